From an optimization exercise on the open Yosys and OpenROAD flow, aimed at small area and a short achievable clock period; shortcuts taken in it are not production practice.
RTL that was checked went through simulation tests only; none was proved equivalent to the original.
Runs are listed by start time; runs that overlapped did not see each other's results, and the first one shown may already differ from the original design.
The series may have gaps, and a smaller design here may also do less where the tests do not look.
No functional check of the RTL was part of runs 11, 14 and 16.

**design/flow/config.mk**
```make
export PLATFORM = sky130hd
export DESIGN_NAME = am_modem
export DESIGN_NICKNAME = am_modem
export VERILOG_FILES = /design/flow/design.v
export SDC_FILE = /design/flow/constraint.sdc
export NUM_CORES = 4
export LEC_CHECK = 0
export CAP_MARGIN = 20
export CORE_MARGIN = 2
export CORE_UTILIZATION = 40
export SLEW_MARGIN = 20
```
**design/flow/constraint.sdc**
```tcl
create_clock -name core_clock -period 60.0 [get_ports {clk_pin}]
set_input_delay 12.0000 -clock core_clock [delete_from_list [all_inputs] [get_ports {clk_pin}]]
set_output_delay 12.0000 -clock core_clock [all_outputs]
set_load 0.01 [all_outputs]
```
**design/flow/design.v**
```verilog
package pack_me;
typedef logic signed [15:0] sig;
typedef logic signed [16:0] psig;
typedef logic signed [31:0] msig;
typedef logic signed [7:0] int_8;
typedef logic signed [15:0] int_16;
typedef logic signed [31:0] int_32;
typedef logic signed [63:0] int_64;
function sig p2(input sig a, input sig b);
    psig intermediate_result;
    intermediate_result = a + b;
    p2 = intermediate_result[16:1];
  endfunction
endpackage
`timescale 1ns / 1ps
`default_nettype none
module AM #(parameter integer FAC_Q8 = 256)(
    input pack_me::sig carrier_in,
    input pack_me::sig signal_in,
    output pack_me::msig signal_out
);
    pack_me::msig mul;
    wire [40:0] inter;
    wire [32:0] full_range;
    pack_me::msig buf_carrier_in;
    assign buf_carrier_in = carrier_in <<< 16;
    assign mul = (carrier_in * signal_in) <<< 1;
    assign inter = (mul * FAC_Q8) >>> 8;
    assign full_range = ($signed(inter[31:0]) + buf_carrier_in) >>> 1;
    assign signal_out = full_range[31:0];
endmodule
`timescale 1ns / 1ps
`default_nettype none
module LP #(parameter integer A_NUM = 1, parameter integer A_DEN = 10)(
    input wire clk,
    input wire rst,
    input pack_me::int_64 sig_in,
    output pack_me::int_64 sig_out
    );
always @(posedge clk) begin
    sig_out <= rst ? 64'sd0 : ((sig_out * (A_DEN - A_NUM)) + (sig_in * A_NUM)) / A_DEN;
end
endmodule
`timescale 1ns / 1ps
`default_nettype none
module HP(
    input wire clk,
    input wire rst,
    input pack_me::int_64 sig_in,
    output pack_me::int_64 sig_out
    );
pack_me::int_64 pre_sig_out, pre_sig_in;
assign pre_sig_out = rst ? 64'sd0 : sig_out;
always @(posedge clk) begin
    sig_out <= (sig_in*1024 - pre_sig_in*1024 + pre_sig_out*1023) >>> 10;
    pre_sig_in <= rst ? 64'sd0 : sig_in;
end
endmodule
`timescale 1ns / 1ps
`default_nettype none
module am_modem(
    input wire clk_pin,
    input wire reset_pin,
    input wire [15:0] carrier,
    input wire [15:0] tone_a,
    input wire [15:0] tone_b,
    output wire [31:0] am_mod,
    output wire [15:0] demod
);
pack_me::sig sin_0, sin_3, sin_5;
always @(posedge clk_pin) begin
    sin_0 <= carrier;
    sin_3 <= tone_a;
    sin_5 <= tone_b;
end
pack_me::psig modulating_inside;
assign modulating_inside = (sin_5 + sin_3 )>> 1;
pack_me::int_32 AM_mod_in;
assign am_mod = AM_mod_in;
AM #(.FAC_Q8(204)) AM_top(
    .carrier_in(sin_0),
    .signal_in(modulating_inside[15:0]),
    .signal_out(AM_mod_in)
);
pack_me::int_16 AM_demod;
pack_me::int_32 AM_mod_abs;
pack_me::int_64 AM_ENV, AM_LP, AM_HP;
assign AM_mod_abs = (AM_mod_in < 0) ? - AM_mod_in : AM_mod_in;
LP LP1(clk_pin, reset_pin, AM_ENV, AM_LP);
HP HP1(clk_pin, reset_pin, AM_LP, AM_HP);
always @(posedge clk_pin) begin
    AM_ENV <= (reset_pin) ? 64'sd0 : ((AM_ENV < AM_mod_abs) ? 64'(AM_mod_abs) : (AM_ENV * 49) / 50);
    AM_demod <= 16'((AM_HP*10) >>> 18);
end
assign demod = AM_demod;
endmodule
```
**design/flow/run.sh**
```bash
#!/bin/bash
# synth_recipe.tcl (not shown) runs the flow's synth.tcl, then flattens the netlist and writes it again
# the make line also repeats each setting of config.mk as NAME=value (left out here)
make -C /OpenROAD-flow-scripts/flow DESIGN_CONFIG=/design/flow/config.mk WORK_HOME=/design/flow/orfs CLKGATE_MAP_FILE= SYNTH_SCRIPT=/design/flow/synth_recipe.tcl finish
```
==> results of run 1 <==
## cell type report
| cell class | count | area, sq um |
|---|---|---|
| fillers | 20600 | 117000 |
| inverters | 1569 | 5890 |
| multi-input cells | 7963 | 68800 |
| flip-flops and latches | 300 | 6010 |
| clock inverters | 30 | 373 |
| clock buffers | 53 | 1250 |
| diodes | 4 | 10.0 |
| well taps | 2688 | 3360 |
| repair buffers | 172 | 1540 |
## sequential cells by signal (all words and copies together), names as in the netlist
register and cells:
AM_demod 16, HP1.sig_out 54, LP1.sig_out 64, sin_3 16, AM_ENV 64, HP1.pre_sig_in 54, sin_5 16, sin_0 16
## cells by family (layout without fill, tap and decap cells)
group | after synthesis | count (layout) | share of synthesized area (%)
buf+inv | 1881 | 1824 | 9.13
compound gates | 2517 | 2517 | 22.4
simple gates | 2933 | 2933 | 18.1
mux | 114 | 114 | 1.53
fa+ha+maj | 1761 | 1761 | 34.6
xor+xnor | 637 | 637 | 7.00
flops | 300 | 300 | 7.31
other cells | 1 | 5 | 0.00457
## cells in the final DEF, fill, tap and decap left out, types with 54 or more instances in the layout
cell type / n
sky130_fd_sc_hd__a211oi_1: 101
sky130_fd_sc_hd__a21o_1: 87
sky130_fd_sc_hd__a21oi_1: 547
sky130_fd_sc_hd__a31oi_1: 116
sky130_fd_sc_hd__and2_1: 217
sky130_fd_sc_hd__and3_1: 72
sky130_fd_sc_hd__buf_4: 75
sky130_fd_sc_hd__clkdlybuf4s50_1: 96
sky130_fd_sc_hd__dfxtp_1: 300
sky130_fd_sc_hd__fa_1: 851
sky130_fd_sc_hd__ha_1: 894
sky130_fd_sc_hd__inv_1: 1565
sky130_fd_sc_hd__mux2i_1: 66
sky130_fd_sc_hd__nand2_1: 630
sky130_fd_sc_hd__nand2b_1: 68
sky130_fd_sc_hd__nand3_1: 168
sky130_fd_sc_hd__nand4_1: 104
sky130_fd_sc_hd__nor2_1: 773
sky130_fd_sc_hd__nor2b_1: 159
sky130_fd_sc_hd__nor3_1: 311
sky130_fd_sc_hd__nor4_1: 69
sky130_fd_sc_hd__o211ai_1: 95
sky130_fd_sc_hd__o21a_1: 146
sky130_fd_sc_hd__o21ai_0: 309
sky130_fd_sc_hd__o21ai_1: 101
sky130_fd_sc_hd__o21bai_1: 62
sky130_fd_sc_hd__o22ai_1: 54
sky130_fd_sc_hd__o31ai_1: 75
sky130_fd_sc_hd__or3_1: 58
sky130_fd_sc_hd__xnor2_1: 408
sky130_fd_sc_hd__xor2_1: 194
## worst min path at each step
stage | from | endpoint | slack, ns
after floorplan | LP1.sig_out[50] | HP1.pre_sig_in[50] | 0.47
after global placement | LP1.sig_out[45] | HP1.pre_sig_in[45] | 0.59
after detailed placement | LP1.sig_out[45] | HP1.pre_sig_in[45] | 0.59
after CTS | LP1.sig_out[36] | HP1.pre_sig_in[36] | 0.60
after global routing | LP1.sig_out[36] | HP1.pre_sig_in[36] | 0.62
final | LP1.sig_out[30] | HP1.pre_sig_in[30] | 0.60
## stage by stage
stage / setup WS, ns / hold slack (ns) / instances / util [%] / area (sq um)
after floorplan: 18.83 / 0.473 / 10100 / - / 82100
after global placement: 10.03 / 0.586 / 12700 / 41.9 / 85500
after detailed placement: 8.69 / 0.590 / 12700 / 41.9 / 85600
after CTS: 8.44 / 0.597 / 12800 / 42.7 / 87200
after global routing: 3.69 / 0.621 / 12800 / 42.7 / 87300
final: 8.09 / 0.598 / 12800 / 42.7 / 87300
## per-layer routing
layer / up-vias / routed length (um)
met4: 0 / 5570
met3: 310 / 12400
met2: 2024 / 113000
li1: 35100 / -
met5: - / 0
met1: 35700 / 107000
## worst register-to-register path: cells and delay by family (launching register included)
family | cells | cell delay (ns)
flops | 1 | 0.52
simple gates | 38 | 11.16
compound gates | 85 | 28.37
xor+xnor | 10 | 4.88
mux | 8 | 3.47
fa+ha+maj | 8 | 2.63
buf+inv | 6 | 0.77
==> flow_metrics.tcl, run 1 <==
set metrics [dict create \
    grtUsageMet1_pct 30.2 \
    post_synthesis_mean_instance_area_sq_um 8.10 \
    cp_max_fo 19 \
    drt-total-wl_mm 238 \
    setup_violations 0 \
    seq_area_frac_synth_pct 7.31 \
    netlist_cell_types 188 \
    grt_pass1_vias 72200 \
    cts.clk_slew.worst_paths_ns 0.07 \
    num_io_pins 98 \
    count_of_buffers_added_by_post_cts_timing_repair_for_setup 0 \
    startpoint_type "flip-flop" \
    worstRegToRegCells 155 \
    regToRegSetupSlack_ns 8.09 \
    synthesis.area_sq_mm 0.0821 \
    start_util_pct 40.2 \
    die_area_sq_mm 0.209 \
    cp_top_family "compound AO/OA/AOI/OAI gates" \
    synth_largest_area_cell "sky130_fd_sc_hd__fa_1" \
    average_wire_per_cell_in_the_routed_design_um 18.6 \
    timing.critical_path.from "AM_ENV[5]" \
    grt_use_met2_pct 38.1 \
    highest_achievable_clock_rate_ghz 0.0193 \
    timing.critical_path.slowest_stage_cell "sky130_fd_sc_hd__a32oi_2" \
    cts_tree "yes" \
    synthMostInstantiatedCell "sky130_fd_sc_hd__inv_1" \
    synthToLayoutAreaGrowth_pct 6.25 \
    rsz_0062_raised_after_global_routing "no" \
    most_utilized_layer_in_the_global_route_result "met2" \
    htree_num_levels 2 \
    gp_congestion 0.940 \
    clock_tree.buffer_depth 3 \
    rows 166 \
    synth_common_cells "sky130_fd_sc_hd__inv_1 (1565), sky130_fd_sc_hd__ha_1 (894), sky130_fd_sc_hd__fa_1 (851)" \
    nets 11800 \
    asyncSetResetFlopFracSynth_pct 0 \
    postSynthCellCount 10100 \
    max_slew_margin_pct 26.4 \
    worstSetupPathDepth 155 \
    die-width_um 457 \
    worst_skew_pair.late_latency_ns 0.67 \
    maximum_number_of_pins_on_one_net_before_global_route_repair 82 \
    finalSetupTns_ns 0 \
    core_area_sq_mm 0.204 \
    routed-via-count 73200 \
    r2r-end "AM_ENV[52]" \
    route.detailed.drc 0 \
    setup.worst_path.end_class "flip-flop" \
    worst_r2r_startpoint "AM_ENV[5]" \
    synth.top_cells.by_area "sky130_fd_sc_hd__fa_1 (21%), sky130_fd_sc_hd__ha_1 (14%), sky130_fd_sc_hd__dfxtp_1 (7.3%), sky130_fd_sc_hd__inv_1 (7.2%), sky130_fd_sc_hd__xnor2_1 (4.5%)" \
    synth.ff_latch_count 300 \
    outcome "timing/DRC/antenna clean" \
    antenna_violating_nets_post_route 0 \
    worstSetupPathType "flip-flop to flip-flop" \
    hold_path_class "flip-flop to flip-flop" \
    grt_pass1_wl_mm 386 \
    cts-buffers-inserted 46 \
    cp_data_required_time_ns 60.54 \
    drt_first_iter_violations 5352 \
    synth.top_cell.area_share_pct 20.7 \
    global_route.overflow_total 0 \
    ctsRootBufferMaster "sky130_fd_sc_hd__clkbuf_16" \
    timing.critical_path.to "AM_ENV[52]" \
    post-route-min-period_ns 51.91 \
    min_period_over_period_pct 86.5 \
    layout-drive-gt1-share_pct 5.98 \
    post_cts_resize_count 0 \
    cts_hold_buffers 0 \
    antenna_found_initial 3 \
    timing.critical_path.arrival_ns 52.46 \
    yosys_warnings 3 \
    path_common_cell "sky130_fd_sc_hd__a21oi_1" \
    synth_flop_cell "sky130_fd_sc_hd__dfxtp_1" \
    worst_slew_pin_slew_ns 1.10 \
    timing_hold_violations_final 0 \
    critical_path.n_buffers_inverters 6 \
    die_h_um 457 \
    detailed_place_hpwl_mm 197 \
    timing_max_transition_violations_final 0 \
    global_route.usage.total_pct 22.3 \
    clock-skew-final_ns 0.0396 \
    io_buffer_count 97 \
    maxCapViolCount 0 \
    critPathMaxStageDelay_ns 0.87 \
    clock_sinks 300 \
    vias_per_cell 5.73 \
    met3_usage_pct 2.22 \
    dr.pass1.iters 8 \
    hold_path_depth 1 \
    synth-edff-count 0 \
]
Power of run 1 is not shown: default switching activity piles up to over one toggle a cycle in this logic, so the estimate is an artifact.
## Run 2: large edit since run 1, in outline
design/flow/design.v: 96 -> 2958 lines; modules unchanged: 0
  am_modem: edited, 36 -> 2953 lines, shown in part
  removed: AM, LP, HP
  code outside the modules changed too, not shown
==> module am_modem, changes in run 2, first 56 of 2968 lines <==
@@ -9,28 +9,2945 @@
 );
-pack_me::sig sin_0, sin_3, sin_5;
+wire n1 = tone_a[0] & tone_b[0];
+wire n2 = tone_a[0] ^ tone_b[0];
+wire n3 = tone_a[1] & tone_b[1];
+wire n4 = tone_a[1] ^ tone_b[1];
+wire n5 = tone_a[2] & tone_b[2];
+wire n6 = tone_a[2] ^ tone_b[2];
+wire n7 = tone_a[3] & tone_b[3];
+wire n8 = tone_a[3] ^ tone_b[3];
+wire n9 = tone_a[4] & tone_b[4];
+wire n10 = tone_a[4] ^ tone_b[4];
+wire n11 = tone_a[5] & tone_b[5];
+wire n12 = tone_a[5] ^ tone_b[5];
+wire n13 = tone_a[6] & tone_b[6];
+wire n14 = tone_a[6] ^ tone_b[6];
+wire n15 = tone_a[7] & tone_b[7];
+wire n16 = tone_a[7] ^ tone_b[7];
+wire n17 = tone_a[8] & tone_b[8];
+wire n18 = tone_a[8] ^ tone_b[8];
+wire n19 = tone_a[9] & tone_b[9];
+wire n20 = tone_a[9] ^ tone_b[9];
+wire n21 = tone_a[10] & tone_b[10];
+wire n22 = tone_a[10] ^ tone_b[10];
+wire n23 = tone_a[11] & tone_b[11];
+wire n24 = tone_a[11] ^ tone_b[11];
+wire n25 = tone_a[12] & tone_b[12];
+wire n26 = tone_a[12] ^ tone_b[12];
+wire n27 = tone_a[13] & tone_b[13];
+wire n28 = tone_a[13] ^ tone_b[13];
+wire n29 = tone_a[14] & tone_b[14];
+wire n30 = tone_a[14] ^ tone_b[14];
+wire n31 = tone_a[15] & tone_b[15];
+wire n32 = tone_a[15] ^ tone_b[15];
+wire n33 = tone_a[15] & tone_b[15];
+wire n34 = tone_a[15] ^ tone_b[15];
+wire n35 = n5 | (n6 & n3);
+wire n36 = n6 & n4;
+wire n37 = n9 | (n10 & n7);
+wire n38 = n10 & n8;
+wire n39 = n13 | (n14 & n11);
+wire n40 = n14 & n12;
+wire n41 = n17 | (n18 & n15);
+wire n42 = n18 & n16;
+wire n43 = n21 | (n22 & n19);
+wire n44 = n22 & n20;
+wire n45 = n25 | (n26 & n23);
+wire n46 = n26 & n24;
+wire n47 = n29 | (n30 & n27);
+wire n48 = n30 & n28;
+wire n49 = n33 | (n34 & n31);
+wire n50 = n34 & n32;
+wire n51 = n3 | (n4 & n1);
+wire n52 = n35 | (n36 & n1);
+wire n53 = n11 | (n12 & n37);
--- a/design/flow/config.mk
+++ b/design/flow/config.mk
@@ -7,2 +7,3 @@
 export LEC_CHECK = 0
+export ABC_AREA = 1
 export CAP_MARGIN = 20
==> run 2 against run 1 <==
Effect of this change:
- largest cell class unchanged
- still clean on timing, DRC and antenna
- highest routed layer unchanged
- die area shrank 65%
- critical path depth fell by 124
- hold slack gained 0.026 ns
- synthesized area is 65% lower
- cell area is 65% lower
- core utilization increased by 1.1 points
- final cell count shrank 61%
- via count fell by 66%
- clock-buffer cell count is 36 lower
- worst setup slack improved by 32 ns
- global-route usage fell by 3.7 points
- synthesized cell count down 61%
==> flow_metrics.tcl, run 2 <==
set metrics [dict create \
    drt_first_iter_violations 1358 \
    timing.critical_path.slowest_stage_cell "sky130_fd_sc_hd__clkinv_1" \
    synth.top_cell.area_share_pct 17.4 \
    io_buffer_count 97 \
    seq_area_frac_synth_pct 13.0 \
    asyncSetResetFlopFracSynth_pct 0 \
    fillerInstances 7171 \
    mostFrequentLayoutCell "sky130_fd_sc_hd__nand2_1" \
    antenna_violating_nets_post_route 0 \
    ctsRootBufferMaster "sky130_fd_sc_hd__clkbuf_16" \
    global_route.usage.total_pct 18.6 \
    met1_length_mm 32.3 \
    rsz_0062_raised_after_global_routing "no" \
    htree_num_levels 4 \
    synth_flop_cell "sky130_fd_sc_hd__dfxtp_1" \
    layout_common_cells "sky130_fd_sc_hd__nand2_1 (780), sky130_fd_sc_hd__inv_1 (674), sky130_fd_sc_hd__nand3_1 (323)" \
    largest_register_ff_count 32 \
    post-route-min-period_ns 20.30 \
    synth.top_cells.by_area "sky130_fd_sc_hd__fa_1 (17%), sky130_fd_sc_hd__dfxtp_1 (13%), sky130_fd_sc_hd__nand2_1 (10%), sky130_fd_sc_hd__ha_1 (10%), sky130_fd_sc_hd__inv_1 (8.9%)" \
    grt_pass1_vias 23400 \
    setup_violations 0 \
    top_layer_used "met4" \
    outcome "timing/DRC/antenna clean" \
    num_io_pins 98 \
    hold_path_class "flip-flop to flip-flop" \
    synth_common_cells "sky130_fd_sc_hd__nand2_1 (782), sky130_fd_sc_hd__inv_1 (674), sky130_fd_sc_hd__nand3_1 (323)" \
    netlist_cell_types 59 \
    post_synthesis_mean_instance_area_sq_um 7.17 \
    grt_pass1_wl_mm 113 \
    path_common_cell "sky130_fd_sc_hd__nand2_1" \
    synth.ff_latch_count 185 \
    global_route.overflow_total 0 \
    critical_path.n_buffers_inverters 8 \
    die_area_sq_mm 0.0734 \
    cts-buffers-inserted 17 \
    layout-drive-gt1-share_pct 8.55 \
    cp_top_family "adder cells" \
    finalHoldWorstSlack_ns 0.624 \
    cts_hold_buffers 0 \
    routed-via-count 24700 \
    worst_slew_pin_slew_ns 1.07 \
    startpoint_type "flip-flop" \
    postSynthCellCount 3974 \
    timing_max_transition_violations_final 0 \
    maximum_number_of_pins_on_one_net_before_global_route_repair 78 \
    dr_wl_met3_mm 2.92 \
    yosys_warnings 1 \
    detailed_place_hpwl_mm 55.0 \
    synthesis.area_sq_mm 0.0285 \
    cts_tree "yes" \
    timing_hold_violations_final 0 \
    dr.pass1.iters 6 \
    setup.worst_path.end_class "primary output" \
    synthMostInstantiatedCell "sky130_fd_sc_hd__nand2_1" \
    nets 4501 \
    average_wire_per_cell_in_the_routed_design_um 13.6 \
    highest_achievable_clock_rate_ghz 0.0493 \
    rows 97 \
    cp_max_fo 14 \
    gp_congestion 0.843 \
    clock_tree.buffer_depth 2 \
    antenna_cells_inserted 0 \
    cts.clk_slew.worst_paths_ns 0.09 \
    core_area_sq_mm 0.0703 \
    finalSetupTns_ns 0 \
    critPathMaxStageDelay_ns 0.72 \
    die-width_um 271 \
    min_period_over_period_pct 33.8 \
    drt-total-wl_mm 67.0 \
    synthToLayoutAreaGrowth_pct 7.96 \
    vias_per_cell 5.02 \
    regMostFlops "hp" \
    clock-skew-final_ns 0.0132 \
    worst_skew_pair.late_latency_ns 0.51 \
    met2RoutedLength_mm 30.8 \
    count_of_buffers_added_by_post_cts_timing_repair_for_setup 0 \
    biggestRegsByFlops "hp x32, env x31, lp x31" \
    antenna_found_initial 0 \
    synth_largest_area_cell "sky130_fd_sc_hd__fa_1" \
    worstSetupPathType "flip-flop to primary output" \
    clock_sinks 185 \
    die_h_um 271 \
    cp_data_required_time_ns 48.00 \
    synth-edff-count 0 \
    route.detailed.drc 0 \
    max_slew_margin_pct 28.6 \
    maxCapViolCount 0 \
    timing.critical_path.arrival_ns 8.30 \
    start_util_pct 40.6 \
    post_cts_resize_count 0 \
]
-- run 2: cell families (layout without fill, tap and decap cells) --
family	count (synthesis)	count (layout)	share of synthesized area (%)
and+or+nand+nor	1652	1652	27.4
buffers and inverters	853	866	11.7
AOI/OAI and AO/OA	489	489	10.7
adders and majority gates	478	478	27.5
xor gates and xnor gates	317	317	9.79
DFF	185	185	13.0
-- run 2: worst register-to-register path: cells and delay by family, from the launching register on --
| family | cells | cell delay [ns] |
|---|---|---|
| simple gates | 102 | 9.41 |
| fa+ha+maj | 3 | 0.85 |
| flops | 1 | 0.49 |
| buf+inv | 7 | 0.57 |
| xor+xnor | 1 | 0.24 |
| compound gates | 14 | 3.06 |
-- run 2: final timing paths --
kind | endpoint | slack, ns | startpoint | depth (start not counted)
min | lp[0] | 0.62 | lp[0] | 3
min reg2reg | lp[0] | 0.62 | lp[0] | 3
max reg2reg | lp[30] | 45.29 | env[2] | 127
max | am_mod[31] | 39.70 | bneg[1] | 31
-- run 2: metal layers --
metal,track usage [%],vias to the layer above
met4,4.13,0
met1,25.3,11400
met3,2.80,55
met5,0,-
met2,31.0,438
li1,-,12800
-- run 2: final cells by class --
type | instances | area, sq um | area share (%)
clock inverters | 15 | 210 | 0.683
repair buffers | 108 | 1050 | 3.41
multi-input cells | 2936 | 21500 | 69.8
inverters | 726 | 2730 | 8.85
clock buffers | 17 | 425 | 1.38
well taps | 940 | 1180 | 3.82
flip-flops and latches | 185 | 3700 | 12.0
-- run 2: through the flow --
step           std cells  util, %  instance area [sq um]  worst slack [ns]
4_1_cts             4927     43.8                  30800             39.61
2_1_floorplan       3974        -                  28500             40.23
5_1_grt             4927     43.8                  30800             39.07
6_report            4927     43.8                  30800             39.70
3_3_place_gp        4895     42.9                  30100             40.24
3_5_place_dp        4895     42.9                  30100             40.15
Power of run 2 is left out for the same reason.
## Run 3: large edit since run 2, in outline
design/flow/design.v: 2958 -> 2979 lines; modules unchanged: 0
  am_modem: edited, 2953 -> 2974 lines, shown in part
==> module am_modem as of run 3, first 39 of 2974 lines <==
module am_modem(
    input wire clk_pin,
    input wire reset_pin,
    input wire [15:0] carrier,
    input wire [15:0] tone_a,
    input wire [15:0] tone_b,
    output wire [31:0] am_mod,
    output wire [15:0] demod
);
wire n1 = ~tone_a[15];
wire n2 = ~tone_a[15];
wire n3 = ~tone_a[15];
wire n4 = ~tone_a[15];
wire n5 = ~tone_b[15];
wire n6 = ~tone_b[15];
wire n7 = ~tone_b[15];
wire n8 = ~tone_b[15];
wire n9 = tone_a[0] & tone_b[0];
wire s10 = tone_a[5] ^ tone_a[4];
wire c11 = tone_a[5] & tone_a[4];
wire s12 = tone_a[6] ^ tone_a[5] ^ tone_a[2];
wire c13 = (tone_a[6] & tone_a[5]) | (tone_a[6] & tone_a[2]) | (tone_a[5] & tone_a[2]);
wire s14 = tone_a[1] ^ tone_b[6] ^ tone_b[5];
wire c15 = (tone_a[1] & tone_b[6]) | (tone_a[1] & tone_b[5]) | (tone_b[6] & tone_b[5]);
wire s16 = tone_a[7] ^ tone_a[6] ^ tone_a[3];
wire c17 = (tone_a[7] & tone_a[6]) | (tone_a[7] & tone_a[3]) | (tone_a[6] & tone_a[3]);
wire s18 = tone_a[2] ^ tone_b[7] ^ tone_b[6];
wire c19 = (tone_a[2] & tone_b[7]) | (tone_a[2] & tone_b[6]) | (tone_b[7] & tone_b[6]);
wire s20 = tone_a[8] ^ tone_a[7] ^ tone_a[4];
wire c21 = (tone_a[8] & tone_a[7]) | (tone_a[8] & tone_a[4]) | (tone_a[7] & tone_a[4]);
wire s22 = tone_a[3] ^ tone_b[8] ^ tone_b[7];
wire c23 = (tone_a[3] & tone_b[8]) | (tone_a[3] & tone_b[7]) | (tone_b[8] & tone_b[7]);
wire s24 = tone_a[9] ^ tone_a[8] ^ tone_a[5];
wire c25 = (tone_a[9] & tone_a[8]) | (tone_a[9] & tone_a[5]) | (tone_a[8] & tone_a[5]);
wire s26 = tone_a[4] ^ tone_b[9] ^ tone_b[8];
wire c27 = (tone_a[4] & tone_b[9]) | (tone_a[4] & tone_b[8]) | (tone_b[9] & tone_b[8]);
wire s28 = tone_a[10] ^ tone_a[9] ^ tone_a[6];
wire c29 = (tone_a[10] & tone_a[9]) | (tone_a[10] & tone_a[6]) | (tone_a[9] & tone_a[6]);
wire s30 = tone_a[5] ^ tone_b[10] ^ tone_b[9];
--- a/design/flow/config.mk
+++ b/design/flow/config.mk
@@ -10,3 +10,4 @@
 export CORE_MARGIN = 2
-export CORE_UTILIZATION = 40
+export CORE_UTILIZATION = 60
+export CTS_BUF_LIST = sky130_fd_sc_hd__clkbuf_4 sky130_fd_sc_hd__clkbuf_8
 export SLEW_MARGIN = 20
==> run 3 against run 2 <==
Effect of this change:
- hold slack worse by 0.034 ns
- via count is 3.6% higher
- wire length shrank 0.41%
- synthesized area grew 7.3%
- maximum frequency rose by 6.7%
- sequential cell count up 24
- still clean on timing, DRC and antenna
- critical endpoint unchanged
- clock skew increased by 0.034 ns
- register-to-register slack improved by 0.04 ns
- critical path depth is 2 higher
==> flow_metrics.tcl, run 3 <==
set metrics [dict create \
    outcome "timing/DRC/antenna clean" \
    detailed_place_hpwl_mm 56.0 \
    layout-drive-gt1-share_pct 10.6 \
    postSynthCellCount 4148 \
    cp_top_family "compound AO/OA/AOI/OAI gates" \
    finalHoldWorstSlack_ns 0.589 \
    seq_area_frac_synth_pct 13.7 \
    num_io_pins 98 \
    io_buffer_count 97 \
    grt_pass1_wl_mm 114 \
    layout_common_cells "sky130_fd_sc_hd__inv_1 (780), sky130_fd_sc_hd__nand2_1 (754), sky130_fd_sc_hd__nand3_1 (304)" \
    worst_skew_pair.late_latency_ns 0.63 \
    timing.critical_path.arrival_ns 7.03 \
    max_slew_margin_pct 43.3 \
    worstSetupPathType "flip-flop to primary output" \
    synth_common_cells "sky130_fd_sc_hd__inv_1 (781), sky130_fd_sc_hd__nand2_1 (756), sky130_fd_sc_hd__nand3_1 (304)" \
    cp_max_fo 16 \
    rows 82 \
    post-route-min-period_ns 19.03 \
    met2RoutedLength_mm 32.2 \
    sequential_cell_area_sq_mm 0.00418 \
    synthesis.area_sq_mm 0.0306 \
    largest_register_ff_count 32 \
    clock_tree.buffer_depth 3 \
    antenna_found_initial 0 \
    hold_path_class "flip-flop to flip-flop" \
    die_area_sq_mm 0.0528 \
    cts-buffers-inserted 41 \
    fillerInstances 4638 \
    clock_sinks 209 \
    synth.top_cells.by_area "sky130_fd_sc_hd__fa_1 (20%), sky130_fd_sc_hd__dfxtp_1 (14%), sky130_fd_sc_hd__ha_1 (9.7%), sky130_fd_sc_hd__inv_1 (9.6%), sky130_fd_sc_hd__nand2_1 (9.3%)" \
    global_route.usage.total_pct 25.8 \
    post_place_instance_area_sq_mm 0.0318 \
    setup_violations 0 \
    met1_length_mm 30.7 \
    antenna_violating_nets_post_route 0 \
    asyncSetResetFlopFracSynth_pct 0 \
    cts_hold_buffers 0 \
    gp_congestion 0.929 \
    synthMostInstantiatedCell "sky130_fd_sc_hd__inv_1" \
    path_common_cell "sky130_fd_sc_hd__nand2_1" \
    antenna_cells_inserted 0 \
    synth-edff-count 0 \
    setup.worst_path.end_class "primary output" \
    worst_slew_pin_slew_ns 0.845 \
    synth_largest_area_cell "sky130_fd_sc_hd__fa_1" \
    rsz_0062_raised_after_global_routing "no" \
    synth_flop_cell "sky130_fd_sc_hd__dfxtp_1" \
    finalSetupTns_ns 0 \
    biggestRegsByFlops "hp x32, env x31, lp x31" \
    mostFrequentLayoutCell "sky130_fd_sc_hd__inv_1" \
    drt-total-wl_mm 66.7 \
    startpoint_type "flip-flop" \
    core_area_sq_mm 0.0503 \
    synthToLayoutAreaGrowth_pct 7.62 \
    critPathMaxStageDelay_ns 0.56 \
    synth.ff_latch_count 209 \
    multi_input_comb_area_sq_mm 0.0226 \
    yosys_warnings 1 \
    htree_num_levels 2 \
    post_cts_resize_count 0 \
    timing_max_transition_violations_final 0 \
    die_h_um 230 \
    post_synthesis_mean_instance_area_sq_um 7.37 \
    route.detailed.drc 0 \
    min_period_over_period_pct 31.7 \
    cp_data_required_time_ns 48.00 \
    synth.top_cell.area_share_pct 19.8 \
    timing_hold_violations_final 0 \
    critical_path.n_buffers_inverters 5 \
    cts.clk_slew.worst_paths_ns 0.06 \
    maxCapViolCount 0 \
    clock-skew-final_ns 0.0469 \
    finalCoreUtilization_pct 65.5 \
    die-width_um 230 \
    cts_tree "yes" \
    global_route.overflow_total 0 \
    dr_wl_met3_mm 2.55 \
    vias_per_cell 5.26 \
    dr.pass1.iters 6 \
    highest_achievable_clock_rate_ghz 0.0525 \
    timing.critical_path.slowest_stage_cell "sky130_fd_sc_hd__clkdlybuf4s50_1" \
    regMostFlops "hp" \
    routed-via-count 25600 \
    maximum_number_of_pins_on_one_net_before_global_route_repair 68 \
    netlist_cell_types 67 \
    grt_pass1_vias 24400 \
    count_of_buffers_added_by_post_cts_timing_repair_for_setup 0 \
    ctsRootBufferMaster "sky130_fd_sc_hd__clkbuf_8" \
    drt_first_iter_violations 1445 \
    postLayoutCellArea_sq_mm 0.0329 \
    start_util_pct 60.8 \
    top_layer_used "met4" \
    average_wire_per_cell_in_the_routed_design_um 13.7 \
    nets 4756 \
]
run 3: changes by cell type after synthesis, sizes merged, moves of 10 or more:
cell,delta
o21ai,-15
xnor2,-16
a21oi,-17
dfxtp,+24
fa,+55
nor2,+18
inv,+118
nand2,+10
run 3: final timing paths:
kind | start | end | slack [ns] | cells past startpoint
max | k_r[7] | am_mod[31] | 40.97 | 33
min | lp[0] | lp[0] | 0.59 | 3
max reg2reg | env[8] | lp[30] | 45.33 | 131
min reg2reg | lp[0] | lp[0] | 0.59 | 3
run 3: layer usage:
| layer | track usage, % | up-vias |
|---|---|---|
| li1 | - | 13200 |
| met1 | 34.2 | 11800 |
| met2 | 45.5 | 497 |
| met3 | 2.62 | 85 |
| met4 | 5.50 | 0 |
| met5 | 0 | - |
run 3: kinds of logic after synthesis:
| logic type | Yosys count | synth area share (%) |
|---|---|---|
| buf+inv | 976 | 12.5 |
| simple gates | 1662 | 26.0 |
| flops | 209 | 13.7 |
| compound gates | 452 | 9.31 |
| mux | 1 | 0.0368 |
| xor+xnor | 307 | 8.88 |
| fa+ha+maj | 541 | 29.6 |
run 3: worst register-to-register path, delay by kind of cell, from the launching register on:
family	cells	cell delay (ns)
AND/OR/NAND/NOR	105	9.69
AO/OA/AOI/OAI	13	2.67
adder cells (fa/ha/maj)	3	0.83
buffers and inverters	9	0.64
flip-flops	1	0.44
XOR/XNOR	1	0.23
run 3: cell type report:
class | instances | area share, %
clock buffers | 57 | 2.25
repair buffers | 103 | 3.07
flip-flops and latches | 209 | 12.7
inverters | 848 | 9.72
well taps | 672 | 2.55
clock inverters | 17 | 1.08
multi-input cells | 2963 | 68.6
run 3: stage by stage:
stage | instances | setup WS [ns]
2_1_floorplan | 4148 | 41.42
3_3_place_gp | 4795 | 41.56
3_5_place_dp | 4795 | 41.52
4_1_cts | 4869 | 40.87
5_1_grt | 4869 | 40.39
6_report | 4869 | 40.97
Power of run 3 is left out for the same reason.
## Run 4: large edit since run 3, in outline
design/flow/design.v: 2979 -> 3181 lines; modules unchanged: 0
  am_modem: edited, 2974 -> 2704 lines, shown in part
  k51_add: new, 164 lines
  prod_add: new, 308 lines, not shown
==> module am_modem as of run 4, first 39 of 2704 lines <==
module am_modem(
    input wire clk_pin,
    input wire reset_pin,
    input wire [15:0] carrier,
    input wire [15:0] tone_a,
    input wire [15:0] tone_b,
    output wire [31:0] am_mod,
    output wire [15:0] demod
);
wire n1 = ~tone_a[15];
wire n2 = ~tone_a[15];
wire n3 = ~tone_a[15];
wire n4 = ~tone_a[15];
wire n5 = ~tone_b[15];
wire n6 = ~tone_b[15];
wire n7 = ~tone_b[15];
wire n8 = ~tone_b[15];
wire n9 = tone_a[0] & tone_b[0];
wire s10 = tone_a[5] ^ tone_a[4];
wire c11 = tone_a[5] & tone_a[4];
wire s12 = tone_a[6] ^ tone_a[5] ^ tone_a[2];
wire c13 = (tone_a[6] & tone_a[5]) | (tone_a[6] & tone_a[2]) | (tone_a[5] & tone_a[2]);
wire s14 = tone_a[1] ^ tone_b[6] ^ tone_b[5];
wire c15 = (tone_a[1] & tone_b[6]) | (tone_a[1] & tone_b[5]) | (tone_b[6] & tone_b[5]);
wire s16 = tone_a[7] ^ tone_a[6] ^ tone_a[3];
wire c17 = (tone_a[7] & tone_a[6]) | (tone_a[7] & tone_a[3]) | (tone_a[6] & tone_a[3]);
wire s18 = tone_a[2] ^ tone_b[7] ^ tone_b[6];
wire c19 = (tone_a[2] & tone_b[7]) | (tone_a[2] & tone_b[6]) | (tone_b[7] & tone_b[6]);
wire s20 = tone_a[8] ^ tone_a[7] ^ tone_a[4];
wire c21 = (tone_a[8] & tone_a[7]) | (tone_a[8] & tone_a[4]) | (tone_a[7] & tone_a[4]);
wire s22 = tone_a[3] ^ tone_b[8] ^ tone_b[7];
wire c23 = (tone_a[3] & tone_b[8]) | (tone_a[3] & tone_b[7]) | (tone_b[8] & tone_b[7]);
wire s24 = tone_a[9] ^ tone_a[8] ^ tone_a[5];
wire c25 = (tone_a[9] & tone_a[8]) | (tone_a[9] & tone_a[5]) | (tone_a[8] & tone_a[5]);
wire s26 = tone_a[4] ^ tone_b[9] ^ tone_b[8];
wire c27 = (tone_a[4] & tone_b[9]) | (tone_a[4] & tone_b[8]) | (tone_b[9] & tone_b[8]);
wire s28 = tone_a[10] ^ tone_a[9] ^ tone_a[6];
wire c29 = (tone_a[10] & tone_a[9]) | (tone_a[10] & tone_a[6]) | (tone_a[9] & tone_a[6]);
wire s30 = tone_a[5] ^ tone_b[10] ^ tone_b[9];
==> module k51_add as of run 4 <==
module k51_add(input wire [21:0] a, input wire [21:0] b, output wire [21:0] s);
wire n1 = a[0] & b[0];
wire n2 = a[0] ^ b[0];
wire n3 = a[1] & b[1];
wire n4 = a[1] ^ b[1];
wire n5 = a[2] & b[2];
wire n6 = a[2] ^ b[2];
wire n7 = a[3] & b[3];
wire n8 = a[3] ^ b[3];
wire n9 = a[4] & b[4];
wire n10 = a[4] ^ b[4];
wire n11 = a[5] & b[5];
wire n12 = a[5] ^ b[5];
wire n13 = a[6] & b[6];
wire n14 = a[6] ^ b[6];
wire n15 = a[7] & b[7];
wire n16 = a[7] ^ b[7];
wire n17 = a[8] & b[8];
wire n18 = a[8] ^ b[8];
wire n19 = a[9] & b[9];
wire n20 = a[9] ^ b[9];
wire n21 = a[10] & b[10];
wire n22 = a[10] ^ b[10];
wire n23 = a[11] & b[11];
wire n24 = a[11] ^ b[11];
wire n25 = a[12] & b[12];
wire n26 = a[12] ^ b[12];
wire n27 = a[13] & b[13];
wire n28 = a[13] ^ b[13];
wire n29 = a[14] & b[14];
wire n30 = a[14] ^ b[14];
wire n31 = a[15] & b[15];
wire n32 = a[15] ^ b[15];
wire n33 = a[16] & b[16];
wire n34 = a[16] ^ b[16];
wire n35 = a[17] & b[17];
wire n36 = a[17] ^ b[17];
wire n37 = a[18] & b[18];
wire n38 = a[18] ^ b[18];
wire n39 = a[19] & b[19];
wire n40 = a[19] ^ b[19];
wire n41 = a[20] & b[20];
wire n42 = a[20] ^ b[20];
wire n43 = a[21] & b[21];
wire n44 = a[21] ^ b[21];
wire n45 = n5 | (n6 & n3);
wire n46 = n6 & n4;
wire n47 = n9 | (n10 & n7);
wire n48 = n10 & n8;
wire n49 = n13 | (n14 & n11);
wire n50 = n14 & n12;
wire n51 = n17 | (n18 & n15);
wire n52 = n18 & n16;
wire n53 = n21 | (n22 & n19);
wire n54 = n22 & n20;
wire n55 = n25 | (n26 & n23);
wire n56 = n26 & n24;
wire n57 = n29 | (n30 & n27);
wire n58 = n30 & n28;
wire n59 = n33 | (n34 & n31);
wire n60 = n34 & n32;
wire n61 = n37 | (n38 & n35);
wire n62 = n38 & n36;
wire n63 = n41 | (n42 & n39);
wire n64 = n42 & n40;
wire n65 = n3 | (n4 & n1);
wire n66 = n45 | (n46 & n1);
wire n67 = n11 | (n12 & n47);
wire n68 = n12 & n48;
wire n69 = n49 | (n50 & n47);
wire n70 = n50 & n48;
wire n71 = n19 | (n20 & n51);
wire n72 = n20 & n52;
wire n73 = n53 | (n54 & n51);
wire n74 = n54 & n52;
wire n75 = n27 | (n28 & n55);
wire n76 = n28 & n56;
wire n77 = n57 | (n58 & n55);
wire n78 = n58 & n56;
wire n79 = n35 | (n36 & n59);
wire n80 = n36 & n60;
wire n81 = n61 | (n62 & n59);
wire n82 = n62 & n60;
wire n83 = n43 | (n44 & n63);
wire n84 = n44 & n64;
wire n85 = n7 | (n8 & n66);
wire n86 = n47 | (n48 & n66);
wire n87 = n67 | (n68 & n66);
wire n88 = n69 | (n70 & n66);
wire n89 = n23 | (n24 & n73);
wire n90 = n24 & n74;
wire n91 = n55 | (n56 & n73);
wire n92 = n56 & n74;
wire n93 = n75 | (n76 & n73);
wire n94 = n76 & n74;
wire n95 = n77 | (n78 & n73);
wire n96 = n78 & n74;
wire n97 = n39 | (n40 & n81);
wire n98 = n40 & n82;
wire n99 = n63 | (n64 & n81);
wire n100 = n64 & n82;
wire n101 = n83 | (n84 & n81);
wire n102 = n84 & n82;
wire n103 = n15 | (n16 & n88);
wire n104 = n51 | (n52 & n88);
wire n105 = n71 | (n72 & n88);
wire n106 = n73 | (n74 & n88);
wire n107 = n89 | (n90 & n88);
wire n108 = n91 | (n92 & n88);
wire n109 = n93 | (n94 & n88);
wire n110 = n95 | (n96 & n88);
wire n111 = n31 | (n32 & n110);
wire n112 = n59 | (n60 & n110);
wire n113 = n79 | (n80 & n110);
wire n114 = n81 | (n82 & n110);
wire n115 = n97 | (n98 & n110);
wire n116 = n99 | (n100 & n110);
wire n117 = n101 | (n102 & n110);
wire n118 = n4 ^ n1;
wire n119 = n6 ^ n65;
wire n120 = n8 ^ n66;
wire n121 = n10 ^ n85;
wire n122 = n12 ^ n86;
wire n123 = n14 ^ n87;
wire n124 = n16 ^ n88;
wire n125 = n18 ^ n103;
wire n126 = n20 ^ n104;
wire n127 = n22 ^ n105;
wire n128 = n24 ^ n106;
wire n129 = n26 ^ n107;
wire n130 = n28 ^ n108;
wire n131 = n30 ^ n109;
wire n132 = n32 ^ n110;
wire n133 = n34 ^ n111;
wire n134 = n36 ^ n112;
wire n135 = n38 ^ n113;
wire n136 = n40 ^ n114;
wire n137 = n42 ^ n115;
wire n138 = n44 ^ n116;
wire [21:0] y;
assign y[0] = n2;
assign y[1] = n118;
assign y[2] = n119;
assign y[3] = n120;
assign y[4] = n121;
assign y[5] = n122;
assign y[6] = n123;
assign y[7] = n124;
assign y[8] = n125;
assign y[9] = n126;
assign y[10] = n127;
assign y[11] = n128;
assign y[12] = n129;
assign y[13] = n130;
assign y[14] = n131;
assign y[15] = n132;
assign y[16] = n133;
assign y[17] = n134;
assign y[18] = n135;
assign y[19] = n136;
assign y[20] = n137;
assign y[21] = n138;
assign s = y[21:0];
endmodule
--- a/design/flow/config.mk
+++ b/design/flow/config.mk
@@ -11,3 +11,3 @@
 export CORE_UTILIZATION = 60
-export CTS_BUF_LIST = sky130_fd_sc_hd__clkbuf_4 sky130_fd_sc_hd__clkbuf_8
 export SLEW_MARGIN = 20
+export SYNTH_HIERARCHICAL = 1
==> run 4 against run 3 <==
Effect of this change:
- still clean on timing, DRC and antenna
- clock skew fell by 0.027 ns
- clock-buffer cell count decreased by 25
- non-clock buffer count shrank 1
- synthesized cell count rose by 0.80%
- sequential cell count did not move
- critical path type unchanged
==> flow_metrics.tcl, run 4 <==
set metrics [dict create \
    worst_skew_pair.late_latency_ns 0.56 \
    die_h_um 231 \
    die-width_um 231 \
    asyncSetResetFlopFracSynth_pct 0 \
    layout_common_cells "sky130_fd_sc_hd__nand2_1 (772), sky130_fd_sc_hd__inv_1 (744), sky130_fd_sc_hd__fa_1 (303)" \
    count_of_buffers_added_by_post_cts_timing_repair_for_setup 0 \
    average_wire_per_cell_in_the_routed_design_um 14.0 \
    post-place-ws_ns 42.25 \
    synth.ff_latch_count 209 \
    routed-via-count 25800 \
    cts_tree "yes" \
    num_io_pins 98 \
    setup.worst_path.end_class "primary output" \
    worstRegToRegCells 120 \
    largest_register_ff_count 32 \
    global_route.usage.total_pct 26.1 \
    grtUsageMet1_pct 34.6 \
    crit_chain "inv_1 > o22ai_1 > xor2_1 > fa_1 > fa_1 > inv_1 > fa_1 > inv_1 > fa_1 > ha_1 > nand2_1 > nor3_2 > nand2_2 > nand2_4 > inv_1 > fa_1 > xnor2_1 > clkdlybuf4s50_1" \
    post_synthesis_mean_instance_area_sq_um 7.40 \
    rows 83 \
    drt_first_iter_violations 1404 \
    post-route-min-period_ns 18.33 \
    route.detailed.drc 0 \
    synth-simple-area-share_pct 26.0 \
    ctsRootBufferMaster "sky130_fd_sc_hd__clkbuf_16" \
    most_utilized_layer_in_the_global_route_result "met2" \
    post_cts_resize_count 0 \
    finalSetupTns_ns 0 \
    synth_largest_area_cell "sky130_fd_sc_hd__fa_1" \
    htree_num_levels 1 \
    worst_slew_pin_slew_ns 0.737 \
    synthToLayoutAreaGrowth_pct 6.51 \
    postSynthCellCount 4181 \
    synth-edff-count 0 \
    timing_hold_violations_final 0 \
    antenna_violating_nets_post_route 0 \
    timing.critical_path.slowest_stage_cell "sky130_fd_sc_hd__clkdlybuf4s50_1" \
    worstSetupPathType "flip-flop to primary output" \
    synth_flop_cell "sky130_fd_sc_hd__dfxtp_1" \
    cp_data_required_time_ns 48.00 \
    met3_usage_pct 2.65 \
    clock_sinks 209 \
    antenna_found_initial 0 \
    outcome "timing/DRC/antenna clean" \
    synthesis.area_sq_mm 0.0310 \
    maxCapViolCount 0 \
    startpoint_type "flip-flop" \
    fin_cells 4871 \
    cts.clk_slew.worst_paths_ns 0.06 \
    highest_achievable_clock_rate_ghz 0.0546 \
    synthMostInstantiatedCell "sky130_fd_sc_hd__nand2_1" \
    synth.top_cell.area_share_pct 19.6 \
    fillerInstances 4719 \
    netlist_cell_types 76 \
    synth_xor_area_share_pct 8.20 \
    muxShareOfSynthArea_pct 0.0364 \
    maximum_number_of_pins_on_one_net_before_global_route_repair 53 \
    regToRegSetupSlack_ns 45.55 \
    clock-skew-final_ns 0.0195 \
    start_util_pct 60.5 \
    detailed_place_hpwl_mm 58.0 \
    rsz_0062_raised_after_global_routing "no" \
    core_area_sq_mm 0.0512 \
    setup_violations 0 \
    multi_input_comb_area_sq_mm 0.0230 \
    timing.critical_path.arrival_ns 6.33 \
    synth-adder-area-share_pct 29.2 \
    min_period_over_period_pct 30.5 \
    cp_max_fo 16 \
    vias_per_cell 5.30 \
    global_route.overflow_total 0 \
    timing_max_transition_violations_final 0 \
    cts_hold_buffers 0 \
    hold_path_depth 2 \
    nets 4762 \
    placed_cells_incl_taps 4822 \
    regMostFlops "hp" \
    sequential_cell_area_sq_mm 0.00418 \
    combinational_family_with_the_most_area_after_synthesis "adder cells" \
    clock_tree.buffer_depth 3 \
    yosys_warnings 7 \
    setup_slack_ns 41.67 \
    dr.pass1.iters 5 \
    synth.top_cells.by_area "sky130_fd_sc_hd__fa_1 (20%), sky130_fd_sc_hd__dfxtp_1 (14%), sky130_fd_sc_hd__ha_1 (9.6%), sky130_fd_sc_hd__nand2_1 (9.4%), sky130_fd_sc_hd__inv_1 (9.0%)" \
    io_buffer_count 97 \
    synth_compound_gate_area_share_pct 10.7 \
    grt_pass1_vias 24500 \
    layout-drive-gt1-share_pct 10.4 \
    mostFrequentLayoutCell "sky130_fd_sc_hd__nand2_1" \
    gp_congestion 0.909 \
    seq_area_frac_synth_pct 13.5 \
    die_area_sq_mm 0.0534 \
    grt_pass1_wl_mm 116 \
    max_slew_margin_pct 49.6 \
    finalCoreUtilization_pct 64.4 \
    drt-total-wl_mm 68.2 \
    synth_common_cells "sky130_fd_sc_hd__nand2_1 (773), sky130_fd_sc_hd__inv_1 (744), sky130_fd_sc_hd__fa_1 (303)" \
    grt_use_met2_pct 46.0 \
    critPathMaxStageDelay_ns 0.64 \
    antenna_cells_inserted 0 \
    cts-buffers-inserted 27 \
    biggestRegsByFlops "hp x32, env x31, lp x31" \
    path_common_cell "sky130_fd_sc_hd__fa_1" \
    hold_path_class "flip-flop to flip-flop" \
]
[run 4: layout make-up]
type                       count  area share (%)
timing repair buffer         102            3.04
sequential                   209            12.7
multi-input combinational   3022            69.7
tap                          680            2.58
inverter                     809            9.24
clock buffer                  32            2.23
clock inverter                17           0.543
[run 4: metrics by stage]
stage	hold slack, ns	area, sq um
after floorplan	0.544	31000
after global placement	0.570	32100
after detailed placement	0.576	32100
after CTS	0.594	33000
after global routing	0.607	33000
final	0.589	33000
[run 4: worst paths after layout]
check | start | end
setup / recovery | k_r[11] | am_mod[10]
hold / removal | lp[30] | lp[30]
setup reg to reg | env[2] | lp[30]
hold reg to reg | lp[30] | lp[30]
[run 4: metal layers]
layer,vias to the layer above,part of all wire [%]
li1,13300,-
met3,88,4.1
met2,470,48
met4,0,2.3
met1,11900,46
met5,-,0
[run 4: worst max-delay path: cells and delay by family (launching register included)]
family                     cells  cell delay, ns
xor gates and xnor gates       2            0.68
buffers and inverters          5            1.27
and+or+nand+nor                4            0.58
adders and majority gates      6            2.75
DFF                            1            0.29
AOI/OAI and AO/OA              1            0.20
[run 4: cell families after synthesis]
group / after synthesis
and+or+nand+nor: 1673
xor gates and xnor gates: 289
buffers and inverters: 951
AOI/OAI and AO/OA: 515
adders and majority gates: 541
other: 2
muxes: 1
DFF: 209
[run 4: modules after synthesis, one instance, submodules excluded]
module    cells inside  area, sq um
prod_add           354         2120
am_modem          3634        27600
k51_add            193         1260
Power of run 4 is left out for the same reason.
==> run 5, diff against run 4 <==
==> design/flow/flow/run.sh (new file) <==
#!/bin/bash
# Layout flow: the standard flow (standard.sh) with two changes:
#  - Yosys's generic synth skips its internal ABC pass (SYNTH_ARGS=-noabc), so the full-adder
#    extraction sees the adders as written; registers and their names are unchanged.
#  - ports are buffered with buf_2 cells instead of the default clkdlybuf4s50_1.
# The make output goes to standard.log; ORFS keeps each tool's log under orfs/logs/.
set -uo pipefail
bash standard.sh SYNTH_ARGS=-noabc "BUFFER_PORTS_ARGS=-buffer_cell sky130_fd_sc_hd__buf_2" finish > standard.log 2>&1
status=$?
tail -n 20 standard.log
exit $status
==> design/flow/standard.sh (new file) <==
#!/bin/bash
# synth_recipe.tcl (not shown) runs the flow's synth.tcl, then flattens the netlist and writes it again
# the make line also repeats each setting of config.mk as NAME=value (left out here)
make -C /OpenROAD-flow-scripts/flow DESIGN_CONFIG=/design/flow/config.mk WORK_HOME=/design/flow/orfs CLKGATE_MAP_FILE= SYNTH_SCRIPT=/design/flow/synth_recipe.tcl "${@:-finish}"
removed: design/flow/run.sh
==> run 5 against run 4 <==
Effect of this change:
- still clean on timing, DRC and antenna
- clock-buffer cell count down 3
- non-clock buffer count down 1
- worst setup slack better by 0.55 ns
- synthesized area down 0.85%
- critical path type unchanged
==> flow_metrics.tcl, run 5 <==
set metrics [dict create \
    post_synthesis_mean_instance_area_sq_um 7.53 \
    die_h_um 230 \
    largest_register_ff_count 32 \
    multi_input_comb_area_sq_mm 0.0234 \
    asyncSetResetFlopFracSynth_pct 0 \
    rows 82 \
    global_route.usage.total_pct 27.9 \
    vias_per_cell 5.41 \
    cts-buffers-inserted 26 \
    worst_slew_pin_slew_ns 0.847 \
    num_io_pins 98 \
    detailed_place_hpwl_mm 60.7 \
    synthMostInstantiatedCell "sky130_fd_sc_hd__nand2_1" \
    drt-total-wl_mm 72.9 \
    outcome "timing/DRC/antenna clean" \
    synth_flop_cell "sky130_fd_sc_hd__dfxtp_1" \
    regToRegSetupSlack_ns 45.43 \
    antenna_violating_nets_post_route 0 \
    worstSetupPathType "flip-flop to primary output" \
    post_place_instance_area_sq_mm 0.0313 \
    finalSetupTns_ns 0 \
    synth_largest_area_cell "sky130_fd_sc_hd__fa_1" \
    sequential_cell_area_sq_mm 0.00418 \
    clock_tree.buffer_depth 3 \
    timing.critical_path.arrival_ns 5.78 \
    route.detailed.drc 0 \
    hp-start "lp[0]" \
    htree_num_levels 1 \
    count_of_buffers_added_by_post_cts_timing_repair_for_setup 0 \
    cts_hold_buffers 0 \
    highest_achievable_clock_rate_ghz 0.0563 \
    antenna_cells_inserted 0 \
    synth.top_cells.by_area "sky130_fd_sc_hd__fa_1 (20%), sky130_fd_sc_hd__dfxtp_1 (14%), sky130_fd_sc_hd__ha_1 (9.9%), sky130_fd_sc_hd__nand2_1 (9.3%), sky130_fd_sc_hd__xor2_1 (7.7%)" \
    hold_path_depth 3 \
    synthToLayoutAreaGrowth_pct 4.72 \
    io_buffer_count 97 \
    setup.worst_path.end_class "primary output" \
    cts.clk_slew.worst_paths_ns 0.06 \
    postLayoutCellArea_sq_mm 0.0321 \
    min_period_over_period_pct 29.6 \
    clock-skew-final_ns 0.0118 \
    biggestRegsByFlops "hp x32, env x31, lp x31" \
    antenna_found_initial 0 \
    synthesis.area_sq_mm 0.0307 \
    post-route-min-period_ns 17.78 \
    cp_max_fo 34 \
    cts_tree "yes" \
    nets 4663 \
    ctsRootBufferMaster "sky130_fd_sc_hd__clkbuf_16" \
    netlist_cell_types 63 \
    worstRegToRegCells 137 \
    synth_common_cells "sky130_fd_sc_hd__nand2_1 (761), sky130_fd_sc_hd__inv_1 (544), sky130_fd_sc_hd__nand3_1 (309)" \
    layout_common_cells "sky130_fd_sc_hd__nand2_1 (760), sky130_fd_sc_hd__inv_1 (544), sky130_fd_sc_hd__nand3_1 (309)" \
    layout-drive-gt1-share_pct 13.7 \
    routed-via-count 25700 \
    mostFrequentLayoutCell "sky130_fd_sc_hd__nand2_1" \
    synth.top_cell.area_share_pct 20.1 \
    setup_violations 0 \
    timing_hold_violations_final 0 \
    start_util_pct 60.9 \
    rsz_0062_raised_after_global_routing "no" \
    drt_first_iter_violations 1352 \
    maximum_number_of_pins_on_one_net_before_global_route_repair 50 \
    regMostFlops "hp" \
    average_wire_per_cell_in_the_routed_design_um 15.3 \
    clock_sinks 209 \
    yosys_warnings 7 \
    min_delay_worst_endpoint "lp[0]" \
    startpoint_type "flip-flop" \
    core_area_sq_mm 0.0504 \
    hold_path_class "flip-flop to flip-flop" \
    worst_skew_pair.late_latency_ns 0.57 \
    worst_r2r_startpoint "env[16]" \
    die-width_um 230 \
    synth-edff-count 0 \
    synth.ff_latch_count 209 \
    gp_congestion 0.886 \
    dr.pass1.iters 5 \
    post_cts_resize_count 0 \
    fillerInstances 4637 \
    maxCapViolCount 0 \
    seq_area_frac_synth_pct 13.6 \
    global_route.overflow_total 0 \
    max_slew_margin_pct 43.5 \
    grt_pass1_wl_mm 122 \
    cp_data_required_time_ns 48.00 \
    r2r-end "lp[25]" \
    timing_max_transition_violations_final 0 \
    postSynthCellCount 4077 \
    die_area_sq_mm 0.0530 \
    grt_pass1_vias 25000 \
]
[run 5: cell count changes in the layout (fill, tap and decap cells not counted), moves of 12 or more]
cell                              change
sky130_fd_sc_hd__a21oi_1             +14
sky130_fd_sc_hd__buf_2               +96
sky130_fd_sc_hd__clkdlybuf4s50_1     -96
sky130_fd_sc_hd__inv_1              -200
sky130_fd_sc_hd__inv_2               +17
sky130_fd_sc_hd__nand2_1             -12
sky130_fd_sc_hd__nand2_2             +16
sky130_fd_sc_hd__nand3_1             +21
sky130_fd_sc_hd__nand4_1             +12
sky130_fd_sc_hd__nor2_1              +63
sky130_fd_sc_hd__nor3_1              -21
sky130_fd_sc_hd__o221ai_1            -13
sky130_fd_sc_hd__xnor2_1             -36
sky130_fd_sc_hd__xor2_1              +44
[run 5: routing by layer]
metal / up-vias / global-route usage, % / routed length (um) / part of all wire [%]
met5: - / 0 / 0 / 0
li1: 13200 / - / - / -
met4: 0 / 8.33 / 2360 / 3.2
met1: 11900 / 35.7 / 32400 / 44
met3: 108 / 2.73 / 2870 / 3.9
met2: 521 / 49.9 / 35300 / 48
[run 5: modules after synthesis, one instance, submodules excluded]
module	copies in the design	flops+latches
am_modem	1	209
prod_add	1	0
k51_add	1	0
[run 5: logic make-up after synthesis]
kind of cell / share of synthesized area, %
compound gates: 10.6
xor+xnor: 8.55
fa+ha+maj: 30.0
simple gates: 27.2
flops: 13.6
buf+inv: 10.0
other cells: 0.0245
[run 5: how the worst max path moves through the flow]
stage,start,endpoint,cells after the start
2_1_floorplan,k_r[16],am_mod[26],20
3_3_place_gp,k_r[13],am_mod[31],21
3_5_place_dp,k_r[11],am_mod[31],21
4_1_cts,k_r[11],am_mod[31],21
5_1_grt,k_r[12],am_mod[31],21
6_report,k_r[11],am_mod[31],21
[run 5: per-stage QoR]
stage          cells  hold WS (ns)  utilization (%)  setup WS [ns]
6_report        4754         0.590             63.8          42.22
5_1_grt         4754         0.606             63.8          41.83
4_1_cts         4754         0.594             63.8          42.20
3_5_place_dp    4706         0.578             62.1          42.80
2_1_floorplan   4078         0.552                -          43.36
3_3_place_gp    4706         0.586             62.1          42.88
[run 5: worst max-delay path, stage by stage (launching register included)]
cell,delay [ns]
sky130_fd_sc_hd__dfxtp_1,0.30
sky130_fd_sc_hd__inv_1,0.39
sky130_fd_sc_hd__o22ai_1,0.19
sky130_fd_sc_hd__xor2_1,0.20
sky130_fd_sc_hd__fa_1,0.62
sky130_fd_sc_hd__fa_1,0.44
sky130_fd_sc_hd__fa_1,0.53
sky130_fd_sc_hd__fa_1,0.42
sky130_fd_sc_hd__ha_1,0.33
sky130_fd_sc_hd__nand2_1,0.10
sky130_fd_sc_hd__nand2_1,0.09
sky130_fd_sc_hd__nand2_1,0.08
sky130_fd_sc_hd__nand2_1,0.06
sky130_fd_sc_hd__a21oi_2,0.15
sky130_fd_sc_hd__nand2_4,0.16
sky130_fd_sc_hd__nand2_1,0.14
sky130_fd_sc_hd__nand2_4,0.09
sky130_fd_sc_hd__nand2_2,0.08
sky130_fd_sc_hd__nand3_1,0.08
sky130_fd_sc_hd__nand2_2,0.08
sky130_fd_sc_hd__buf_4,0.43
sky130_fd_sc_hd__buf_2,0.23
[run 5: layout make-up]
class	count	area share [%]
clock inverter	19	0.576
sequential	209	13.0
inverter	615	7.18
multi-input combinational	3109	72.9
tap	672	2.62
clock buffer	29	2.09
timing repair buffer	101	1.60
Power of run 5 is left out for the same reason.
--- run 6: outline of the changes from run 5 ---
design/flow/design.v: 3181 -> 3180 lines; modules unchanged: 2
  am_modem: edited, 2704 -> 2580 lines, shown in part
  ab_add: new, 123 lines
==> module am_modem as of run 6, first 56 of 2580 lines <==
module am_modem(
    input wire clk_pin,
    input wire reset_pin,
    input wire [15:0] carrier,
    input wire [15:0] tone_a,
    input wire [15:0] tone_b,
    output wire [31:0] am_mod,
    output wire [15:0] demod
);
wire [16:0] ab_a;
assign ab_a[0] = tone_a[0];
assign ab_a[1] = tone_a[1];
assign ab_a[2] = tone_a[2];
assign ab_a[3] = tone_a[3];
assign ab_a[4] = tone_a[4];
assign ab_a[5] = tone_a[5];
assign ab_a[6] = tone_a[6];
assign ab_a[7] = tone_a[7];
assign ab_a[8] = tone_a[8];
assign ab_a[9] = tone_a[9];
assign ab_a[10] = tone_a[10];
assign ab_a[11] = tone_a[11];
assign ab_a[12] = tone_a[12];
assign ab_a[13] = tone_a[13];
assign ab_a[14] = tone_a[14];
assign ab_a[15] = tone_a[15];
assign ab_a[16] = tone_a[15];
wire [16:0] ab_b;
assign ab_b[0] = tone_b[0];
assign ab_b[1] = tone_b[1];
assign ab_b[2] = tone_b[2];
assign ab_b[3] = tone_b[3];
assign ab_b[4] = tone_b[4];
assign ab_b[5] = tone_b[5];
assign ab_b[6] = tone_b[6];
assign ab_b[7] = tone_b[7];
assign ab_b[8] = tone_b[8];
assign ab_b[9] = tone_b[9];
assign ab_b[10] = tone_b[10];
assign ab_b[11] = tone_b[11];
assign ab_b[12] = tone_b[12];
assign ab_b[13] = tone_b[13];
assign ab_b[14] = tone_b[14];
assign ab_b[15] = tone_b[15];
assign ab_b[16] = tone_b[15];
wire [16:0] ab_s;
ab_add u_ab(.a(ab_a), .b(ab_b), .s(ab_s));
wire s1 = ab_s[6] ^ ab_s[5];
wire c2 = ab_s[6] & ab_s[5];
wire s3 = ab_s[7] ^ ab_s[6] ^ ab_s[3];
wire c4 = (ab_s[7] & ab_s[6]) | (ab_s[7] & ab_s[3]) | (ab_s[6] & ab_s[3]);
wire s5 = ab_s[8] ^ ab_s[7] ^ ab_s[4];
wire c6 = (ab_s[8] & ab_s[7]) | (ab_s[8] & ab_s[4]) | (ab_s[7] & ab_s[4]);
wire s7 = ab_s[9] ^ ab_s[8] ^ ab_s[5];
wire c8 = (ab_s[9] & ab_s[8]) | (ab_s[9] & ab_s[5]) | (ab_s[8] & ab_s[5]);
wire s9 = ab_s[10] ^ ab_s[9] ^ ab_s[6];
==> module ab_add as of run 6 <==
module ab_add(input wire [16:0] a, input wire [16:0] b, output wire [16:0] s);
wire n1 = a[0] & b[0];
wire n2 = a[0] ^ b[0];
wire n3 = a[1] & b[1];
wire n4 = a[1] ^ b[1];
wire n5 = a[2] & b[2];
wire n6 = a[2] ^ b[2];
wire n7 = a[3] & b[3];
wire n8 = a[3] ^ b[3];
wire n9 = a[4] & b[4];
wire n10 = a[4] ^ b[4];
wire n11 = a[5] & b[5];
wire n12 = a[5] ^ b[5];
wire n13 = a[6] & b[6];
wire n14 = a[6] ^ b[6];
wire n15 = a[7] & b[7];
wire n16 = a[7] ^ b[7];
wire n17 = a[8] & b[8];
wire n18 = a[8] ^ b[8];
wire n19 = a[9] & b[9];
wire n20 = a[9] ^ b[9];
wire n21 = a[10] & b[10];
wire n22 = a[10] ^ b[10];
wire n23 = a[11] & b[11];
wire n24 = a[11] ^ b[11];
wire n25 = a[12] & b[12];
wire n26 = a[12] ^ b[12];
wire n27 = a[13] & b[13];
wire n28 = a[13] ^ b[13];
wire n29 = a[14] & b[14];
wire n30 = a[14] ^ b[14];
wire n31 = a[15] & b[15];
wire n32 = a[15] ^ b[15];
wire n33 = a[16] & b[16];
wire n34 = a[16] ^ b[16];
wire n35 = n5 | (n6 & n3);
wire n36 = n6 & n4;
wire n37 = n9 | (n10 & n7);
wire n38 = n10 & n8;
wire n39 = n13 | (n14 & n11);
wire n40 = n14 & n12;
wire n41 = n17 | (n18 & n15);
wire n42 = n18 & n16;
wire n43 = n21 | (n22 & n19);
wire n44 = n22 & n20;
wire n45 = n25 | (n26 & n23);
wire n46 = n26 & n24;
wire n47 = n29 | (n30 & n27);
wire n48 = n30 & n28;
wire n49 = n33 | (n34 & n31);
wire n50 = n34 & n32;
wire n51 = n3 | (n4 & n1);
wire n52 = n35 | (n36 & n1);
wire n53 = n11 | (n12 & n37);
wire n54 = n12 & n38;
wire n55 = n39 | (n40 & n37);
wire n56 = n40 & n38;
wire n57 = n19 | (n20 & n41);
wire n58 = n20 & n42;
wire n59 = n43 | (n44 & n41);
wire n60 = n44 & n42;
wire n61 = n27 | (n28 & n45);
wire n62 = n28 & n46;
wire n63 = n47 | (n48 & n45);
wire n64 = n48 & n46;
wire n65 = n7 | (n8 & n52);
wire n66 = n37 | (n38 & n52);
wire n67 = n53 | (n54 & n52);
wire n68 = n55 | (n56 & n52);
wire n69 = n23 | (n24 & n59);
wire n70 = n24 & n60;
wire n71 = n45 | (n46 & n59);
wire n72 = n46 & n60;
wire n73 = n61 | (n62 & n59);
wire n74 = n62 & n60;
wire n75 = n63 | (n64 & n59);
wire n76 = n64 & n60;
wire n77 = n15 | (n16 & n68);
wire n78 = n41 | (n42 & n68);
wire n79 = n57 | (n58 & n68);
wire n80 = n59 | (n60 & n68);
wire n81 = n69 | (n70 & n68);
wire n82 = n71 | (n72 & n68);
wire n83 = n73 | (n74 & n68);
wire n84 = n75 | (n76 & n68);
wire n85 = n31 | (n32 & n84);
wire n86 = n49 | (n50 & n84);
wire n87 = n4 ^ n1;
wire n88 = n6 ^ n51;
wire n89 = n8 ^ n52;
wire n90 = n10 ^ n65;
wire n91 = n12 ^ n66;
wire n92 = n14 ^ n67;
wire n93 = n16 ^ n68;
wire n94 = n18 ^ n77;
wire n95 = n20 ^ n78;
wire n96 = n22 ^ n79;
wire n97 = n24 ^ n80;
wire n98 = n26 ^ n81;
wire n99 = n28 ^ n82;
wire n100 = n30 ^ n83;
wire n101 = n32 ^ n84;
wire n102 = n34 ^ n85;
wire [16:0] y;
assign y[0] = n2;
assign y[1] = n87;
assign y[2] = n88;
assign y[3] = n89;
assign y[4] = n90;
assign y[5] = n91;
assign y[6] = n92;
assign y[7] = n93;
assign y[8] = n94;
assign y[9] = n95;
assign y[10] = n96;
assign y[11] = n97;
assign y[12] = n98;
assign y[13] = n99;
assign y[14] = n100;
assign y[15] = n101;
assign y[16] = n102;
assign s = y[16:0];
endmodule
==> run 6 against run 5 <==
Effect of this change:
- first-iteration DRC count rose by 5.2%
- maximum frequency decreased by 1.7%
- clock-buffer cell count rose by 5
- sequential share of layout area increased by 1.2 points
- die area fell by 8.2%
- global-route usage is 2.2 points higher
- cell area fell by 8.1%
- final cell count down 8.3%
- register-to-register slack better by 1.0 ns
- sequential cell count unchanged
==> flow_metrics.tcl, run 6 <==
set metrics [dict create \
    outcome "timing/DRC/antenna clean" \
    maximum_number_of_pins_on_one_net_before_global_route_repair 52 \
    rows 79 \
    nets 4283 \
    detailed_place_hpwl_mm 59.8 \
    clock_sinks 209 \
    die_h_um 221 \
    io_buffer_count 97 \
    timing_max_transition_violations_final 0 \
    drt-total-wl_mm 72.2 \
    setup.worst_path.end_class "primary output" \
    num_io_pins 98 \
    post-route-min-period_ns 18.09 \
    regToRegSetupSlack_ns 46.44 \
    post_synthesis_mean_instance_area_sq_um 7.47 \
    worstSetupPathType "flip-flop to primary output" \
    route.detailed.drc 0 \
    core_area_sq_mm 0.0465 \
    postLayoutCellArea_sq_mm 0.0295 \
    grt_pass1_vias 24000 \
    highest_achievable_clock_rate_ghz 0.0553 \
    worst_slew_pin_slew_ns 0.989 \
    placed_cells_incl_taps 4310 \
    timing.critical_path.slowest_stage_cell "sky130_fd_sc_hd__nand2_2" \
    drt_first_iter_violations 1422 \
    grt_pass1_wl_mm 117 \
    hold_path_depth 4 \
    critical_path.n_buffers_inverters 3 \
    htree_num_levels 1 \
    worstSetupPathDepth 20 \
    postSynthCellCount 3764 \
    cts.clk_slew.worst_paths_ns 0.06 \
    timing_hold_violations_final 0 \
    worst_skew_pair.late_latency_ns 0.60 \
    cts-buffers-inserted 28 \
    layout_common_cells "sky130_fd_sc_hd__nand2_1 (856), sky130_fd_sc_hd__inv_1 (515), sky130_fd_sc_hd__xor2_1 (275)" \
    setup_violations 0 \
    count_of_buffers_added_by_post_cts_timing_repair_for_setup 0 \
    synthesis.area_sq_mm 0.0281 \
    yosys_warnings 7 \
    global_route.overflow_total 0 \
    ctsRootBufferMaster "sky130_fd_sc_hd__clkbuf_16" \
    gp_congestion 1.04 \
    synthToLayoutAreaGrowth_pct 4.97 \
    rsz_0062_raised_after_global_routing "no" \
    startpoint_type "flip-flop" \
    layout-drive-gt1-share_pct 11.6 \
    vias_per_cell 5.52 \
    worstRegToRegCells 36 \
    biggestRegsByFlops "hp x32, env x31, lp x31" \
    average_wire_per_cell_in_the_routed_design_um 16.5 \
    mostFrequentLayoutCell "sky130_fd_sc_hd__nand2_1" \
    post_place_instance_area_sq_mm 0.0285 \
    hold_path_class "flip-flop to flip-flop" \
    clock_tree.buffer_depth 3 \
    cp_top_family "adder cells" \
    antenna_cells_inserted 0 \
    crit_chain "inv_1 > o22ai_1 > xor2_1 > fa_1 > fa_1 > fa_1 > fa_1 > ha_1 > nand2_1 > inv_1 > nand2_1 > nand2_1 > nand2_1 > nand2_2 > a21oi_2 > nand2_4 > nand2_2 > nand3_1 > nand2_2 > buf_2" \
    start_util_pct 60.6 \
    cp_data_required_time_ns 48.00 \
    clock-skew-final_ns 0.0395 \
    min_period_over_period_pct 30.2 \
    post_cts_resize_count 0 \
    routed-via-count 24100 \
    largest_register_ff_count 32 \
    cp_max_fo 34 \
    antenna_found_initial 1 \
    timing.critical_path.arrival_ns 6.09 \
    global_route.usage.total_pct 30.1 \
    regMostFlops "hp" \
    antenna_violating_nets_post_route 0 \
    die_area_sq_mm 0.0486 \
    cts_tree "yes" \
    maxCapViolCount 0 \
    finalSetupTns_ns 0 \
    cts_hold_buffers 0 \
    die-width_um 221 \
    critPathMaxStageDelay_ns 0.69 \
    fin_cells 4361 \
    max_slew_margin_pct 33.6 \
    dr.pass1.iters 6 \
]
==> run 6: cell count changes in the layout (fill, tap and decap cells not counted), moves of 29 or more <==
| cell | previous run | this run |
|---|---|---|
| sky130_fd_sc_hd__inv_2 | 70 | 33 |
| sky130_fd_sc_hd__inv_1 | 544 | 515 |
| sky130_fd_sc_hd__nand2_1 | 760 | 856 |
| sky130_fd_sc_hd__nor2_1 | 260 | 169 |
| sky130_fd_sc_hd__fa_1 | 308 | 253 |
| sky130_fd_sc_hd__nand4_1 | 95 | 49 |
| sky130_fd_sc_hd__nand3_1 | 309 | 228 |
==> run 6: layout make-up <==
class                           instances  area (sq um)
Multi-Input combinational cell       2842         21000
Fill cell                            4116         16900
Sequential cell                       209          4180
Inverter                              553          2080
Clock buffer                           34           773
Tap cell                              607           759
Timing Repair Buffer                  100           512
Clock inverter                         16           228
==> run 6: path summary, 6_finish.rpt <==
path | start | end
max | k_r[11] | am_mod[31]
max reg2reg | hp[10] | hp[31]
min | lp[30] | lp[30]
min reg2reg | lp[30] | lp[30]
==> run 6: worst min-delay path: stages, from the launching register on <==
cell and delay [ns]:
sky130_fd_sc_hd__dfxtp_1 0.30, sky130_fd_sc_hd__inv_1 0.08, sky130_fd_sc_hd__xor2_1 0.07, sky130_fd_sc_hd__inv_1 0.06
sky130_fd_sc_hd__a21oi_1 0.06
==> run 6: through the flow <==
stage               utilization [%]  hold WS [ns]  setup WS (ns)
finish                         63.6         0.608          41.91
global route                   63.6         0.667          41.54
CTS                            63.5         0.602          41.94
detailed placement             61.4         0.587          42.55
global placement               61.4         0.577          42.65
floorplan                         -         0.552          43.36
==> run 6: layer usage <==
layer | vias to the layer above | GRT usage (%) | wire [um]
li1 | 12000 | - | -
met1 | 11300 | 35.3 | 29400
met2 | 593 | 54.3 | 35600
met3 | 177 | 3.01 | 2750
met4 | 2 | 16.0 | 4330
met5 | - | 0 | 13
Power of run 6 is left out for the same reason.
==> run 7, diff against run 6 <==
--- a/design/flow/design.v
+++ b/design/flow/design.v
@@ -90,4 +90,4 @@
 wire c38 = (ab_s[2] & ab_s[1]) | (ab_s[2] & s1) | (ab_s[1] & s1);
-wire s39 = ab_s[2] ^ s3 ^ c2;
-wire c40 = (ab_s[2] & s3) | (ab_s[2] & c2) | (s3 & c2);
+wire s39 = ab_s[2] ^ c2 ^ s3;
+wire c40 = (ab_s[2] & c2) | (ab_s[2] & s3) | (c2 & s3);
 wire s41 = ab_s[3] ^ s5 ^ c4;
@@ -253,2 +253,3 @@
 reg [21:0] k_r;
+reg [21:0] kn_r;    
 reg [7:0] bneg, bone, btwo;
@@ -257,2 +258,3 @@
     k_r <= k_in;
+    kn_r <= ~k_in;
     bneg <= bneg_in; bone <= bone_in; btwo <= btwo_in;
@@ -352,94 +354,94 @@
 wire pp194 = ((~btwon[3] & k_r[21])) ^ ~bnegn[3];
-wire pp195 = ((bone[4] & k_r[0])) ^ bneg[4];
-wire pp196 = ((bone[4] & k_r[1]) | (btwo[4] & k_r[0])) ^ bneg[4];
-wire pp197 = ((bone[4] & k_r[2]) | (btwo[4] & k_r[1])) ^ bneg[4];
-wire pp198 = ((bone[4] & k_r[3]) | (btwo[4] & k_r[2])) ^ bneg[4];
-wire pp199 = ((bone[4] & k_r[4]) | (btwo[4] & k_r[3])) ^ bneg[4];
-wire pp200 = ((bone[4] & k_r[5]) | (btwo[4] & k_r[4])) ^ bneg[4];
-wire pp201 = ((bone[4] & k_r[6]) | (btwo[4] & k_r[5])) ^ bneg[4];
-wire pp202 = ((bone[4] & k_r[7]) | (btwo[4] & k_r[6])) ^ bneg[4];
-wire pp203 = ((bone[4] & k_r[8]) | (btwo[4] & k_r[7])) ^ bneg[4];
-wire pp204 = ((bone[4] & k_r[9]) | (btwo[4] & k_r[8])) ^ bneg[4];
-wire pp205 = ((bone[4] & k_r[10]) | (btwo[4] & k_r[9])) ^ bneg[4];
-wire pp206 = ((bone[4] & k_r[11]) | (btwo[4] & k_r[10])) ^ bneg[4];
-wire pp207 = ((~bonen[4] & k_r[12]) | (~btwon[4] & k_r[11])) ^ ~bnegn[4];
-wire pp208 = ((~bonen[4] & k_r[13]) | (~btwon[4] & k_r[12])) ^ ~bnegn[4];
-wire pp209 = ((~bonen[4] & k_r[14]) | (~btwon[4] & k_r[13])) ^ ~bnegn[4];
-wire pp210 = ((~bonen[4] & k_r[15]) | (~btwon[4] & k_r[14])) ^ ~bnegn[4];
-wire pp211 = ((~bonen[4] & k_r[16]) | (~btwon[4] & k_r[15])) ^ ~bnegn[4];
-wire pp212 = ((~bonen[4] & k_r[17]) | (~btwon[4] & k_r[16])) ^ ~bnegn[4];
-wire pp213 = ((~bonen[4] & k_r[18]) | (~btwon[4] & k_r[17])) ^ ~bnegn[4];
-wire pp214 = ((~bonen[4] & k_r[19]) | (~btwon[4] & k_r[18])) ^ ~bnegn[4];
-wire pp215 = ((~bonen[4] & k_r[20]) | (~btwon[4] & k_r[19])) ^ ~bnegn[4];
-wire pp216 = ((~bonen[4] & k_r[21]) | (~btwon[4] & k_r[20])) ^ ~bnegn[4];
-wire pp217 = ((~btwon[4] & k_r[21])) ^ ~bnegn[4];
-wire pp218 = ((bone[5] & k_r[0])) ^ bneg[5];
-wire pp219 = ((bone[5] & k_r[1]) | (btwo[5] & k_r[0])) ^ bneg[5];
-wire pp220 = ((bone[5] & k_r[2]) | (btwo[5] & k_r[1])) ^ bneg[5];
-wire pp221 = ((bone[5] & k_r[3]) | (btwo[5] & k_r[2])) ^ bneg[5];
-wire pp222 = ((bone[5] & k_r[4]) | (btwo[5] & k_r[3])) ^ bneg[5];
-wire pp223 = ((bone[5] & k_r[5]) | (btwo[5] & k_r[4])) ^ bneg[5];
-wire pp224 = ((bone[5] & k_r[6]) | (btwo[5] & k_r[5])) ^ bneg[5];
-wire pp225 = ((bone[5] & k_r[7]) | (btwo[5] & k_r[6])) ^ bneg[5];
-wire pp226 = ((bone[5] & k_r[8]) | (btwo[5] & k_r[7])) ^ bneg[5];
-wire pp227 = ((bone[5] & k_r[9]) | (btwo[5] & k_r[8])) ^ bneg[5];
-wire pp228 = ((bone[5] & k_r[10]) | (btwo[5] & k_r[9])) ^ bneg[5];
-wire pp229 = ((bone[5] & k_r[11]) | (btwo[5] & k_r[10])) ^ bneg[5];
-wire pp230 = ((~bonen[5] & k_r[12]) | (~btwon[5] & k_r[11])) ^ ~bnegn[5];
-wire pp231 = ((~bonen[5] & k_r[13]) | (~btwon[5] & k_r[12])) ^ ~bnegn[5];
-wire pp232 = ((~bonen[5] & k_r[14]) | (~btwon[5] & k_r[13])) ^ ~bnegn[5];
-wire pp233 = ((~bonen[5] & k_r[15]) | (~btwon[5] & k_r[14])) ^ ~bnegn[5];
-wire pp234 = ((~bonen[5] & k_r[16]) | (~btwon[5] & k_r[15])) ^ ~bnegn[5];
-wire pp235 = ((~bonen[5] & k_r[17]) | (~btwon[5] & k_r[16])) ^ ~bnegn[5];
-wire pp236 = ((~bonen[5] & k_r[18]) | (~btwon[5] & k_r[17])) ^ ~bnegn[5];
-wire pp237 = ((~bonen[5] & k_r[19]) | (~btwon[5] & k_r[18])) ^ ~bnegn[5];
-wire pp238 = ((~bonen[5] & k_r[20]) | (~btwon[5] & k_r[19])) ^ ~bnegn[5];
-wire pp239 = ((~bonen[5] & k_r[21]) | (~btwon[5] & k_r[20])) ^ ~bnegn[5];
-wire pp240 = ((~btwon[5] & k_r[21])) ^ ~bnegn[5];
-wire pp241 = ((bone[6] & k_r[0])) ^ bneg[6];
-wire pp242 = ((bone[6] & k_r[1]) | (btwo[6] & k_r[0])) ^ bneg[6];
-wire pp243 = ((bone[6] & k_r[2]) | (btwo[6] & k_r[1])) ^ bneg[6];
-wire pp244 = ((bone[6] & k_r[3]) | (btwo[6] & k_r[2])) ^ bneg[6];
-wire pp245 = ((bone[6] & k_r[4]) | (btwo[6] & k_r[3])) ^ bneg[6];
-wire pp246 = ((bone[6] & k_r[5]) | (btwo[6] & k_r[4])) ^ bneg[6];
-wire pp247 = ((bone[6] & k_r[6]) | (btwo[6] & k_r[5])) ^ bneg[6];
-wire pp248 = ((bone[6] & k_r[7]) | (btwo[6] & k_r[6])) ^ bneg[6];
-wire pp249 = ((bone[6] & k_r[8]) | (btwo[6] & k_r[7])) ^ bneg[6];
-wire pp250 = ((bone[6] & k_r[9]) | (btwo[6] & k_r[8])) ^ bneg[6];
-wire pp251 = ((bone[6] & k_r[10]) | (btwo[6] & k_r[9])) ^ bneg[6];
-wire pp252 = ((bone[6] & k_r[11]) | (btwo[6] & k_r[10])) ^ bneg[6];
-wire pp253 = ((~bonen[6] & k_r[12]) | (~btwon[6] & k_r[11])) ^ ~bnegn[6];
-wire pp254 = ((~bonen[6] & k_r[13]) | (~btwon[6] & k_r[12])) ^ ~bnegn[6];
-wire pp255 = ((~bonen[6] & k_r[14]) | (~btwon[6] & k_r[13])) ^ ~bnegn[6];
-wire pp256 = ((~bonen[6] & k_r[15]) | (~btwon[6] & k_r[14])) ^ ~bnegn[6];
-wire pp257 = ((~bonen[6] & k_r[16]) | (~btwon[6] & k_r[15])) ^ ~bnegn[6];
-wire pp258 = ((~bonen[6] & k_r[17]) | (~btwon[6] & k_r[16])) ^ ~bnegn[6];
-wire pp259 = ((~bonen[6] & k_r[18]) | (~btwon[6] & k_r[17])) ^ ~bnegn[6];
-wire pp260 = ((~bonen[6] & k_r[19]) | (~btwon[6] & k_r[18])) ^ ~bnegn[6];
-wire pp261 = ((~bonen[6] & k_r[20]) | (~btwon[6] & k_r[19])) ^ ~bnegn[6];
-wire pp262 = ((~bonen[6] & k_r[21]) | (~btwon[6] & k_r[20])) ^ ~bnegn[6];
-wire pp263 = ((~btwon[6] & k_r[21])) ^ ~bnegn[6];
-wire pp264 = ((bone[7] & k_r[0])) ^ bneg[7];
-wire pp265 = ((bone[7] & k_r[1]) | (btwo[7] & k_r[0])) ^ bneg[7];
-wire pp266 = ((bone[7] & k_r[2]) | (btwo[7] & k_r[1])) ^ bneg[7];
-wire pp267 = ((bone[7] & k_r[3]) | (btwo[7] & k_r[2])) ^ bneg[7];
-wire pp268 = ((bone[7] & k_r[4]) | (btwo[7] & k_r[3])) ^ bneg[7];
-wire pp269 = ((bone[7] & k_r[5]) | (btwo[7] & k_r[4])) ^ bneg[7];
-wire pp270 = ((bone[7] & k_r[6]) | (btwo[7] & k_r[5])) ^ bneg[7];
-wire pp271 = ((bone[7] & k_r[7]) | (btwo[7] & k_r[6])) ^ bneg[7];
-wire pp272 = ((bone[7] & k_r[8]) | (btwo[7] & k_r[7])) ^ bneg[7];
-wire pp273 = ((bone[7] & k_r[9]) | (btwo[7] & k_r[8])) ^ bneg[7];
-wire pp274 = ((bone[7] & k_r[10]) | (btwo[7] & k_r[9])) ^ bneg[7];
-wire pp275 = ((bone[7] & k_r[11]) | (btwo[7] & k_r[10])) ^ bneg[7];
-wire pp276 = ((~bonen[7] & k_r[12]) | (~btwon[7] & k_r[11])) ^ ~bnegn[7];
-wire pp277 = ((~bonen[7] & k_r[13]) | (~btwon[7] & k_r[12])) ^ ~bnegn[7];
-wire pp278 = ((~bonen[7] & k_r[14]) | (~btwon[7] & k_r[13])) ^ ~bnegn[7];
-wire pp279 = ((~bonen[7] & k_r[15]) | (~btwon[7] & k_r[14])) ^ ~bnegn[7];
-wire pp280 = ((~bonen[7] & k_r[16]) | (~btwon[7] & k_r[15])) ^ ~bnegn[7];
-wire pp281 = ((~bonen[7] & k_r[17]) | (~btwon[7] & k_r[16])) ^ ~bnegn[7];
-wire pp282 = ((~bonen[7] & k_r[18]) | (~btwon[7] & k_r[17])) ^ ~bnegn[7];
-wire pp283 = ((~bonen[7] & k_r[19]) | (~btwon[7] & k_r[18])) ^ ~bnegn[7];
-wire pp284 = ((~bonen[7] & k_r[20]) | (~btwon[7] & k_r[19])) ^ ~bnegn[7];
-wire pp285 = ((~bonen[7] & k_r[21]) | (~btwon[7] & k_r[20])) ^ ~bnegn[7];
-wire pp286 = ((~btwon[7] & k_r[21])) ^ ~bnegn[7];
+wire pp195 = ((bone[4] & ~kn_r[0])) ^ bneg[4];
+wire pp196 = ((bone[4] & ~kn_r[1]) | (btwo[4] & ~kn_r[0])) ^ bneg[4];
+wire pp197 = ((bone[4] & ~kn_r[2]) | (btwo[4] & ~kn_r[1])) ^ bneg[4];
+wire pp198 = ((bone[4] & ~kn_r[3]) | (btwo[4] & ~kn_r[2])) ^ bneg[4];
+wire pp199 = ((bone[4] & ~kn_r[4]) | (btwo[4] & ~kn_r[3])) ^ bneg[4];
+wire pp200 = ((bone[4] & ~kn_r[5]) | (btwo[4] & ~kn_r[4])) ^ bneg[4];
+wire pp201 = ((bone[4] & ~kn_r[6]) | (btwo[4] & ~kn_r[5])) ^ bneg[4];
+wire pp202 = ((bone[4] & ~kn_r[7]) | (btwo[4] & ~kn_r[6])) ^ bneg[4];
+wire pp203 = ((bone[4] & ~kn_r[8]) | (btwo[4] & ~kn_r[7])) ^ bneg[4];
+wire pp204 = ((bone[4] & ~kn_r[9]) | (btwo[4] & ~kn_r[8])) ^ bneg[4];
+wire pp205 = ((bone[4] & ~kn_r[10]) | (btwo[4] & ~kn_r[9])) ^ bneg[4];
+wire pp206 = ((bone[4] & ~kn_r[11]) | (btwo[4] & ~kn_r[10])) ^ bneg[4];
+wire pp207 = ((~bonen[4] & ~kn_r[12]) | (~btwon[4] & ~kn_r[11])) ^ ~bnegn[4];
+wire pp208 = ((~bonen[4] & ~kn_r[13]) | (~btwon[4] & ~kn_r[12])) ^ ~bnegn[4];
+wire pp209 = ((~bonen[4] & ~kn_r[14]) | (~btwon[4] & ~kn_r[13])) ^ ~bnegn[4];
+wire pp210 = ((~bonen[4] & ~kn_r[15]) | (~btwon[4] & ~kn_r[14])) ^ ~bnegn[4];
+wire pp211 = ((~bonen[4] & ~kn_r[16]) | (~btwon[4] & ~kn_r[15])) ^ ~bnegn[4];
+wire pp212 = ((~bonen[4] & ~kn_r[17]) | (~btwon[4] & ~kn_r[16])) ^ ~bnegn[4];
+wire pp213 = ((~bonen[4] & ~kn_r[18]) | (~btwon[4] & ~kn_r[17])) ^ ~bnegn[4];
+wire pp214 = ((~bonen[4] & ~kn_r[19]) | (~btwon[4] & ~kn_r[18])) ^ ~bnegn[4];
+wire pp215 = ((~bonen[4] & ~kn_r[20]) | (~btwon[4] & ~kn_r[19])) ^ ~bnegn[4];
+wire pp216 = ((~bonen[4] & ~kn_r[21]) | (~btwon[4] & ~kn_r[20])) ^ ~bnegn[4];
+wire pp217 = ((~btwon[4] & ~kn_r[21])) ^ ~bnegn[4];
+wire pp218 = ((bone[5] & ~kn_r[0])) ^ bneg[5];
+wire pp219 = ((bone[5] & ~kn_r[1]) | (btwo[5] & ~kn_r[0])) ^ bneg[5];
+wire pp220 = ((bone[5] & ~kn_r[2]) | (btwo[5] & ~kn_r[1])) ^ bneg[5];
+wire pp221 = ((bone[5] & ~kn_r[3]) | (btwo[5] & ~kn_r[2])) ^ bneg[5];
+wire pp222 = ((bone[5] & ~kn_r[4]) | (btwo[5] & ~kn_r[3])) ^ bneg[5];
+wire pp223 = ((bone[5] & ~kn_r[5]) | (btwo[5] & ~kn_r[4])) ^ bneg[5];
+wire pp224 = ((bone[5] & ~kn_r[6]) | (btwo[5] & ~kn_r[5])) ^ bneg[5];
+wire pp225 = ((bone[5] & ~kn_r[7]) | (btwo[5] & ~kn_r[6])) ^ bneg[5];
+wire pp226 = ((bone[5] & ~kn_r[8]) | (btwo[5] & ~kn_r[7])) ^ bneg[5];
+wire pp227 = ((bone[5] & ~kn_r[9]) | (btwo[5] & ~kn_r[8])) ^ bneg[5];
+wire pp228 = ((bone[5] & ~kn_r[10]) | (btwo[5] & ~kn_r[9])) ^ bneg[5];
+wire pp229 = ((bone[5] & ~kn_r[11]) | (btwo[5] & ~kn_r[10])) ^ bneg[5];
+wire pp230 = ((~bonen[5] & ~kn_r[12]) | (~btwon[5] & ~kn_r[11])) ^ ~bnegn[5];
+wire pp231 = ((~bonen[5] & ~kn_r[13]) | (~btwon[5] & ~kn_r[12])) ^ ~bnegn[5];
+wire pp232 = ((~bonen[5] & ~kn_r[14]) | (~btwon[5] & ~kn_r[13])) ^ ~bnegn[5];
+wire pp233 = ((~bonen[5] & ~kn_r[15]) | (~btwon[5] & ~kn_r[14])) ^ ~bnegn[5];
+wire pp234 = ((~bonen[5] & ~kn_r[16]) | (~btwon[5] & ~kn_r[15])) ^ ~bnegn[5];
+wire pp235 = ((~bonen[5] & ~kn_r[17]) | (~btwon[5] & ~kn_r[16])) ^ ~bnegn[5];
+wire pp236 = ((~bonen[5] & ~kn_r[18]) | (~btwon[5] & ~kn_r[17])) ^ ~bnegn[5];
+wire pp237 = ((~bonen[5] & ~kn_r[19]) | (~btwon[5] & ~kn_r[18])) ^ ~bnegn[5];
+wire pp238 = ((~bonen[5] & ~kn_r[20]) | (~btwon[5] & ~kn_r[19])) ^ ~bnegn[5];
+wire pp239 = ((~bonen[5] & ~kn_r[21]) | (~btwon[5] & ~kn_r[20])) ^ ~bnegn[5];
+wire pp240 = ((~btwon[5] & ~kn_r[21])) ^ ~bnegn[5];
+wire pp241 = ((bone[6] & ~kn_r[0])) ^ bneg[6];
+wire pp242 = ((bone[6] & ~kn_r[1]) | (btwo[6] & ~kn_r[0])) ^ bneg[6];
+wire pp243 = ((bone[6] & ~kn_r[2]) | (btwo[6] & ~kn_r[1])) ^ bneg[6];
+wire pp244 = ((bone[6] & ~kn_r[3]) | (btwo[6] & ~kn_r[2])) ^ bneg[6];
+wire pp245 = ((bone[6] & ~kn_r[4]) | (btwo[6] & ~kn_r[3])) ^ bneg[6];
+wire pp246 = ((bone[6] & ~kn_r[5]) | (btwo[6] & ~kn_r[4])) ^ bneg[6];
+wire pp247 = ((bone[6] & ~kn_r[6]) | (btwo[6] & ~kn_r[5])) ^ bneg[6];
+wire pp248 = ((bone[6] & ~kn_r[7]) | (btwo[6] & ~kn_r[6])) ^ bneg[6];
+wire pp249 = ((bone[6] & ~kn_r[8]) | (btwo[6] & ~kn_r[7])) ^ bneg[6];
+wire pp250 = ((bone[6] & ~kn_r[9]) | (btwo[6] & ~kn_r[8])) ^ bneg[6];
+wire pp251 = ((bone[6] & ~kn_r[10]) | (btwo[6] & ~kn_r[9])) ^ bneg[6];
+wire pp252 = ((bone[6] & ~kn_r[11]) | (btwo[6] & ~kn_r[10])) ^ bneg[6];
+wire pp253 = ((~bonen[6] & ~kn_r[12]) | (~btwon[6] & ~kn_r[11])) ^ ~bnegn[6];
+wire pp254 = ((~bonen[6] & ~kn_r[13]) | (~btwon[6] & ~kn_r[12])) ^ ~bnegn[6];
+wire pp255 = ((~bonen[6] & ~kn_r[14]) | (~btwon[6] & ~kn_r[13])) ^ ~bnegn[6];
+wire pp256 = ((~bonen[6] & ~kn_r[15]) | (~btwon[6] & ~kn_r[14])) ^ ~bnegn[6];
+wire pp257 = ((~bonen[6] & ~kn_r[16]) | (~btwon[6] & ~kn_r[15])) ^ ~bnegn[6];
+wire pp258 = ((~bonen[6] & ~kn_r[17]) | (~btwon[6] & ~kn_r[16])) ^ ~bnegn[6];
+wire pp259 = ((~bonen[6] & ~kn_r[18]) | (~btwon[6] & ~kn_r[17])) ^ ~bnegn[6];
+wire pp260 = ((~bonen[6] & ~kn_r[19]) | (~btwon[6] & ~kn_r[18])) ^ ~bnegn[6];
+wire pp261 = ((~bonen[6] & ~kn_r[20]) | (~btwon[6] & ~kn_r[19])) ^ ~bnegn[6];
+wire pp262 = ((~bonen[6] & ~kn_r[21]) | (~btwon[6] & ~kn_r[20])) ^ ~bnegn[6];
+wire pp263 = ((~btwon[6] & ~kn_r[21])) ^ ~bnegn[6];
+wire pp264 = ((bone[7] & ~kn_r[0])) ^ bneg[7];
+wire pp265 = ((bone[7] & ~kn_r[1]) | (btwo[7] & ~kn_r[0])) ^ bneg[7];
+wire pp266 = ((bone[7] & ~kn_r[2]) | (btwo[7] & ~kn_r[1])) ^ bneg[7];
+wire pp267 = ((bone[7] & ~kn_r[3]) | (btwo[7] & ~kn_r[2])) ^ bneg[7];
+wire pp268 = ((bone[7] & ~kn_r[4]) | (btwo[7] & ~kn_r[3])) ^ bneg[7];
+wire pp269 = ((bone[7] & ~kn_r[5]) | (btwo[7] & ~kn_r[4])) ^ bneg[7];
+wire pp270 = ((bone[7] & ~kn_r[6]) | (btwo[7] & ~kn_r[5])) ^ bneg[7];
+wire pp271 = ((bone[7] & ~kn_r[7]) | (btwo[7] & ~kn_r[6])) ^ bneg[7];
+wire pp272 = ((bone[7] & ~kn_r[8]) | (btwo[7] & ~kn_r[7])) ^ bneg[7];
+wire pp273 = ((bone[7] & ~kn_r[9]) | (btwo[7] & ~kn_r[8])) ^ bneg[7];
+wire pp274 = ((bone[7] & ~kn_r[10]) | (btwo[7] & ~kn_r[9])) ^ bneg[7];
+wire pp275 = ((bone[7] & ~kn_r[11]) | (btwo[7] & ~kn_r[10])) ^ bneg[7];
+wire pp276 = ((~bonen[7] & ~kn_r[12]) | (~btwon[7] & ~kn_r[11])) ^ ~bnegn[7];
+wire pp277 = ((~bonen[7] & ~kn_r[13]) | (~btwon[7] & ~kn_r[12])) ^ ~bnegn[7];
+wire pp278 = ((~bonen[7] & ~kn_r[14]) | (~btwon[7] & ~kn_r[13])) ^ ~bnegn[7];
+wire pp279 = ((~bonen[7] & ~kn_r[15]) | (~btwon[7] & ~kn_r[14])) ^ ~bnegn[7];
+wire pp280 = ((~bonen[7] & ~kn_r[16]) | (~btwon[7] & ~kn_r[15])) ^ ~bnegn[7];
+wire pp281 = ((~bonen[7] & ~kn_r[17]) | (~btwon[7] & ~kn_r[16])) ^ ~bnegn[7];
+wire pp282 = ((~bonen[7] & ~kn_r[18]) | (~btwon[7] & ~kn_r[17])) ^ ~bnegn[7];
+wire pp283 = ((~bonen[7] & ~kn_r[19]) | (~btwon[7] & ~kn_r[18])) ^ ~bnegn[7];
+wire pp284 = ((~bonen[7] & ~kn_r[20]) | (~btwon[7] & ~kn_r[19])) ^ ~bnegn[7];
+wire pp285 = ((~bonen[7] & ~kn_r[21]) | (~btwon[7] & ~kn_r[20])) ^ ~bnegn[7];
+wire pp286 = ((~btwon[7] & ~kn_r[21])) ^ ~bnegn[7];
 wire s287 = pp113 ^ pp134;
@@ -555,64 +557,64 @@
 wire c397 = (pp220 & pp241) | (pp220 & bneg[6]) | (pp241 & bneg[6]);
-wire s398 = s291 ^ s293 ^ c290;
-wire c399 = (s291 & s293) | (s291 & c290) | (s293 & c290);
-wire s400 = pp221 ^ pp242 ^ s295;
-wire c401 = (pp221 & pp242) | (pp221 & s295) | (pp242 & s295);
-wire s402 = s297 ^ c292 ^ c294;
-wire c403 = (s297 & c292) | (s297 & c294) | (c292 & c294);
-wire s404 = bneg[7] ^ s299 ^ s301;
-wire c405 = (bneg[7] & s299) | (bneg[7] & s301) | (s299 & s301);
-wire s406 = s303 ^ c296 ^ c298;
-wire c407 = (s303 & c296) | (s303 & c298) | (c296 & c298);
-wire s408 = s305 ^ s307 ^ s309;
-wire c409 = (s305 & s307) | (s305 & s309) | (s307 & s309);
-wire s410 = c300 ^ c302 ^ c304;
-wire c411 = (c300 & c302) | (c300 & c304) | (c302 & c304);
-wire s412 = s311 ^ s313 ^ s315;
-wire c413 = (s311 & s313) | (s311 & s315) | (s313 & s315);
-wire s414 = c306 ^ c308 ^ c310;
-wire c415 = (c306 & c308) | (c306 & c310) | (c308 & c310);
-wire s416 = s317 ^ s319 ^ s321;
-wire c417 = (s317 & s319) | (s317 & s321) | (s319 & s321);
-wire s418 = c312 ^ c314 ^ c316;
-wire c419 = (c312 & c314) | (c312 & c316) | (c314 & c316);
-wire s420 = s323 ^ s325 ^ s327;
-wire c421 = (s323 & s325) | (s323 & s327) | (s325 & s327);
-wire s422 = c318 ^ c320 ^ c322;
-wire c423 = (c318 & c320) | (c318 & c322) | (c320 & c322);
-wire s424 = s329 ^ s331 ^ s333;
-wire c425 = (s329 & s331) | (s329 & s333) | (s331 & s333);
-wire s426 = c324 ^ c326 ^ c328;
-wire c427 = (c324 & c326) | (c324 & c328) | (c326 & c328);
-wire s428 = s335 ^ s337 ^ s339;
-wire c429 = (s335 & s337) | (s335 & s339) | (s337 & s339);
-wire s430 = c330 ^ c332 ^ c334;
-wire c431 = (c330 & c332) | (c330 & c334) | (c332 & c334);
-wire s432 = s341 ^ s343 ^ s345;
-wire c433 = (s341 & s343) | (s341 & s345) | (s343 & s345);
-wire s434 = c336 ^ c338 ^ c340;
-wire c435 = (c336 & c338) | (c336 & c340) | (c338 & c340);
-wire s436 = s347 ^ s349 ^ s351;
-wire c437 = (s347 & s349) | (s347 & s351) | (s349 & s351);
-wire s438 = c342 ^ c344 ^ c346;
-wire c439 = (c342 & c344) | (c342 & c346) | (c344 & c346);
-wire s440 = s353 ^ s355 ^ s357;
-wire c441 = (s353 & s355) | (s353 & s357) | (s355 & s357);
-wire s442 = c348 ^ c350 ^ c352;
-wire c443 = (c348 & c350) | (c348 & c352) | (c350 & c352);
-wire s444 = s359 ^ s361 ^ n363;
-wire c445 = (s359 & s361) | (s359 & n363) | (s361 & n363);
+wire s398 = s293 ^ c290 ^ s291;
+wire c399 = (s293 & c290) | (s293 & s291) | (c290 & s291);
+wire s400 = pp221 ^ pp242 ^ s297;
+wire c401 = (pp221 & pp242) | (pp221 & s297) | (pp242 & s297);
+wire s402 = c294 ^ s295 ^ c292;
+wire c403 = (c294 & s295) | (c294 & c292) | (s295 & c292);
+wire s404 = bneg[7] ^ s303 ^ c298;
+wire c405 = (bneg[7] & s303) | (bneg[7] & c298) | (s303 & c298);
+wire s406 = s299 ^ s301 ^ c296;
+wire c407 = (s299 & s301) | (s299 & c296) | (s301 & c296);
+wire s408 = s309 ^ c304 ^ s305;
+wire c409 = (s309 & c304) | (s309 & s305) | (c304 & s305);
+wire s410 = s307 ^ c300 ^ c302;
+wire c411 = (s307 & c300) | (s307 & c302) | (c300 & c302);
+wire s412 = s315 ^ c310 ^ s311;
+wire c413 = (s315 & c310) | (s315 & s311) | (c310 & s311);
+wire s414 = s313 ^ c306 ^ c308;
+wire c415 = (s313 & c306) | (s313 & c308) | (c306 & c308);
+wire s416 = s321 ^ c316 ^ s317;
+wire c417 = (s321 & c316) | (s321 & s317) | (c316 & s317);
+wire s418 = s319 ^ c312 ^ c314;
+wire c419 = (s319 & c312) | (s319 & c314) | (c312 & c314);
+wire s420 = s327 ^ c322 ^ s323;
+wire c421 = (s327 & c322) | (s327 & s323) | (c322 & s323);
+wire s422 = s325 ^ c318 ^ c320;
+wire c423 = (s325 & c318) | (s325 & c320) | (c318 & c320);
+wire s424 = s333 ^ c328 ^ s329;
+wire c425 = (s333 & c328) | (s333 & s329) | (c328 & s329);
+wire s426 = s331 ^ c324 ^ c326;
+wire c427 = (s331 & c324) | (s331 & c326) | (c324 & c326);
+wire s428 = s339 ^ c334 ^ s335;
+wire c429 = (s339 & c334) | (s339 & s335) | (c334 & s335);
+wire s430 = s337 ^ c330 ^ c332;
+wire c431 = (s337 & c330) | (s337 & c332) | (c330 & c332);
+wire s432 = s345 ^ c340 ^ s341;
+wire c433 = (s345 & c340) | (s345 & s341) | (c340 & s341);
+wire s434 = s343 ^ c336 ^ c338;
+wire c435 = (s343 & c336) | (s343 & c338) | (c336 & c338);
+wire s436 = s351 ^ c346 ^ s347;
+wire c437 = (s351 & c346) | (s351 & s347) | (c346 & s347);
+wire s438 = s349 ^ c342 ^ c344;
+wire c439 = (s349 & c342) | (s349 & c344) | (c342 & c344);
+wire s440 = c352 ^ s353 ^ s355;
+wire c441 = (c352 & s353) | (c352 & s355) | (s353 & s355);
+wire s442 = s357 ^ c348 ^ c350;
+wire c443 = (s357 & c348) | (s357 & c350) | (c348 & c350);
+wire s444 = n363 ^ s359 ^ s361;
+wire c445 = (n363 & s359) | (n363 & s361) | (s359 & s361);
 wire s446 = c354 ^ c356 ^ c358;
 wire c447 = (c354 & c356) | (c354 & c358) | (c356 & c358);
-wire s448 = pp275 ^ s364 ^ s366;
-wire c449 = (pp275 & s364) | (pp275 & s366) | (s364 & s366);
-wire s450 = c360 ^ c362 ^ pp274;
-wire c451 = (c360 & c362) | (c360 & pp274) | (c362 & pp274);
-wire s452 = ~(pp276 ^ s368);
-wire c453 = pp276 | s368;
-wire s454 = s370 ^ c365 ^ c367;
-wire c455 = (s370 & c365) | (s370 & c367) | (c365 & c367);
+wire s448 = pp275 ^ pp274 ^ s364;
+wire c449 = (pp275 & pp274) | (pp275 & s364) | (pp274 & s364);
+wire s450 = s366 ^ c360 ^ c362;
+wire c451 = (s366 & c360) | (s366 & c362) | (c360 & c362);
+wire s452 = ~(pp276 ^ s370);
+wire c453 = pp276 | s370;
+wire s454 = s368 ^ c365 ^ c367;
+wire c455 = (s368 & c365) | (s368 & c367) | (c365 & c367);
 wire s456 = pp235 ^ pp256 ^ pp277;
 wire c457 = (pp235 & pp256) | (pp235 & pp277) | (pp256 & pp277);
-wire s458 = s372 ^ c369 ^ c371;
-wire c459 = (s372 & c369) | (s372 & c371) | (c369 & c371);
+wire s458 = c371 ^ s372 ^ c369;
+wire c459 = (c371 & s372) | (c371 & c369) | (s372 & c369);
 wire s460 = pp236 ^ pp257 ^ pp278;
@@ -640,18 +642,18 @@
 wire c482 = (pp152 & pp173) | (pp152 & s378) | (pp173 & s378);
-wire s483 = bneg[4] ^ s380 ^ s382;
-wire c484 = (bneg[4] & s380) | (bneg[4] & s382) | (s380 & s382);
-wire s485 = s384 ^ s386 ^ c381;
-wire c486 = (s384 & s386) | (s384 & c381) | (s386 & c381);
-wire s487 = s388 ^ s390 ^ c385;
-wire c488 = (s388 & s390) | (s388 & c385) | (s390 & c385);
-wire s489 = s392 ^ s394 ^ c389;
-wire c490 = (s392 & s394) | (s392 & c389) | (s394 & c389);
-wire s491 = s396 ^ s398 ^ c393;
-wire c492 = (s396 & s398) | (s396 & c393) | (s398 & c393);
-wire s493 = s400 ^ s402 ^ c397;
-wire c494 = (s400 & s402) | (s400 & c397) | (s402 & c397);
-wire s495 = s404 ^ s406 ^ c401;
-wire c496 = (s404 & s406) | (s404 & c401) | (s406 & c401);
-wire s497 = s408 ^ s410 ^ c405;
-wire c498 = (s408 & s410) | (s408 & c405) | (s410 & c405);
+wire s483 = bneg[4] ^ s382 ^ c379;
+wire c484 = (bneg[4] & s382) | (bneg[4] & c379) | (s382 & c379);
+wire s485 = s386 ^ c383 ^ s384;
+wire c486 = (s386 & c383) | (s386 & s384) | (c383 & s384);
+wire s487 = c387 ^ s388 ^ c385;
+wire c488 = (c387 & s388) | (c387 & c385) | (s388 & c385);
+wire s489 = s392 ^ c389 ^ s394;
+wire c490 = (s392 & c389) | (s392 & s394) | (c389 & s394);
+wire s491 = s396 ^ c393 ^ c395;
+wire c492 = (s396 & c393) | (s396 & c395) | (c393 & c395);
+wire s493 = c397 ^ s400 ^ s402;
+wire c494 = (c397 & s400) | (c397 & s402) | (s400 & s402);
+wire s495 = s404 ^ c401 ^ s406;
+wire c496 = (s404 & c401) | (s404 & s406) | (c401 & s406);
+wire s497 = c405 ^ s408 ^ s410;
+wire c498 = (c405 & s408) | (c405 & s410) | (s408 & s410);
 wire s499 = s412 ^ s414 ^ c409;
@@ -678,12 +680,12 @@
 wire c520 = (s452 & s454) | (s452 & c449) | (s454 & c449);
-wire s521 = s456 ^ s458 ^ c453;
-wire c522 = (s456 & s458) | (s456 & c453) | (s458 & c453);
-wire s523 = s460 ^ s462 ^ c457;
-wire c524 = (s460 & s462) | (s460 & c457) | (s462 & c457);
-wire s525 = s464 ^ s466 ^ c461;
-wire c526 = (s464 & s466) | (s464 & c461) | (s466 & c461);
-wire s527 = s468 ^ n470 ^ c465;
-wire c528 = (s468 & n470) | (s468 & c465) | (n470 & c465);
-wire s529 = pp281 ^ s471 ^ c469;
-wire c530 = (pp281 & s471) | (pp281 & c469) | (s471 & c469);
+wire s521 = s456 ^ c453 ^ s458;
+wire c522 = (s456 & c453) | (s456 & s458) | (c453 & s458);
+wire s523 = s460 ^ c457 ^ s462;
+wire c524 = (s460 & c457) | (s460 & s462) | (c457 & s462);
+wire s525 = s464 ^ c461 ^ s466;
+wire c526 = (s464 & c461) | (s464 & s466) | (c461 & s466);
+wire s527 = n470 ^ s468 ^ c465;
+wire c528 = (n470 & s468) | (n470 & c465) | (s468 & c465);
+wire s529 = pp281 ^ pp280 ^ s471;
+wire c530 = (pp281 & pp280) | (pp281 & s471) | (pp280 & s471);
 wire s531 = ~(pp282 ^ s473);
@@ -702,18 +704,18 @@
 wire c544 = (pp150 & s477) | (pp150 & c476) | (s477 & c476);
-wire s545 = s376 ^ s479 ^ c478;
-wire c546 = (s376 & s479) | (s376 & c478) | (s479 & c478);
-wire s547 = c377 ^ s481 ^ c480;
-wire c548 = (c377 & s481) | (c377 & c480) | (s481 & c480);
-wire s549 = c379 ^ s483 ^ c482;
-wire c550 = (c379 & s483) | (c379 & c482) | (s483 & c482);
-wire s551 = c383 ^ s485 ^ c484;
-wire c552 = (c383 & s485) | (c383 & c484) | (s485 & c484);
-wire s553 = c387 ^ s487 ^ c486;
-wire c554 = (c387 & s487) | (c387 & c486) | (s487 & c486);
-wire s555 = c391 ^ s489 ^ c488;
-wire c556 = (c391 & s489) | (c391 & c488) | (s489 & c488);
-wire s557 = c395 ^ s491 ^ c490;
-wire c558 = (c395 & s491) | (c395 & c490) | (s491 & c490);
-wire s559 = c399 ^ s493 ^ c492;
-wire c560 = (c399 & s493) | (c399 & c492) | (s493 & c492);
+wire s545 = s376 ^ c478 ^ s479;
+wire c546 = (s376 & c478) | (s376 & s479) | (c478 & s479);
+wire s547 = c377 ^ c480 ^ s481;
+wire c548 = (c377 & c480) | (c377 & s481) | (c480 & s481);
+wire s549 = s380 ^ s483 ^ c482;
+wire c550 = (s380 & s483) | (s380 & c482) | (s483 & c482);
+wire s551 = c381 ^ c484 ^ s485;
+wire c552 = (c381 & c484) | (c381 & s485) | (c484 & s485);
+wire s553 = s390 ^ s487 ^ c486;
+wire c554 = (s390 & s487) | (s390 & c486) | (s487 & c486);
+wire s555 = c391 ^ c488 ^ s489;
+wire c556 = (c391 & c488) | (c391 & s489) | (c488 & s489);
+wire s557 = s398 ^ s491 ^ c490;
+wire c558 = (s398 & s491) | (s398 & c490) | (s491 & c490);
+wire s559 = c399 ^ c492 ^ s493;
+wire c560 = (c399 & c492) | (c399 & s493) | (c492 & s493);
 wire s561 = c403 ^ s495 ^ c494;
@@ -752,4 +754,4 @@
 wire c594 = (c467 & s527) | (c467 & c526) | (s527 & c526);
-wire s595 = pp280 ^ s529 ^ c528;
-wire c596 = (pp280 & s529) | (pp280 & c528) | (s529 & c528);
+wire s595 = c469 ^ s529 ^ c528;
+wire c596 = (c469 & s529) | (c469 & c528) | (s529 & c528);
 wire s597 = c472 ^ s531 ^ c530;
--- a/design/flow/config.mk
+++ b/design/flow/config.mk
@@ -10,3 +10,3 @@
 export CORE_MARGIN = 2
-export CORE_UTILIZATION = 60
+export CORE_UTILIZATION = 70
 export SLEW_MARGIN = 20
==> run 7 against run 6 <==
Effect of this change:
- non-clock buffer count is 1 lower
- register-to-register slack got worse by 0.28 ns
- largest cell class unchanged
- wire length is 7.8% lower
- still clean on timing, DRC and antenna
- critical endpoint is now am_mod[26]
==> flow_metrics.tcl, run 7 <==
set metrics [dict create \
    outcome "timing/DRC/antenna clean" \
    detailed_place_hpwl_mm 54.9 \
    worst_skew_pair.late_latency_ns 0.58 \
    dr.pass1.iters 7 \
    cts_hold_buffers 0 \
    yosys_warnings 7 \
    cp_data_required_time_ns 48.00 \
    path_common_cell "sky130_fd_sc_hd__fa_1" \
    setup_slack_ns 42.37 \
    start_util_pct 70.5 \
    die_h_um 206 \
    setup.worst_path.end_class "primary output" \
    layout-drive-gt1-share_pct 12.1 \
    timing_max_transition_violations_final 0 \
    cts_tree "yes" \
    drt_first_iter_violations 1636 \
    most_utilized_layer_in_the_global_route_result "met2" \
    met3_usage_pct 3.04 \
    min_period_over_period_pct 29.4 \
    timing.critical_path.slowest_stage_cell "sky130_fd_sc_hd__dfxtp_1" \
    die_area_sq_mm 0.0426 \
    rsz_0062_raised_after_global_routing "no" \
    largest_register_ff_count 32 \
    drt-total-wl_mm 66.5 \
    layout_common_cells "sky130_fd_sc_hd__nand2_1 (829), sky130_fd_sc_hd__inv_1 (549), sky130_fd_sc_hd__xor2_1 (279)" \
    synthToLayoutAreaGrowth_pct 4.24 \
    postSynthCellCount 3808 \
    ctsRootBufferMaster "sky130_fd_sc_hd__clkbuf_16" \
    rows 74 \
    post_cts_resize_count 0 \
    critPathMaxStageDelay_ns 0.83 \
    crit_chain "xor2_1 > fa_1 > fa_1 > fa_1 > fa_1 > ha_1 > nand2_1 > inv_1 > nand2_1 > nand2_1 > a21oi_2 > nand2_4 > nand2_1 > nand2_4 > fa_1 > xor2_1 > buf_2" \
    regToRegSetupSlack_ns 46.16 \
    core_area_sq_mm 0.0406 \
    worst_slew_pin_slew_ns 0.977 \
    startpoint_type "flip-flop" \
    synthesis.area_sq_mm 0.0286 \
    post_synthesis_mean_instance_area_sq_um 7.52 \
    global_route.overflow_total 0 \
    antenna_violating_nets_post_route 0 \
    nets 4322 \
    biggestRegsByFlops "hp x32, env x31, lp x31" \
    cts-buffers-inserted 27 \
    die-width_um 206 \
    htree_num_levels 1 \
    num_io_pins 98 \
    io_buffer_count 97 \
    hold_path_class "flip-flop to flip-flop" \
    route.detailed.drc 0 \
    antenna_found_initial 2 \
    timing_hold_violations_final 0 \
    post-place-ws_ns 42.95 \
    clock-skew-final_ns 0.0288 \
    average_wire_per_cell_in_the_routed_design_um 15.4 \
    maximum_number_of_pins_on_one_net_before_global_route_repair 47 \
    clock_sinks 231 \
    setup_violations 0 \
    cts.clk_slew.worst_paths_ns 0.06 \
    worstSetupPathType "flip-flop to primary output" \
    global_route.usage.total_pct 31.5 \
    placed_cells_incl_taps 4276 \
    gp_congestion 0.926 \
    maxCapViolCount 0 \
    regMostFlops "hp" \
    post-route-min-period_ns 17.63 \
    count_of_buffers_added_by_post_cts_timing_repair_for_setup 0 \
    highest_achievable_clock_rate_ghz 0.0567 \
    grt_pass1_wl_mm 110 \
    clock_tree.buffer_depth 3 \
    vias_per_cell 5.66 \
    grtUsageMet1_pct 37.7 \
    fin_cells 4327 \
    finalSetupTns_ns 0 \
    grt_pass1_vias 23800 \
    grt_use_met2_pct 59.8 \
    mostFrequentLayoutCell "sky130_fd_sc_hd__nand2_1" \
    routed-via-count 24500 \
    max_slew_margin_pct 34.8 \
    cp_max_fo 13 \
    timing.critical_path.arrival_ns 5.63 \
]
-- run 7: layout make-up --
cell class	count	area, sq um
Clock inverter	19	214
Inverter	586	2200
Multi-Input combinational cell	2828	20900
Timing Repair Buffer	99	500
Antenna cell	1	2.50
Sequential cell	231	4620
Tap cell	532	666
Clock buffer	31	731
Fill cell	3209	10800
-- run 7: routing by layer --
layer  vias up  routed length, um
met2       586              34400
met1     11700              27900
met5         -                  0
met4         0               1710
li1      12100                  -
met3       121               2520
-- run 7: stage by stage --
stage / instance area, sq um / hold WS [ns] / utilization (%)
6_report: 29900 / 0.612 / 73.5
5_1_grt: 29900 / 0.650 / 73.5
4_1_cts: 29900 / 0.623 / 73.4
3_5_place_dp: 28900 / 0.599 / 71.1
3_3_place_gp: 28900 / 0.585 / 71.1
2_1_floorplan: 28700 / 0.552 / -
-- run 7: final timing paths --
kind,to,startpoint,cells past startpoint
worst max-delay path,am_mod[26],bneg[4],17
worst min-delay path,dm[0],hp[15],1
worst max register to register,lp[25],env[26],127
worst min register to register,dm[0],hp[15],1
-- run 7: critical path, delay by kind of cell (launching register included) --
kind	cells	cell delay (ns)
buffers and inverters	2	0.23
AOI/OAI and AO/OA	1	0.15
xor gates and xnor gates	2	0.52
DFF	1	0.83
adders and majority gates	6	2.62
and+or+nand+nor	6	0.69
Power of run 7 is left out for the same reason.
==> run 8, diff against run 7 <==
==> design/flow/design.v: back to that of run 6 <==
--- a/design/flow/config.mk
+++ b/design/flow/config.mk
@@ -10,3 +10,5 @@
 export CORE_MARGIN = 2
-export CORE_UTILIZATION = 70
+export CORE_UTILIZATION = 60
+export CTS_CLUSTER_DIAMETER = 150
+export CTS_CLUSTER_SIZE = 24
 export SLEW_MARGIN = 20
==> run 8 against run 7 <==
Effect of this change:
- global-route usage shrank 1.7 points
- cell area shrank 3.3%
- register-to-register slack gained 0.23 ns
- still clean on timing, DRC and antenna
- clock skew grew 0.0031 ns
- non-clock buffer count is the same
- critical endpoint is now am_mod[31]
==> flow_metrics.tcl, run 8 <==
set metrics [dict create \
    hold_path_depth 4 \
    count_of_buffers_added_by_post_cts_timing_repair_for_setup 0 \
    synthToLayoutAreaGrowth_pct 2.65 \
    maximum_number_of_pins_on_one_net_before_global_route_repair 52 \
    detailed_place_hpwl_mm 59.8 \
    layout_common_cells "sky130_fd_sc_hd__nand2_1 (856), sky130_fd_sc_hd__inv_1 (515), sky130_fd_sc_hd__xor2_1 (275)" \
    nets 4266 \
    hold_path_class "flip-flop to flip-flop" \
    max_slew_margin_pct 25.4 \
    global_route.usage.total_pct 29.8 \
    outcome "timing/DRC/antenna clean" \
    vias_per_cell 5.54 \
    num_io_pins 98 \
    grt_pass1_vias 23700 \
    yosys_warnings 7 \
    regMostFlops "hp" \
    worstRegToRegCells 36 \
    postSynthCellCount 3764 \
    cts_hold_buffers 0 \
    io_buffer_count 97 \
    synthesis.area_sq_mm 0.0281 \
    rows 79 \
    antenna_found_initial 0 \
    finalSetupTns_ns 0 \
    gp_congestion 1.04 \
    antenna_violating_nets_post_route 0 \
    drt-total-wl_mm 71.6 \
    maxCapViolCount 0 \
    timing_hold_violations_final 0 \
    post_place_instance_area_sq_mm 0.0285 \
    timing.critical_path.arrival_ns 6.02 \
    worstSetupPathType "flip-flop to primary output" \
    startpoint_type "flip-flop" \
    dr.pass1.iters 6 \
    cts.clk_slew.worst_paths_ns 0.12 \
    sequential_cell_area_sq_mm 0.00418 \
    fillerInstances 4178 \
    multi_input_comb_area_sq_mm 0.0210 \
    highest_achievable_clock_rate_ghz 0.0555 \
    min_period_over_period_pct 30.0 \
    timing.critical_path.from "k_r[11]" \
    route.detailed.drc 0 \
    worst_r2r_startpoint "hp[10]" \
    start_util_pct 60.6 \
    postLayoutCellArea_sq_mm 0.0289 \
    r2r-end "hp[31]" \
    regToRegSetupSlack_ns 46.39 \
    die_area_sq_mm 0.0486 \
    cp_max_fo 34 \
    htree_num_levels 1 \
    worst_slew_pin_slew_ns 1.12 \
    largest_register_ff_count 32 \
    routed-via-count 23900 \
    biggestRegsByFlops "hp x32, env x31, lp x31" \
    timing_max_transition_violations_final 0 \
    cts-buffers-inserted 12 \
    die-width_um 221 \
    post_synthesis_mean_instance_area_sq_um 7.47 \
    core_area_sq_mm 0.0465 \
    global_route.overflow_total 0 \
    setup.worst_path.end_class "primary output" \
    grt_pass1_wl_mm 116 \
    rsz_0062_raised_after_global_routing "no" \
    post_cts_resize_count 0 \
    clock_tree.buffer_depth 3 \
    layout-drive-gt1-share_pct 10.8 \
    clock_sinks 209 \
    clock-skew-final_ns 0.0319 \
    average_wire_per_cell_in_the_routed_design_um 16.6 \
    setup_violations 0 \
    cts_tree "yes" \
    cp_data_required_time_ns 48.00 \
    ctsRootBufferMaster "sky130_fd_sc_hd__clkbuf_16" \
    mostFrequentLayoutCell "sky130_fd_sc_hd__nand2_1" \
    timing.critical_path.to "am_mod[31]" \
    antenna_cells_inserted 0 \
    drt_first_iter_violations 1452 \
    post-route-min-period_ns 18.02 \
    worst_skew_pair.late_latency_ns 0.52 \
    die_h_um 221 \
]
## run 8: layer usage
| layer | global-route usage (%) | vias up | wire length [um] |
|---|---|---|---|
| met3 | 2.53 | 153 | 2700 |
| li1 | - | 12000 | - |
| met4 | 14.1 | 0 | 3820 |
| met2 | 54.4 | 597 | 35600 |
| met5 | 0 | - | 0 |
| met1 | 35.2 | 11200 | 29400 |
## run 8: critical path, cell delays in order (launching register included)
cell	delay, ns
sky130_fd_sc_hd__dfxtp_1	0.31
sky130_fd_sc_hd__inv_1	0.43
sky130_fd_sc_hd__o22ai_1	0.20
sky130_fd_sc_hd__xor2_1	0.19
sky130_fd_sc_hd__fa_1	0.64
sky130_fd_sc_hd__fa_1	0.46
sky130_fd_sc_hd__fa_1	0.54
sky130_fd_sc_hd__fa_1	0.42
sky130_fd_sc_hd__ha_1	0.37
sky130_fd_sc_hd__nand2_1	0.12
sky130_fd_sc_hd__inv_1	0.04
sky130_fd_sc_hd__nand2_1	0.05
sky130_fd_sc_hd__nand2_1	0.07
sky130_fd_sc_hd__nand2_1	0.09
sky130_fd_sc_hd__nand2_2	0.13
sky130_fd_sc_hd__a21oi_2	0.20
sky130_fd_sc_hd__nand2_4	0.12
sky130_fd_sc_hd__nand2_2	0.09
sky130_fd_sc_hd__nand3_1	0.08
sky130_fd_sc_hd__nand2_2	0.68
sky130_fd_sc_hd__buf_2	0.27
## run 8: layout make-up
cell class,count,share of cell area (%)
multi-input combinational,2842,72.7
sequential,209,14.5
inverter,553,7.19
tap,607,2.63
timing repair buffer,99,1.73
clock buffer,13,1.13
clock inverter,2,0.121
## run 8: stage by stage
step	worst slack (ns)	utilization [%]	cells	hold WS (ns)
after CTS	42.00	62.2	4325	0.611
after floorplan	43.36	-	3765	0.552
after global placement	42.65	61.4	4310	0.577
after detailed placement	42.55	61.4	4310	0.587
after global routing	41.61	62.2	4325	0.676
final	41.98	62.2	4325	0.616
## run 8: how the worst min path moves through the flow
stage                        end  slack, ns   start
after detailed placement  lp[30]       0.59  lp[30]
after CTS                 lp[30]       0.61  lp[30]
final                     lp[30]       0.62  lp[30]
after floorplan           dm[14]       0.55  hp[31]
after global routing      lp[30]       0.68  lp[30]
after global placement     lp[0]       0.58   lp[0]
Power of run 8 is left out for the same reason.
==> run 9, diff against run 8 <==
==> design/flow/design.v: back to that of run 7 <==
--- a/design/flow/config.mk
+++ b/design/flow/config.mk
@@ -10,3 +10,3 @@
 export CORE_MARGIN = 2
-export CORE_UTILIZATION = 60
+export CORE_UTILIZATION = 70
 export CTS_CLUSTER_DIAMETER = 150
==> run 9 against run 8 <==
Effect of this change:
- worst setup slack better by 0.43 ns
- hold slack better by 0.0040 ns
- maximum frequency is 2.4% higher
- cell area is 1.3% higher
- still clean
- global-route usage is 1.1 points higher
- via count is 1.6% higher
- synthesized area is 1.8% higher
- non-clock buffer count stayed put
- critical endpoint is now am_mod[26]
- sequential share of layout area is 1.3 points higher
- clock-buffer cell count is 1 higher
- wire length is 8.7% lower
- core utilization is 9.8 points higher
==> flow_metrics.tcl, run 9 <==
set metrics [dict create \
    outcome "timing/DRC/antenna clean" \
    ctsRootBufferMaster "sky130_fd_sc_hd__clkbuf_16" \
    multi_input_comb_area_sq_mm 0.0209 \
    detailed_place_hpwl_mm 54.9 \
    biggestRegsByFlops "hp x32, env x31, lp x31" \
    timing_max_transition_violations_final 0 \
    grt_pass1_wl_mm 108 \
    die_area_sq_mm 0.0426 \
    clock_tree.buffer_depth 3 \
    max_slew_margin_pct 36.1 \
    die_h_um 206 \
    post-place-ws_ns 42.95 \
    htree_num_levels 1 \
    clock-skew-final_ns 0.0413 \
    routed-via-count 24300 \
    start_util_pct 70.5 \
    maximum_number_of_pins_on_one_net_before_global_route_repair 47 \
    fillerInstances 3298 \
    critPathMaxStageDelay_ns 0.84 \
    io_buffer_count 97 \
    num_io_pins 98 \
    global_route.overflow_total 0 \
    largest_register_ff_count 32 \
    cts_tree "yes" \
    die-width_um 206 \
    rsz_0062_raised_after_global_routing "no" \
    core_area_sq_mm 0.0406 \
    timing.critical_path.arrival_ns 5.59 \
    worst_slew_pin_slew_ns 0.951 \
    post_cts_resize_count 0 \
    mostFrequentLayoutCell "sky130_fd_sc_hd__nand2_1" \
    crit_chain "xor2_1 > fa_1 > fa_1 > fa_1 > fa_1 > ha_1 > nand2_1 > inv_1 > nand2_1 > nand2_1 > a21oi_2 > nand2_4 > nand2_1 > nand2_4 > fa_1 > xor2_1 > buf_2" \
    regMostFlops "hp" \
    grt_pass1_vias 23600 \
    count_of_buffers_added_by_post_cts_timing_repair_for_setup 0 \
    min_period_over_period_pct 29.3 \
    layout_common_cells "sky130_fd_sc_hd__nand2_1 (829), sky130_fd_sc_hd__inv_1 (549), sky130_fd_sc_hd__xor2_1 (279)" \
    timing_hold_violations_final 0 \
    cp_max_fo 13 \
    synthesis.area_sq_mm 0.0286 \
    setup.worst_path.end_class "primary output" \
    drt_first_iter_violations 1657 \
    layout-drive-gt1-share_pct 11.2 \
    route.detailed.drc 0 \
    antenna_found_initial 1 \
    maxCapViolCount 0 \
    sequential_cell_area_sq_mm 0.00462 \
    clock_sinks 231 \
    startpoint_type "flip-flop" \
    vias_per_cell 5.67 \
    timing.critical_path.slowest_stage_cell "sky130_fd_sc_hd__dfxtp_1" \
    worstSetupPathType "flip-flop to primary output" \
    yosys_warnings 7 \
    average_wire_per_cell_in_the_routed_design_um 15.2 \
    finalSetupTns_ns 0 \
    cts.clk_slew.worst_paths_ns 0.11 \
    nets 4308 \
    cp_data_required_time_ns 48.00 \
    drt-total-wl_mm 65.4 \
    rows 74 \
    post-route-min-period_ns 17.59 \
    post_synthesis_mean_instance_area_sq_um 7.52 \
    path_common_cell "sky130_fd_sc_hd__fa_1" \
    gp_congestion 0.926 \
    synthToLayoutAreaGrowth_pct 2.12 \
    dr.pass1.iters 8 \
    global_route.usage.total_pct 30.9 \
    highest_achievable_clock_rate_ghz 0.0568 \
    setup_slack_ns 42.41 \
    cts-buffers-inserted 13 \
    cts_hold_buffers 0 \
    antenna_violating_nets_post_route 0 \
    postSynthCellCount 3808 \
    hold_path_class "flip-flop to flip-flop" \
    worst_skew_pair.late_latency_ns 0.52 \
    setup_violations 0 \
]
run 9: cell type report:
class	instances	share of cell area [%]
antenna	1	0.00855
clock buffer	14	1.12
clock inverter	1	0.0299
inverter	586	7.52
multi-input combinational	2828	71.5
sequential	231	15.8
tap	532	2.28
timing repair buffer	99	1.71
run 9: critical path: cells and delay by family (launching register included):
family | cells | cell delay [ns]
adder cells (fa/ha/maj) | 6 | 2.62
AO/OA/AOI/OAI | 1 | 0.15
AND/OR/NAND/NOR | 6 | 0.70
buffers and inverters | 2 | 0.24
XOR/XNOR | 2 | 0.52
flip-flops | 1 | 0.84
run 9: per-layer routing:
layer	global-route usage [%]	part of all wire, %
met5	0	0
met4	7.55	2.3
met3	2.89	4.0
met2	58.9	52
met1	37.2	42
run 9: worst paths after layout:
kind                            slack (ns)  cells past startpoint  startpoint         end
worst max-delay path                 42.41                     17     bneg[4]  am_mod[26]
worst min-delay path                  0.62                      1      hp[15]       dm[0]
worst max register to register       46.08                    127     env[26]      lp[25]
worst min register to register        0.62                      1      hp[15]       dm[0]
run 9: stage by stage:
step | std cells | area (sq um) | utilization, % | hold WS, ns
5_1_grt | 4291 | 29300 | 72.0 | 0.661
6_report | 4292 | 29300 | 72.0 | 0.620
2_1_floorplan | 3809 | 28700 | - | 0.552
3_3_place_gp | 4276 | 28900 | 71.1 | 0.585
3_5_place_dp | 4276 | 28900 | 71.1 | 0.599
4_1_cts | 4291 | 29200 | 72.0 | 0.631
Power of run 9 is left out for the same reason.
==> run 10, diff against run 9 <==
--- a/design/flow/config.mk
+++ b/design/flow/config.mk
@@ -10,3 +10,3 @@
 export CORE_MARGIN = 2
-export CORE_UTILIZATION = 70
+export CORE_UTILIZATION = 80
 export CTS_CLUSTER_DIAMETER = 150
==> run 10 against run 9 <==
Effect of this change:
- still clean on timing, DRC and antenna
- hold slack lost 0.0037 ns
- synthesized area is the same
- via count grew 3.9%
- wire length grew 8.3%
- clock-buffer cell count shrank 1
- global-route usage grew 7.3 points
- register-to-register slack lost 0.51 ns
- synthesized cell count is the same
- critical path depth grew 1
- non-clock buffer count grew 1
- final cell count shrank 1.6%
==> flow_metrics.tcl, run 10 <==
set metrics [dict create \
    startpoint_type "flip-flop" \
    setup_violations 0 \
    biggestRegsByFlops "hp x32, env x31, lp x31" \
    post_cts_resize_count 0 \
    drt-total-wl_mm 70.8 \
    min_period_over_period_pct 29.4 \
    io_buffer_count 97 \
    post-route-min-period_ns 17.65 \
    average_wire_per_cell_in_the_routed_design_um 16.8 \
    maxCapViolCount 0 \
    mostFrequentLayoutCell "sky130_fd_sc_hd__nand2_1" \
    path_common_cell "sky130_fd_sc_hd__nand2_1" \
    yosys_warnings 7 \
    outcome "timing/DRC/antenna clean" \
    timing.critical_path.arrival_ns 5.65 \
    rsz_0062_raised_after_global_routing "no" \
    count_of_buffers_added_by_post_cts_timing_repair_for_setup 0 \
    critPathMaxStageDelay_ns 0.81 \
    global_route.usage.total_pct 38.2 \
    worst_r2r_startpoint "env[26]" \
    regToRegSetupSlack_ns 45.57 \
    nets 4309 \
    die-width_um 193 \
    die_area_sq_mm 0.0373 \
    clock_sinks 231 \
    start_util_pct 80.9 \
    ctsRootBufferMaster "sky130_fd_sc_hd__clkbuf_16" \
    clock_tree.buffer_depth 3 \
    cp_max_fo 12 \
    min_delay_worst_endpoint "lp[30]" \
    setup.worst_path.end_class "primary output" \
    drt_first_iter_violations 1907 \
    timing.critical_path.slowest_stage_cell "sky130_fd_sc_hd__dfxtp_1" \
    worstSetupPathType "flip-flop to primary output" \
    postSynthCellCount 3808 \
    cts_tree "yes" \
    grt_pass1_wl_mm 120 \
    regMostFlops "hp" \
    vias_per_cell 5.99 \
    num_io_pins 98 \
    finalSetupTns_ns 0 \
    rows 69 \
    grt_pass1_vias 26200 \
    synthesis.area_sq_mm 0.0286 \
    crit_chain "inv_1 > xor2_1 > ha_1 > fa_1 > fa_1 > fa_1 > ha_1 > nand2_1 > nor3_2 > nand2_2 > nand2_4 > nand2_1 > nand2_4 > nand2_2 > nand2_1 > nand2_1 > nand2_2 > buf_2" \
    cts.clk_slew.worst_paths_ns 0.12 \
    maximum_number_of_pins_on_one_net_before_global_route_repair 50 \
    timing_hold_violations_final 0 \
    detailed_place_hpwl_mm 58.5 \
    global_route.overflow_total 0 \
    route.detailed.drc 0 \
    htree_num_levels 1 \
    largest_register_ff_count 32 \
    cp_data_required_time_ns 48.00 \
    core_area_sq_mm 0.0354 \
    hold_path_class "flip-flop to flip-flop" \
    cts-buffers-inserted 13 \
    gp_congestion 0.942 \
    timing_max_transition_violations_final 0 \
    highest_achievable_clock_rate_ghz 0.0567 \
    worstRegToRegCells 127 \
    max_slew_margin_pct 36.2 \
    worst_slew_pin_slew_ns 0.950 \
    layout-drive-gt1-share_pct 11.3 \
    die_h_um 193 \
    post_synthesis_mean_instance_area_sq_um 7.52 \
    antenna_found_initial 2 \
    dr.pass1.iters 9 \
    hold_path_depth 4 \
    antenna_violating_nets_post_route 0 \
    routed-via-count 25300 \
    r2r-end "lp[27]" \
    clock-skew-final_ns 0.0643 \
    worst_skew_pair.late_latency_ns 0.54 \
    cts_hold_buffers 0 \
    layout_common_cells "sky130_fd_sc_hd__nand2_1 (829), sky130_fd_sc_hd__inv_1 (549), sky130_fd_sc_hd__xor2_1 (279)" \
    hp-start "lp[30]" \
    synthToLayoutAreaGrowth_pct 1.86 \
]
## run 10: cell type report
class,instances,area (sq um)
multi-input cells,2828,20900
fillers,2293,6210
inverters,586,2200
diodes,1,2.50
repair buffers,100,508
clock inverters,2,20.0
clock buffers,13,325
well taps,461,577
flip-flops and latches,231,4620
## run 10: how the worst max path moves through the flow
stage	startpoint	slack, ns	endpoint
final	bneg[7]	42.35	am_mod[31]
after global routing	bneg[2]	42.11	am_mod[26]
after CTS	bneg[7]	42.42	am_mod[31]
after detailed placement	bneg[3]	43.00	am_mod[31]
after global placement	bneg[2]	43.09	am_mod[31]
after floorplan	bnegn[4]	43.37	am_mod[26]
## run 10: critical path: cells and delay by family (launching register included)
family        cells  cell delay, ns
buf+inv           2            0.42
simple gates     10            1.51
flops             1            0.81
xor+xnor          1            0.21
fa+ha+maj         5            2.14
## run 10: metrics by stage
step / setup slack, ns / util, % / hold slack [ns] / instance area, sq um / std cells
floorplan: 43.37 / - / 0.552 / 28700 / 3809
global placement: 43.09 / 81.4 / 0.578 / 28800 / 4206
detailed placement: 43.00 / 81.4 / 0.597 / 28800 / 4206
CTS: 42.42 / 82.4 / 0.615 / 29200 / 4221
global route: 42.11 / 82.4 / 0.633 / 29200 / 4221
finish: 42.35 / 82.4 / 0.616 / 29200 / 4222
## run 10: routing by layer
layer,routed length [um],GRT usage [%]
met1,27000,43.6
met2,36400,71.1
met3,3670,3.85
met4,3690,18.9
met5,13,0
Power of run 10 is left out for the same reason.
--- run 11: outline of the changes from run 10 ---
design/flow/design.v: 3182 -> 3186 lines; modules unchanged: 3
  am_modem: edited, 2582 -> 2586 lines, shown in part
==> module am_modem as of run 11, first 56 of 2586 lines <==
module am_modem(
    input wire clk_pin,
    input wire reset_pin,
    input wire [15:0] carrier,
    input wire [15:0] tone_a,
    input wire [15:0] tone_b,
    output wire [31:0] am_mod,
    output wire [15:0] demod
);
wire [16:0] ab_a;
assign ab_a[0] = tone_a[0];
assign ab_a[1] = tone_a[1];
assign ab_a[2] = tone_a[2];
assign ab_a[3] = tone_a[3];
assign ab_a[4] = tone_a[4];
assign ab_a[5] = tone_a[5];
assign ab_a[6] = tone_a[6];
assign ab_a[7] = tone_a[7];
assign ab_a[8] = tone_a[8];
assign ab_a[9] = tone_a[9];
assign ab_a[10] = tone_a[10];
assign ab_a[11] = tone_a[11];
assign ab_a[12] = tone_a[12];
assign ab_a[13] = tone_a[13];
assign ab_a[14] = tone_a[14];
assign ab_a[15] = tone_a[15];
assign ab_a[16] = tone_a[15];
wire [16:0] ab_b;
assign ab_b[0] = tone_b[0];
assign ab_b[1] = tone_b[1];
assign ab_b[2] = tone_b[2];
assign ab_b[3] = tone_b[3];
assign ab_b[4] = tone_b[4];
assign ab_b[5] = tone_b[5];
assign ab_b[6] = tone_b[6];
assign ab_b[7] = tone_b[7];
assign ab_b[8] = tone_b[8];
assign ab_b[9] = tone_b[9];
assign ab_b[10] = tone_b[10];
assign ab_b[11] = tone_b[11];
assign ab_b[12] = tone_b[12];
assign ab_b[13] = tone_b[13];
assign ab_b[14] = tone_b[14];
assign ab_b[15] = tone_b[15];
assign ab_b[16] = tone_b[15];
wire [16:0] ab_s;
ab_add u_ab(.a(ab_a), .b(ab_b), .s(ab_s));
wire s1 = ab_s[6] ^ ab_s[5];
wire c2 = ab_s[6] & ab_s[5];
wire s3 = ab_s[7] ^ ab_s[6] ^ ab_s[3];
wire c4 = (ab_s[7] & ab_s[6]) | (ab_s[7] & ab_s[3]) | (ab_s[6] & ab_s[3]);
wire s5 = ab_s[8] ^ ab_s[7] ^ ab_s[4];
wire c6 = (ab_s[8] & ab_s[7]) | (ab_s[8] & ab_s[4]) | (ab_s[7] & ab_s[4]);
wire s7 = ab_s[9] ^ ab_s[8] ^ ab_s[5];
wire c8 = (ab_s[9] & ab_s[8]) | (ab_s[9] & ab_s[5]) | (ab_s[8] & ab_s[5]);
wire s9 = ab_s[10] ^ ab_s[9] ^ ab_s[6];
==> design/flow/flow/run.sh (replaced) <==
#!/bin/bash
# Layout flow: the standard flow (standard.sh) with these changes:
#  - Yosys's generic synth skips its internal ABC pass (SYNTH_ARGS=-noabc), so the full-adder
#    extraction sees the adders as written; registers and their names are unchanged.
#  - the multiplier's input registers (Booth digits of the carrier and k), each of which drives
#    a whole row or column of partial products, get the 4x drive strength of the same flip-flop.
#  - ports are buffered with buf_2 cells instead of the default clkdlybuf4s50_1.
# Each make run's output goes to its own log here; ORFS keeps each tool's log under orfs/logs/.
set -uo pipefail
RES="$(pwd)/orfs/results/${FLOW_PLATFORM}/am_modem/base"
ARGS=(SYNTH_ARGS=-noabc "BUFFER_PORTS_ARGS=-buffer_cell sky130_fd_sc_hd__buf_2")
bash standard.sh "${ARGS[@]}" "$RES/1_2_yosys.v" > synth.log 2>&1 || { tail -n 20 synth.log; exit 1; }
sed -i -E 's/^( *)sky130_fd_sc_hd__dfxtp_1( +\\(bneg|bone|btwo|k_r)\[)/\1sky130_fd_sc_hd__dfxtp_4\2/' "$RES/1_2_yosys.v"
grep -c "dfxtp_4" "$RES/1_2_yosys.v" > upsized.log
bash standard.sh "${ARGS[@]}" finish > standard.log 2>&1
status=$?
tail -n 20 standard.log
exit $status
--- a/design/flow/config.mk
+++ b/design/flow/config.mk
@@ -10,3 +10,3 @@
 export CORE_MARGIN = 2
-export CORE_UTILIZATION = 80
+export CORE_UTILIZATION = 70
 export CTS_CLUSTER_DIAMETER = 150
==> run 11 against run 10 <==
Effect of this change:
- largest cell class unchanged
- register-to-register slack better by 0.65 ns
- non-clock buffer count unchanged
- sequential share of layout area fell by 2.4 points
- synthesized area fell by 2.6%
- die area rose by 11%
- critical path depth rose by 3
- worst setup slack worse by 0.36 ns
- synthesized cell count shrank 2.8%
- highest routed layer is now met4
- first-iteration DRC count decreased by 13%
- core utilization fell by 9.6 points
==> flow_metrics.tcl, run 11 <==
set metrics [dict create \
    outcome "timing/DRC/antenna clean" \
    start_util_pct 70.5 \
    critical_path.n_buffers_inverters 4 \
    mostFrequentLayoutCell "sky130_fd_sc_hd__nand2_1" \
    die-width_um 204 \
    rsz_0062_raised_after_global_routing "no" \
    biggestRegsByFlops "hp x32, env x31, lp x31" \
    grt_pass1_vias 23800 \
    critPathMaxStageDelay_ns 0.58 \
    max_slew_margin_pct 35.3 \
    clock_sinks 185 \
    average_wire_per_cell_in_the_routed_design_um 16.0 \
    placed_cells_incl_taps 4167 \
    antenna_violating_nets_post_route 0 \
    route.detailed.drc 0 \
    fillerInstances 3090 \
    antenna_found_initial 0 \
    clock_tree.buffer_depth 2 \
    cp_max_fo 34 \
    startpoint_type "flip-flop" \
    ctsRootBufferMaster "sky130_fd_sc_hd__clkbuf_16" \
    largest_register_ff_count 32 \
    worstSetupPathType "flip-flop to primary output" \
    cts_hold_buffers 0 \
    htree_num_levels 4 \
    count_of_buffers_added_by_post_cts_timing_repair_for_setup 0 \
    setup_violations 0 \
    grt_pass1_wl_mm 111 \
    hold_path_class "flip-flop to flip-flop" \
    detailed_place_hpwl_mm 53.7 \
    num_io_pins 98 \
    finalHoldWorstSlack_ns 0.609 \
    yosys_warnings 7 \
    dr.pass1.iters 6 \
    timing_hold_violations_final 0 \
    io_buffer_count 97 \
    cp_top_family "adder cells" \
    die_h_um 204 \
    crit_chain "inv_1 > o22ai_1 > xor2_1 > fa_1 > fa_1 > fa_1 > fa_1 > ha_1 > nand2_1 > inv_1 > nand2_1 > nand2_1 > a21oi_2 > nand2_4 > nand2_1 > nand2_4 > nand2_2 > nand3_1 > nand2_2 > buf_4 > buf_2" \
    worst_skew_pair.late_latency_ns 0.51 \
    routed-via-count 24100 \
    nets 4210 \
    vias_per_cell 5.74 \
    antenna_cells_inserted 0 \
    regMostFlops "hp" \
    postLayoutCellArea_sq_mm 0.0288 \
    synthToLayoutAreaGrowth_pct 3.23 \
    cts_tree "yes" \
    layout_common_cells "sky130_fd_sc_hd__nand2_1 (790), sky130_fd_sc_hd__inv_1 (494), sky130_fd_sc_hd__xor2_1 (278)" \
    timing_max_transition_violations_final 0 \
    post_place_instance_area_sq_mm 0.0282 \
    cts-buffers-inserted 17 \
    highest_achievable_clock_rate_ghz 0.0555 \
    gp_congestion 0.936 \
    fin_cells 4199 \
    post_cts_resize_count 0 \
    drt_first_iter_violations 1662 \
    post-route-min-period_ns 18.01 \
    core_area_sq_mm 0.0395 \
    setup.worst_path.end_class "primary output" \
    clock-skew-final_ns 0.0191 \
    post_synthesis_mean_instance_area_sq_um 7.53 \
    timing.critical_path.arrival_ns 6.01 \
    cp_data_required_time_ns 48.00 \
    synthesis.area_sq_mm 0.0279 \
    layout-drive-gt1-share_pct 15.5 \
    postSynthCellCount 3703 \
    rows 73 \
    cts.clk_slew.worst_paths_ns 0.08 \
    global_route.overflow_total 0 \
    drt-total-wl_mm 67.0 \
    min_period_over_period_pct 30.0 \
    finalSetupTns_ns 0 \
    maximum_number_of_pins_on_one_net_before_global_route_repair 48 \
    maxCapViolCount 0 \
    die_area_sq_mm 0.0415 \
    global_route.usage.total_pct 33.0 \
    worst_slew_pin_slew_ns 0.970 \
    timing.critical_path.slowest_stage_cell "sky130_fd_sc_hd__fa_1" \
]
-- run 11: changes by cell type in the layout (fill, tap and decap cells not counted), sizes merged, moves of 8 or more --
cell | previous run | this run
nor2 | 185 | 169
clkinv | 2 | 13
inv | 586 | 536
dfxtp | 231 | 185
nand2 | 992 | 1025
o211ai | 5 | 13
nand3 | 281 | 254
-- run 11: stage by stage --
stage | setup WS, ns | utilization (%)
4_1_cts | 42.02 | 72.8
3_3_place_gp | 42.71 | 71.2
2_1_floorplan | 43.23 | -
5_1_grt | 41.67 | 72.8
3_5_place_dp | 42.57 | 71.2
6_report | 41.99 | 72.8
-- run 11: path summary, 6_finish.rpt --
check                    end  startpoint  slack [ns]  depth (start not counted)
setup / recovery  am_mod[31]     bone[0]       41.99                         21
hold / removal        dm[14]      hp[31]        0.61                          1
setup reg to reg      hp[31]      hp[10]       46.22                         36
hold reg to reg       dm[14]      hp[31]        0.61                          1
-- run 11: cell type report --
type                       count  area (sq um)  area share (%)
sequential                   185          3880            13.5
clock inverter                15           200           0.695
timing repair buffer         100           508            1.76
inverter                     537          2030            7.03
multi-input combinational   2820         21100            73.3
clock buffer                  17           425            1.48
tap                          525           657            2.28
-- run 11: worst reg2reg max path, delay by kind of cell (launching register included) --
family	cells	cell delay (ns)
flops	1	0.47
xor+xnor	2	0.37
fa+ha+maj	32	12.64
buf+inv	1	0.14
simple gates	1	0.06
-- run 11: per-layer routing --
| metal | global-route usage, % | wire length (um) | up-vias |
|---|---|---|---|
| met5 | 0 | 0 | - |
| met4 | 13.7 | 2430 | 0 |
| met3 | 4.78 | 3800 | 185 |
| met2 | 60.0 | 33900 | 866 |
| met1 | 38.8 | 26900 | 11300 |
| li1 | - | - | 11800 |
Power of run 11 is left out for the same reason.
==> run 12, diff against run 11 <==
==> design/flow/design.v: back to that of run 7 <==
==> design/flow/flow/run.sh (replaced) <==
#!/bin/bash
# Layout flow: the standard flow (standard.sh) with these changes:
#  - Yosys's generic synth skips its internal ABC pass (SYNTH_ARGS=-noabc), so the full-adder
#    extraction sees the adders as written; registers and their names are unchanged.
#  - the multiplier's input registers get a stronger drive of the same flip-flop: the Booth
#    digit registers (each drives half a row of partial products) 4x, the k registers 2x.
#  - ports are buffered with buf_2 cells instead of the default clkdlybuf4s50_1.
# Each make run's output goes to its own log here; ORFS keeps each tool's log under orfs/logs/.
set -uo pipefail
RES="$(pwd)/orfs/results/${FLOW_PLATFORM}/am_modem/base"
ARGS=(SYNTH_ARGS=-noabc "BUFFER_PORTS_ARGS=-buffer_cell sky130_fd_sc_hd__buf_2")
bash standard.sh "${ARGS[@]}" "$RES/1_2_yosys.v" > synth.log 2>&1 || { tail -n 20 synth.log; exit 1; }
sed -i -E -e 's/^( *)sky130_fd_sc_hd__dfxtp_1( +\\(bneg|bone|btwo)n?\[)/\1sky130_fd_sc_hd__dfxtp_4\2/' \
          -e 's/^( *)sky130_fd_sc_hd__dfxtp_1( +\\kn?_r\[)/\1sky130_fd_sc_hd__dfxtp_2\2/' "$RES/1_2_yosys.v"
grep -c "dfxtp_[24]" "$RES/1_2_yosys.v" > upsized.log
bash standard.sh "${ARGS[@]}" finish > standard.log 2>&1
status=$?
tail -n 20 standard.log
exit $status
==> run 12 against run 11 <==
Effect of this change:
- wire length is 2.4% lower
- clock skew rose by 0.028 ns
- clock-buffer cell count decreased by 1
- maximum frequency increased by 2.9%
- die area is 3.5% higher
- via count is 1.0% higher
- critical path type unchanged
- critical endpoint is now am_mod[10]
==> flow_metrics.tcl, run 12 <==
set metrics [dict create \
    die_h_um 207 \
    maxCapViolCount 0 \
    finalHoldWorstSlack_ns 0.606 \
    finalSetupTns_ns 0 \
    die-width_um 207 \
    critical_path.n_buffers_inverters 3 \
    setup.worst_path.end_class "primary output" \
    antenna_cells_inserted 0 \
    clock_sinks 231 \
    start_util_pct 70.9 \
    rsz_0062_raised_after_global_routing "no" \
    dr.pass1.iters 9 \
    clock-skew-final_ns 0.0469 \
    crit_chain "inv_1 > xor2_1 > fa_1 > fa_1 > fa_1 > fa_1 > ha_1 > nand2_1 > inv_1 > nand2_1 > nand2_1 > a21oi_2 > nand2_4 > fa_1 > xor2_1 > buf_2" \
    cp_top_family "adder cells" \
    maximum_number_of_pins_on_one_net_before_global_route_repair 47 \
    global_route.overflow_total 0 \
    layout_common_cells "sky130_fd_sc_hd__nand2_1 (829), sky130_fd_sc_hd__inv_1 (549), sky130_fd_sc_hd__xor2_1 (279)" \
    worst_slew_pin_slew_ns 0.930 \
    cp_data_required_time_ns 48.00 \
    highest_achievable_clock_rate_ghz 0.0571 \
    detailed_place_hpwl_mm 55.0 \
    outcome "timing/DRC/antenna clean" \
    ctsRootBufferMaster "sky130_fd_sc_hd__clkbuf_16" \
    cts.clk_slew.worst_paths_ns 0.12 \
    post_synthesis_mean_instance_area_sq_um 7.59 \
    fillerInstances 3265 \
    path_common_cell "sky130_fd_sc_hd__fa_1" \
    cts-buffers-inserted 13 \
    postSynthCellCount 3808 \
    die_area_sq_mm 0.0429 \
    clock_tree.buffer_depth 3 \
    worst_skew_pair.late_latency_ns 0.53 \
    largest_register_ff_count 32 \
    regMostFlops "hp" \
    timing_hold_violations_final 0 \
    gp_congestion 0.932 \
    cp_max_fo 12 \
    min_period_over_period_pct 29.2 \
    drt_first_iter_violations 1458 \
    hold_path_class "flip-flop to flip-flop" \
    global_route.usage.total_pct 30.6 \
    post_cts_resize_count 0 \
    io_buffer_count 97 \
    cts_hold_buffers 0 \
    count_of_buffers_added_by_post_cts_timing_repair_for_setup 0 \
    antenna_violating_nets_post_route 0 \
    layout-drive-gt1-share_pct 13.7 \
    htree_num_levels 1 \
    grt_pass1_vias 24500 \
    cts_tree "yes" \
    synthToLayoutAreaGrowth_pct 2.18 \
    grtUsageMet1_pct 36.9 \
    setup_violations 0 \
    critPathMaxStageDelay_ns 0.59 \
    core_area_sq_mm 0.0407 \
    vias_per_cell 5.67 \
    yosys_warnings 7 \
    route.detailed.drc 0 \
    timing.critical_path.slowest_stage_cell "sky130_fd_sc_hd__fa_1" \
    antenna_found_initial 1 \
    routed-via-count 24400 \
    average_wire_per_cell_in_the_routed_design_um 15.2 \
    biggestRegsByFlops "hp x32, env x31, lp x31" \
    timing_max_transition_violations_final 0 \
    startpoint_type "flip-flop" \
    max_slew_margin_pct 37.6 \
    met3_usage_pct 2.38 \
    most_utilized_layer_in_the_global_route_result "met2" \
    post-route-min-period_ns 17.50 \
    num_io_pins 98 \
    rows 74 \
    timing.critical_path.arrival_ns 5.50 \
    synthesis.area_sq_mm 0.0289 \
    worstSetupPathType "flip-flop to primary output" \
    grt_pass1_wl_mm 111 \
    mostFrequentLayoutCell "sky130_fd_sc_hd__nand2_1" \
    nets 4309 \
    drt-total-wl_mm 65.4 \
    grt_use_met2_pct 57.2 \
]
run 12: path summary, 6_finish.rpt:
kind | to | cells after the start | slack [ns] | startpoint
worst min register to register | lp[30] | 4 | 0.61 | lp[30]
worst max register to register | lp[25] | 129 | 45.84 | env[26]
worst min-delay path | lp[30] | 4 | 0.61 | lp[30]
worst max-delay path | am_mod[10] | 16 | 42.50 | bnegn[0]
run 12: area by class of cell:
cell class	count	area (sq um)	area share, %
flip-flops and latches	231	4860	16.5
clock inverters	2	20.0	0.0678
well taps	532	666	2.26
repair buffers	100	508	1.72
inverters	586	2200	7.45
multi-input cells	2828	20900	70.9
clock buffers	16	337	1.14
run 12: per-layer routing:
layer  part of all wire (%)  up-vias
li1                       -    12000
met1                     41    11500
met2                     51      689
met3                    4.0      155
met4                    3.4        0
met5                      0        -
run 12: per-stage QoR:
step	area [sq um]	worst slack [ns]	cells	util (%)
floorplan	28900	43.35	3809	-
global placement	29200	43.17	4277	71.6
detailed placement	29200	43.07	4277	71.6
CTS	29500	42.51	4295	72.4
global route	29500	42.24	4295	72.5
finish	29500	42.50	4295	72.5
run 12: worst register-to-register path, delay by kind of cell, from the launching register on:
kind	cells	cell delay, ns
adders and majority gates	3	0.89
buffers and inverters	25	1.63
DFF	1	0.65
AOI/OAI and AO/OA	13	2.05
and+or+nand+nor	88	8.84
Power of run 12 is left out for the same reason.
==> run 13, diff against run 12 <==
==> design/flow/flow/run.sh (replaced) <==
#!/bin/bash
# Layout flow: the standard flow (standard.sh) with these changes:
#  - synthesis is synth_recipe.tcl with ORFS's synth.tcl replaced by a copy in which the final
#    ABC mapping of the top module uses flow/top.abc (ABC's area-recovering map without the
#    buffering and gate sizing steps; the layout's own repair sizes and buffers later); the
#    adder modules are mapped with the standard script. Registers and their names are unchanged.
#  - Yosys's generic synth skips its internal ABC pass (SYNTH_ARGS=-noabc), so the full-adder
#    extraction sees the adders as written.
#  - ports are buffered with buf_2 cells instead of the default clkdlybuf4s50_1.
# Each step's output goes to its own log here; ORFS keeps each tool's log under orfs/logs/.
set -uo pipefail
WORK="$(pwd)"
python3 - "$FLOW_HOME/scripts/synth.tcl" "$WORK/flow/top.abc" "$WORK/synth_mod.tcl" <<'PY' > prep.log 2>&1 || exit 1
import sys
src, abc, out = sys.argv[1:4]
s = open(src).read()
old = "  log_cmd abc {*}$abc_args\n"
assert s.count(old) == 1
new = ("  set top_args $abc_args\n"
       "  lset top_args [expr {[lsearch -exact $top_args -script] + 1}] " + abc + "\n"
       "  log_cmd abc {*}$top_args $::env(DESIGN_NAME)\n"
       "  log_cmd abc {*}$abc_args {*_add}\n")
open(out, "w").write(s.replace(old, new))
print("wrote", out)
PY
python3 - "$WORK/synth_recipe.tcl" "$WORK/synth_mod.tcl" "$WORK/synth_own.tcl" <<'PY' >> prep.log 2>&1 || exit 1
import sys
src, mod, out = sys.argv[1:4]
s = open(src).read()
old = "source $::env(SCRIPTS_DIR)/synth.tcl"
assert s.count(old) == 1
open(out, "w").write(s.replace(old, "source " + mod))
print("wrote", out)
PY
bash standard.sh SYNTH_ARGS=-noabc "BUFFER_PORTS_ARGS=-buffer_cell sky130_fd_sc_hd__buf_2" \
    "SYNTH_SCRIPT=$WORK/synth_own.tcl" finish > standard.log 2>&1
status=$?
tail -n 20 standard.log
exit $status
==> design/flow/flow/top.abc (new file) <==
strash
dch
map -B 0.9
topo
stime -c
==> run 13 against run 12 <==
Effect of this change:
- still clean on timing, DRC and antenna
- hold slack worse by 0.015 ns
- sequential cell count is the same
- clock skew is 0.012 ns higher
- largest cell class unchanged
==> flow_metrics.tcl, run 13 <==
set metrics [dict create \
    timing_max_transition_violations_final 0 \
    die_area_sq_mm 0.0410 \
    antenna_cells_inserted 0 \
    hold_path_depth 4 \
    nets 4310 \
    cts_tree "yes" \
    start_util_pct 71.1 \
    clock-skew-final_ns 0.0589 \
    cts_hold_buffers 0 \
    core_area_sq_mm 0.0388 \
    layout-drive-gt1-share_pct 5.40 \
    htree_num_levels 1 \
    dr.pass1.iters 7 \
    fillerInstances 2995 \
    maximum_number_of_pins_on_one_net_before_global_route_repair 47 \
    die_h_um 203 \
    cp_top_family "adder cells" \
    regToRegSetupSlack_ns 44.12 \
    regMostFlops "hp" \
    largest_register_ff_count 32 \
    layout_common_cells "sky130_fd_sc_hd__nand2_1 (957), sky130_fd_sc_hd__clkinv_1 (485), sky130_fd_sc_hd__xor2_1 (280)" \
    vias_per_cell 5.77 \
    outcome "timing/DRC/antenna clean" \
    hold_path_class "flip-flop to flip-flop" \
    synthesis.area_sq_mm 0.0276 \
    die-width_um 203 \
    setup_violations 0 \
    post-route-min-period_ns 17.74 \
    count_of_buffers_added_by_post_cts_timing_repair_for_setup 0 \
    route.detailed.drc 0 \
    biggestRegsByFlops "hp x32, env x31, lp x31" \
    yosys_warnings 7 \
    post_synthesis_mean_instance_area_sq_um 7.43 \
    max_slew_margin_pct 37.7 \
    global_route.overflow_total 0 \
    worst_skew_pair.late_latency_ns 0.54 \
    gp_congestion 0.951 \
    synthToLayoutAreaGrowth_pct 3.54 \
    finalSetupTns_ns 0 \
    clock_sinks 231 \
    worstRegToRegCells 129 \
    routed-via-count 24700 \
    worst_r2r_startpoint "env[5]" \
    drt-total-wl_mm 65.7 \
    timing.critical_path.arrival_ns 5.74 \
    worstSetupPathType "flip-flop to primary output" \
    drt_first_iter_violations 1804 \
    path_common_cell "sky130_fd_sc_hd__nand2_1" \
    global_route.usage.total_pct 32.6 \
    worst_slew_pin_slew_ns 0.929 \
    rsz_0062_raised_after_global_routing "no" \
    setup.worst_path.end_class "primary output" \
    clock_tree.buffer_depth 3 \
    ctsRootBufferMaster "sky130_fd_sc_hd__clkbuf_16" \
    grt_pass1_vias 24600 \
    average_wire_per_cell_in_the_routed_design_um 15.3 \
    min_delay_worst_endpoint "lp[30]" \
    rows 72 \
    startpoint_type "flip-flop" \
    post_cts_resize_count 0 \
    mostFrequentLayoutCell "sky130_fd_sc_hd__nand2_1" \
    io_buffer_count 97 \
    antenna_found_initial 2 \
    timing.critical_path.slowest_stage_cell "sky130_fd_sc_hd__fa_1" \
    critPathMaxStageDelay_ns 0.55 \
    postSynthCellCount 3717 \
    maxCapViolCount 0 \
    cts-buffers-inserted 13 \
    detailed_place_hpwl_mm 55.3 \
    highest_achievable_clock_rate_ghz 0.0564 \
    cp_max_fo 11 \
    hp-start "lp[30]" \
    grt_pass1_wl_mm 112 \
    antenna_violating_nets_post_route 0 \
    critical_path.n_buffers_inverters 4 \
    min_period_over_period_pct 29.6 \
    num_io_pins 98 \
    timing_hold_violations_final 0 \
    cp_data_required_time_ns 48.00 \
    crit_chain "clkinv_1 > xor2_1 > fa_1 > clkinv_1 > fa_1 > clkinv_1 > fa_1 > fa_1 > ha_1 > nand2_1 > nand2_1 > nand2_1 > nand2_1 > nand2_1 > nand2_1 > a21oi_2 > nand2_4 > fa_1 > xor2_1 > buf_2" \
    cts.clk_slew.worst_paths_ns 0.11 \
    r2r-end "lp[25]" \
]
==> run 13: final cells by class <==
| class | instances | area, sq um | share of cell area, % |
|---|---|---|---|
| multi-input combinational | 2828 | 20200 | 70.8 |
| sequential | 231 | 4620 | 16.2 |
| inverter | 586 | 2200 | 7.69 |
| tap | 518 | 648 | 2.27 |
| timing repair buffer | 101 | 523 | 1.83 |
| clock buffer | 13 | 325 | 1.14 |
| clock inverter | 3 | 22.5 | 0.0788 |
==> run 13: metal layers <==
layer  vias up  part of all wire, %  track usage (%)
met4         2                  3.5             11.4
met3       154                  4.0             2.52
met2       719                   52             61.7
li1      12100                    -                -
met5         -                0.017                0
met1     11700                   41             38.7
==> run 13: worst max-delay path by stage <==
| stage | startpoint | endpoint | slack [ns] | cells past startpoint |
|---|---|---|---|---|
| floorplan | bnegn[1] | am_mod[26] | 43.30 | 20 |
| global placement | bnegn[1] | am_mod[26] | 42.94 | 20 |
| detailed placement | bnegn[1] | am_mod[26] | 42.79 | 20 |
| CTS | bnegn[1] | am_mod[26] | 42.24 | 20 |
| global route | env[5] | lp[25] | 41.94 | 131 |
| finish | bnegn[1] | am_mod[26] | 42.26 | 20 |
==> run 13: worst min-delay path: stages, from the launching register on <==
cell,delay [ns]
sky130_fd_sc_hd__dfxtp_1,0.32
sky130_fd_sc_hd__clkinv_1,0.06
sky130_fd_sc_hd__xor2_1,0.07
sky130_fd_sc_hd__clkinv_1,0.05
sky130_fd_sc_hd__a21oi_1,0.05
==> run 13: per-stage QoR <==
step                std cells  util, %  hold WS, ns  instance area, sq um  worst slack, ns
finish                   4280     73.6        0.591                 28600            42.26
global route             4280     73.6        0.609                 28600            41.94
CTS                      4279     73.6        0.589                 28600            42.24
detailed placement       4263     72.7        0.569                 28200            42.79
global placement         4263     72.7        0.554                 28200            42.94
floorplan                3718        -        0.538                 27600            43.30
Power of run 13 is left out for the same reason.
--- run 14: outline of the changes from run 13 ---
design/flow/design.v: 3182 -> 3123 lines; modules unchanged: 2
  am_modem: edited, 2582 -> 2646 lines, shown in part
  removed: ab_add
==> module am_modem as of run 14, first 58 of 2646 lines <==
module am_modem(
    input wire clk_pin,
    input wire reset_pin,
    input wire [15:0] carrier,
    input wire [15:0] tone_a,
    input wire [15:0] tone_b,
    output wire [31:0] am_mod,
    output wire [15:0] demod
);
wire n1 = tone_a[0] & tone_b[0];
wire n2 = tone_a[0] ^ tone_b[0];
wire n3 = tone_a[1] & tone_b[1];
wire n4 = tone_a[1] ^ tone_b[1];
wire n5 = tone_a[2] & tone_b[2];
wire n6 = tone_a[2] ^ tone_b[2];
wire n7 = tone_a[3] & tone_b[3];
wire n8 = tone_a[3] ^ tone_b[3];
wire n9 = tone_a[4] & tone_b[4];
wire n10 = tone_a[4] ^ tone_b[4];
wire n11 = tone_a[5] & tone_b[5];
wire n12 = tone_a[5] ^ tone_b[5];
wire n13 = tone_a[6] & tone_b[6];
wire n14 = tone_a[6] ^ tone_b[6];
wire n15 = tone_a[7] & tone_b[7];
wire n16 = tone_a[7] ^ tone_b[7];
wire n17 = tone_a[8] & tone_b[8];
wire n18 = tone_a[8] ^ tone_b[8];
wire n19 = tone_a[9] & tone_b[9];
wire n20 = tone_a[9] ^ tone_b[9];
wire n21 = tone_a[10] & tone_b[10];
wire n22 = tone_a[10] ^ tone_b[10];
wire n23 = tone_a[11] & tone_b[11];
wire n24 = tone_a[11] ^ tone_b[11];
wire n25 = tone_a[12] & tone_b[12];
wire n26 = tone_a[12] ^ tone_b[12];
wire n27 = tone_a[13] & tone_b[13];
wire n28 = tone_a[13] ^ tone_b[13];
wire n29 = tone_a[14] & tone_b[14];
wire n30 = tone_a[14] ^ tone_b[14];
wire n31 = tone_a[15] & tone_b[15];
wire n32 = tone_a[15] ^ tone_b[15];
wire n33 = tone_a[15] & tone_b[15];
wire n34 = tone_a[15] ^ tone_b[15];
wire n35 = n5 | (n6 & n3);
wire n36 = n6 & n4;
wire n37 = n9 | (n10 & n7);
wire n38 = n10 & n8;
wire n39 = n13 | (n14 & n11);
wire n40 = n14 & n12;
wire n41 = n17 | (n18 & n15);
wire n42 = n18 & n16;
wire n43 = n21 | (n22 & n19);
wire n44 = n22 & n20;
wire n45 = n25 | (n26 & n23);
wire n46 = n26 & n24;
wire n47 = n29 | (n30 & n27);
wire n48 = n30 & n28;
wire n49 = n33 | (n34 & n31);
--- a/design/flow/flow/run.sh
+++ b/design/flow/flow/run.sh
@@ -7,3 +7,4 @@
 #  - Yosys's generic synth skips its internal ABC pass (SYNTH_ARGS=-noabc), so the full-adder
-#    extraction sees the adders as written.
+#    extraction sees the adders as written; only full adders are extracted (half adders are left
+#    to ABC, which merges them into the surrounding logic).
 #  - ports are buffered with buf_2 cells instead of the default clkdlybuf4s50_1.
@@ -22,3 +23,7 @@
        "  log_cmd abc {*}$abc_args {*_add}\n")
-open(out, "w").write(s.replace(old, new))
+s = s.replace(old, new)
+old = "  extract_fa {*}[dont_use_extract_fa_args]"
+assert s.count(old) == 1
+s = s.replace(old, "  extract_fa -fa")
+open(out, "w").write(s)
 print("wrote", out)
==> run 14 against run 13 <==
Effect of this change:
- still clean on timing, DRC and antenna
- clock-buffer cell count is the same
- hold slack got worse by 0.024 ns
- synthesized cell count increased by 14%
- non-clock buffer count shrank 2
- worst setup slack got worse by 0.12 ns
- sequential share of layout area down 0.098 points
- wire length decreased by 4.7%
- critical path type unchanged
- highest routed layer is now met4
==> flow_metrics.tcl, run 14 <==
set metrics [dict create \
    outcome "timing/DRC/antenna clean" \
    dr_wl_met3_mm 2.95 \
    clock-skew-final_ns 0.0397 \
    max_slew_margin_pct 41.7 \
    worst_slew_pin_slew_ns 0.869 \
    yosys_warnings 7 \
    maximum_number_of_pins_on_one_net_before_global_route_repair 38 \
    io_buffer_count 97 \
    synthMostInstantiatedCell "sky130_fd_sc_hd__nand2_1" \
    grt_pass1_vias 24400 \
    num_io_pins 98 \
    antenna_violating_nets_post_route 0 \
    hold_path_class "flip-flop to flip-flop" \
    startpoint_type "flip-flop" \
    antenna_cells_inserted 0 \
    regToRegSetupSlack_ns 46.12 \
    postLayoutCellArea_sq_mm 0.0288 \
    start_util_pct 71.3 \
    synth_largest_area_cell "sky130_fd_sc_hd__fa_1" \
    regMostFlops "hp" \
    htree_num_levels 1 \
    cts_tree "yes" \
    r2r-end "hp[31]" \
    min_period_over_period_pct 29.8 \
    timing.critical_path.slowest_stage_cell "sky130_fd_sc_hd__fa_1" \
    synth.top_cells.by_area "sky130_fd_sc_hd__fa_1 (18%), sky130_fd_sc_hd__nand2_1 (17%), sky130_fd_sc_hd__dfxtp_1 (17%), sky130_fd_sc_hd__xor2_1 (9.5%), sky130_fd_sc_hd__clkinv_1 (7.5%)" \
    average_wire_per_cell_in_the_routed_design_um 13.0 \
    cts-buffers-inserted 13 \
    rows 72 \
    seq_area_frac_synth_pct 16.7 \
    finalSetupTns_ns 0 \
    synthesis.area_sq_mm 0.0277 \
    biggestRegsByFlops "hp x32, env x31, lp x31" \
    die_area_sq_mm 0.0412 \
    grt_pass1_wl_mm 107 \
    postSynthCellCount 4247 \
    fillerInstances 3354 \
    met2RoutedLength_mm 30.5 \
    cp_max_fo 33 \
    post_cts_resize_count 0 \
    timing_hold_violations_final 0 \
    post-route-min-period_ns 17.86 \
    setup_violations 0 \
    clock_tree.buffer_depth 3 \
    largest_register_ff_count 32 \
    crit_chain "clkinv_1 > xor2_1 > fa_1 > fa_1 > fa_1 > fa_1 > nor2_1 > nor2_1 > nand3_1 > nor3_4 > nand2_1 > nor2_1 > nand2_1 > nand2_4 > nand2_1 > nand2_1 > nand2_1 > nand2_2 > buf_4 > buf_2" \
    timing.critical_path.arrival_ns 5.86 \
    global_route.usage.total_pct 30.9 \
    timing.critical_path.from "bnegn[0]" \
    route.detailed.drc 0 \
    drt_first_iter_violations 1461 \
    post_synthesis_mean_instance_area_sq_um 6.52 \
    mostFrequentLayoutCell "sky130_fd_sc_hd__nand2_1" \
    cts.clk_slew.worst_paths_ns 0.10 \
    die-width_um 203 \
    worstRegToRegCells 36 \
    synth_common_cells "sky130_fd_sc_hd__nand2_1 (1281), sky130_fd_sc_hd__clkinv_1 (550), sky130_fd_sc_hd__nor2_1 (445)" \
    detailed_place_hpwl_mm 52.7 \
    post_place_instance_area_sq_mm 0.0284 \
    synth-edff-count 0 \
    synth_flop_cell "sky130_fd_sc_hd__dfxtp_1" \
    core_area_sq_mm 0.0388 \
    vias_per_cell 5.48 \
    critPathMaxStageDelay_ns 0.56 \
    met1_length_mm 27.1 \
    maxCapViolCount 0 \
    hp-start "lp[0]" \
    layout_common_cells "sky130_fd_sc_hd__nand2_1 (1280), sky130_fd_sc_hd__clkinv_1 (550), sky130_fd_sc_hd__nor2_1 (445)" \
    layout-drive-gt1-share_pct 4.92 \
    netlist_cell_types 53 \
    count_of_buffers_added_by_post_cts_timing_repair_for_setup 0 \
    top_layer_used "met4" \
    routed-via-count 26400 \
    fin_cells 4824 \
    die_h_um 203 \
    antenna_found_initial 0 \
    timing.critical_path.to "am_mod[31]" \
    path_common_cell "sky130_fd_sc_hd__nand2_1" \
    drt-total-wl_mm 62.6 \
    synth.ff_latch_count 231 \
    rsz_0062_raised_after_global_routing "no" \
    global_route.overflow_total 0 \
    synth.top_cell.area_share_pct 18.3 \
    highest_achievable_clock_rate_ghz 0.0560 \
    cts_hold_buffers 0 \
    gp_congestion 0.935 \
    asyncSetResetFlopFracSynth_pct 0 \
    timing_max_transition_violations_final 0 \
    synthToLayoutAreaGrowth_pct 3.87 \
    worstSetupPathType "flip-flop to primary output" \
    placed_cells_incl_taps 4810 \
    setup.worst_path.end_class "primary output" \
    ctsRootBufferMaster "sky130_fd_sc_hd__clkbuf_16" \
    worst_skew_pair.late_latency_ns 0.52 \
    cp_data_required_time_ns 48.00 \
    worst_r2r_startpoint "hp[10]" \
    clock_sinks 231 \
    nets 4610 \
    dr.pass1.iters 5 \
]
[run 14: layout make-up]
type	count	area (sq um)	share of cell area [%]
multi-input cells	3299	20200	70.1
flip-flops and latches	231	4620	16.1
inverters	663	2490	8.66
well taps	518	648	2.25
repair buffers	99	500	1.74
clock buffers	13	325	1.13
clock inverters	1	11.3	0.0392
[run 14: worst max-delay path, delay by kind of cell, from the launching register on]
| family | cells | cell delay [ns] |
|---|---|---|
| adder cells (fa/ha/maj) | 4 | 2.00 |
| flip-flops | 1 | 0.40 |
| XOR/XNOR | 1 | 0.42 |
| buffers and inverters | 3 | 1.12 |
| AND/OR/NAND/NOR | 12 | 1.35 |
[run 14: cell families after synthesis]
| kind of cell | count (synthesis) | share of synthesized area, % |
|---|---|---|
| AOI/OAI and AO/OA | 535 | 11.6 |
| xor gates and xnor gates | 325 | 10.3 |
| adders and majority gates | 253 | 18.3 |
| buffers and inverters | 720 | 10.5 |
| DFF | 231 | 16.7 |
| other | 1 | 0.0135 |
| and+or+nand+nor | 2182 | 32.6 |
[run 14: stage by stage]
step / utilization [%] / setup WS, ns / hold WS (ns)
after CTS: 74.1 / 42.12 / 0.568
after floorplan: - / 42.69 / 0.497
after global placement: 73.2 / 42.33 / 0.528
final: 74.1 / 42.14 / 0.566
after global routing: 74.1 / 41.73 / 0.628
after detailed placement: 73.2 / 42.21 / 0.537
[run 14: worst min path at each step]
stage | end | cells past startpoint
floorplan | lp[0] | 2
global placement | lp[0] | 2
detailed placement | lp[0] | 2
CTS | lp[0] | 2
global route | dm[15] | 2
finish | lp[0] | 2
[run 14: metal layers]
metal	track usage, %	vias to the layer above
met3	2.84	121
met1	38.9	12000
met4	9.75	0
met2	55.9	693
met5	0	-
li1	-	13600
[run 14: Yosys stat by module (local to each module, per instance)]
module / flip-flops and latches / area, sq um / cells inside / copies in the design
am_modem: 231 / 24300 / 3581 / 1
k51_add: 0 / 1320 / 246 / 1
prod_add: 0 / 2110 / 420 / 1
Power of run 14 is left out for the same reason.
==> run 15, diff against run 14 <==
==> design/flow/design.v: back to that of run 7 <==
==> run 15 against run 14 <==
Effect of this change:
- synthesized cell count is 0.94% higher
- die area increased by 1.0%
- worst setup slack better by 0.29 ns
- core utilization down 1.0 points
- largest cell class unchanged
- highest routed layer unchanged
==> flow_metrics.tcl, run 15 <==
set metrics [dict create \
    cp_max_fo 11 \
    cp_data_required_time_ns 48.00 \
    outcome "timing/DRC/antenna clean" \
    antenna_cells_inserted 0 \
    grt_pass1_vias 24200 \
    core_area_sq_mm 0.0396 \
    largest_register_ff_count 32 \
    timing_max_transition_violations_final 0 \
    most_utilized_layer_in_the_global_route_result "met2" \
    htree_num_levels 1 \
    antenna_found_initial 0 \
    worst_skew_pair.late_latency_ns 0.52 \
    clock_sinks 231 \
    detailed_place_hpwl_mm 55.0 \
    worstSetupPathType "flip-flop to primary output" \
    ctsRootBufferMaster "sky130_fd_sc_hd__clkbuf_16" \
    maxCapViolCount 0 \
    grt_pass1_wl_mm 111 \
    start_util_pct 70.6 \
    worst_slew_pin_slew_ns 0.999 \
    count_of_buffers_added_by_post_cts_timing_repair_for_setup 0 \
    timing.critical_path.arrival_ns 5.56 \
    gp_congestion 0.977 \
    average_wire_per_cell_in_the_routed_design_um 13.5 \
    clock_tree.buffer_depth 3 \
    vias_per_cell 5.47 \
    route.detailed.drc 0 \
    post-place-ws_ns 42.99 \
    yosys_warnings 7 \
    layout_common_cells "sky130_fd_sc_hd__nand2_1 (1293), sky130_fd_sc_hd__clkinv_1 (527), sky130_fd_sc_hd__nor2_1 (441)" \
    postSynthCellCount 4287 \
    met3_usage_pct 2.58 \
    finalSetupTns_ns 0 \
    drt-total-wl_mm 65.7 \
    dr.pass1.iters 7 \
    synthesis.area_sq_mm 0.0280 \
    rsz_0062_raised_after_global_routing "no" \
    setup.worst_path.end_class "primary output" \
    maximum_number_of_pins_on_one_net_before_global_route_repair 39 \
    cts_hold_buffers 0 \
    hold_path_class "flip-flop to flip-flop" \
    cts_tree "yes" \
    post-route-min-period_ns 17.56 \
    global_route.overflow_total 0 \
    max_slew_margin_pct 32.7 \
    routed-via-count 26600 \
    num_io_pins 98 \
    synthToLayoutAreaGrowth_pct 3.48 \
    min_period_over_period_pct 29.3 \
    setup_slack_ns 42.44 \
    global_route.usage.total_pct 31.9 \
    die_area_sq_mm 0.0416 \
    highest_achievable_clock_rate_ghz 0.0569 \
    die_h_um 204 \
    cts-buffers-inserted 13 \
    mostFrequentLayoutCell "sky130_fd_sc_hd__nand2_1" \
    rows 73 \
    cts.clk_slew.worst_paths_ns 0.11 \
    clock-skew-final_ns 0.0298 \
    drt_first_iter_violations 1715 \
    grtUsageMet1_pct 40.4 \
    post_cts_resize_count 0 \
    grt_use_met2_pct 56.8 \
    layout-drive-gt1-share_pct 5.08 \
    nets 4635 \
    die-width_um 204 \
    regMostFlops "hp" \
    post_synthesis_mean_instance_area_sq_um 6.53 \
    timing_hold_violations_final 0 \
    startpoint_type "flip-flop" \
    biggestRegsByFlops "hp x32, env x31, lp x31" \
    antenna_violating_nets_post_route 0 \
    setup_violations 0 \
    io_buffer_count 97 \
]
-- run 15: cell type report --
| class | instances | area (sq um) |
|---|---|---|
| Sequential cell | 231 | 4620 |
| Clock inverter | 1 | 11.3 |
| Fill cell | 3465 | 10700 |
| Timing Repair Buffer | 101 | 515 |
| Clock buffer | 13 | 325 |
| Multi-Input combinational cell | 3323 | 20300 |
| Tap cell | 525 | 657 |
| Inverter | 662 | 2490 |
-- run 15: path summary, 6_finish.rpt --
| check | cells past startpoint | slack, ns | to | startpoint |
|---|---|---|---|---|
| worst max-delay path | 17 | 42.44 | am_mod[26] | bnegn[0] |
| worst min-delay path | 2 | 0.58 | lp[0] | lp[0] |
| worst max register to register | 36 | 46.07 | hp[31] | hp[10] |
| worst min register to register | 2 | 0.58 | lp[0] | lp[0] |
-- run 15: routing by layer --
layer / share of wire [%] / up-vias / wire length, um
li1: - / 13700 / -
met1: 43 / 12000 / 28300
met2: 49 / 686 / 31900
met3: 4.3 / 135 / 2850
met4: 4.1 / 0 / 2670
met5: 0 / - / 0
-- run 15: critical path, stage by stage, from the launching register on --
cell and delay [ns]:
sky130_fd_sc_hd__dfxtp_1 0.38, sky130_fd_sc_hd__clkinv_1 0.43, sky130_fd_sc_hd__xor2_1 0.45, sky130_fd_sc_hd__fa_1 0.50
sky130_fd_sc_hd__fa_1 0.51, sky130_fd_sc_hd__fa_1 0.53, sky130_fd_sc_hd__fa_1 0.47, sky130_fd_sc_hd__nand2_1 0.13
sky130_fd_sc_hd__a21oi_2 0.08, sky130_fd_sc_hd__nand2_1 0.07, sky130_fd_sc_hd__nand2_1 0.12, sky130_fd_sc_hd__nand2_1 0.11
sky130_fd_sc_hd__nand2_2 0.14, sky130_fd_sc_hd__a21oi_2 0.20, sky130_fd_sc_hd__nand2_4 0.10, sky130_fd_sc_hd__fa_1 0.38
sky130_fd_sc_hd__xnor2_1 0.26, sky130_fd_sc_hd__buf_2 0.18
-- run 15: through the flow --
| stage | cell area [sq um] | hold slack, ns | std cells | util, % |
|---|---|---|---|---|
| final | 29000 | 0.578 | 4856 | 73.1 |
| after global routing | 29000 | 0.623 | 4856 | 73.1 |
| after CTS | 29000 | 0.571 | 4856 | 73.1 |
| after detailed placement | 28600 | 0.534 | 4842 | 72.2 |
| after global placement | 28600 | 0.542 | 4842 | 72.2 |
| after floorplan | 28000 | 0.497 | 4290 | - |
Power of run 15 is left out for the same reason.
## Run 16: large edit since run 15, in outline
design/flow/design.v: 3182 -> 3174 lines; modules unchanged: 3
  am_modem: edited, 2582 -> 2574 lines, shown in part
==> module am_modem as of run 16, first 56 of 2574 lines <==
module am_modem(
    input wire clk_pin,
    input wire reset_pin,
    input wire [15:0] carrier,
    input wire [15:0] tone_a,
    input wire [15:0] tone_b,
    output wire [31:0] am_mod,
    output wire [15:0] demod
);
wire [16:0] ab_a;
assign ab_a[0] = tone_a[0];
assign ab_a[1] = tone_a[1];
assign ab_a[2] = tone_a[2];
assign ab_a[3] = tone_a[3];
assign ab_a[4] = tone_a[4];
assign ab_a[5] = tone_a[5];
assign ab_a[6] = tone_a[6];
assign ab_a[7] = tone_a[7];
assign ab_a[8] = tone_a[8];
assign ab_a[9] = tone_a[9];
assign ab_a[10] = tone_a[10];
assign ab_a[11] = tone_a[11];
assign ab_a[12] = tone_a[12];
assign ab_a[13] = tone_a[13];
assign ab_a[14] = tone_a[14];
assign ab_a[15] = tone_a[15];
assign ab_a[16] = tone_a[15];
wire [16:0] ab_b;
assign ab_b[0] = tone_b[0];
assign ab_b[1] = tone_b[1];
assign ab_b[2] = tone_b[2];
assign ab_b[3] = tone_b[3];
assign ab_b[4] = tone_b[4];
assign ab_b[5] = tone_b[5];
assign ab_b[6] = tone_b[6];
assign ab_b[7] = tone_b[7];
assign ab_b[8] = tone_b[8];
assign ab_b[9] = tone_b[9];
assign ab_b[10] = tone_b[10];
assign ab_b[11] = tone_b[11];
assign ab_b[12] = tone_b[12];
assign ab_b[13] = tone_b[13];
assign ab_b[14] = tone_b[14];
assign ab_b[15] = tone_b[15];
assign ab_b[16] = tone_b[15];
wire [16:0] ab_s;
ab_add u_ab(.a(ab_a), .b(ab_b), .s(ab_s));
wire s1 = ab_s[6] ^ ab_s[5];
wire c2 = ab_s[6] & ab_s[5];
wire s3 = ab_s[7] ^ ab_s[6] ^ ab_s[3];
wire c4 = (ab_s[7] & ab_s[6]) | (ab_s[7] & ab_s[3]) | (ab_s[6] & ab_s[3]);
wire s5 = ab_s[8] ^ ab_s[7] ^ ab_s[4];
wire c6 = (ab_s[8] & ab_s[7]) | (ab_s[8] & ab_s[4]) | (ab_s[7] & ab_s[4]);
wire s7 = ab_s[9] ^ ab_s[8] ^ ab_s[5];
wire c8 = (ab_s[9] & ab_s[8]) | (ab_s[9] & ab_s[5]) | (ab_s[8] & ab_s[5]);
wire s9 = ab_s[10] ^ ab_s[9] ^ ab_s[6];
--- a/design/flow/flow/run.sh
+++ b/design/flow/flow/run.sh
@@ -7,4 +7,3 @@
 #  - Yosys's generic synth skips its internal ABC pass (SYNTH_ARGS=-noabc), so the full-adder
-#    extraction sees the adders as written; only full adders are extracted (half adders are left
-#    to ABC, which merges them into the surrounding logic).
+#    extraction sees the adders as written.
 #  - ports are buffered with buf_2 cells instead of the default clkdlybuf4s50_1.
@@ -23,7 +22,3 @@
        "  log_cmd abc {*}$abc_args {*_add}\n")
-s = s.replace(old, new)
-old = "  extract_fa {*}[dont_use_extract_fa_args]"
-assert s.count(old) == 1
-s = s.replace(old, "  extract_fa -fa")
-open(out, "w").write(s)
+open(out, "w").write(s.replace(old, new))
 print("wrote", out)
==> run 16 against run 15 <==
Effect of this change:
- wire length rose by 1.4%
- global-route usage rose by 1.1 points
- clock-buffer cell count did not move
- maximum frequency fell by 2.0%
- hold slack improved by 0.0054 ns
- die area fell by 0.67%
- via count fell by 6.7%
- core utilization rose by 0.88 points
- sequential share of layout area rose by 0.10 points
- clock skew rose by 0.00064 ns
- critical endpoint is now am_mod[31]
- highest routed layer unchanged
==> flow_metrics.tcl, run 16 <==
set metrics [dict create \
    outcome "timing/DRC/antenna clean" \
    yosys_warnings 7 \
    clock_sinks 231 \
    cts_hold_buffers 0 \
    hold_path_depth 4 \
    timing.critical_path.arrival_ns 5.92 \
    startpoint_type "flip-flop" \
    routed-via-count 24800 \
    max_slew_margin_pct 35.0 \
    drt-total-wl_mm 66.6 \
    htree_num_levels 1 \
    hp-start "lp[30]" \
    ctsRootBufferMaster "sky130_fd_sc_hd__clkbuf_16" \
    cts.clk_slew.worst_paths_ns 0.11 \
    global_route.overflow_total 0 \
    clock_tree.buffer_depth 3 \
    antenna_found_initial 0 \
    grt_pass1_wl_mm 113 \
    io_buffer_count 97 \
    worst_skew_pair.late_latency_ns 0.51 \
    grt_pass1_vias 24900 \
    worst_slew_pin_slew_ns 0.968 \
    rows 72 \
    biggestRegsByFlops "hp x32, env x31, lp x31" \
    drt_first_iter_violations 1724 \
    setup.worst_path.end_class "primary output" \
    dr.pass1.iters 6 \
    timing_hold_violations_final 0 \
    cts_tree "yes" \
    layout_common_cells "sky130_fd_sc_hd__nand2_1 (965), sky130_fd_sc_hd__clkinv_1 (479), sky130_fd_sc_hd__nand3_1 (294)" \
    gp_congestion 0.922 \
    route.detailed.drc 0 \
    worstRegToRegCells 132 \
    die_area_sq_mm 0.0413 \
    min_period_over_period_pct 29.9 \
    nets 4340 \
    clock-skew-final_ns 0.0304 \
    timing_max_transition_violations_final 0 \
    hold_path_class "flip-flop to flip-flop" \
    start_util_pct 71.4 \
    largest_register_ff_count 32 \
    num_io_pins 98 \
    highest_achievable_clock_rate_ghz 0.0558 \
    vias_per_cell 5.76 \
    count_of_buffers_added_by_post_cts_timing_repair_for_setup 0 \
    post_cts_resize_count 0 \
    rsz_0062_raised_after_global_routing "no" \
    regMostFlops "hp" \
    die-width_um 203 \
    fillerInstances 3096 \
    finalSetupTns_ns 0 \
    cts-buffers-inserted 13 \
    die_h_um 203 \
    antenna_cells_inserted 0 \
    synthesis.area_sq_mm 0.0278 \
    antenna_violating_nets_post_route 0 \
    worst_r2r_startpoint "lp[1]" \
    setup_violations 0 \
    regToRegSetupSlack_ns 44.58 \
    synthToLayoutAreaGrowth_pct 3.52 \
    layout-drive-gt1-share_pct 5.28 \
    post-route-min-period_ns 17.92 \
    worstSetupPathType "flip-flop to primary output" \
    cp_data_required_time_ns 48.00 \
    mostFrequentLayoutCell "sky130_fd_sc_hd__nand2_1" \
    r2r-end "lp[25]" \
    maxCapViolCount 0 \
    detailed_place_hpwl_mm 55.8 \
    global_route.usage.total_pct 33.0 \
    average_wire_per_cell_in_the_routed_design_um 15.5 \
    core_area_sq_mm 0.0389 \
    postSynthCellCount 3747 \
    post_synthesis_mean_instance_area_sq_um 7.42 \
    cp_max_fo 34 \
    min_delay_worst_endpoint "lp[30]" \
    maximum_number_of_pins_on_one_net_before_global_route_repair 73 \
]
==> run 16: layout make-up <==
| cell class | count | area, sq um | area share, % |
|---|---|---|---|
| timing repair buffer | 101 | 515 | 1.79 |
| sequential | 231 | 4620 | 16.1 |
| tap | 518 | 648 | 2.25 |
| clock buffer | 13 | 325 | 1.13 |
| clock inverter | 2 | 37.5 | 0.130 |
| inverter | 580 | 2180 | 7.57 |
| multi-input combinational | 2864 | 20400 | 71.1 |
==> run 16: stage by stage <==
stage                     hold WS [ns]  worst slack [ns]  area, sq um  util (%)  std cells
final                            0.583             42.08        28800      73.9       4309
after global routing             0.614             41.65        28800      73.9       4309
after CTS                        0.591             42.04        28800      73.9       4309
after detailed placement         0.571             42.59        28400      73.0       4294
after global placement           0.560             42.80        28400      73.0       4294
after floorplan                  0.538             43.30        27800         -       3748
==> run 16: layer usage <==
metal / wire length, um / up-vias / global-route usage, %
li1: - / 12200 / -
met1: 27400 / 11700 / 39.8
met2: 33800 / 737 / 61.8
met3: 3070 / 156 / 2.72
met4: 2300 / 0 / 10.8
met5: 0 / - / 0
==> run 16: worst max-delay path by stage <==
stage	slack, ns	startpoint	cells after the start	end
floorplan	43.30	bnegn[1]	20	am_mod[26]
global placement	42.80	bnegn[1]	22	am_mod[31]
detailed placement	42.59	bnegn[1]	22	am_mod[31]
CTS	42.04	bnegn[1]	22	am_mod[31]
global route	41.65	bnegn[1]	22	am_mod[31]
finish	42.08	bnegn[1]	22	am_mod[31]
==> run 16: critical path, cell delays in order (launching register included) <==
cell                       delay [ns]
sky130_fd_sc_hd__dfxtp_1         0.38
sky130_fd_sc_hd__clkinv_1        0.40
sky130_fd_sc_hd__xor2_1          0.32
sky130_fd_sc_hd__fa_1            0.57
sky130_fd_sc_hd__clkinv_1        0.09
sky130_fd_sc_hd__fa_1            0.52
sky130_fd_sc_hd__clkinv_1        0.08
sky130_fd_sc_hd__fa_1            0.54
sky130_fd_sc_hd__fa_1            0.43
sky130_fd_sc_hd__ha_1            0.37
sky130_fd_sc_hd__nand2_1         0.09
sky130_fd_sc_hd__nand2_1         0.09
sky130_fd_sc_hd__nand2_1         0.08
sky130_fd_sc_hd__nand2_1         0.11
sky130_fd_sc_hd__nand2_1         0.09
sky130_fd_sc_hd__nand2_1         0.07
sky130_fd_sc_hd__a21oi_2         0.15
sky130_fd_sc_hd__nand2_4         0.12
sky130_fd_sc_hd__nand2_2         0.09
sky130_fd_sc_hd__nand3_1         0.08
sky130_fd_sc_hd__nand2_2         0.07
sky130_fd_sc_hd__buf_4           0.45
sky130_fd_sc_hd__buf_2           0.23
Power of run 16 is left out for the same reason.
==> run 17, diff against run 16 <==
==> design/flow/design.v: back to that of run 7 <==
==> design/flow/flow/top.abc (replaced) <==
strash
dch -f
map -B 0.9
topo
stime -c
==> run 17 against run 16 <==
Effect of this change:
- maximum frequency grew 0.50%
- global-route usage shrank 1.2 points
- die area shrank 0.37%
- critical path type unchanged
- clock-buffer cell count grew 1
- non-clock buffer count grew 1
- critical path depth is the same
- synthesized cell count grew 0.11%
- wire length shrank 4.7%
- synthesized area shrank 0.38%
- critical endpoint unchanged
- cell area shrank 0.41%
- register-to-register slack gained 1.4 ns
==> flow_metrics.tcl, run 17 <==
set metrics [dict create \
    outcome "timing/DRC/antenna clean" \
    fin_cells 4314 \
    drt-total-wl_mm 63.5 \
    antenna_found_initial 0 \
    setup_slack_ns 42.17 \
    post_synthesis_mean_instance_area_sq_um 7.38 \
    r2r-end "lp[25]" \
    layout_common_cells "sky130_fd_sc_hd__nand2_1 (1049), sky130_fd_sc_hd__clkinv_1 (476), sky130_fd_sc_hd__xor2_1 (273)" \
    nets 4345 \
    timing.critical_path.slowest_stage_cell "sky130_fd_sc_hd__fa_1" \
    worstRegToRegCells 109 \
    timing.critical_path.to "am_mod[31]" \
    num_io_pins 98 \
    worst_skew_pair.late_latency_ns 0.52 \
    average_wire_per_cell_in_the_routed_design_um 14.7 \
    maximum_number_of_pins_on_one_net_before_global_route_repair 48 \
    detailed_place_hpwl_mm 53.6 \
    rsz_0062_raised_after_global_routing "no" \
    count_of_buffers_added_by_post_cts_timing_repair_for_setup 0 \
    cts-buffers-inserted 13 \
    maxCapViolCount 0 \
    rows 72 \
    critPathMaxStageDelay_ns 0.56 \
    io_buffer_count 97 \
    htree_num_levels 1 \
    clock-skew-final_ns 0.0395 \
    gp_congestion 0.947 \
    grt_pass1_vias 24200 \
    cp_data_required_time_ns 48.00 \
    die_h_um 203 \
    antenna_cells_inserted 0 \
    timing.critical_path.arrival_ns 5.83 \
    antenna_violating_nets_post_route 0 \
    die-width_um 203 \
    grt_pass1_wl_mm 109 \
    biggestRegsByFlops "hp x32, env x31, lp x31" \
    startpoint_type "flip-flop" \
    yosys_warnings 7 \
    path_common_cell "sky130_fd_sc_hd__nand2_1" \
    postSynthCellCount 3751 \
    post-route-min-period_ns 17.83 \
    cp_top_family "adder cells" \
    finalSetupTns_ns 0 \
    finalCoreUtilization_pct 73.8 \
    dr.pass1.iters 6 \
    cts_hold_buffers 0 \
    start_util_pct 71.3 \
    timing.critical_path.from "bnegn[1]" \
    layout-drive-gt1-share_pct 5.51 \
    ctsRootBufferMaster "sky130_fd_sc_hd__clkbuf_16" \
    post-place-ws_ns 42.69 \
    cts_tree "yes" \
    worstSetupPathDepth 22 \
    vias_per_cell 5.65 \
    worst_r2r_startpoint "lp[1]" \
    global_route.overflow_total 0 \
    global_route.usage.total_pct 31.8 \
    hold_path_class "flip-flop to flip-flop" \
    post_cts_resize_count 0 \
    timing_max_transition_violations_final 0 \
    synthToLayoutAreaGrowth_pct 3.49 \
    crit_chain "clkinv_1 > xor2_1 > fa_1 > clkinv_1 > fa_1 > clkinv_1 > fa_1 > fa_1 > ha_1 > nand2_1 > nand2_1 > nand2_1 > nand2_1 > nand2_1 > nand2_1 > a21oi_2 > nand2_4 > nand2_2 > nand3_1 > nand2_2 > buf_4 > buf_2" \
    cts.clk_slew.worst_paths_ns 0.12 \
    regMostFlops "hp" \
    setup.worst_path.end_class "primary output" \
    worstSetupPathType "flip-flop to primary output" \
    worst_slew_pin_slew_ns 0.950 \
    mostFrequentLayoutCell "sky130_fd_sc_hd__nand2_1" \
    synthesis.area_sq_mm 0.0277 \
    critical_path.n_buffers_inverters 5 \
    min_period_over_period_pct 29.7 \
    timing_hold_violations_final 0 \
    highest_achievable_clock_rate_ghz 0.0561 \
    core_area_sq_mm 0.0388 \
    cp_max_fo 34 \
    placed_cells_incl_taps 4299 \
    clock_tree.buffer_depth 3 \
    largest_register_ff_count 32 \
    clock_sinks 231 \
    setup_violations 0 \
    max_slew_margin_pct 36.2 \
    route.detailed.drc 0 \
    routed-via-count 24400 \
    regToRegSetupSlack_ns 45.97 \
    drt_first_iter_violations 1530 \
    die_area_sq_mm 0.0412 \
]
## run 17: worst register-to-register path, delay by kind of cell, from the launching register on
family | cells | cell delay, ns
buffers and inverters | 11 | 1.17
adder cells (fa/ha/maj) | 3 | 0.72
AND/OR/NAND/NOR | 84 | 9.04
AO/OA/AOI/OAI | 11 | 2.60
flip-flops | 1 | 0.46
## run 17: area by class of cell
cell class	instances	area, sq um
Clock buffer	14	329
Clock inverter	1	8.76
Fill cell	3125	10200
Inverter	577	2170
Multi-Input combinational cell	2871	20400
Sequential cell	231	4620
Tap cell	518	648
Timing Repair Buffer	102	523
## run 17: per-stage QoR
step	cell area, sq um	hold slack, ns
finish	28700	0.612
global route	28700	0.668
CTS	28700	0.615
detailed placement	28300	0.582
global placement	28300	0.572
floorplan	27700	0.552
## run 17: metal layers
metal / GRT usage [%] / share of wire [%] / wire (um) / vias up
li1: - / - / - / 12200
met1: 38.6 / 42 / 26500 / 11400
met2: 59.8 / 51 / 32400 / 652
met3: 2.13 / 4.0 / 2520 / 138
met4: 10.1 / 3.4 / 2150 / 0
met5: 0 / 0 / 0 / -
## run 17: worst min path at each step
stage	cells after the start	start	slack, ns	endpoint
2_1_floorplan	2	lp[30]	0.55	lp[30]
3_3_place_gp	2	lp[30]	0.57	lp[30]
4_1_cts	2	lp[30]	0.61	lp[30]
3_5_place_dp	2	lp[30]	0.58	lp[30]
5_1_grt	2	lp[30]	0.67	lp[30]
6_report	2	lp[30]	0.61	lp[30]
Power of run 17 is left out for the same reason.
==> run 18, diff against run 17 <==
==> design/flow/flow/top.abc (replaced) <==
strash
dc2
dch -f
map -B 0.9
topo
stime -c
==> run 18 against run 17 <==
Effect of this change:
- register-to-register slack worse by 5.0 ns
- hold slack better by 0.0016 ns
- critical endpoint is now lp[30]
- global-route usage is 0.16 points lower
- clock-buffer cell count is 1 lower
- worst setup slack worse by 1.2 ns
- sequential cell count stayed put
==> flow_metrics.tcl, run 18 <==
set metrics [dict create \
    met2RoutedLength_mm 31.3 \
    die_h_um 200 \
    ctsRootBufferMaster "sky130_fd_sc_hd__clkbuf_16" \
    post_cts_resize_count 0 \
    top_layer_used "met4" \
    global_route.usage.total_pct 31.6 \
    largest_register_ff_count 32 \
    r2r-end "lp[30]" \
    antenna_found_initial 0 \
    clock_sinks 231 \
    finalCoreUtilization_pct 73.9 \
    gp_congestion 0.912 \
    post_place_instance_area_sq_mm 0.0276 \
    dr.pass1.iters 9 \
    synthesis.area_sq_mm 0.0270 \
    timing_max_transition_violations_final 0 \
    min_delay_worst_endpoint "lp[30]" \
    drt-total-wl_mm 62.6 \
    setup.worst_path.end_class "flip-flop" \
    cts-buffers-inserted 13 \
    core_area_sq_mm 0.0378 \
    rows 71 \
    layout-drive-gt1-share_pct 6.66 \
    layout_common_cells "sky130_fd_sc_hd__nand2_1 (807), sky130_fd_sc_hd__clkinv_1 (518), sky130_fd_sc_hd__fa_1 (253)" \
    postSynthCellCount 3557 \
    die_area_sq_mm 0.0401 \
    detailed_place_hpwl_mm 52.3 \
    post-route-min-period_ns 19.02 \
    count_of_buffers_added_by_post_cts_timing_repair_for_setup 0 \
    global_route.overflow_total 0 \
    die-width_um 200 \
    dr_wl_met3_mm 3.28 \
    biggestRegsByFlops "hp x32, env x31, lp x31" \
    clock-skew-final_ns 0.0335 \
    vias_per_cell 5.73 \
    regMostFlops "hp" \
    cts_tree "yes" \
    average_wire_per_cell_in_the_routed_design_um 15.2 \
    io_buffer_count 97 \
    met1_length_mm 25.5 \
    yosys_warnings 7 \
    outcome "timing/DRC/antenna clean" \
    maximum_number_of_pins_on_one_net_before_global_route_repair 40 \
    path_common_cell "sky130_fd_sc_hd__nand2_1" \
    rsz_0062_raised_after_global_routing "no" \
    hp-start "lp[30]" \
    cts_hold_buffers 0 \
    cts.clk_slew.worst_paths_ns 0.10 \
    highest_achievable_clock_rate_ghz 0.0526 \
    hold_path_class "flip-flop to flip-flop" \
    setup_violations 0 \
    mostFrequentLayoutCell "sky130_fd_sc_hd__nand2_1" \
    route.detailed.drc 0 \
    hold_path_depth 3 \
    nets 4151 \
    antenna_violating_nets_post_route 0 \
    worstSetupPathType "flip-flop to flip-flop" \
    postLayoutCellArea_sq_mm 0.0279 \
    clock_tree.buffer_depth 3 \
    critPathMaxStageDelay_ns 0.45 \
    htree_num_levels 1 \
    worst_slew_pin_slew_ns 0.941 \
    cp_max_fo 5 \
    drt_first_iter_violations 1521 \
    cp_data_required_time_ns 60.44 \
    num_io_pins 98 \
    min_period_over_period_pct 31.7 \
    antenna_cells_inserted 0 \
    timing.critical_path.arrival_ns 19.47 \
    routed-via-count 23600 \
    worst_r2r_startpoint "lp[1]" \
    finalSetupTns_ns 0 \
    worst_skew_pair.late_latency_ns 0.51 \
    timing.critical_path.slowest_stage_cell "sky130_fd_sc_hd__dfxtp_1" \
    startpoint_type "flip-flop" \
    grt_pass1_wl_mm 107 \
    timing_hold_violations_final 0 \
    worstRegToRegCells 173 \
    maxCapViolCount 0 \
    post_synthesis_mean_instance_area_sq_um 7.58 \
    synthToLayoutAreaGrowth_pct 3.64 \
    start_util_pct 71.3 \
    max_slew_margin_pct 36.8 \
    grt_pass1_vias 23500 \
    regToRegSetupSlack_ns 40.98 \
]
run 18: area by class of cell:
type	count	area, sq um
Clock buffer	13	325
Clock inverter	2	37.5
Fill cell	2993	9890
Inverter	619	2320
Multi-Input combinational cell	2635	19500
Sequential cell	231	4620
Tap cell	511	639
Timing Repair Buffer	102	523
run 18: worst max-delay path, delay by kind of cell (launching register included):
family	cells	cell delay, ns
flip-flops	1	0.45
AND/OR/NAND/NOR	135	12.67
adder cells (fa/ha/maj)	3	0.84
XOR/XNOR	1	0.19
AO/OA/AOI/OAI	20	3.56
buffers and inverters	14	1.26
run 18: metal layers:
| layer | track usage, % | vias up |
|---|---|---|
| li1 | - | 11600 |
| met1 | 37.6 | 11000 |
| met2 | 59.0 | 808 |
| met3 | 3.53 | 220 |
| met4 | 10.9 | 0 |
| met5 | 0 | - |
run 18: worst max path at each step:
stage,slack [ns],cells after the start,to,start
finish,40.98,173,lp[30],lp[1]
global route,38.40,175,lp[30],lp[1]
CTS,41.59,171,lp[30],lp[1]
detailed placement,41.63,171,lp[30],lp[1]
global placement,42.68,22,am_mod[31],bnegn[2]
floorplan,43.30,20,am_mod[26],bnegn[1]
run 18: through the flow:
stage,std cells,hold slack (ns),setup slack (ns)
floorplan,3558,0.552,43.30
global placement,4098,0.573,42.68
detailed placement,4098,0.586,41.63
CTS,4113,0.612,41.59
global route,4113,0.640,38.40
finish,4113,0.613,40.98
Power of run 18 is left out for the same reason.

[what the ideal ports hide]
The flow's constraints put no driver on any port. The routed layouts listed below were extracted and timed again, unchanged, in two steps. Step 1, drivers: a clkbuf_16 drives clk_pin and a buf_2 each remaining input, both assumed. Step 2 adds t to the input delays and takes it off the output delays; t is the mean of the earliest and latest rising clock arrival at the registers after step 1. Input paths then give back, and output paths get back, about the clock's delay inside the block. Three values: no drivers, after step 1, after step 2; two values: the first two.
| run | t (ns) | setup slack, ns | hold WS [ns] | worst setup path after step 2 | worst register clock-pin slew, ns |
|---|---|---|---|---|---|
| run 1 | 0.726 | 8.088 / 8.088 / 8.088 | 0.598 / 0.598 / 0.598 | register to register | 0.07 / 0.07 |
| run 2 | 0.566 | 39.704 / 39.637 / 40.203 | 0.624 / 0.624 / 0.624 | register to output | 0.09 / 0.09 |
| run 3 | 0.661 | 40.970 / 40.911 / 41.573 | 0.589 / 0.589 / 0.589 | register to output | 0.08 / 0.08 |
| run 4 | 0.606 | 41.674 / 41.616 / 42.222 | 0.589 / 0.589 / 0.589 | register to output | 0.07 / 0.07 |
| run 5 | 0.621 | 42.222 / 42.165 / 42.786 | 0.590 / 0.590 / 0.590 | register to output | 0.07 / 0.07 |
| run 6 | 0.649 | 41.908 / 41.843 / 42.492 | 0.608 / 0.608 / 0.608 | register to output | 0.07 / 0.07 |
| run 7 | 0.619 | 42.369 / 42.310 / 42.929 | 0.612 / 0.612 / 0.612 | register to output | 0.07 / 0.07 |
| run 8 | 0.565 | 41.979 / 41.914 / 42.479 | 0.616 / 0.616 / 0.616 | register to output | 0.12 / 0.12 |
| run 9 | 0.556 | 42.406 / 42.350 / 42.906 | 0.620 / 0.620 / 0.620 | register to output | 0.12 / 0.12 |
| run 10 | 0.561 | 42.351 / 42.296 / 42.857 | 0.616 / 0.616 / 0.616 | register to output | 0.12 / 0.12 |
| run 11 | 0.564 | 41.989 / 41.929 / 42.492 | 0.609 / 0.609 / 0.609 | register to output | 0.08 / 0.08 |
| run 12 | 0.566 | 42.497 / 42.439 / 43.004 | 0.606 / 0.606 / 0.606 | register to output | 0.12 / 0.12 |
| run 13 | 0.569 | 42.257 / 42.197 / 42.765 | 0.591 / 0.591 / 0.591 | register to output | 0.11 / 0.11 |
| run 14 | 0.559 | 42.140 / 42.080 / 42.242 | 0.566 / 0.566 / 0.566 | input to register | 0.12 / 0.12 |
| run 15 | 0.560 | 42.435 / 42.376 / 42.937 | 0.578 / 0.578 / 0.578 | register to output | 0.12 / 0.12 |
| run 16 | 0.553 | 42.083 / 42.023 / 42.576 | 0.583 / 0.583 / 0.583 | register to output | 0.11 / 0.11 |
| run 17 | 0.561 | 42.172 / 42.114 / 42.675 | 0.612 / 0.612 / 0.612 | register to output | 0.12 / 0.12 |
| run 18 | 0.548 | 40.978 / 40.978 / 40.978 | 0.613 / 0.613 / 0.613 | register to register | 0.11 / 0.11 |
After both steps every run listed still meets setup and hold.
